What follows belongs to an exercise in optimizing a design on an open flow for small area; a production flow would make more cautious choices. Where RTL was checked, it was by simulation tests only, not by an equivalence proof against the original. The runs stand in the order in which they began. Some may have run side by side, so a run need not build on the results above it, and the first need not be the original design. Not every run is shown, and edits may drop behaviour that the tests do not exercise. Only the layout flow was run in runs 1, 4, 8 to 10, 17, 20 and 22; the RTL was not checked for function there. The clock cells of runs 15 to 22 come from the design's own scripts or RTL, not from TritonCTS. The clock input has no modelled driver; a real chip could not lean on it and would need a root buffer or a full tree. Power is estimated from default activity; no workload was simulated.

==> flow/design.v <==
`default_nettype none
`timescale 1ns/1ps
module acorn_prng (
    input clk,
    input reset,
    input wire load,
    input wire [1:0] select,
    input wire [11:0] gpio_seed,
    input wire [11:0] LA1_seed,
    output reg [11:0] out,
    output [12:0] io_oeb,
    output wire reset_out
);
assign io_oeb = 13'b0;
assign reset_out = reset;
reg [11:0] seed;
reg [11:0] r01;
reg [11:0] r02;
reg [11:0] r03;
reg [11:0] r04;
reg [11:0] r05;
reg [11:0] r06;
reg [11:0] r07;
reg [11:0] r08;
reg [11:0] r09;
reg [11:0] r010;
reg [11:0] r011;
reg [11:0] r012;
reg [11:0] r013;
reg [11:0] r014;
reg [11:0] r015;
reg [11:0] r10;
reg [11:0] r11;
reg [11:0] r12;
reg [11:0] r13;
reg [11:0] r14;
reg [11:0] r15;
reg [11:0] r16;
reg [11:0] r17;
reg [11:0] r18;
reg [11:0] r19;
reg [11:0] r110;
reg [11:0] r111;
reg [11:0] r112;
reg [11:0] r113;
reg [11:0] r114;
reg [11:0] r115;
reg [3:0] counter;
always @(posedge clk) begin
	if (reset) begin 
		counter <= 0;
		r01 <= 0;
		r02 <= 0;
		r03 <= 0;
		r04 <= 0;
		r05 <= 0;
		r06 <= 0;
		r07 <= 0;
		r08 <= 0;
		r09 <= 0;
		r010 <= 0;
		r011 <= 0;
		r012 <= 0;
		r013 <= 0;
		r014 <= 0;
		r015 <= 0;
		r11 <= 0;
		r12 <= 0;
		r13 <= 0;
		r14 <= 0;
		r15 <= 0;
		r16 <= 0;
		r17 <= 0;
		r18 <= 0;
		r19 <= 0;
		r110 <= 0;
		r111 <= 0;
		r112 <= 0;
		r113 <= 0;
		r114 <= 0;
		r115 <= 0;
		out <= 0;
		seed <= 0;
	end else 
	if (load) begin
	if(select == 2'b00)
	seed <= 12'b100000000001;
	if(select == 2'b11)
	seed <= 12'b111111111111;
	if(select == 2'b01)
	seed <= gpio_seed;
	if(select == 2'b10)
	seed <= LA1_seed;
	end else begin
	counter <= counter + 1;
	if(counter == 0)
	r11 <= r01+seed;
	if(counter == 1)
	r12 <= r02+r11;
	if(counter == 2)
	r13 <= r03+r12;
	if(counter == 3)
	r14 <= r04+r13;
	if(counter == 4)
	r15 <= r05+r14;
	if(counter == 5)
	r16 <= r06+r15;
	if(counter == 6)
	r17 <= r07+r16;
	if(counter == 7)
	r18 <= r08+r17;
	if(counter == 8)
	r19 <= r09+r18;
	if(counter == 9)
	r110 <= r010+r19;
	if(counter == 10)
	r111 <= r011+r110;
	if(counter == 11)
	r112 <= r012+r111;
	if(counter == 12)
	r113 <= r013+r112;
	if(counter == 13)
	r114 <= r014+r113;
	if(counter == 14)
	r115 <= r015+r114;
	if(counter == 15)
		out <= r115;
		r01 <= r11;
		r02 <= r12;
		r03 <= r13;
		r04 <= r14;
		r05 <= r15;
		r06 <= r16;
		r07 <= r17;
		r08 <= r18;
		r09 <= r19;
		r010 <= r110;
		r011 <= r111;
		r012 <= r112;
		r013 <= r113;
		r014 <= r114;
		r015 <= r115;
	end
end
endmodule
==> flow/run.sh <==
#!/bin/bash
# synth_recipe.tcl (not shown) runs the flow's synth.tcl, then flattens the netlist and writes it again
# the make line also repeats each setting of config.mk as NAME=value (left out here)
make -C /OpenROAD-flow-scripts/flow DESIGN_CONFIG=/design/flow/config.mk WORK_HOME=/design/flow/orfs CLKGATE_MAP_FILE= SYNTH_SCRIPT=/design/flow/synth_recipe.tcl finish
==> flow/config.mk <==
export PLATFORM = sky130hd
export DESIGN_NAME = acorn_prng
export DESIGN_NICKNAME = acorn_prng
export VERILOG_FILES = /design/flow/design.v
export SDC_FILE = /design/flow/constraint.sdc
export NUM_CORES = 4
export LEC_CHECK = 0
export CAP_MARGIN = 20
export CORE_MARGIN = 2
export CORE_UTILIZATION = 40
export SLEW_MARGIN = 20
==> flow/constraint.sdc <==
create_clock -name core_clock -period 5.0 [get_ports {clk}]
set_input_delay 1.0000 -clock core_clock [delete_from_list [all_inputs] [get_ports {clk}]]
set_output_delay 1.0000 -clock core_clock [all_outputs]
set_load 0.01 [all_outputs]
==> results of run 1 <==
==> layout make-up <==
cell class,count,area [um2]
Clock buffer,70,1370
Clock inverter,10,88.8
Inverter,20,75.1
Fill cell,5101,28300
Timing Repair Buffer,44,468
Multi-Input combinational cell,1833,12600
Sequential cell,388,7770
Tap cell,680,851
==> placed cells by master (no fill, tap or decap), types with 3 or more instances in the layout <==
master	synthesis	routed
sky130_fd_sc_hd__xor2_1	45	45
sky130_fd_sc_hd__a22o_1	30	30
sky130_fd_sc_hd__inv_1	19	19
sky130_fd_sc_hd__o21ai_0	84	84
sky130_fd_sc_hd__clkbuf_8	0	15
sky130_fd_sc_hd__clkinv_2	0	5
sky130_fd_sc_hd__nor4b_1	26	26
sky130_fd_sc_hd__nor2b_1	31	31
sky130_fd_sc_hd__xnor2_1	88	88
sky130_fd_sc_hd__a211o_1	15	15
sky130_fd_sc_hd__fa_1	15	15
sky130_fd_sc_hd__a311o_1	13	13
sky130_fd_sc_hd__o31ai_1	3	3
sky130_fd_sc_hd__and3_1	12	12
sky130_fd_sc_hd__o21bai_1	28	28
sky130_fd_sc_hd__dfxtp_1	388	388
sky130_fd_sc_hd__a21o_1	32	32
sky130_fd_sc_hd__a211oi_2	5	5
sky130_fd_sc_hd__clkbuf_16	0	45
sky130_fd_sc_hd__nand3_1	3	3
sky130_fd_sc_hd__o21a_1	29	29
sky130_fd_sc_hd__clkdlybuf4s50_1	0	39
sky130_fd_sc_hd__ha_1	172	172
sky130_fd_sc_hd__a31oi_1	27	27
sky130_fd_sc_hd__a21oi_1	210	210
sky130_fd_sc_hd__o21ai_1	6	6
sky130_fd_sc_hd__mux2i_1	207	207
sky130_fd_sc_hd__conb_1	1	13
sky130_fd_sc_hd__o31ai_4	12	12
sky130_fd_sc_hd__clkbuf_1	43	10
sky130_fd_sc_hd__nor3_1	32	32
sky130_fd_sc_hd__nor2_1	343	343
sky130_fd_sc_hd__and2_1	6	6
sky130_fd_sc_hd__o22ai_1	14	14
sky130_fd_sc_hd__nand2_1	245	245
sky130_fd_sc_hd__nand2b_1	14	14
sky130_fd_sc_hd__a211oi_1	62	62
==> worst reg2reg max path, cell delays in order (launching register included) <==
cell	delay [ns]
sky130_fd_sc_hd__dfxtp_1	0.35
sky130_fd_sc_hd__ha_1	0.25
sky130_fd_sc_hd__fa_1	0.42
sky130_fd_sc_hd__a21oi_1	0.16
sky130_fd_sc_hd__nor2b_1	0.08
sky130_fd_sc_hd__a311o_1	0.44
sky130_fd_sc_hd__a31oi_1	0.25
sky130_fd_sc_hd__mux2i_1	0.21
sky130_fd_sc_hd__nand2_1	0.06
==> power by group through the flow <==
stage          Clock (mW)  Sequential [mW]  Combinational [mW]
2_1_floorplan           0             3.19               0.234
3_3_place_gp            0             3.20               0.296
3_5_place_dp            0             3.20               0.302
4_1_cts              3.32             3.13               0.304
5_1_grt              3.46             3.13               0.333
6_report             3.23             3.13               0.301
==> cell families after synthesis <==
logic type | after synthesis | synth area share, %
mux | 207 | 9.89
simple gates | 716 | 14.5
buf+inv | 140 | 3.06
flops | 388 | 37.1
xor+xnor | 133 | 5.56
fa+ha+maj | 187 | 11.7
compound gates | 577 | 18.2
other cells | 1 | 0.0179
==> routing by layer <==
metal	routed length, um	vias up	global-route usage [%]
li1	-	8278	-
met1	21500	7585	21.5
met2	21300	149	29.1
met3	1310	57	2.81
met4	788	0	4.06
met5	0	-	0
==> worst max-delay path by stage <==
stage | end | start | cells past startpoint
after floorplan | r15[8]$_SDFFE_PP0P_ | load | 7
after global placement | r18[10]$_SDFFE_PP0P_ | reset | 4
after detailed placement | r16[10]$_SDFFE_PP0P_ | reset | 4
after CTS | reset_out | reset | 2
after global routing | reset_out | reset | 2
final | reset_out | reset | 2
==> through the flow <==
| stage | hold slack, ns | instance area [um2] | worst slack [ns] | utilization [%] |
|---|---|---|---|---|
| 6_report | 0.462 | 23200 | 1.87 | 45.1 |
| 5_1_grt | 0.488 | 23200 | 1.75 | 45.1 |
| 4_1_cts | 0.462 | 23200 | 1.80 | 45.1 |
| 3_5_place_dp | 0.454 | 21800 | 1.66 | 42.2 |
| 3_3_place_gp | 0.446 | 21800 | 1.73 | 42.2 |
| 2_1_floorplan | 0.441 | 21000 | 2.80 | - |
==> results.cfg, run 1 <==
[worst_setup_path]
path_cells = buf_8 > clkdlybuf4s50_1
worst_setup_path_end_kind = output pin
crit_family = buffers and inverters
r2r_end = r16[10]$_SDFFE_PP0P_
cpPeakStageDelay_ns = 0.67
worst_r2r_path_depth = 8
path_buf_inv = 2
worstPathMaxFanout = 112
critical_path.slowest_cell = sky130_fd_sc_hd__clkdlybuf4s50_1
worst_setup_slack_for_register_to_register_paths_ns = 2.66
worst_r2r_startpoint = r15[0]$_SDFFE_PP0P_
worstPathArrival_ns = 2.13
setup.worst_path.start_class = primary input
worstPathRequired_ns = 4.00
worst-setup-path-type = in2out

[layout]
finish.net_count = 2547
layoutNonFillerInstCount = 3045
flow.area_growth_from_synthesis_pct = 10.8
total_inserted_antenna_cells = 0
share_of_layout_cells_above_drive_strength_1_pct = 4.02

[cts]
post_cts_buffers = 0
worst_setup_hold_path_clk_slew_ns = 0.06
cts_max_path_buffers = 3
tritoncts.num_buffers = 44
cts-hold-fix-buffers = 0
cts.sink_count = 388
clock_latency_ns = 0.57
clock_tree_from_tritoncts = done
cts.root.buffer_cell = sky130_fd_sc_hd__clkbuf_16
post_cts.resized_instances = 0
htreeDepth = 2

[die]
chipWidth_um = 233
die_boundary_height_um = 233
floorplan.initialDensity_pct = 40.7
coreArea_um2 = 51500
floorplan.io_pins = 55
total_number_of_placement_rows = 83
die_area_um2 = 54200

[placement]
detailed_place_hpwl_um = 30700
gp_routability_congestion = 0.780
place.detailed.instances = 2965
io_buffers = 41

[worst_hold_path]
worst_hold_path.num_cells = 2
endpoint_with_the_worst_hold_slack = out[8]$_SDFFE_PP0P_
worst_hold_path_type = reg2reg
holdCritStartpoint = out[8]$_SDFFE_PP0P_

[global_routing]
global_route.usage.total_pct = 16.7
grt_pass1_wl_um = 76700
first_global_vias = 15700
grt_overflow = 0
maximum_number_of_pins_on_one_net_before_global_route_repair = 219
grt_antenna_before_repair = 0

[power]
clk_network_pwr_share_pct = 48.5
switchingPower_mw = 1.51
total_power_mw = 6.66
cell_internal_pwr_mw = 5.15
p_sw_share_pct = 22.7
peakVddDrop_mv = 0.253
comb_power_share_pct = 4.5
pleak_nw = 9.93
seq_power_share_pct = 47.0
cellPowerDensity_nw_per_um2 = 287

[drt]
finalWirelength_um = 44900
avgRoutedWirePerCell_um = 14.8
drt.antenna.violating_nets = 0
drcViolationCount = 0
initialDrtViolationCount = 813
detail_route.vias_per_cell = 5.28
vias = 16100
dr.pass1.iters = 5

[timing]
max_slew_margin_pct = 28.0
finalSetupViolCount = 0
final.setup_skew_ns = 0.0127
timing.final.max_slew_violations = 0
finalSetupTns_ns = 0
final_min_period_over_clock_period_pct = 62.6
rsz0062_at_grt = no
max_slew.worst_pin.slew_ns = 1.08
timing.fmax_mhz = 320
finalCriticalPeriod_ns = 3.13
hold_viol_final = 0

[flow_run]
max_cap_check_violation_count = 0

[synthesis]
synth_edf_count = 0
yosys.area.top_type = sky130_fd_sc_hd__dfxtp_1
yosys_warnings = 1
syn-instance-count = 2349
synth_top_area_share_pct = 37.1
yosysSeqAreaShare_pct = 37.1
synthesis.area_per_instance_um2 = 8.92
synth.ff_latch_count = 388
leading_cell_types_by_total_area_after_synthesis = sky130_fd_sc_hd__dfxtp_1 (37%), sky130_fd_sc_hd__ha_1 (10%), sky130_fd_sc_hd__mux2i_1 (9.9%), sky130_fd_sc_hd__nor2_1 (6.1%), sky130_fd_sc_hd__a21oi_1 (5.0%)
synthesis.area_um2 = 21000
post-synth-top-count-cell = sky130_fd_sc_hd__dfxtp_1
most_used_standard_cells_in_the_synthesized_netlist = sky130_fd_sc_hd__dfxtp_1 (388), sky130_fd_sc_hd__nor2_1 (343), sky130_fd_sc_hd__nand2_1 (245), sky130_fd_sc_hd__a21oi_1 (210), sky130_fd_sc_hd__mux2i_1 (207)
synth_async_sr_flop_share_pct = 0
yosys.cell_types.count = 47
most_instantiated_flip_flop_cell_in_the_synthesis_netlist = sky130_fd_sc_hd__dfxtp_1

[outcome]
outcome = timing/DRC/antenna clean
==> run 2, diff against run 1 <==
==> flow/design.v (replaced) <==
`default_nettype none
`timescale 1ns/1ps
module acorn_prng (
    input clk,
    input reset,
    input wire load,
    input wire [1:0] select,
    input wire [11:0] gpio_seed,
    input wire [11:0] LA1_seed,
    output reg [11:0] out,
    output [12:0] io_oeb,
    output wire reset_out
);
assign io_oeb = 13'b0;
assign reset_out = reset;
reg [11:0] seed;
reg [3:0]  counter;
reg        first;           
reg [11:0] ring [0:13];
wire c0   = (counter == 4'd0);
wire c15  = (counter == 4'd15);
wire step = ~(counter[3] & counter[2] & counter[1]);    
wire [11:0] opa = c0  ? seed : ring[0];
wire [11:0] opb = c15 ? out  : (first ? 12'd0 : ring[1]);
wire [11:0] sum = opa + opb;
integer i;
always @(posedge clk) begin
	if (!load && step) begin
		ring[0] <= sum;
		for (i = 1; i < 13; i = i + 1)
			ring[i] <= ring[i+1];
		ring[13] <= ring[0];
	end
end
always @(posedge clk) begin
	if (reset) begin
		counter <= 0;
		first   <= 1'b1;
		out     <= 0;
		seed    <= 0;
	end else if (load) begin
		case (select)
			2'b00: seed <= 12'h801;
			2'b01: seed <= gpio_seed;
			2'b10: seed <= LA1_seed;
			2'b11: seed <= 12'hfff;
		endcase
	end else begin
		counter <= counter + 1'b1;
		if (c15) begin
			out   <= sum;
			first <= 1'b0;
		end
	end
end
endmodule
==> results.cfg, run 2 <==
[synthesis]
synth_edf_count = 168
synthesis.area_per_instance_um2 = 16.0
most_used_standard_cells_in_the_synthesized_netlist = sky130_fd_sc_hd__edfxtp_1 (168), sky130_fd_sc_hd__nand2_1 (36), sky130_fd_sc_hd__a21oi_1 (32), sky130_fd_sc_hd__nor2_1 (31), sky130_fd_sc_hd__dfxtp_1 (29)
synth_async_sr_flop_share_pct = 0
synthesis.area_um2 = 7220
synth.ff_latch_count = 197
yosys.area.top_type = sky130_fd_sc_hd__edfxtp_1
syn-instance-count = 452
yosys.cell_types.count = 45
post-synth-top-count-cell = sky130_fd_sc_hd__edfxtp_1
leading_cell_types_by_total_area_after_synthesis = sky130_fd_sc_hd__edfxtp_1 (70%), sky130_fd_sc_hd__dfxtp_1 (8.0%), sky130_fd_sc_hd__ha_1 (2.3%), sky130_fd_sc_hd__a21oi_1 (2.2%), sky130_fd_sc_hd__nand2_1 (1.9%)
synth_top_area_share_pct = 69.9
yosys_warnings = 2
yosysSeqAreaShare_pct = 77.9
most_instantiated_flip_flop_cell_in_the_synthesis_netlist = sky130_fd_sc_hd__edfxtp_1

[timing]
hold_slack_ns = 0.421
finalCriticalPeriod_ns = 3.17
rsz0062_at_grt = no
timing.final.max_slew_violations = 0
finalSetupTns_ns = 0
final.setup_skew_ns = 0.0126
timing.fmax_mhz = 316
final_min_period_over_clock_period_pct = 63.3
finalSetupViolCount = 0
max_slew.worst_pin.slew_ns = 0.976
max_slew_margin_pct = 34.9
hold_viol_final = 0

[flow_run]
max_cap_check_violation_count = 0

[drt]
vias = 3628
drcViolationCount = 0
finalWirelength_um = 12400
detail_route.vias_per_cell = 4.90
dr.pass1.iters = 4
avgRoutedWirePerCell_um = 16.7
initialDrtViolationCount = 233
drt.antenna.violating_nets = 0

[layout]
share_of_layout_cells_above_drive_strength_1_pct = 10.5
top_register = ring
top_regs = ring (168), out (12), seed (12)
finish.net_count = 542
largest_register_ffs = 168
layout_commonest_cell = sky130_fd_sc_hd__edfxtp_1
flow.area_growth_from_synthesis_pct = 17.3
finalCoreUtilization_pct = 47.5
total_inserted_antenna_cells = 0
layout_common_cells = sky130_fd_sc_hd__edfxtp_1 (168), sky130_fd_sc_hd__clkdlybuf4s50_1 (41), sky130_fd_sc_hd__nand2_1 (36), sky130_fd_sc_hd__a21oi_1 (32), sky130_fd_sc_hd__nor2_1 (31)

[power]
switchingPower_uw = 774
peakVddDrop_mv = 0.307
p_sw_share_pct = 22.4
seq_power_share_pct = 55.8
comb_power_share_pct = 4.8
clk_network_pwr_share_pct = 39.4
cell_internal_pwr_mw = 2.69
cellPowerDensity_nw_per_um2 = 409
pleak_nw = 3.09
total_power_mw = 3.46

[global_routing]
maximum_number_of_pins_on_one_net_before_global_route_repair = 71
grt_overflow = 0
grt_antenna_before_repair = 0
first_global_vias = 3654
global_route.usage.total_pct = 13.5
grt_pass1_wl_um = 19700

[die]
floorplan.initialDensity_pct = 40.5
die_area_um2 = 19100
coreArea_um2 = 17800
total_number_of_placement_rows = 49
floorplan.io_pins = 55
die_boundary_height_um = 138
chipWidth_um = 138

[worst_setup_path]
worstPathArrival_ns = 3.49
path_cells = inv_1 > ha_1 > nor3b_2 > buf_4 > mux2_2 > ha_1 > fa_1 > a211oi_1 > o21bai_1 > a211oi_1 > xnor2_1 > a21o_1
cpPeakStageDelay_ns = 0.42
critical_path.slowest_cell = sky130_fd_sc_hd__fa_1
worstPathRequired_ns = 5.33
worst_setup_path_end_kind = flip-flop
setup.worst_path.start_class = flip-flop
worst-setup-path-type = reg2reg
worstPathMaxFanout = 12

[cts]
htreeDepth = 4
tritoncts.num_buffers = 17
cts.root.buffer_cell = sky130_fd_sc_hd__clkbuf_16
post_cts.resized_instances = 0
post_cts_buffers = 0
worst_setup_hold_path_clk_slew_ns = 0.07
clock_latency_ns = 0.43
cts_max_path_buffers = 2
cts-hold-fix-buffers = 0
cts.sink_count = 197
clock_tree_from_tritoncts = done

[outcome]
outcome = timing/DRC/antenna clean

[placement]
io_buffers = 41
gp_routability_congestion = 0.831
detailed_place_hpwl_um = 7670

[worst_hold_path]
worst_hold_path_type = reg2reg
## run 2: cells by family (layout without fill, tap and decap cells)
family | Yosys count | after routing | share of synthesized area [%]
compound gates | 61 | 61 | 5.20
xor+xnor | 14 | 14 | 1.70
fa+ha+maj | 14 | 14 | 2.53
buf+inv | 38 | 86 | 2.79
flops | 197 | 197 | 77.9
mux | 14 | 14 | 2.13
other cells | 1 | 13 | 0.0519
simple gates | 113 | 113 | 7.68
## run 2: per-stage QoR
step           setup WS (ns)  cells  instance area [um2]
6_report                1.83    741                 8470
5_1_grt                 1.56    741                 8470
4_1_cts                 1.84    741                 8470
3_5_place_dp            1.62    709                 7860
3_3_place_gp            1.67    709                 7860
2_1_floorplan          0.498    464                 7280
## run 2: path summary, 6_finish.rpt
path,from,to,slack [ns],cells past startpoint
hold reg to reg,ring[4][10]$_DFFE_PP_,ring[3][10]$_DFFE_PP_,0.42,0
hold / removal,ring[4][10]$_DFFE_PP_,ring[3][10]$_DFFE_PP_,0.42,0
setup / recovery,counter[1]$_SDFFE_PP0N_,out[10]$_SDFFE_PP0P_,1.83,12
setup reg to reg,counter[1]$_SDFFE_PP0N_,out[10]$_SDFFE_PP0P_,1.83,12
## run 2: power by group through the flow
stage | logic [mW] | clock network, mW | registers, mW
5_1_grt | 0.184 | 1.47 | 1.94
2_1_floorplan | 0.120 | 0 | 1.95
3_3_place_gp | 0.162 | 0 | 1.97
4_1_cts | 0.166 | 1.41 | 1.93
6_report | 0.165 | 1.36 | 1.93
3_5_place_dp | 0.166 | 0 | 1.97
## run 2: final cells by class
| type | instances | area, um2 |
|---|---|---|
| Inverter | 7 | 26.3 |
| Timing Repair Buffer | 47 | 468 |
| Clock buffer | 17 | 425 |
| Fill cell | 1523 | 9370 |
| Sequential cell | 197 | 5630 |
| Tap cell | 229 | 287 |
| Multi-Input combinational cell | 229 | 1450 |
| Clock inverter | 15 | 183 |
## run 2: worst max-delay path: cells and delay by family (launching register included)
family / cells / cell delay [ns]
AOI/OAI and AO/OA: 4 / 0.92
xor gates and xnor gates: 1 / 0.14
adders and majority gates: 3 / 0.79
buffers and inverters: 2 / 0.33
DFF: 1 / 0.37
muxes: 1 / 0.36
and+or+nand+nor: 1 / 0.14
## run 2: routing by layer
metal | global-route usage (%) | routed length, um | vias to the layer above
met5 | 0 | 0 | -
met4 | 5.48 | 197 | 0
met3 | 3.74 | 509 | 14
met2 | 20.5 | 5740 | 68
met1 | 18.6 | 5920 | 1795
li1 | - | - | 1751
==> run 3, diff against run 2 <==
--- a/flow/config.mk
+++ b/flow/config.mk
@@ -7,5 +7,7 @@
 export LEC_CHECK = 0
+export ABC_AREA = 1
 export CAP_MARGIN = 20
 export CORE_MARGIN = 2
-export CORE_UTILIZATION = 40
+export CORE_UTILIZATION = 60
+export CTS_BUF_LIST = sky130_fd_sc_hd__clkbuf_4 sky130_fd_sc_hd__clkbuf_8
 export SLEW_MARGIN = 20
==> results.cfg, run 3 <==
[synthesis]
most_instantiated_flip_flop_cell_in_the_synthesis_netlist = sky130_fd_sc_hd__edfxtp_1
synth.ff_latch_count = 197
synth_async_sr_flop_share_pct = 0
most_used_standard_cells_in_the_synthesized_netlist = sky130_fd_sc_hd__edfxtp_1 (168), sky130_fd_sc_hd__nand2_1 (73), sky130_fd_sc_hd__inv_1 (49), sky130_fd_sc_hd__nand3_1 (38), sky130_fd_sc_hd__o21ai_0 (38)
synth_edf_count = 168
yosysSeqAreaShare_pct = 75.1
synthesis.area_um2 = 7490
synthesis.area_per_instance_um2 = 14.0
post-synth-top-count-cell = sky130_fd_sc_hd__edfxtp_1
syn-instance-count = 535
yosys.cell_types.count = 35
yosys_warnings = 2
leading_cell_types_by_total_area_after_synthesis = sky130_fd_sc_hd__edfxtp_1 (67%), sky130_fd_sc_hd__dfxtp_1 (7.8%), sky130_fd_sc_hd__nand2_1 (3.7%), sky130_fd_sc_hd__nand3_1 (2.5%), sky130_fd_sc_hd__o21ai_0 (2.5%)
synth_top_area_share_pct = 67.4
yosys.area.top_type = sky130_fd_sc_hd__edfxtp_1

[layout]
share_of_layout_cells_above_drive_strength_1_pct = 10.8
final_area_um2 = 8450
finish.net_count = 625
layoutNonFillerInstCount = 763
top_regs = ring (168), out (12), seed (12)
total_inserted_antenna_cells = 0
layout_commonest_cell = sky130_fd_sc_hd__edfxtp_1
fillers = 868
layout_common_cells = sky130_fd_sc_hd__edfxtp_1 (168), sky130_fd_sc_hd__nand2_1 (73), sky130_fd_sc_hd__inv_1 (48), sky130_fd_sc_hd__clkdlybuf4s50_1 (41)
top_register = ring
largest_register_ffs = 168
flow.area_growth_from_synthesis_pct = 12.9

[timing]
finalCriticalPeriod_ns = 3.40
final.setup_skew_ns = 0.00807
final_min_period_over_clock_period_pct = 67.9
max_slew.worst_pin.slew_ns = 0.647
postLayoutSetupSlackWorst_ns = 1.60
finalSetupViolCount = 0
timing.final.max_slew_violations = 0
timing.fmax_mhz = 294
finalSetupTns_ns = 0
max_slew_margin_pct = 56.9
rsz0062_at_grt = no
hold_viol_final = 0

[flow_run]
max_cap_check_violation_count = 0

[worst_hold_path]
worst_hold_path_type = reg2reg

[global_routing]
grt_overflow = 0
first_global_vias = 3705
maximum_number_of_pins_on_one_net_before_global_route_repair = 56
grt_pass1_wl_um = 18700
global_route.usage.total_pct = 19.2
grt_antenna_before_repair = 0

[cts]
htreeDepth = 4
tritoncts.num_buffers = 17
worst_setup_hold_path_clk_slew_ns = 0.09
post_cts.resized_instances = 0
cts_max_path_buffers = 2
clock_latency_ns = 0.47
clock_tree_from_tritoncts = done
cts-hold-fix-buffers = 0
cts.root.buffer_cell = sky130_fd_sc_hd__clkbuf_8
cts.sink_count = 197
post_cts_buffers = 0

[die]
chipWidth_um = 116
coreArea_um2 = 12100
die_area_um2 = 13400
die_boundary_height_um = 116
floorplan.io_pins = 55
total_number_of_placement_rows = 40
floorplan.initialDensity_pct = 61.8

[power]
pleak_nw = 3.22
total_power_mw = 3.24
peakVddDrop_mv = 0.213
cellPowerDensity_nw_per_um2 = 383

[placement]
gp_routability_congestion = 0.933
dpl_worst_slack_ns = 1.47
detailed_place_hpwl_um = 7600
place.detailed.instances = 731
placed_cell_area_um2 = 8000
io_buffers = 41

[worst_setup_path]
worstPathMaxFanout = 11
worstPathRequired_ns = 4.00
crit_family = buffers and inverters
worstPathArrival_ns = 2.40
worst_setup_path_end_kind = output pin
cpPeakStageDelay_ns = 0.75
critical_path.slowest_cell = sky130_fd_sc_hd__clkdlybuf4s50_1
path_buf_inv = 2
critPathMostFrequentCell = sky130_fd_sc_hd__clkdlybuf4s50_1
path_cells = clkdlybuf4s50_1 > clkdlybuf4s50_1
setup.worst_path.start_class = primary input
worst-setup-path-type = in2out

[drt]
finalWirelength_um = 11700
detail_route.vias_per_cell = 5.21
drt.antenna.violating_nets = 0
avgRoutedWirePerCell_um = 15.4
initialDrtViolationCount = 422
drcViolationCount = 0
vias = 3974
dr.pass1.iters = 4

[outcome]
outcome = timing/DRC/antenna clean
[run 3: routing by layer]
metal	wire (um)	track usage (%)
met3	566	6.17
met2	5090	27.0
met1	5900	28.3
met5	0	0
met4	179	7.38
[run 3: through the flow]
step / util, % / hold WS (ns)
after floorplan: - / 0.400
after global placement: 66.1 / 0.401
after detailed placement: 66.1 / 0.405
after CTS: 69.8 / 0.420
after global routing: 69.8 / 0.420
final: 69.8 / 0.419
[run 3: layout make-up]
cell class / count / area (um2) / area share, %
sequential: 197 / 5630 / 66.6
multi-input combinational: 269 / 1520 / 18.0
timing repair buffer: 46 / 448 / 5.30
clock buffer: 19 / 249 / 2.95
tap: 168 / 210 / 2.49
clock inverter: 13 / 203 / 2.40
inverter: 51 / 195 / 2.31
[run 3: kinds of logic after synthesis]
logic type | Yosys count | share of synthesized area, %
compound gates | 75 | 5.43
xor+xnor | 5 | 0.585
fa+ha+maj | 14 | 2.44
buf+inv | 81 | 5.16
flops | 197 | 75.1
mux | 11 | 2.16
other cells | 1 | 0.0501
simple gates | 151 | 9.06
[run 3: where the power goes]
part	switching, mW	leakage [nW]	internal, mW
combinational	0.106	1.11	0.0748
sequential	0.0366	1.89	1.90
clock	0.520	0.226	0.605
[run 3: path summary, 6_finish.rpt]
| check | depth (start not counted) | startpoint | slack, ns | endpoint |
|---|---|---|---|---|
| setup / recovery | 2 | reset | 1.60 | reset_out |
| hold / removal | 0 | ring[6][1]$_DFFE_PP_ | 0.42 | ring[5][1]$_DFFE_PP_ |
| setup reg to reg | 13 | counter[1]$_SDFFE_PP0N_ | 2.16 | out[6]$_SDFFE_PP0P_ |
| hold reg to reg | 0 | ring[6][1]$_DFFE_PP_ | 0.42 | ring[5][1]$_DFFE_PP_ |
==> run 4, diff against run 3 <==
--- a/flow/design.v
+++ b/flow/design.v
@@ -18,2 +18,3 @@
 reg        first;           
+reg        seed_zero;       
 reg [11:0] ring [0:13];
@@ -22,3 +23,3 @@
 wire step = ~(counter[3] & counter[2] & counter[1]);    
-wire [11:0] opa = c0  ? seed : ring[0];
+wire [11:0] opa = c0  ? (seed_zero ? 12'd0 : seed) : ring[0];
 wire [11:0] opb = c15 ? out  : (first ? 12'd0 : ring[1]);
@@ -35,8 +36,3 @@
 always @(posedge clk) begin
-	if (reset) begin
-		counter <= 0;
-		first   <= 1'b1;
-		out     <= 0;
-		seed    <= 0;
-	end else if (load) begin
+	if (load) begin
 		case (select)
@@ -47,2 +43,12 @@
 		endcase
+	end
+end
+always @(posedge clk) begin
+	if (reset) begin
+		counter <= 0;
+		first   <= 1'b1;
+		out     <= 0;
+		seed_zero <= 1'b1;
+	end else if (load) begin
+		seed_zero <= 1'b0;
 	end else begin
--- a/flow/config.mk
+++ b/flow/config.mk
@@ -7,7 +7,5 @@
 export LEC_CHECK = 0
-export ABC_AREA = 1
 export CAP_MARGIN = 20
 export CORE_MARGIN = 2
-export CORE_UTILIZATION = 60
-export CTS_BUF_LIST = sky130_fd_sc_hd__clkbuf_4 sky130_fd_sc_hd__clkbuf_8
+export CORE_UTILIZATION = 40
 export SLEW_MARGIN = 20
==> results.cfg, run 4 <==
[outcome]
outcome = timing/DRC/antenna clean

[drt]
avgRoutedWirePerCell_um = 15.6
finalWirelength_um = 11500
drt.antenna.violating_nets = 0
detail_route.vias_per_cell = 4.96
drcViolationCount = 0
dr.pass1.iters = 5
initialDrtViolationCount = 308
vias = 3660

[global_routing]
gr-usage-met2_pct = 18.2
maximum_number_of_pins_on_one_net_before_global_route_repair = 123
first_global_vias = 3579
grt_overflow = 0
grt_pass1_wl_um = 18500
global_route.usage.total_pct = 12.5
grtUsageMet1_pct = 17.5
global_route.peak_usage_layer = met2
grt_antenna_before_repair = 0
met3_usage_pct = 4.14

[synthesis]
synth_edf_count = 180
post_synth_xor_area_fraction_pct = 1.68
synthesis.area_um2 = 7280
post_synth_mux_area_share_pct = 0.412
yosys_warnings = 2
synth_top_area_share_pct = 74.2
post-synth-top-count-cell = sky130_fd_sc_hd__edfxtp_1
leading_cell_types_by_total_area_after_synthesis = sky130_fd_sc_hd__edfxtp_1 (74%), sky130_fd_sc_hd__dfxtp_1 (4.9%), sky130_fd_sc_hd__nand2_1 (2.3%), sky130_fd_sc_hd__ha_1 (2.2%), sky130_fd_sc_hd__nor2_1 (1.6%)
synth_simple_gate_area_share_pct = 8.30
synth_async_sr_flop_share_pct = 0
synth_compound_area_share_pct = 5.10
yosys.area.top_type = sky130_fd_sc_hd__edfxtp_1
most_instantiated_flip_flop_cell_in_the_synthesis_netlist = sky130_fd_sc_hd__edfxtp_1
syn-instance-count = 452
yosys.cell_types.count = 43
yosys.area_share.adder_pct = 2.51
most_used_standard_cells_in_the_synthesized_netlist = sky130_fd_sc_hd__edfxtp_1 (180), sky130_fd_sc_hd__nand2_1 (45), sky130_fd_sc_hd__nor2_1 (31), sky130_fd_sc_hd__a21oi_1 (20), sky130_fd_sc_hd__dfxtp_1 (18)
synth_top_family_by_area = simple AND/OR/NAND/NOR gates
yosysSeqAreaShare_pct = 79.2
synthesis.area_per_instance_um2 = 16.1
synth.ff_latch_count = 198

[worst_setup_path]
path_cells = clkdlybuf4s50_1 > clkdlybuf4s50_1
setup.worst_path.start_class = primary input
worstPathArrival_ns = 2.75
cp_num_cells = 2
critical_path.slowest_cell = sky130_fd_sc_hd__clkdlybuf4s50_1
worstPathMaxFanout = 22
worst_r2r_path_depth = 10
cpPeakStageDelay_ns = 1.06
crit_family = buffers and inverters
critPathMostFrequentCell = sky130_fd_sc_hd__clkdlybuf4s50_1
worst-setup-path-type = in2out
path_buf_inv = 2
worst_setup_path_end_kind = output pin
worstPathRequired_ns = 4.00

[flow_run]
max_cap_check_violation_count = 0

[die]
coreArea_um2 = 17900
die_area_um2 = 19300
die_boundary_height_um = 139
total_number_of_placement_rows = 49
floorplan.io_pins = 55
chipWidth_um = 139
floorplan.initialDensity_pct = 40.7

[timing]
timing.fmax_mhz = 267
hold_viol_final = 0
max_slew.worst_pin.slew_ns = 0.897
finalSetupViolCount = 0
rsz0062_at_grt = no
finalCriticalPeriod_ns = 3.75
finalSetupTns_ns = 0
timing.final.max_slew_violations = 0
final_min_period_over_clock_period_pct = 74.9
hold_slack_ns = 0.420
final.setup_skew_ns = 0.00793
max_slew_margin_pct = 40.0

[placement]
detailed_place_hpwl_um = 7050
gp_routability_congestion = 0.856
io_buffers = 41

[cts]
post_cts.resized_instances = 0
clock_tree_from_tritoncts = done
cts.root.buffer_cell = sky130_fd_sc_hd__clkbuf_16
cts.sink_count = 198
worst_setup_hold_path_clk_slew_ns = 0.07
cts_max_path_buffers = 2
post_cts_buffers = 0
tritoncts.num_buffers = 17
htreeDepth = 4
clock_latency_ns = 0.43
cts-hold-fix-buffers = 0

[power]
cell_internal_pwr_mw = 2.73
cellPowerDensity_nw_per_um2 = 408
p_sw_share_pct = 21.1
comb_power_share_pct = 4.5
pleak_nw = 3.06
peakVddDrop_mv = 0.237
seq_power_share_pct = 56.6
clk_network_pwr_share_pct = 38.9
switchingPower_uw = 731

[layout]
layout_commonest_cell = sky130_fd_sc_hd__edfxtp_1
top_regs = ring (168), out (12), seed (12)
share_of_layout_cells_above_drive_strength_1_pct = 7.27
flow.area_growth_from_synthesis_pct = 16.6
largest_register_ffs = 168
layout_common_cells = sky130_fd_sc_hd__edfxtp_1 (180), sky130_fd_sc_hd__nand2_1 (45), sky130_fd_sc_hd__clkdlybuf4s50_1 (41), sky130_fd_sc_hd__nor2_1 (31), sky130_fd_sc_hd__a21oi_1 (20)
finish.net_count = 540
fillers = 1515
total_inserted_antenna_cells = 0
top_register = ring

[worst_hold_path]
worst_hold_path.num_cells = 0
worst_hold_path_type = reg2reg
## run 4: cell types whose count changed after synthesis, moves of 12 or more
cell,previous run,this run
sky130_fd_sc_hd__edfxtp_1,168,180
sky130_fd_sc_hd__o21ai_0,38,17
sky130_fd_sc_hd__nand2b_1,0,13
sky130_fd_sc_hd__nand2_1,73,45
sky130_fd_sc_hd__inv_1,49,7
sky130_fd_sc_hd__nand3_1,38,3
## run 4: metal layers
metal	part of all wire [%]	vias to the layer above	wire [um]
met5	0	-	0
met4	2.0	0	232
met3	5.7	18	657
met2	44	109	5110
met1	48	1802	5510
li1	-	1731	-
## run 4: area by class of cell
| class | count | area [um2] | share of cell area (%) |
|---|---|---|---|
| inverters | 7 | 26.3 | 0.310 |
| clock buffers | 17 | 425 | 5.01 |
| flip-flops and latches | 198 | 5770 | 67.9 |
| clock inverters | 14 | 163 | 1.92 |
| repair buffers | 44 | 445 | 5.25 |
| multi-input cells | 229 | 1380 | 16.2 |
| well taps | 229 | 287 | 3.38 |
## run 4: power by group through the flow
| stage | clock network, mW | logic, mW | registers, mW |
|---|---|---|---|
| after floorplan | 0 | 0.111 | 1.98 |
| after global placement | 0 | 0.150 | 1.99 |
| after detailed placement | 0 | 0.155 | 2.00 |
| after CTS | 1.39 | 0.157 | 1.96 |
| after global routing | 1.45 | 0.174 | 1.97 |
| final | 1.35 | 0.156 | 1.96 |
## run 4: worst reg2reg max path, cell delays in order (launching register included)
cell                       delay (ns)
sky130_fd_sc_hd__dfxtp_1         0.44
sky130_fd_sc_hd__inv_1           0.07
sky130_fd_sc_hd__ha_1            0.17
sky130_fd_sc_hd__or3b_1          0.63
sky130_fd_sc_hd__o21ai_0         0.32
sky130_fd_sc_hd__ha_1            0.38
sky130_fd_sc_hd__a211oi_1        0.07
sky130_fd_sc_hd__o21ai_0         0.48
sky130_fd_sc_hd__nand4_1         0.22
sky130_fd_sc_hd__and3_1          0.25
sky130_fd_sc_hd__xor2_1          0.16
## run 4: logic make-up after synthesis
group / Yosys count
adder cells (fa/ha/maj): 14
AND/OR/NAND/NOR: 124
AO/OA/AOI/OAI: 61
multiplexers: 3
other: 1
XOR/XNOR: 14
buffers and inverters: 37
flip-flops: 198
## run 4: path summary, 6_finish.rpt
check | from | to | slack (ns)
worst min register to register | ring[4][11]$_DFFE_PP_ | ring[3][11]$_DFFE_PP_ | 0.42
worst max register to register | counter[1]$_SDFFE_PP0N_ | ring[0][11]$_DFFE_PP_ | 1.55
worst min-delay path | ring[4][11]$_DFFE_PP_ | ring[3][11]$_DFFE_PP_ | 0.42
worst max-delay path | reset | reset_out | 1.25
## run 4: stage by stage
| stage | instance area (um2) | cells | total power [mW] | util [%] | setup WS [ns] |
|---|---|---|---|---|---|
| global route | 8490 | 738 | 3.60 | 47.4 | 1.23 |
| floorplan | 7340 | 464 | 2.10 | - | 0.675 |
| global placement | 7900 | 707 | 2.14 | 44.1 | 1.30 |
| CTS | 8490 | 738 | 3.51 | 47.4 | 1.27 |
| finish | 8490 | 738 | 3.46 | 47.4 | 1.25 |
| detailed placement | 7900 | 707 | 2.15 | 44.1 | 1.28 |
==> run 5, diff against run 4 <==
--- a/flow/design.v
+++ b/flow/design.v
@@ -18,3 +18,2 @@
 reg        first;           
-reg        seed_zero;       
 reg [11:0] ring [0:13];
@@ -23,3 +22,3 @@
 wire step = ~(counter[3] & counter[2] & counter[1]);    
-wire [11:0] opa = c0  ? (seed_zero ? 12'd0 : seed) : ring[0];
+wire [11:0] opa = c0  ? seed : ring[0];
 wire [11:0] opb = c15 ? out  : (first ? 12'd0 : ring[1]);
@@ -36,3 +35,8 @@
 always @(posedge clk) begin
-	if (load) begin
+	if (reset) begin
+		counter <= 0;
+		first   <= 1'b1;
+		out     <= 0;
+		seed    <= 0;
+	end else if (load) begin
 		case (select)
@@ -43,12 +47,2 @@
 		endcase
-	end
-end
-always @(posedge clk) begin
-	if (reset) begin
-		counter <= 0;
-		first   <= 1'b1;
-		out     <= 0;
-		seed_zero <= 1'b1;
-	end else if (load) begin
-		seed_zero <= 1'b0;
 	end else begin
==> flow/flow/run.sh (new file) <==
#!/bin/bash
set -euo pipefail
export BUFFER_PORTS_ARGS="-buffer_cell sky130_fd_sc_hd__buf_1"
export CTS_ARGS="-sink_clustering_enable -repair_clock_nets -dont_use_dummy_load -buf_list sky130_fd_sc_hd__clkbuf_8"
bash standard.sh > standard.log 2>&1
==> flow/standard.sh (new file) <==
#!/bin/bash
# synth_recipe.tcl (not shown) runs the flow's synth.tcl, then flattens the netlist and writes it again
# the make line also repeats each setting of config.mk as NAME=value (left out here)
make -C /OpenROAD-flow-scripts/flow DESIGN_CONFIG=/design/flow/config.mk WORK_HOME=/design/flow/orfs CLKGATE_MAP_FILE= SYNTH_SCRIPT=/design/flow/synth_recipe.tcl "${@:-finish}"
removed: flow/run.sh
==> results.cfg, run 5 <==
[outcome]
outcome = timing/DRC/antenna clean

[drt]
vias = 3610
drt.antenna.violating_nets = 0
detail_route.vias_per_cell = 4.99
avgRoutedWirePerCell_um = 17.0
initialDrtViolationCount = 241
drcViolationCount = 0
finalWirelength_um = 12300
dr.pass1.iters = 4

[timing]
timing.fmax_mhz = 319
max_slew_margin_pct = 38.1
final_min_period_over_clock_period_pct = 62.7
hold_viol_final = 0
max_slew.worst_pin.slew_ns = 0.929
finalCriticalPeriod_ns = 3.14
hold_slack_ns = 0.402
finalSetupTns_ns = 0
timing.final.max_slew_violations = 0
final.setup_skew_ns = 0.0315
finalSetupViolCount = 0
rsz0062_at_grt = no

[worst_setup_path]
worst_r2r_path_depth = 11
cp_num_cells = 11
cp-startpoint = counter[1]$_SDFFE_PP0N_
critPathMostFrequentCell = sky130_fd_sc_hd__ha_1
worstPathRequired_ns = 5.17
worstPathArrival_ns = 3.31
crit_end = ring[0][11]$_DFFE_PP_
crit_family = simple AND/OR/NAND/NOR gates
cpPeakStageDelay_ns = 0.51
setup.worst_path.start_class = flip-flop
critical_path.slowest_cell = sky130_fd_sc_hd__o21ai_0
worst-setup-path-type = reg2reg
worst_setup_path_end_kind = flip-flop
worst_setup_slack_for_register_to_register_paths_ns = 1.86
worstPathMaxFanout = 12
path_buf_inv = 2
r2r_end = ring[0][11]$_DFFE_PP_
path_cells = inv_1 > ha_1 > nor3b_2 > buf_4 > mux2_2 > ha_1 > o21ai_1 > o21ai_0 > nand4_1 > and3_1 > xor2_1
worst_r2r_startpoint = counter[1]$_SDFFE_PP0N_

[die]
die_boundary_height_um = 138
chipWidth_um = 138
floorplan.io_pins = 55
floorplan.initialDensity_pct = 40.5
coreArea_um2 = 17800
total_number_of_placement_rows = 49
die_area_um2 = 19100

[synthesis]
yosysSeqAreaShare_pct = 77.9
synth_async_sr_flop_share_pct = 0
synthesis.area_um2 = 7220
most_instantiated_flip_flop_cell_in_the_synthesis_netlist = sky130_fd_sc_hd__edfxtp_1
yosys_warnings = 2
synthesis.area_per_instance_um2 = 16.0
most_used_standard_cells_in_the_synthesized_netlist = sky130_fd_sc_hd__edfxtp_1 (168), sky130_fd_sc_hd__nand2_1 (36), sky130_fd_sc_hd__a21oi_1 (32), sky130_fd_sc_hd__nor2_1 (31), sky130_fd_sc_hd__dfxtp_1 (29)
yosys.area.top_type = sky130_fd_sc_hd__edfxtp_1
synth_top_area_share_pct = 69.9
synth_simple_gate_area_share_pct = 7.68
leading_cell_types_by_total_area_after_synthesis = sky130_fd_sc_hd__edfxtp_1 (70%), sky130_fd_sc_hd__dfxtp_1 (8.0%), sky130_fd_sc_hd__ha_1 (2.3%), sky130_fd_sc_hd__a21oi_1 (2.2%), sky130_fd_sc_hd__nand2_1 (1.9%)
synth.ff_latch_count = 197
post_synth_xor_area_fraction_pct = 1.70
synth_compound_area_share_pct = 5.20
syn-instance-count = 452
yosys.area_share.adder_pct = 2.53
post-synth-top-count-cell = sky130_fd_sc_hd__edfxtp_1
synth_edf_count = 168
synth_top_family_by_area = simple AND/OR/NAND/NOR gates
yosys.cell_types.count = 45
post_synth_mux_area_share_pct = 2.13

[global_routing]
maximum_number_of_pins_on_one_net_before_global_route_repair = 169
first_global_vias = 3664
global_route.usage.total_pct = 13.4
grt_overflow = 0
grt_antenna_before_repair = 0
grt_pass1_wl_um = 19600

[worst_hold_path]
worst_hold_path_type = reg2reg

[cts]
tritoncts.num_buffers = 17
post_cts_buffers = 0
clock_tree_from_tritoncts = done
cts.sink_count = 197
clock_latency_ns = 0.45
post_cts.resized_instances = 0
worst_setup_hold_path_clk_slew_ns = 0.09
cts_max_path_buffers = 2
cts-hold-fix-buffers = 0
cts.root.buffer_cell = sky130_fd_sc_hd__clkbuf_8
htreeDepth = 4

[layout]
top_register = ring
layout_common_cells = sky130_fd_sc_hd__edfxtp_1 (168), sky130_fd_sc_hd__buf_1 (41), sky130_fd_sc_hd__nand2_1 (36), sky130_fd_sc_hd__a21oi_1 (32), sky130_fd_sc_hd__nor2_1 (31)
flow.area_growth_from_synthesis_pct = 8.23
finalCoreUtilization_pct = 43.8
finish.net_count = 539
layout_commonest_cell = sky130_fd_sc_hd__edfxtp_1
share_of_layout_cells_above_drive_strength_1_pct = 7.49
total_inserted_antenna_cells = 0
largest_register_ffs = 168
top_regs = ring (168), out (12), seed (12)

[placement]
detailed_place_hpwl_um = 7800
io_buffers = 41
gp_routability_congestion = 0.834

[power]
peakVddDrop_mv = 0.180
cellPowerDensity_nw_per_um2 = 363
pleak_nw = 2.80

[flow_run]
max_cap_check_violation_count = 0
## run 5: worst min path at each step
stage,startpoint,endpoint,slack [ns],depth (start not counted)
after global routing,ring[10][7]$_DFFE_PP_,ring[9][7]$_DFFE_PP_,0.42,0
final,ring[10][7]$_DFFE_PP_,ring[9][7]$_DFFE_PP_,0.40,0
after CTS,ring[10][7]$_DFFE_PP_,ring[9][7]$_DFFE_PP_,0.40,0
after floorplan,ring[11][0]$_DFFE_PP_,ring[10][0]$_DFFE_PP_,0.40,0
after detailed placement,ring[11][0]$_DFFE_PP_,ring[10][0]$_DFFE_PP_,0.40,0
after global placement,ring[3][11]$_DFFE_PP_,ring[2][11]$_DFFE_PP_,0.40,0
## run 5: area by class of cell
cell class,instances,area [um2]
clock buffer,17,234
timing repair buffer,44,189
tap,229,287
inverter,7,26.3
fill,1578,10000
multi-input combinational,229,1450
sequential,197,5630
## run 5: cell families (layout without fill, tap and decap cells)
logic type / count (synthesis) / count (layout)
and+or+nand+nor: 113 / 113
other: 1 / 13
muxes: 14 / 14
xor gates and xnor gates: 14 / 14
DFF: 197 / 197
adders and majority gates: 14 / 14
buffers and inverters: 38 / 68
AOI/OAI and AO/OA: 61 / 61
## run 5: through the flow
step	cells	worst slack [ns]	area (um2)	total power [mW]
floorplan	464	0.498	7280	2.07
global placement	706	1.98	7580	2.11
detailed placement	706	1.94	7580	2.12
CTS	723	1.88	7810	2.88
global route	723	1.60	7810	2.96
finish	723	1.86	7810	2.83
## run 5: per-layer routing
metal  up-vias  GRT usage [%]  wire (um)
li1       1725              -          -
met1      1788           18.3       5830
met2        76           20.2       5610
met3        21           3.71        523
met4         0           6.28        301
met5         -              0          0
## run 5: power breakdown
part | internal [mW] | switching [mW]
sequential | 1.90 | 0.0383
clock | 0.301 | 0.449
combinational | 0.0542 | 0.0948
total | 2.25 | 0.582
==> run 6, diff against run 5 <==
==> flow/flow/run.sh (replaced) <==
#!/bin/bash
set -euo pipefail
export BUFFER_PORTS_ARGS="-buffer_cell sky130_fd_sc_hd__buf_1"
export CTS_ARGS="-sink_clustering_enable -repair_clock_nets -dont_use_dummy_load -sink_clustering_size 50 -sink_clustering_max_diameter 150 -buf_list sky130_fd_sc_hd__clkbuf_16"
bash standard.sh > standard.log 2>&1
==> results.cfg, run 6 <==
[worst_setup_path]
r2r_end = ring[0][11]$_DFFE_PP_
worst_r2r_path_depth = 11
worst_r2r_startpoint = counter[1]$_SDFFE_PP0N_
worstPathRequired_ns = 5.15
path_buf_inv = 2
worst_setup_path_end_kind = flip-flop
worstPathArrival_ns = 3.30
worst_setup_slack_for_register_to_register_paths_ns = 1.86
worst-setup-path-type = reg2reg
cpPeakStageDelay_ns = 0.52
critical_path.slowest_cell = sky130_fd_sc_hd__o21ai_0
cp-startpoint = counter[1]$_SDFFE_PP0N_
worstPathMaxFanout = 12
crit_family = compound AO/OA/AOI/OAI gates
setup.worst_path.start_class = flip-flop
path_cells = inv_1 > ha_1 > nor3b_2 > buf_4 > mux2_2 > ha_1 > o21ai_1 > o21ai_0 > nand4_1 > and3_1 > xor2_1
critPathMostFrequentCell = sky130_fd_sc_hd__ha_1

[cts]
tritoncts.num_buffers = 17
post_cts.resized_instances = 0
cts.root.buffer_cell = sky130_fd_sc_hd__clkbuf_16
clock_latency_ns = 0.43
clock_tree_from_tritoncts = done
htreeDepth = 4
worst_setup_hold_path_clk_slew_ns = 0.06
cts.sink_count = 197
post_cts_buffers = 0
cts-hold-fix-buffers = 0
cts_max_path_buffers = 2

[timing]
final_min_period_over_clock_period_pct = 62.9
rsz0062_at_grt = no
max_slew_margin_pct = 35.6
hold_slack_ns = 0.408
final.setup_skew_ns = 0.0213
timing.fmax_mhz = 318
postLayoutSetupSlackWorst_ns = 1.86
timing.final.max_slew_violations = 0
finalSetupViolCount = 0
max_slew.worst_pin.slew_ns = 0.965
finalCriticalPeriod_ns = 3.14
finalSetupTns_ns = 0
hold_viol_final = 0

[die]
total_number_of_placement_rows = 49
die_area_um2 = 19100
die_boundary_height_um = 138
floorplan.io_pins = 55
chipWidth_um = 138
coreArea_um2 = 17800
floorplan.initialDensity_pct = 40.5

[layout]
multi_input_comb_area_um2 = 1450
total_inserted_antenna_cells = 0
largest_register_ffs = 168
finish.net_count = 539
fillers = 1565
top_register = ring
flow.area_growth_from_synthesis_pct = 10.9
share_of_layout_cells_above_drive_strength_1_pct = 7.49
layout_commonest_cell = sky130_fd_sc_hd__edfxtp_1
layout_common_cells = sky130_fd_sc_hd__edfxtp_1 (168), sky130_fd_sc_hd__buf_1 (41), sky130_fd_sc_hd__nand2_1 (36), sky130_fd_sc_hd__a21oi_1 (32), sky130_fd_sc_hd__nor2_1 (31)
sequential_cell_area_um2 = 5630
top_regs = ring (168), out (12), seed (12)
finalCoreUtilization_pct = 44.9

[drt]
avgRoutedWirePerCell_um = 17.1
drt.antenna.violating_nets = 0
vias = 3623
drcViolationCount = 0
finalWirelength_um = 12400
initialDrtViolationCount = 269
dr.pass1.iters = 4
detail_route.vias_per_cell = 5.01

[synthesis]
synth_edf_count = 168
synthesis.area_per_instance_um2 = 16.0
synth_top_area_share_pct = 69.9
synth.ff_latch_count = 197
synthesis.area_um2 = 7220
post-synth-top-count-cell = sky130_fd_sc_hd__edfxtp_1
syn-instance-count = 452
yosys_warnings = 2
yosysSeqAreaShare_pct = 77.9
yosys.area.top_type = sky130_fd_sc_hd__edfxtp_1
most_instantiated_flip_flop_cell_in_the_synthesis_netlist = sky130_fd_sc_hd__edfxtp_1
most_used_standard_cells_in_the_synthesized_netlist = sky130_fd_sc_hd__edfxtp_1 (168), sky130_fd_sc_hd__nand2_1 (36), sky130_fd_sc_hd__a21oi_1 (32), sky130_fd_sc_hd__nor2_1 (31), sky130_fd_sc_hd__dfxtp_1 (29)
yosys.cell_types.count = 45
synth_async_sr_flop_share_pct = 0
leading_cell_types_by_total_area_after_synthesis = sky130_fd_sc_hd__edfxtp_1 (70%), sky130_fd_sc_hd__dfxtp_1 (8.0%), sky130_fd_sc_hd__ha_1 (2.3%), sky130_fd_sc_hd__a21oi_1 (2.2%), sky130_fd_sc_hd__nand2_1 (1.9%)

[placement]
dpl_worst_slack_ns = 1.94
gp_routability_congestion = 0.834
detailed_place_hpwl_um = 7800
io_buffers = 41

[global_routing]
first_global_vias = 3667
maximum_number_of_pins_on_one_net_before_global_route_repair = 169
global_route.usage.total_pct = 13.6
grt_overflow = 0
grt_antenna_before_repair = 0
grt_pass1_wl_um = 19700

[power]
pleak_nw = 2.89
peakVddDrop_mv = 0.325
cellPowerDensity_nw_per_um2 = 397

[outcome]
outcome = timing/DRC/antenna clean

[worst_hold_path]
holdCritStartpoint = ring[10][7]$_DFFE_PP_
worst_hold_path_type = reg2reg
worst_hold_path.num_cells = 0
endpoint_with_the_worst_hold_slack = ring[9][7]$_DFFE_PP_

[flow_run]
max_cap_check_violation_count = 0
==> run 6: cell types whose count changed in the layout (fill, tap and decap cells not counted) <==
| cell | change |
|---|---|
| sky130_fd_sc_hd__clkbuf_8 | -17 |
| sky130_fd_sc_hd__clkbuf_16 | +17 |
==> run 6: how the worst max path moves through the flow <==
stage	end	slack (ns)	cells past startpoint
2_1_floorplan	ring[0][0]$_DFFE_PP_	0.50	2
3_5_place_dp	out[8]$_SDFFE_PP0P_	1.94	12
4_1_cts	ring[0][8]$_DFFE_PP_	1.90	11
3_3_place_gp	ring[0][10]$_DFFE_PP_	1.98	11
5_1_grt	ring[0][10]$_DFFE_PP_	1.61	11
6_report	ring[0][11]$_DFFE_PP_	1.86	11
==> run 6: power by group <==
| part | internal (mW) | switching [mW] | leakage [nW] |
|---|---|---|---|
| Sequential | 1.90 | 0.0387 | 1.89 |
| Clock | 0.591 | 0.501 | 0.209 |
| Combinational | 0.0542 | 0.0948 | 0.786 |
| Total | 2.54 | 0.634 | 2.89 |
==> run 6: final cells by class <==
type / instances / area share [%]
multi-input combinational: 229 / 18.1
inverter: 7 / 0.328
timing repair buffer: 44 / 2.36
sequential: 197 / 70.3
clock buffer: 17 / 5.31
tap: 229 / 3.58
==> run 6: cell families after synthesis <==
family | Yosys count | share of synthesized area (%)
flops | 197 | 77.9
simple gates | 113 | 7.68
compound gates | 61 | 5.20
buf+inv | 38 | 2.79
fa+ha+maj | 14 | 2.53
xor+xnor | 14 | 1.70
mux | 14 | 2.13
other cells | 1 | 0.0519
==> run 6: metal layers <==
metal | up-vias | share of wire (%) | GRT usage [%]
met3 | 27 | 4.0 | 3.71
li1 | 1731 | - | -
met4 | 0 | 3.1 | 7.09
met1 | 1785 | 47 | 18.3
met5 | - | 0 | 0
met2 | 80 | 46 | 20.2
==> run 6: through the flow <==
stage | cell area [um2] | power [mW] | std cells
2_1_floorplan | 7280 | 2.07 | 464
3_3_place_gp | 7580 | 2.11 | 706
3_5_place_dp | 7580 | 2.12 | 706
4_1_cts | 8010 | 3.21 | 723
5_1_grt | 8010 | 3.30 | 723
6_report | 8010 | 3.18 | 723
==> run 7, diff against run 6 <==
==> flow/flow/run.sh (replaced) <==
#!/bin/bash
set -euo pipefail
export BUFFER_PORTS_ARGS="-buffer_cell sky130_fd_sc_hd__buf_1"
export CTS_ARGS="-sink_clustering_enable -repair_clock_nets -dont_use_dummy_load -sink_clustering_size 30 -sink_clustering_max_diameter 100 -buf_list sky130_fd_sc_hd__clkbuf_8"
bash standard.sh > standard.log 2>&1
==> results.cfg, run 7 <==
[synthesis]
syn-instance-count = 452
synth_edf_count = 168
most_instantiated_flip_flop_cell_in_the_synthesis_netlist = sky130_fd_sc_hd__edfxtp_1
yosysSeqAreaShare_pct = 77.9
yosys.cell_types.count = 45
synthesis.area_um2 = 7220
post-synth-top-count-cell = sky130_fd_sc_hd__edfxtp_1
most_used_standard_cells_in_the_synthesized_netlist = sky130_fd_sc_hd__edfxtp_1 (168), sky130_fd_sc_hd__nand2_1 (36), sky130_fd_sc_hd__a21oi_1 (32), sky130_fd_sc_hd__nor2_1 (31), sky130_fd_sc_hd__dfxtp_1 (29)
synth.ff_latch_count = 197
leading_cell_types_by_total_area_after_synthesis = sky130_fd_sc_hd__edfxtp_1 (70%), sky130_fd_sc_hd__dfxtp_1 (8.0%), sky130_fd_sc_hd__ha_1 (2.3%), sky130_fd_sc_hd__a21oi_1 (2.2%), sky130_fd_sc_hd__nand2_1 (1.9%)
synth_async_sr_flop_share_pct = 0
synth_top_area_share_pct = 69.9
synthesis.area_per_instance_um2 = 16.0
yosys.area.top_type = sky130_fd_sc_hd__edfxtp_1
yosys_warnings = 2

[drt]
initialDrtViolationCount = 241
vias = 3610
dr.pass1.iters = 4
drt.antenna.violating_nets = 0
detail_route.vias_per_cell = 4.99
drcViolationCount = 0
finalWirelength_um = 12300
avgRoutedWirePerCell_um = 17.0

[global_routing]
global_route.usage.total_pct = 13.4
grt_overflow = 0
first_global_vias = 3664
maximum_number_of_pins_on_one_net_before_global_route_repair = 169
grt_pass1_wl_um = 19600
grt_antenna_before_repair = 0

[worst_setup_path]
worst_r2r_startpoint = counter[1]$_SDFFE_PP0N_
critical_path.slowest_cell = sky130_fd_sc_hd__o21ai_0
critPathMostFrequentCell = sky130_fd_sc_hd__ha_1
r2r_end = ring[0][11]$_DFFE_PP_
path_cells = inv_1 > ha_1 > nor3b_2 > buf_4 > mux2_2 > ha_1 > o21ai_1 > o21ai_0 > nand4_1 > and3_1 > xor2_1
worst_r2r_path_depth = 11
cpPeakStageDelay_ns = 0.51
worstPathRequired_ns = 5.17
worstPathMaxFanout = 12
worstPathArrival_ns = 3.31
cp-startpoint = counter[1]$_SDFFE_PP0N_
crit_end = ring[0][11]$_DFFE_PP_
worst_setup_slack_for_register_to_register_paths_ns = 1.86
worst-setup-path-type = reg2reg
setup.worst_path.start_class = flip-flop
worst_setup_path_end_kind = flip-flop

[layout]
layout_commonest_cell = sky130_fd_sc_hd__edfxtp_1
top_register = ring
multi_input_comb_area_um2 = 1450
share_of_layout_cells_above_drive_strength_1_pct = 7.49
flow.area_growth_from_synthesis_pct = 8.23
sequential_cell_area_um2 = 5630
top_regs = ring (168), out (12), seed (12)
finalCoreUtilization_pct = 43.8
layout_common_cells = sky130_fd_sc_hd__edfxtp_1 (168), sky130_fd_sc_hd__buf_1 (41), sky130_fd_sc_hd__nand2_1 (36), sky130_fd_sc_hd__a21oi_1 (32), sky130_fd_sc_hd__nor2_1 (31)
fillers = 1578
final_area_um2 = 7810
largest_register_ffs = 168
total_inserted_antenna_cells = 0
finish.net_count = 539

[power]
cellPowerDensity_nw_per_um2 = 363
pleak_nw = 2.80
peakVddDrop_mv = 0.180

[timing]
finalCriticalPeriod_ns = 3.14
finalSetupViolCount = 0
hold_viol_final = 0
timing.fmax_mhz = 319
timing.final.max_slew_violations = 0
final_min_period_over_clock_period_pct = 62.7
finalSetupTns_ns = 0
max_slew_margin_pct = 38.1
final.setup_skew_ns = 0.0315
max_slew.worst_pin.slew_ns = 0.929
rsz0062_at_grt = no

[die]
die_area_um2 = 19100
coreArea_um2 = 17800
chipWidth_um = 138
floorplan.io_pins = 55
die_boundary_height_um = 138
total_number_of_placement_rows = 49
floorplan.initialDensity_pct = 40.5

[cts]
cts.root.buffer_cell = sky130_fd_sc_hd__clkbuf_8
post_cts.resized_instances = 0
tritoncts.num_buffers = 17
post_cts_buffers = 0
cts_max_path_buffers = 2
cts.sink_count = 197
clock_tree_from_tritoncts = done
cts-hold-fix-buffers = 0
htreeDepth = 4
clock_latency_ns = 0.45
worst_setup_hold_path_clk_slew_ns = 0.09

[placement]
placed_cell_area_um2 = 7580
io_buffers = 41
gp_routability_congestion = 0.834
detailed_place_hpwl_um = 7800

[outcome]
outcome = timing/DRC/antenna clean

[flow_run]
max_cap_check_violation_count = 0

[worst_hold_path]
worst_hold_path_type = reg2reg
==> run 7: cell counts after synthesis <==
Identical to the previous run, type by type.
==> run 7: power by group <==
| part | switching (mW) | leakage, nW | total [mW] | internal [mW] |
|---|---|---|---|---|
| clock | 0.449 | 0.122 | 0.750 | 0.301 |
| sequential | 0.0383 | 1.89 | 1.93 | 1.90 |
| combinational | 0.0948 | 0.786 | 0.149 | 0.0542 |
==> run 7: critical path, delay by kind of cell, from the launching register on <==
family	cells	cell delay, ns
buf+inv	2	0.27
mux	1	0.29
xor+xnor	1	0.16
simple gates	3	0.60
compound gates	2	0.58
flops	1	0.44
fa+ha+maj	2	0.53
==> run 7: how the worst min path moves through the flow <==
| stage | depth (start not counted) | startpoint | slack (ns) | to |
|---|---|---|---|---|
| after CTS | 0 | ring[10][7]$_DFFE_PP_ | 0.40 | ring[9][7]$_DFFE_PP_ |
| after floorplan | 0 | ring[11][0]$_DFFE_PP_ | 0.40 | ring[10][0]$_DFFE_PP_ |
| after detailed placement | 0 | ring[11][0]$_DFFE_PP_ | 0.40 | ring[10][0]$_DFFE_PP_ |
| after global routing | 0 | ring[10][7]$_DFFE_PP_ | 0.42 | ring[9][7]$_DFFE_PP_ |
| final | 0 | ring[10][7]$_DFFE_PP_ | 0.40 | ring[9][7]$_DFFE_PP_ |
| after global placement | 0 | ring[3][11]$_DFFE_PP_ | 0.40 | ring[2][11]$_DFFE_PP_ |
==> run 7: logic make-up after synthesis <==
logic type      after synthesis  share of synthesized area, %
fa+ha+maj                    14                          2.53
buf+inv                      38                          2.79
other cells                   1                        0.0519
simple gates                113                          7.68
flops                       197                          77.9
mux                          14                          2.13
xor+xnor                     14                          1.70
compound gates               61                          5.20
==> run 7: cell type report <==
cell class              count  share of cell area [%]
clock buffers              17                    2.99
inverters                   7                   0.336
multi-input cells         229                    18.6
flip-flops and latches    197                    72.0
repair buffers             44                    2.42
well taps                 229                    3.67
==> run 7: stage by stage <==
stage / setup WS [ns] / total power [mW] / hold WS [ns] / std cells
floorplan: 0.498 / 2.07 / 0.400 / 464
CTS: 1.88 / 2.88 / 0.403 / 723
global placement: 1.98 / 2.11 / 0.400 / 706
global route: 1.60 / 2.96 / 0.416 / 723
detailed placement: 1.94 / 2.12 / 0.405 / 706
finish: 1.86 / 2.83 / 0.402 / 723
==> run 7: per-layer routing <==
metal	GRT usage [%]	routed length, um	share of wire (%)	vias to the layer above
met5	0	0	0	-
met4	6.28	301	2.5	0
met2	20.2	5610	46	76
met1	18.3	5830	48	1788
li1	-	-	-	1725
met3	3.71	523	4.3	21
==> run 8, diff against run 7 <==
--- a/flow/design.v
+++ b/flow/design.v
@@ -24,3 +24,12 @@
 wire [11:0] opb = c15 ? out  : (first ? 12'd0 : ring[1]);
-wire [11:0] sum = opa + opb;
+wire [12:0] cy;
+wire [11:0] sum;
+assign cy[0] = 1'b0;
+genvar g;
+generate
+	for (g = 0; g < 12; g = g + 1) begin : add
+		assign sum[g]  = opa[g] ^ opb[g] ^ cy[g];
+		assign cy[g+1] = (opa[g] & opb[g]) | (cy[g] & (opa[g] ^ opb[g]));
+	end
+endgenerate
 integer i;
==> flow/flow/run.sh (replaced) <==
#!/bin/bash
set -euo pipefail
export BUFFER_PORTS_ARGS="-buffer_cell sky130_fd_sc_hd__buf_1"
export CTS_ARGS="-repair_clock_nets -dont_use_dummy_load -buf_list sky130_fd_sc_hd__clkbuf_8"
bash standard.sh > standard.log 2>&1
==> results.cfg, run 8 <==
[outcome]
outcome = timing/DRC/antenna clean

[global_routing]
grt_pass1_wl_um = 16800
maximum_number_of_pins_on_one_net_before_global_route_repair = 126
first_global_vias = 3144
grt_overflow = 0
grt_antenna_before_repair = 0
global_route.usage.total_pct = 12.3

[worst_hold_path]
holdCritStartpoint = ring[12][5]$_DFFE_PP_
endpoint_with_the_worst_hold_slack = ring[11][5]$_DFFE_PP_
worst_hold_path_type = reg2reg
worst_hold_path.num_cells = 0

[power]
peakVddDrop_mv = 0.186
clk_network_pwr_share_pct = 26.2
comb_power_share_pct = 5.3
seq_power_share_pct = 68.5
cell_internal_pwr_mw = 2.26
pleak_nw = 2.65
cellPowerDensity_nw_per_um2 = 363
switchingPower_uw = 570
p_sw_share_pct = 20.2

[layout]
layout_commonest_cell = sky130_fd_sc_hd__edfxtp_1
fillers = 1496
top_register = ring
top_regs = ring (168), out (12), seed (12)
largest_register_ffs = 168
share_of_layout_cells_above_drive_strength_1_pct = 14.7
flow.area_growth_from_synthesis_pct = 10.8
total_inserted_antenna_cells = 0
final_area_um2 = 7780
finish.net_count = 501
layout_common_cells = sky130_fd_sc_hd__edfxtp_1 (168), sky130_fd_sc_hd__buf_1 (41), sky130_fd_sc_hd__a21oi_1 (34), sky130_fd_sc_hd__nor2_1 (32), sky130_fd_sc_hd__dfxtp_1 (27)

[drt]
detail_route.vias_per_cell = 4.76
dr.pass1.iters = 4
drcViolationCount = 0
drt.antenna.violating_nets = 0
vias = 3243
avgRoutedWirePerCell_um = 15.8
finalWirelength_um = 10800
initialDrtViolationCount = 179

[synthesis]
yosys.cell_types.count = 39
syn-instance-count = 402
yosysSeqAreaShare_pct = 80.2
synthesis.area_per_instance_um2 = 17.5
yosys.area.top_type = sky130_fd_sc_hd__edfxtp_1
synth_top_area_share_pct = 71.9
synth.ff_latch_count = 197
leading_cell_types_by_total_area_after_synthesis = sky130_fd_sc_hd__edfxtp_1 (72%), sky130_fd_sc_hd__dfxtp_1 (8.3%), sky130_fd_sc_hd__fa_1 (2.9%), sky130_fd_sc_hd__a21oi_1 (2.4%), sky130_fd_sc_hd__buf_4 (1.8%)
synth_async_sr_flop_share_pct = 0
most_used_standard_cells_in_the_synthesized_netlist = sky130_fd_sc_hd__edfxtp_1 (168), sky130_fd_sc_hd__a21oi_1 (34), sky130_fd_sc_hd__nor2_1 (32), sky130_fd_sc_hd__dfxtp_1 (29), sky130_fd_sc_hd__buf_4 (17)
synth_edf_count = 168
yosys_warnings = 2
synthesis.area_um2 = 7020
post-synth-top-count-cell = sky130_fd_sc_hd__edfxtp_1
most_instantiated_flip_flop_cell_in_the_synthesis_netlist = sky130_fd_sc_hd__edfxtp_1

[cts]
clock_latency_ns = 0.44
cts.root.buffer_cell = sky130_fd_sc_hd__clkbuf_8
worst_setup_hold_path_clk_slew_ns = 0.08
clock_tree_from_tritoncts = done
cts.sink_count = 197
tritoncts.num_buffers = 17
cts_max_path_buffers = 2
htreeDepth = 4

[die]
chipWidth_um = 136
total_number_of_placement_rows = 48
coreArea_um2 = 17200
die_boundary_height_um = 136
die_area_um2 = 18600
floorplan.initialDensity_pct = 40.7
floorplan.io_pins = 55

[placement]
gp_routability_congestion = 0.780
io_buffers = 41
placed_cell_area_um2 = 7410
detailed_place_hpwl_um = 6720

[timing]
timing.final.max_slew_violations = 0
timing.fmax_mhz = 203
finalCriticalPeriod_ns = 4.92
hold_viol_final = 0
hold_slack_ns = 0.400
max_slew_margin_pct = 48.6
final_min_period_over_clock_period_pct = 98.3
final.setup_skew_ns = 0.0224
finalSetupViolCount = 0
rsz0062_at_grt = yes
max_slew.worst_pin.slew_ns = 0.772

[flow_run]
max_cap_check_violation_count = 0

[worst_setup_path]
worstPathRequired_ns = 5.19
worst_r2r_startpoint = counter[0]$_SDFFE_PP0N_
worst_setup_path_end_kind = flip-flop
r2r_end = ring[0][11]$_DFFE_PP_
worst-setup-path-type = reg2reg
worstPathArrival_ns = 5.11
worst_r2r_path_depth = 20
worstPathMaxFanout = 4
setup.worst_path.start_class = flip-flop
worst_setup_slack_for_register_to_register_paths_ns = 0.08
[run 8: cell types whose count changed after synthesis, sizes merged, moves of 6 or more]
cell,delta
nand3b,-11
ha,-10
nand2b,+8
xnor2,-6
nand2,-22
mux2,-7
fa,+9
[run 8: per-stage QoR]
step | cells | setup TNS [ns] | util, % | setup WS, ns | power, mW
floorplan | 414 | 0 | - | 0.0190 | 2.07
global placement | 659 | 0 | 43.0 | 0.0849 | 2.10
detailed placement | 659 | -0.155 | 43.0 | -0.109 | 2.11
CTS | 678 | -0.00881 | 44.5 | -0.00881 | 2.85
global route | 682 | -0.199 | 45.1 | -0.107 | 2.95
finish | 682 | 0 | 45.1 | 0.0836 | 2.83
[run 8: worst max path at each step]
stage                            start               endpoint  slack (ns)  depth (start not counted)
2_1_floorplan  counter[0]$_SDFFE_PP0N_  ring[0][11]$_DFFE_PP_        0.02                         21
3_3_place_gp   counter[0]$_SDFFE_PP0N_  ring[0][11]$_DFFE_PP_        0.08                         20
5_1_grt        counter[0]$_SDFFE_PP0N_  ring[0][11]$_DFFE_PP_       -0.11                         20
4_1_cts        counter[1]$_SDFFE_PP0N_  ring[0][11]$_DFFE_PP_      -0.009                         20
3_5_place_dp   counter[0]$_SDFFE_PP0N_  ring[0][11]$_DFFE_PP_       -0.11                         20
6_report       counter[0]$_SDFFE_PP0N_  ring[0][11]$_DFFE_PP_        0.08                         20
[run 8: routing by layer]
| layer | vias to the layer above | track usage (%) | wire length, um |
|---|---|---|---|
| met5 | - | 0 | 0 |
| met4 | 0 | 4.17 | 130 |
| met3 | 9 | 4.14 | 613 |
| met2 | 73 | 17.9 | 4840 |
| met1 | 1617 | 17.5 | 5210 |
| li1 | 1544 | - | - |
[run 8: power by group through the flow]
stage	clock network, mW	logic [mW]	registers (mW)
6_report	0.740	0.151	1.94
5_1_grt	0.837	0.168	1.94
3_5_place_dp	0	0.138	1.97
3_3_place_gp	0	0.133	1.97
4_1_cts	0.778	0.141	1.93
2_1_floorplan	0	0.112	1.96
[run 8: final cells by class]
class                      count  area, um2  share of cell area [%]
timing repair buffer          56        279                    3.59
clock buffer                  17        234                    3.01
sequential                   197       5630                    72.4
tap                          225        282                    3.62
multi-input combinational    176       1300                    16.7
inverter                      11       46.3                   0.595
[run 8: critical path, stage by stage (launching register included)]
cell and delay [ns]:
sky130_fd_sc_hd__dfxtp_4 0.39, sky130_fd_sc_hd__inv_4 0.04, sky130_fd_sc_hd__ha_4 0.14, sky130_fd_sc_hd__nor3b_4 0.15
sky130_fd_sc_hd__buf_4 0.13, sky130_fd_sc_hd__mux2_2 0.23, sky130_fd_sc_hd__fa_2 0.21, sky130_fd_sc_hd__fa_2 0.19
sky130_fd_sc_hd__fa_2 0.19, sky130_fd_sc_hd__inv_2 0.03, sky130_fd_sc_hd__fa_2 0.33, sky130_fd_sc_hd__fa_2 0.35
sky130_fd_sc_hd__fa_2 0.35, sky130_fd_sc_hd__fa_2 0.34, sky130_fd_sc_hd__fa_2 0.35, sky130_fd_sc_hd__fa_2 0.34
sky130_fd_sc_hd__fa_2 0.38, sky130_fd_sc_hd__nand2b_4 0.15, sky130_fd_sc_hd__a21boi_2 0.17, sky130_fd_sc_hd__nor2_1 0.07
sky130_fd_sc_hd__xnor2_1 0.13
[run 8: what timing repair did]
item	in CTS	in global routing
setup buffers	2	4
gates resized for setup	6	20
setup endpoints to repair	2	2
hold buffers	0	0
pin swaps	1	0
[run 8: cells by family (layout without fill, tap and decap cells)]
kind of cell    Yosys count  count (layout)  synth area share (%)
fa+ha+maj                13              13                  3.39
other cells               1              13                0.0535
flops                   197             197                  80.2
mux                      12              12                  1.78
compound gates           53              53                  4.89
simple gates             81              81                  5.81
xor+xnor                  4               4                 0.499
buf+inv                  41              84                  3.39
==> run 9, diff against run 8 <==
==> flow/flow/run.sh (replaced) <==
#!/bin/bash
set -euo pipefail
export BUFFER_PORTS_ARGS="-buffer_cell sky130_fd_sc_hd__buf_1"
export CTS_ARGS="-sink_clustering_enable -repair_clock_nets -dont_use_dummy_load -sink_buffer_max_cap_derate 1.0 -buf_list sky130_fd_sc_hd__clkbuf_8"
bash standard.sh > standard.log 2>&1
==> results.cfg, run 9 <==
[worst_setup_path]
cp-startpoint = counter[0]$_SDFFE_PP0N_
worst_setup_path_end_kind = flip-flop
worst_setup_slack_for_register_to_register_paths_ns = 0.08
worst_r2r_startpoint = counter[0]$_SDFFE_PP0N_
worstPathArrival_ns = 5.11
worstPathRequired_ns = 5.19
worstPathMaxFanout = 4
crit_end = ring[0][11]$_DFFE_PP_
setup.worst_path.start_class = flip-flop
r2r_end = ring[0][11]$_DFFE_PP_
worst-setup-path-type = reg2reg
worst_r2r_path_depth = 20

[layout]
flow.area_growth_from_synthesis_pct = 10.8
top_regs = ring (168), out (12), seed (12)
largest_register_ffs = 168
multi_input_comb_area_um2 = 1300
finish.net_count = 501
final_area_um2 = 7780
top_register = ring
sequential_cell_area_um2 = 5630
fillers = 1496
total_inserted_antenna_cells = 0
layout_common_cells = sky130_fd_sc_hd__edfxtp_1 (168), sky130_fd_sc_hd__buf_1 (41), sky130_fd_sc_hd__a21oi_1 (34), sky130_fd_sc_hd__nor2_1 (32), sky130_fd_sc_hd__dfxtp_1 (27)
layout_commonest_cell = sky130_fd_sc_hd__edfxtp_1
share_of_layout_cells_above_drive_strength_1_pct = 14.7
finalCoreUtilization_pct = 45.1

[synthesis]
synth_simple_gate_area_share_pct = 5.81
synth_async_sr_flop_share_pct = 0
yosysSeqAreaShare_pct = 80.2
yosys.area.top_type = sky130_fd_sc_hd__edfxtp_1
yosys.area_share.adder_pct = 3.39
synthesis.area_per_instance_um2 = 17.5
most_used_standard_cells_in_the_synthesized_netlist = sky130_fd_sc_hd__edfxtp_1 (168), sky130_fd_sc_hd__a21oi_1 (34), sky130_fd_sc_hd__nor2_1 (32), sky130_fd_sc_hd__dfxtp_1 (29), sky130_fd_sc_hd__buf_4 (17)
synth_top_family_by_area = simple AND/OR/NAND/NOR gates
yosys_warnings = 2
yosys.cell_types.count = 39
leading_cell_types_by_total_area_after_synthesis = sky130_fd_sc_hd__edfxtp_1 (72%), sky130_fd_sc_hd__dfxtp_1 (8.3%), sky130_fd_sc_hd__fa_1 (2.9%), sky130_fd_sc_hd__a21oi_1 (2.4%), sky130_fd_sc_hd__buf_4 (1.8%)
synth_edf_count = 168
synth.ff_latch_count = 197
synthesis.area_um2 = 7020
post_synth_xor_area_fraction_pct = 0.499
synth_top_area_share_pct = 71.9
synth_compound_area_share_pct = 4.89
post-synth-top-count-cell = sky130_fd_sc_hd__edfxtp_1
post_synth_mux_area_share_pct = 1.78
syn-instance-count = 402
most_instantiated_flip_flop_cell_in_the_synthesis_netlist = sky130_fd_sc_hd__edfxtp_1

[die]
floorplan.initialDensity_pct = 40.7
floorplan.io_pins = 55
die_area_um2 = 18600
die_boundary_height_um = 136
chipWidth_um = 136
total_number_of_placement_rows = 48
coreArea_um2 = 17200

[timing]
finalSetupViolCount = 0
hold_viol_final = 0
final_min_period_over_clock_period_pct = 98.3
timing.fmax_mhz = 203
max_slew_margin_pct = 48.6
finalCriticalPeriod_ns = 4.92
rsz0062_at_grt = yes
final.setup_skew_ns = 0.0224
timing.final.max_slew_violations = 0
max_slew.worst_pin.slew_ns = 0.772

[power]
peakVddDrop_mv = 0.186
pleak_nw = 2.65
cellPowerDensity_nw_per_um2 = 363

[cts]
worst_setup_hold_path_clk_slew_ns = 0.08
cts.sink_count = 197
tritoncts.num_buffers = 17
clock_tree_from_tritoncts = done
clock_latency_ns = 0.44
htreeDepth = 4
cts_max_path_buffers = 2
cts.root.buffer_cell = sky130_fd_sc_hd__clkbuf_8

[placement]
io_buffers = 41
detailed_place_hpwl_um = 6720
placed_cell_area_um2 = 7410
gp_routability_congestion = 0.780

[global_routing]
first_global_vias = 3144
maximum_number_of_pins_on_one_net_before_global_route_repair = 126
global_route.usage.total_pct = 12.3
grt_pass1_wl_um = 16800
grt_overflow = 0
grt_antenna_before_repair = 0

[worst_hold_path]
worst_hold_path_type = reg2reg
holdCritStartpoint = ring[12][5]$_DFFE_PP_

[drt]
drcViolationCount = 0
drt.antenna.violating_nets = 0
detail_route.vias_per_cell = 4.76
initialDrtViolationCount = 179
finalWirelength_um = 10800
avgRoutedWirePerCell_um = 15.8
dr.pass1.iters = 4
vias = 3243

[outcome]
outcome = timing/DRC/antenna clean

[flow_run]
max_cap_check_violation_count = 0
run 9: cell counts in the layout (fill, tap and decap cells not counted):
Identical to the previous run, type by type.
run 9: metrics by stage:
| stage | setup WS [ns] | std cells | setup TNS, ns | power [mW] | hold slack [ns] |
|---|---|---|---|---|---|
| after floorplan | 0.0190 | 414 | 0 | 2.07 | 0.400 |
| after global placement | 0.0849 | 659 | 0 | 2.10 | 0.404 |
| after detailed placement | -0.109 | 659 | -0.155 | 2.11 | 0.405 |
| after CTS | -0.00881 | 678 | -0.00881 | 2.85 | 0.399 |
| after global routing | -0.107 | 682 | -0.199 | 2.95 | 0.401 |
| final | 0.0836 | 682 | 0 | 2.83 | 0.400 |
run 9: final cells by class:
cell class	count	share of cell area, %
flip-flops and latches	197	72.4
multi-input cells	176	16.7
well taps	225	3.62
repair buffers	56	3.59
clock buffers	17	3.01
inverters	11	0.595
run 9: logic make-up after synthesis:
group / count (synthesis)
multiplexers: 12
adder cells (fa/ha/maj): 13
flip-flops: 197
XOR/XNOR: 4
AND/OR/NAND/NOR: 81
AO/OA/AOI/OAI: 53
other: 1
buffers and inverters: 41
run 9: worst min-delay path by stage:
stage          slack (ns)                     to  cells past startpoint
2_1_floorplan        0.40  ring[10][0]$_DFFE_PP_                      0
3_3_place_gp         0.40  ring[12][6]$_DFFE_PP_                      0
3_5_place_dp         0.40   ring[3][7]$_DFFE_PP_                      0
4_1_cts              0.40  ring[11][5]$_DFFE_PP_                      0
5_1_grt              0.40  ring[11][5]$_DFFE_PP_                      0
6_report             0.40  ring[11][5]$_DFFE_PP_                      0
run 9: repair_timing:
item                                    in CTS  in global routing
hold endpoints to repair                     0                  0
setup buffers                                2                  4
pin swaps                                    1                  0
endpoints found under the setup margin       2                  2
hold buffers                                 0                  0
resized for setup                            6                 20
run 9: critical path: stages (launching register included):
cell and delay [ns]:
sky130_fd_sc_hd__dfxtp_4 0.39, sky130_fd_sc_hd__inv_4 0.04, sky130_fd_sc_hd__ha_4 0.14, sky130_fd_sc_hd__nor3b_4 0.15, sky130_fd_sc_hd__buf_4 0.13, sky130_fd_sc_hd__mux2_2 0.23
sky130_fd_sc_hd__fa_2 0.21, sky130_fd_sc_hd__fa_2 0.19, sky130_fd_sc_hd__fa_2 0.19, sky130_fd_sc_hd__inv_2 0.03, sky130_fd_sc_hd__fa_2 0.33, sky130_fd_sc_hd__fa_2 0.35
sky130_fd_sc_hd__fa_2 0.35, sky130_fd_sc_hd__fa_2 0.34, sky130_fd_sc_hd__fa_2 0.35, sky130_fd_sc_hd__fa_2 0.34, sky130_fd_sc_hd__fa_2 0.38, sky130_fd_sc_hd__nand2b_4 0.15
sky130_fd_sc_hd__a21boi_2 0.17, sky130_fd_sc_hd__nor2_1 0.07, sky130_fd_sc_hd__xnor2_1 0.13
run 9: layer usage:
metal / vias up / wire [um] / global-route usage, %
met3: 9 / 613 / 4.14
met1: 1617 / 5210 / 17.5
met4: 0 / 130 / 4.17
met2: 73 / 4840 / 17.9
li1: 1544 / - / -
met5: - / 0 / 0
run 9: power breakdown:
part           internal [mW]  total, mW  switching [mW]
clock network          0.301      0.740           0.439
logic                 0.0591      0.151          0.0916
registers               1.90       1.94          0.0397
==> run 10, diff against run 9 <==
==> flow/design.v (replaced) <==
`default_nettype none
`timescale 1ns/1ps
module acorn_prng (
    input clk,
    input reset,
    input wire load,
    input wire [1:0] select,
    input wire [11:0] gpio_seed,
    input wire [11:0] LA1_seed,
    output reg [11:0] out,
    output [12:0] io_oeb,
    output wire reset_out
);
assign io_oeb = 13'b0;
assign reset_out = reset;
reg [11:0] seed;
reg [3:0]  counter;
reg        first;           
reg [11:0] ring [0:13];
reg        c0;              
reg        c15;             
reg        c14;             
reg        rdb;             
wire step = ~(counter[3] & counter[2] & counter[1]);    
wire [11:0] opa = c0  ? seed : ring[0];
wire [11:0] opb = ({12{c15}} & out) | ({12{rdb}} & ring[1]);
wire [12:0] cy;
wire [11:0] sum;
assign cy[0] = 1'b0;
genvar g;
generate
	for (g = 0; g < 12; g = g + 1) begin : add
		assign sum[g]  = opa[g] ^ opb[g] ^ cy[g];
		assign cy[g+1] = (opa[g] & opb[g]) | (cy[g] & (opa[g] ^ opb[g]));
	end
endgenerate
wire        sh = ~load & step;
wire        hd = load | c14 | c15;           
wire [11:0] ring_nx [0:13];
genvar r;
generate
	for (r = 0; r < 14; r = r + 1) begin : rg
		wire [11:0] src = (r == 0) ? sum : (r == 13) ? ring[0] : ring[(r + 1) % 14];
		assign ring_nx[r] = ({12{sh}} & src) | ({12{hd}} & ring[r]);
		always @(posedge clk)
			ring[r] <= ring_nx[r];
	end
endgenerate
wire        ld     = load & ~reset;
wire        ld_g   = ld & ~select[1] &  select[0];
wire        ld_l   = ld &  select[1] & ~select[0];
wire        ld_f   = ld &  select[1] &  select[0];
wire        ld_e   = ld & (select[1] ~^ select[0]);
wire        keep_s = ~load & ~reset;
wire [11:0] seed_nx = ({12{ld_g}} & gpio_seed) | ({12{ld_l}} & LA1_seed)
                    | {ld_e, {10{ld_f}}, ld_e} | ({12{keep_s}} & seed);
wire        upd    = ~reset & ~load & c15;
wire        keep_o = ~reset & (load | ~c15);
wire [11:0] out_nx = ({12{upd}} & sum) | ({12{keep_o}} & out);
wire        run      = ~reset & ~load;
wire [3:0]  cnt_nx   = reset ? 4'd0 : run ? counter + 1'b1 : counter;
wire        c15_nx   = reset ? 1'b0 : run ? c14 : c15;
wire        first_nx = reset | (first & ~(run & c15));
always @(posedge clk) begin
	seed    <= seed_nx;
	out     <= out_nx;
	counter <= cnt_nx;
	c0      <= reset ? 1'b1 : run ? c15 : c0;
	c14     <= reset ? 1'b0 : run ? (counter == 4'd13) : c14;
	c15     <= c15_nx;
	first   <= first_nx;
	rdb     <= ~c15_nx & ~first_nx;
end
endmodule
==> flow/flow/run.sh (replaced) <==
#!/bin/bash
set -euo pipefail
export BUFFER_PORTS_ARGS="-buffer_cell sky130_fd_sc_hd__buf_1"
export CTS_ARGS="-sink_clustering_enable -repair_clock_nets -dont_use_dummy_load -buf_list sky130_fd_sc_hd__clkbuf_8"
bash standard.sh > standard.log 2>&1
==> results.cfg, run 10 <==
[drt]
drcViolationCount = 0
avgRoutedWirePerCell_um = 15.6
drt.antenna.violating_nets = 0
vias = 4487
initialDrtViolationCount = 312
dr.pass1.iters = 4
finalWirelength_um = 13100
detail_route.vias_per_cell = 5.35

[cts]
cts_max_path_buffers = 3
cts.root.buffer_cell = sky130_fd_sc_hd__clkbuf_8
cts-hold-fix-buffers = 0
clock_tree_from_tritoncts = done
htreeDepth = 2
cts.sink_count = 201
clock_latency_ns = 0.50
worst_setup_hold_path_clk_slew_ns = 0.05
tritoncts.num_buffers = 34

[layout]
multi_input_comb_area_um2 = 2690
top_regs = ring (168), out (12), seed (12)
layout_commonest_cell = sky130_fd_sc_hd__dfxtp_1
layout_common_cells = sky130_fd_sc_hd__dfxtp_1 (200), sky130_fd_sc_hd__a22o_1 (178), sky130_fd_sc_hd__buf_1 (41), sky130_fd_sc_hd__clkbuf_8 (34), sky130_fd_sc_hd__a21oi_1 (26)
largest_register_ffs = 168
total_inserted_antenna_cells = 0
final_area_um2 = 7730
share_of_layout_cells_above_drive_strength_1_pct = 10.9
flow.area_growth_from_synthesis_pct = 9.69
layoutNonFillerInstCount = 838
top_register = ring
sequential_cell_area_um2 = 4030
fillers = 1587
finish.net_count = 657

[timing]
finalCriticalPeriod_ns = 4.94
final_min_period_over_clock_period_pct = 98.9
max_slew_margin_pct = 37.8
hold_viol_final = 0
final.setup_skew_ns = 0.0337
rsz0062_at_grt = yes
finalSetupViolCount = 0
timing.fmax_mhz = 202
timing.final.max_slew_violations = 0
max_slew.worst_pin.slew_ns = 0.932

[synthesis]
post-synth-top-count-cell = sky130_fd_sc_hd__dfxtp_1
yosysSeqAreaShare_pct = 57.1
most_used_standard_cells_in_the_synthesized_netlist = sky130_fd_sc_hd__dfxtp_1 (201), sky130_fd_sc_hd__a22o_1 (178), sky130_fd_sc_hd__a21oi_1 (26), sky130_fd_sc_hd__nand2_1 (22), sky130_fd_sc_hd__clkbuf_1 (21)
synth.ff_latch_count = 201
most_instantiated_flip_flop_cell_in_the_synthesis_netlist = sky130_fd_sc_hd__dfxtp_1
synthesis.area_per_instance_um2 = 12.1
leading_cell_types_by_total_area_after_synthesis = sky130_fd_sc_hd__dfxtp_1 (57%), sky130_fd_sc_hd__a22o_1 (22%), sky130_fd_sc_hd__fa_1 (2.8%), sky130_fd_sc_hd__buf_6 (2.4%), sky130_fd_sc_hd__a21oi_1 (1.8%)
yosys_warnings = 2
synth_top_area_share_pct = 57.1
synth_edf_count = 0
syn-instance-count = 584
synthesis.area_um2 = 7050
yosys.cell_types.count = 30
yosys.area.top_type = sky130_fd_sc_hd__dfxtp_1
synth_async_sr_flop_share_pct = 0

[die]
coreArea_um2 = 17200
chipWidth_um = 137
floorplan.io_pins = 55
die_area_um2 = 18700
total_number_of_placement_rows = 48
floorplan.initialDensity_pct = 40.9
die_boundary_height_um = 137

[placement]
place.detailed.instances = 803
detailed_place_hpwl_um = 7520
io_buffers = 41
placed_cell_area_um2 = 7210
gp_routability_congestion = 0.806

[global_routing]
grt_antenna_before_repair = 0
grt_pass1_wl_um = 22200
grt_overflow = 0
maximum_number_of_pins_on_one_net_before_global_route_repair = 169
first_global_vias = 4460
global_route.usage.total_pct = 14.7

[worst_setup_path]
worstPathRequired_ns = 5.37
worst_setup_path_end_kind = flip-flop
cpPeakStageDelay_ns = 0.43
worstPathArrival_ns = 5.32
path_buf_inv = 1
crit_family = adder cells
worstPathMaxFanout = 2
critPathMostFrequentCell = sky130_fd_sc_hd__fa_2
critical_path.slowest_cell = sky130_fd_sc_hd__fa_2
worst-setup-path-type = reg2reg
setup.worst_path.start_class = flip-flop
path_cells = mux2_4 > ha_4 > fa_2 > fa_2 > fa_2 > fa_2 > fa_2 > fa_2 > fa_2 > fa_2 > fa_2 > inv_2 > fa_2 > a211oi_1

[power]
cellPowerDensity_nw_per_um2 = 436
peakVddDrop_mv = 0.259
pleak_nw = 3.04

[flow_run]
max_cap_check_violation_count = 0

[worst_hold_path]
worst_hold_path_type = reg2reg

[outcome]
outcome = timing/DRC/antenna clean
-- run 10: stage by stage --
step	power, mW	setup slack (ns)	TNS (ns)	hold slack [ns]	util [%]
CTS	3.42	0.00605	0	0.446	44.6
finish	3.37	0.0558	0	0.446	44.9
detailed placement	2.25	0.0324	0	0.440	41.9
global route	3.55	-0.0282	-0.0536	0.466	44.9
floorplan	2.19	0.146	0	0.424	-
global placement	2.24	0.118	0	0.434	41.9
-- run 10: cell type report --
| type | count | share of cell area, % |
|---|---|---|
| Sequential cell | 201 | 52.0 |
| Tap cell | 225 | 3.64 |
| Timing Repair Buffer | 49 | 3.35 |
| Multi-Input combinational cell | 325 | 34.7 |
| Clock buffer | 34 | 6.05 |
| Inverter | 4 | 0.194 |
-- run 10: timing repair --
| item | CTS | global route |
|---|---|---|
| resized for setup | 0 | 9 |
| endpoints found under the hold margin | 0 | 0 |
| setup buffers | 0 | 0 |
| setup endpoints to repair | 0 | 4 |
-- run 10: worst paths after layout --
| check | from | endpoint | slack [ns] | cells after the start |
|---|---|---|---|---|
| min | first$_DFF_P_ | first$_DFF_P_ | 0.45 | 1 |
| max | c0$_SDFFE_PP1P_ | out[10]$_DFF_P_ | 0.06 | 14 |
| max reg2reg | c0$_SDFFE_PP1P_ | out[10]$_DFF_P_ | 0.06 | 14 |
| min reg2reg | first$_DFF_P_ | first$_DFF_P_ | 0.45 | 1 |
-- run 10: kinds of logic (layout without fill, tap and decap cells) --
| logic type | after synthesis | after routing | synth area share (%) |
|---|---|---|---|
| flip-flops | 201 | 201 | 57.1 |
| AO/OA/AOI/OAI | 232 | 232 | 27.0 |
| other | 1 | 13 | 0.0532 |
| multiplexers | 13 | 13 | 2.02 |
| adder cells (fa/ha/maj) | 13 | 13 | 3.37 |
| AND/OR/NAND/NOR | 50 | 50 | 3.44 |
| XOR/XNOR | 4 | 4 | 0.692 |
| buffers and inverters | 70 | 87 | 6.32 |
-- run 10: power breakdown --
group          switching (mW)  leakage [nW]  total [mW]  internal (mW)
sequential              0.120          1.64        1.93           1.81
combinational           0.122          1.16       0.301          0.179
clock                   0.544         0.244        1.14          0.601
total                   0.786          3.04        3.37           2.59
-- run 10: metal layers --
metal  global-route usage, %  vias to the layer above  share of wire [%]
li1                        -                     2188                  -
met2                    20.6                       87                 42
met5                       0                        -                  0
met1                    21.0                     2183                 50
met3                    4.30                       29                5.2
met4                    6.19                        0                2.4
==> run 11, diff against run 10 <==
--- a/flow/design.v
+++ b/flow/design.v
@@ -21,3 +21,2 @@
 reg        c15;             
-reg        c14;             
 reg        rdb;             
@@ -37,3 +36,3 @@
 wire        sh = ~load & step;
-wire        hd = load | c14 | c15;           
+wire        hd = load | c15 | (counter == 4'd14);    
 wire [11:0] ring_nx [0:13];
@@ -61,3 +60,3 @@
 wire [3:0]  cnt_nx   = reset ? 4'd0 : run ? counter + 1'b1 : counter;
-wire        c15_nx   = reset ? 1'b0 : run ? c14 : c15;
+wire        c15_nx   = reset ? 1'b0 : run ? (counter == 4'd14) : c15;
 wire        first_nx = reset | (first & ~(run & c15));
@@ -68,3 +67,2 @@
 	c0      <= reset ? 1'b1 : run ? c15 : c0;
-	c14     <= reset ? 1'b0 : run ? (counter == 4'd13) : c14;
 	c15     <= c15_nx;
==> results.cfg, run 11 <==
[layout]
top_register = ring
fillers = 1619
final_area_um2 = 7460
total_inserted_antenna_cells = 0
top_regs = ring (168), out (12), seed (12)
layout_commonest_cell = sky130_fd_sc_hd__dfxtp_1
layout_common_cells = sky130_fd_sc_hd__dfxtp_1 (199), sky130_fd_sc_hd__a22o_1 (178), sky130_fd_sc_hd__buf_1 (41), sky130_fd_sc_hd__a21oi_1 (26), sky130_fd_sc_hd__nand2_1 (21)
flow.area_growth_from_synthesis_pct = 6.12
finish.net_count = 639
largest_register_ffs = 168
share_of_layout_cells_above_drive_strength_1_pct = 8.74

[placement]
io_buffers = 41
detailed_place_hpwl_um = 7550
placed_cell_area_um2 = 7190
gp_routability_congestion = 0.759

[cts]
cts-hold-fix-buffers = 0
clock_latency_ns = 0.46
post_cts_buffers = 0
htreeDepth = 4
worst_setup_hold_path_clk_slew_ns = 0.08
tritoncts.num_buffers = 17
cts_max_path_buffers = 2
clock_tree_from_tritoncts = done
cts.sink_count = 200
cts.root.buffer_cell = sky130_fd_sc_hd__clkbuf_8

[power]
seq_power_share_pct = 64.6
cellPowerDensity_nw_per_um2 = 397
peakVddDrop_mv = 0.182
comb_power_share_pct = 10.0
p_sw_share_pct = 23.3
pleak_nw = 2.91
switchingPower_uw = 691
cell_internal_pwr_mw = 2.27
clk_network_pwr_share_pct = 25.4
total_power_mw = 2.97

[die]
die_boundary_height_um = 137
chipWidth_um = 137
total_number_of_placement_rows = 48
coreArea_um2 = 17200
die_area_um2 = 18700
floorplan.initialDensity_pct = 40.8
floorplan.io_pins = 55

[drt]
detail_route.vias_per_cell = 5.31
avgRoutedWirePerCell_um = 15.2
dr.pass1.iters = 4
initialDrtViolationCount = 226
drt.antenna.violating_nets = 0
finalWirelength_um = 12500
vias = 4354
drcViolationCount = 0

[synthesis]
post-synth-top-count-cell = sky130_fd_sc_hd__dfxtp_1
syn-instance-count = 583
leading_cell_types_by_total_area_after_synthesis = sky130_fd_sc_hd__dfxtp_1 (57%), sky130_fd_sc_hd__a22o_1 (22%), sky130_fd_sc_hd__fa_1 (2.8%), sky130_fd_sc_hd__buf_6 (2.4%), sky130_fd_sc_hd__a21oi_1 (1.9%)
most_used_standard_cells_in_the_synthesized_netlist = sky130_fd_sc_hd__dfxtp_1 (200), sky130_fd_sc_hd__a22o_1 (178), sky130_fd_sc_hd__a21oi_1 (26), sky130_fd_sc_hd__clkbuf_1 (22), sky130_fd_sc_hd__nand2_1 (21)
yosys.cell_types.count = 32
yosys_warnings = 2
synth_edf_count = 0
synthesis.area_um2 = 7030
yosysSeqAreaShare_pct = 56.9
synth.ff_latch_count = 200
yosys.area.top_type = sky130_fd_sc_hd__dfxtp_1
synth_async_sr_flop_share_pct = 0
most_instantiated_flip_flop_cell_in_the_synthesis_netlist = sky130_fd_sc_hd__dfxtp_1
synth_top_area_share_pct = 56.9
synthesis.area_per_instance_um2 = 12.1

[timing]
timing.final.max_slew_violations = 0
finalSetupViolCount = 0
final_min_period_over_clock_period_pct = 97.4
timing.fmax_mhz = 205
max_slew.worst_pin.slew_ns = 0.925
finalSetupTns_ns = 0
max_slew_margin_pct = 38.2
final.setup_skew_ns = 0.0311
finalCriticalPeriod_ns = 4.87
hold_viol_final = 0
rsz0062_at_grt = no

[worst_setup_path]
critPathMostFrequentCell = sky130_fd_sc_hd__fa_2
worstPathMaxFanout = 2
setup.worst_path.start_class = flip-flop
worst_setup_path_end_kind = flip-flop
worst-setup-path-type = reg2reg
path_buf_inv = 1
worstPathArrival_ns = 5.20
path_cells = mux2_4 > ha_4 > fa_2 > fa_2 > fa_2 > fa_2 > fa_2 > fa_2 > fa_2 > fa_2 > fa_2 > inv_2 > fa_2 > xnor3_1 > a22o_1
worstPathRequired_ns = 5.33
critical_path.slowest_cell = sky130_fd_sc_hd__fa_2
crit_family = adder cells
cpPeakStageDelay_ns = 0.39

[global_routing]
global_route.usage.total_pct = 14.1
grt_pass1_wl_um = 21000
first_global_vias = 4213
grt_overflow = 0
grt_antenna_before_repair = 0
maximum_number_of_pins_on_one_net_before_global_route_repair = 91

[worst_hold_path]
worst_hold_path_type = reg2reg

[flow_run]
max_cap_check_violation_count = 0

[outcome]
outcome = timing/DRC/antenna clean
-- run 11: stage by stage --
stage	util [%]	std cells	hold slack, ns	worst slack (ns)
finish	43.3	820	0.457	0.131
floorplan	-	595	0.419	0.0750
global route	43.3	820	0.486	0.00176
detailed placement	41.7	803	0.437	0.0270
CTS	43.1	820	0.456	0.00853
global placement	41.7	803	0.432	0.112
-- run 11: layout make-up --
| class | instances | area (um2) | share of cell area, % |
|---|---|---|---|
| clock buffers | 17 | 234 | 3.14 |
| well taps | 225 | 282 | 3.77 |
| repair buffers | 50 | 241 | 3.24 |
| inverters | 4 | 15.0 | 0.201 |
| multi-input cells | 324 | 2690 | 36.0 |
| flip-flops and latches | 200 | 4010 | 53.7 |
-- run 11: metal layers --
layer,up-vias,part of all wire [%],track usage [%]
met4,0,0.71,4.17
li1,2159,-,-
met1,2122,51,19.9
met2,68,45,20.8
met3,5,3.7,4.00
met5,-,0,0
-- run 11: timing repair --
action | in CTS | in global routing
endpoints found under the setup margin | 1 | 4
pin swaps | 0 | 0
gates resized for setup | 1 | 9
-- run 11: cell families (layout without fill, tap and decap cells) --
| kind of cell | count (synthesis) | in the layout | synth area share, % |
|---|---|---|---|
| buffers and inverters | 71 | 71 | 6.41 |
| adder cells (fa/ha/maj) | 13 | 13 | 3.38 |
| flip-flops | 200 | 200 | 56.9 |
| AND/OR/NAND/NOR | 49 | 49 | 3.47 |
| AO/OA/AOI/OAI | 233 | 233 | 27.2 |
| multiplexers | 12 | 12 | 1.89 |
| other | 1 | 13 | 0.0533 |
| XOR/XNOR | 4 | 4 | 0.694 |
-- run 11: power groups by stage --
| stage | Clock (mW) | Sequential (mW) | Combinational [mW] |
|---|---|---|---|
| finish | 0.753 | 1.92 | 0.297 |
| global route | 0.850 | 1.94 | 0.332 |
| floorplan | 0 | 1.91 | 0.270 |
| detailed placement | 0 | 1.95 | 0.294 |
| global placement | 0 | 1.95 | 0.285 |
| CTS | 0.788 | 1.92 | 0.298 |
-- run 11: worst reg2reg max path: cells and delay by family (launching register included) --
family	cells	cell delay [ns]
fa+ha+maj	11	3.61
flops	1	0.36
mux	1	0.32
xor+xnor	1	0.22
compound gates	1	0.20
buf+inv	1	0.07
-- run 11: path summary, 6_finish.rpt --
check / start / endpoint / slack, ns / cells after the start
setup reg to reg: c0$_SDFFE_PP1P_ / ring[0][11]$_DFF_P_ / 0.13 / 15
hold reg to reg: ring[6][5]$_DFF_P_ / ring[5][5]$_DFF_P_ / 0.46 / 1
hold / removal: ring[6][5]$_DFF_P_ / ring[5][5]$_DFF_P_ / 0.46 / 1
setup / recovery: c0$_SDFFE_PP1P_ / ring[0][11]$_DFF_P_ / 0.13 / 15
==> run 12, diff against run 11 <==
--- a/flow/config.mk
+++ b/flow/config.mk
@@ -7,2 +7,3 @@
 export LEC_CHECK = 0
+export ABC_AREA = 1
 export CAP_MARGIN = 20
==> results.cfg, run 12 <==
[layout]
final_area_um2 = 8610
largest_register_ffs = 168
finish.net_count = 853
layoutNonFillerInstCount = 1079
layout_common_cells = sky130_fd_sc_hd__dfxtp_1 (199), sky130_fd_sc_hd__inv_1 (198), sky130_fd_sc_hd__o22ai_2 (150), sky130_fd_sc_hd__nand2_1 (62), sky130_fd_sc_hd__buf_1 (41)
top_regs = ring (168), out (12), seed (12)
flow.area_growth_from_synthesis_pct = 5.34
layout_commonest_cell = sky130_fd_sc_hd__dfxtp_1
top_register = ring
finalCoreUtilization_pct = 42.7
total_inserted_antenna_cells = 0
share_of_layout_cells_above_drive_strength_1_pct = 25.5

[worst_setup_path]
cpPeakStageDelay_ns = 0.45
critical_path.slowest_cell = sky130_fd_sc_hd__fa_2
worst_setup_slack_for_register_to_register_paths_ns = 0.16
critPathMostFrequentCell = sky130_fd_sc_hd__fa_2
worst-setup-path-type = reg2reg
worstPathRequired_ns = 5.37
worst_r2r_path_depth = 15
worstPathMaxFanout = 5
r2r_end = ring[0][10]$_DFF_P_
worst_setup_path_end_kind = flip-flop
path_cells = nand2_1 > o21ai_0 > ha_2 > fa_2 > fa_2 > fa_2 > fa_2 > fa_2 > fa_2 > fa_2 > fa_2 > fa_2 > inv_2 > fa_2 > o22ai_1
setup.worst_path.start_class = flip-flop
worstPathArrival_ns = 5.21
worst_r2r_startpoint = c0$_SDFFE_PP1P_

[power]
p_sw_share_pct = 26.6
cellPowerDensity_nw_per_um2 = 381
total_power_mw = 3.28
clk_network_pwr_share_pct = 23.4
pleak_nw = 3.06
seq_power_share_pct = 57.7
comb_power_share_pct = 18.9
switchingPower_uw = 874
cell_internal_pwr_mw = 2.41
peakVddDrop_mv = 0.178

[placement]
detailed_place_hpwl_um = 8230
gp_routability_congestion = 0.810
place.detailed.instances = 1062
placed_cell_area_um2 = 8360
dpl_worst_slack_ns = 0.0439
io_buffers = 41

[drt]
drt.antenna.violating_nets = 0
drcViolationCount = 0
initialDrtViolationCount = 310
vias = 4949
finalWirelength_um = 13300
detail_route.vias_per_cell = 4.59
dr.pass1.iters = 4
avgRoutedWirePerCell_um = 12.3

[global_routing]
first_global_vias = 4879
global_route.usage.total_pct = 12.8
grt_antenna_before_repair = 0
grt_pass1_wl_um = 22900
grt_overflow = 0
maximum_number_of_pins_on_one_net_before_global_route_repair = 113

[cts]
tritoncts.num_buffers = 17
cts.sink_count = 200
worst_setup_hold_path_clk_slew_ns = 0.11
htreeDepth = 4
clock_latency_ns = 0.47
cts.root.buffer_cell = sky130_fd_sc_hd__clkbuf_8
cts_max_path_buffers = 2
clock_tree_from_tritoncts = done

[timing]
finalSetupViolCount = 0
hold_slack_ns = 0.473
finalSetupTns_ns = 0
timing.final.max_slew_violations = 0
max_slew.worst_pin.slew_ns = 0.870
max_slew_margin_pct = 42.0
final_min_period_over_clock_period_pct = 96.9
hold_viol_final = 0
postLayoutSetupSlackWorst_ns = 0.156
finalCriticalPeriod_ns = 4.84
final.setup_skew_ns = 0.0381
timing.fmax_mhz = 206
rsz0062_at_grt = no

[synthesis]
yosysSeqAreaShare_pct = 49.0
yosys.area.top_type = sky130_fd_sc_hd__dfxtp_1
syn-instance-count = 787
synth.ff_latch_count = 200
yosys_warnings = 2
most_instantiated_flip_flop_cell_in_the_synthesis_netlist = sky130_fd_sc_hd__dfxtp_1
most_used_standard_cells_in_the_synthesized_netlist = sky130_fd_sc_hd__dfxtp_1 (200), sky130_fd_sc_hd__inv_1 (200), sky130_fd_sc_hd__o22ai_2 (150), sky130_fd_sc_hd__nand2_1 (62), sky130_fd_sc_hd__o22ai_1 (39)
leading_cell_types_by_total_area_after_synthesis = sky130_fd_sc_hd__dfxtp_1 (49%), sky130_fd_sc_hd__o22ai_2 (23%), sky130_fd_sc_hd__inv_1 (9.2%), sky130_fd_sc_hd__o22ai_1 (3.0%), sky130_fd_sc_hd__nand2_1 (2.8%)
synth_async_sr_flop_share_pct = 0
synthesis.area_per_instance_um2 = 10.4
yosys.cell_types.count = 28
synth_top_area_share_pct = 49.0
synth_edf_count = 0
synthesis.area_um2 = 8170

[outcome]
outcome = timing/DRC/antenna clean

[die]
floorplan.io_pins = 55
die_boundary_height_um = 147
total_number_of_placement_rows = 52
die_area_um2 = 21600
chipWidth_um = 147
coreArea_um2 = 20200
floorplan.initialDensity_pct = 40.5

[flow_run]
max_cap_check_violation_count = 0

[worst_hold_path]
worst_hold_path_type = reg2reg
holdCritStartpoint = ring[13][8]$_DFF_P_
endpoint_with_the_worst_hold_slack = ring[12][8]$_DFF_P_
worst_hold_path.num_cells = 2
[run 12: cell count changes in the layout (fill, tap and decap cells not counted), moves of 12 or more]
cell,delta
sky130_fd_sc_hd__inv_1,+195
sky130_fd_sc_hd__a21oi_1,-25
sky130_fd_sc_hd__a22o_1,-178
sky130_fd_sc_hd__nand2_1,+41
sky130_fd_sc_hd__o21ai_0,+16
sky130_fd_sc_hd__nand2b_1,-15
sky130_fd_sc_hd__o22ai_2,+150
sky130_fd_sc_hd__nand4_1,+12
sky130_fd_sc_hd__o22ai_1,+39
[run 12: routing by layer]
metal / global-route usage (%) / vias up / part of all wire, %
met1: 17.7 / 2261 / 53
li1: - / 2584 / -
met3: 3.82 / 16 / 4.6
met4: 4.42 / 0 / 1.7
met2: 19.2 / 88 / 41
met5: 0 / - / 0
[run 12: logic make-up (layout without fill, tap and decap cells)]
logic type	count (synthesis)	in the layout	synth area share, %
adder cells (fa/ha/maj)	13	13	2.91
flip-flops	200	200	49.0
AO/OA/AOI/OAI	208	208	27.1
other	1	13	0.0459
AND/OR/NAND/NOR	101	101	5.57
buffers and inverters	264	274	15.4
[run 12: worst max-delay path by stage]
stage / startpoint / endpoint / slack (ns) / cells after the start
after floorplan: c15$_DFF_P_ / ring[0][10]$_DFF_P_ / 0.05 / 16
after global placement: c0$_SDFFE_PP1P_ / ring[0][10]$_DFF_P_ / 0.09 / 14
after detailed placement: c0$_SDFFE_PP1P_ / ring[0][10]$_DFF_P_ / 0.04 / 14
after CTS: c0$_SDFFE_PP1P_ / ring[0][10]$_DFF_P_ / 0.04 / 14
after global routing: rdb$_DFF_P_ / out[11]$_DFF_P_ / 0.02 / 20
final: c0$_SDFFE_PP1P_ / ring[0][10]$_DFF_P_ / 0.16 / 15
[run 12: critical path, delay by kind of cell, from the launching register on]
family	cells	cell delay [ns]
buffers and inverters	1	0.07
adders and majority gates	11	4.05
AOI/OAI and AO/OA	2	0.26
and+or+nand+nor	1	0.05
DFF	1	0.35
[run 12: power groups by stage]
stage | Clock, mW | Sequential, mW | Combinational, mW
floorplan | 0 | 1.92 | 0.551
global placement | 0 | 1.93 | 0.610
detailed placement | 0 | 1.93 | 0.616
CTS | 0.808 | 1.90 | 0.623
global route | 0.864 | 1.92 | 0.691
finish | 0.770 | 1.89 | 0.620
[run 12: repair_timing]
| action | CTS | global route |
|---|---|---|
| resized for setup | 0 | 6 |
| hold buffers | 0 | 0 |
| endpoints found under the setup margin | 0 | 4 |
| setup buffers | 0 | 0 |
[run 12: cell type report]
type / instances / area [um2]
fill: 1994 / 11600
sequential: 200 / 4010
multi-input combinational: 335 / 3010
inverter: 205 / 779
tap: 270 / 338
timing repair buffer: 52 / 249
clock buffer: 17 / 234
==> run 13, diff against run 12 <==
--- a/flow/config.mk
+++ b/flow/config.mk
@@ -7,6 +7,5 @@
 export LEC_CHECK = 0
-export ABC_AREA = 1
 export CAP_MARGIN = 20
 export CORE_MARGIN = 2
-export CORE_UTILIZATION = 40
+export CORE_UTILIZATION = 55
 export SLEW_MARGIN = 20
==> results.cfg, run 13 <==
[worst_setup_path]
worst_r2r_startpoint = c0$_SDFFE_PP1P_
setup.worst_path.start_class = flip-flop
worst_r2r_path_depth = 15
cp-startpoint = c0$_SDFFE_PP1P_
worstPathRequired_ns = 5.32
worst_setup_slack_for_register_to_register_paths_ns = 0.15
worstPathArrival_ns = 5.17
worst-setup-path-type = reg2reg
worstPathMaxFanout = 2
worst_setup_path_end_kind = flip-flop
r2r_end = ring[0][11]$_DFF_P_

[synthesis]
yosys.area.top_type = sky130_fd_sc_hd__dfxtp_1
most_instantiated_flip_flop_cell_in_the_synthesis_netlist = sky130_fd_sc_hd__dfxtp_1
synth.ff_latch_count = 200
post-synth-top-count-cell = sky130_fd_sc_hd__dfxtp_1
leading_cell_types_by_total_area_after_synthesis = sky130_fd_sc_hd__dfxtp_1 (57%), sky130_fd_sc_hd__a22o_1 (22%), sky130_fd_sc_hd__fa_1 (2.8%), sky130_fd_sc_hd__buf_6 (2.4%), sky130_fd_sc_hd__a21oi_1 (1.9%)
yosys_warnings = 2
synthesis.area_um2 = 7030
synthesis.area_per_instance_um2 = 12.1
syn-instance-count = 583
synth_top_area_share_pct = 56.9
yosys.cell_types.count = 32
synth_edf_count = 0
synth_async_sr_flop_share_pct = 0
yosysSeqAreaShare_pct = 56.9
most_used_standard_cells_in_the_synthesized_netlist = sky130_fd_sc_hd__dfxtp_1 (200), sky130_fd_sc_hd__a22o_1 (178), sky130_fd_sc_hd__a21oi_1 (26), sky130_fd_sc_hd__clkbuf_1 (22), sky130_fd_sc_hd__nand2_1 (21)

[global_routing]
first_global_vias = 4030
grt_antenna_before_repair = 0
grt_pass1_wl_um = 20000
global_route.usage.total_pct = 18.7
maximum_number_of_pins_on_one_net_before_global_route_repair = 169
grt_overflow = 0

[worst_hold_path]
worst_hold_path_type = reg2reg
holdCritStartpoint = first$_DFF_P_
worst_hold_path.num_cells = 1
endpoint_with_the_worst_hold_slack = first$_DFF_P_

[placement]
detailed_place_hpwl_um = 7220
placed_cell_area_um2 = 7120
io_buffers = 41
gp_routability_congestion = 0.782

[cts]
tritoncts.num_buffers = 17
clock_tree_from_tritoncts = done
cts.sink_count = 200
htreeDepth = 4
cts-hold-fix-buffers = 0
cts.root.buffer_cell = sky130_fd_sc_hd__clkbuf_8
worst_setup_hold_path_clk_slew_ns = 0.07
cts_max_path_buffers = 2
clock_latency_ns = 0.45

[layout]
largest_register_ffs = 168
layout_common_cells = sky130_fd_sc_hd__dfxtp_1 (200), sky130_fd_sc_hd__a22o_1 (178), sky130_fd_sc_hd__buf_1 (41), sky130_fd_sc_hd__a21oi_1 (26), sky130_fd_sc_hd__nand2_1 (21)
share_of_layout_cells_above_drive_strength_1_pct = 8.24
finalCoreUtilization_pct = 58.8
final_area_um2 = 7390
fillers = 1072
total_inserted_antenna_cells = 0
flow.area_growth_from_synthesis_pct = 5.07
top_regs = ring (168), out (12), seed (12)
top_register = ring
layout_commonest_cell = sky130_fd_sc_hd__dfxtp_1
finish.net_count = 639

[die]
die_area_um2 = 13700
die_boundary_height_um = 117
floorplan.initialDensity_pct = 55.9
coreArea_um2 = 12600
chipWidth_um = 117
floorplan.io_pins = 55
total_number_of_placement_rows = 41

[drt]
finalWirelength_um = 12200
drcViolationCount = 0
dr.pass1.iters = 5
drt.antenna.violating_nets = 0
initialDrtViolationCount = 320
avgRoutedWirePerCell_um = 15.9
vias = 4315
detail_route.vias_per_cell = 5.63

[timing]
timing.final.max_slew_violations = 0
max_slew_margin_pct = 32.2
hold_viol_final = 0
max_slew.worst_pin.slew_ns = 1.02
finalCriticalPeriod_ns = 4.85
finalSetupViolCount = 0
final.setup_skew_ns = 0.0220
final_min_period_over_clock_period_pct = 97.1
rsz0062_at_grt = no
timing.fmax_mhz = 206
finalSetupTns_ns = 0

[power]
pleak_nw = 2.91
peakVddDrop_mv = 0.219
cellPowerDensity_nw_per_um2 = 401

[flow_run]
max_cap_check_violation_count = 0

[outcome]
outcome = timing/DRC/antenna clean
run 13: cell count changes after synthesis, moves of 11 or more:
cell / delta
sky130_fd_sc_hd__a21o_1: +11
sky130_fd_sc_hd__clkbuf_1: +16
sky130_fd_sc_hd__nand2_1: -41
sky130_fd_sc_hd__o22ai_2: -150
sky130_fd_sc_hd__inv_1: -196
sky130_fd_sc_hd__nand4_1: -12
sky130_fd_sc_hd__buf_4: -13
sky130_fd_sc_hd__a22o_1: +178
sky130_fd_sc_hd__o21ai_0: -17
sky130_fd_sc_hd__nand2b_1: +15
sky130_fd_sc_hd__a21oi_1: +25
sky130_fd_sc_hd__o22ai_1: -39
run 13: kinds of logic after synthesis:
group	after synthesis	share of synthesized area, %
AOI/OAI and AO/OA	233	27.2
DFF	200	56.9
buffers and inverters	71	6.41
and+or+nand+nor	49	3.47
adders and majority gates	13	3.38
muxes	12	1.89
xor gates and xnor gates	4	0.694
other	1	0.0533
run 13: metal layers:
layer	global-route usage, %	routed length, um
met3	5.92	519
met2	25.8	5220
met4	7.14	145
met1	27.4	6330
met5	0	0
run 13: worst max-delay path by stage:
stage	endpoint	slack, ns	cells after the start
global placement	ring[0][11]$_DFF_P_	0.08	15
floorplan	ring[0][11]$_DFF_P_	0.08	17
CTS	ring[0][11]$_DFF_P_	0.02	15
global route	ring[0][11]$_DFF_P_	0.01	15
finish	ring[0][11]$_DFF_P_	0.15	15
detailed placement	ring[0][11]$_DFF_P_	0.05	15
run 13: timing repair:
action	CTS	global route
setup buffers	0	0
endpoints found under the setup margin	0	4
gates resized for setup	0	3
run 13: metrics by stage:
| step | setup WS (ns) | power, mW | instances | hold WS, ns |
|---|---|---|---|---|
| final | 0.145 | 2.96 | 767 | 0.444 |
| after global routing | 0.0105 | 3.11 | 767 | 0.479 |
| after CTS | 0.0221 | 3.00 | 766 | 0.450 |
| after detailed placement | 0.0548 | 2.24 | 749 | 0.431 |
| after global placement | 0.0831 | 2.23 | 749 | 0.427 |
| after floorplan | 0.0750 | 2.18 | 595 | 0.419 |
run 13: layout make-up:
| type | count | area, um2 | share of cell area [%] |
|---|---|---|---|
| clock buffer | 17 | 234 | 3.17 |
| inverter | 4 | 15.0 | 0.203 |
| multi-input combinational | 324 | 2670 | 36.1 |
| sequential | 200 | 4000 | 54.2 |
| tap | 172 | 215 | 2.91 |
| timing repair buffer | 50 | 254 | 3.44 |
run 13: worst max-delay path, stage by stage (launching register included):
cell and delay, ns:
sky130_fd_sc_hd__dfxtp_1 0.34, sky130_fd_sc_hd__mux2_2 0.34, sky130_fd_sc_hd__ha_1 0.19, sky130_fd_sc_hd__fa_2 0.35
sky130_fd_sc_hd__fa_2 0.35, sky130_fd_sc_hd__fa_2 0.35, sky130_fd_sc_hd__fa_2 0.35, sky130_fd_sc_hd__fa_2 0.35
sky130_fd_sc_hd__fa_2 0.34, sky130_fd_sc_hd__fa_2 0.35, sky130_fd_sc_hd__fa_2 0.40, sky130_fd_sc_hd__fa_2 0.35
sky130_fd_sc_hd__inv_2 0.07, sky130_fd_sc_hd__fa_1 0.18, sky130_fd_sc_hd__xnor3_1 0.23, sky130_fd_sc_hd__a22o_1 0.21
run 13: power breakdown:
group,internal [mW],total [mW],switching [mW]
clock,0.301,0.752,0.450
combinational,0.176,0.297,0.121
sequential,1.80,1.91,0.118
==> run 14, diff against run 13 <==
--- a/flow/design.v
+++ b/flow/design.v
@@ -17,3 +17,2 @@
 reg [3:0]  counter;
-reg        first;           
 reg [11:0] ring [0:13];
@@ -61,3 +60,2 @@
 wire        c15_nx   = reset ? 1'b0 : run ? (counter == 4'd14) : c15;
-wire        first_nx = reset | (first & ~(run & c15));
 always @(posedge clk) begin
@@ -68,4 +66,3 @@
 	c15     <= c15_nx;
-	first   <= first_nx;
-	rdb     <= ~c15_nx & ~first_nx;
+	rdb     <= reset ? 1'b0 : (run & c15) ? 1'b1 : (run & (counter == 4'd14)) ? 1'b0 : rdb;
 end
--- a/flow/config.mk
+++ b/flow/config.mk
@@ -9,3 +9,3 @@
 export CORE_MARGIN = 2
-export CORE_UTILIZATION = 55
+export CORE_UTILIZATION = 40
 export SLEW_MARGIN = 20
==> results.cfg, run 14 <==
[outcome]
outcome = timing/DRC/antenna clean

[die]
floorplan.io_pins = 55
die_area_um2 = 18600
floorplan.initialDensity_pct = 40.7
total_number_of_placement_rows = 48
die_boundary_height_um = 136
chipWidth_um = 136
coreArea_um2 = 17200

[worst_setup_path]
setup.worst_path.start_class = flip-flop
r2r_end = ring[0][11]$_DFF_P_
path_cells = mux2_2 > ha_2 > fa_2 > fa_2 > fa_2 > fa_2 > fa_2 > fa_2 > fa_2 > fa_2 > fa_2 > inv_2 > fa_1 > xnor3_1 > a22o_1
critical_path.slowest_cell = sky130_fd_sc_hd__fa_2
worst_r2r_path_depth = 15
worst_setup_slack_for_register_to_register_paths_ns = 0.10
worstPathMaxFanout = 2
worst-setup-path-type = reg2reg
cpPeakStageDelay_ns = 0.39
critPathMostFrequentCell = sky130_fd_sc_hd__fa_2
worst_setup_path_end_kind = flip-flop
crit_family = adder cells
worstPathArrival_ns = 5.22
cp_num_cells = 15
path_buf_inv = 1
worstPathRequired_ns = 5.32
worst_r2r_startpoint = c0$_SDFFE_PP1P_

[layout]
top_regs = ring (168), out (12), seed (12)
top_register = ring
fillers = 1651
layout_commonest_cell = sky130_fd_sc_hd__dfxtp_1
multi_input_comb_area_um2 = 2650
flow.area_growth_from_synthesis_pct = 5.83
largest_register_ffs = 168
sequential_cell_area_um2 = 3990
layout_common_cells = sky130_fd_sc_hd__dfxtp_1 (198), sky130_fd_sc_hd__a22o_1 (178), sky130_fd_sc_hd__buf_1 (41), sky130_fd_sc_hd__a21oi_1 (27), sky130_fd_sc_hd__nand2_1 (22)
total_inserted_antenna_cells = 0
finish.net_count = 638
share_of_layout_cells_above_drive_strength_1_pct = 8.59

[drt]
finalWirelength_um = 12600
initialDrtViolationCount = 291
drt.antenna.violating_nets = 0
drcViolationCount = 0
dr.pass1.iters = 4
avgRoutedWirePerCell_um = 15.4
vias = 4401
detail_route.vias_per_cell = 5.37

[synthesis]
synth_async_sr_flop_share_pct = 0
post_synth_mux_area_share_pct = 1.89
post_synth_xor_area_fraction_pct = 0.697
yosys.area_share.adder_pct = 3.40
most_used_standard_cells_in_the_synthesized_netlist = sky130_fd_sc_hd__dfxtp_1 (199), sky130_fd_sc_hd__a22o_1 (178), sky130_fd_sc_hd__a21oi_1 (27), sky130_fd_sc_hd__nand2_1 (22), sky130_fd_sc_hd__clkbuf_1 (21)
most_instantiated_flip_flop_cell_in_the_synthesis_netlist = sky130_fd_sc_hd__dfxtp_1
synthesis.area_um2 = 7000
synth_compound_area_share_pct = 27.4
yosys.cell_types.count = 30
synth.ff_latch_count = 199
yosys.area.top_type = sky130_fd_sc_hd__dfxtp_1
syn-instance-count = 580
synth_top_family_by_area = compound AO/OA/AOI/OAI gates
synthesis.area_per_instance_um2 = 12.1
post-synth-top-count-cell = sky130_fd_sc_hd__dfxtp_1
synth_top_area_share_pct = 56.9
yosysSeqAreaShare_pct = 56.9
synth_simple_gate_area_share_pct = 3.32
yosys_warnings = 2
leading_cell_types_by_total_area_after_synthesis = sky130_fd_sc_hd__dfxtp_1 (57%), sky130_fd_sc_hd__a22o_1 (22%), sky130_fd_sc_hd__fa_1 (2.9%), sky130_fd_sc_hd__buf_6 (2.4%), sky130_fd_sc_hd__a21oi_1 (1.9%)
synth_edf_count = 0

[cts]
clock_latency_ns = 0.46
tritoncts.num_buffers = 17
htreeDepth = 4
cts_max_path_buffers = 2
cts.root.buffer_cell = sky130_fd_sc_hd__clkbuf_8
worst_setup_hold_path_clk_slew_ns = 0.09
clock_tree_from_tritoncts = done
cts.sink_count = 199

[timing]
hold_viol_final = 0
finalCriticalPeriod_ns = 4.90
max_slew.worst_pin.slew_ns = 1.05
timing.fmax_mhz = 204
rsz0062_at_grt = no
hold_slack_ns = 0.452
timing.final.max_slew_violations = 0
final.setup_skew_ns = 0.0364
final_min_period_over_clock_period_pct = 97.9
max_slew_margin_pct = 30.0
finalSetupViolCount = 0
finalSetupTns_ns = 0

[global_routing]
grtUsageMet1_pct = 20.3
grt_pass1_wl_um = 20900
met3_usage_pct = 4.33
gr-usage-met2_pct = 20.3
grt_overflow = 0
grt_antenna_before_repair = 0
first_global_vias = 4156
global_route.peak_usage_layer = met2
maximum_number_of_pins_on_one_net_before_global_route_repair = 127
global_route.usage.total_pct = 14.3

[worst_hold_path]
holdCritStartpoint = ring[6][6]$_DFF_P_
endpoint_with_the_worst_hold_slack = ring[5][6]$_DFF_P_
worst_hold_path_type = reg2reg
worst_hold_path.num_cells = 1

[power]
cellPowerDensity_nw_per_um2 = 399
total_power_mw = 2.96
peakVddDrop_mv = 0.190
pleak_nw = 2.88

[placement]
io_buffers = 41
detailed_place_hpwl_um = 7610
gp_routability_congestion = 0.815

[flow_run]
max_cap_check_violation_count = 0
-- run 14: kinds of logic after synthesis --
logic type / count (synthesis)
flops: 199
mux: 12
buf+inv: 70
fa+ha+maj: 13
other cells: 1
compound gates: 233
simple gates: 48
xor+xnor: 4
-- run 14: cell type report --
type	count	share of cell area, %
multi-input combinational	323	35.8
timing repair buffer	51	3.26
inverter	4	0.203
sequential	199	53.8
tap	225	3.80
clock buffer	17	3.16
-- run 14: worst max path at each step --
stage	slack, ns	from	to
after floorplan	0.15	c15$_SDFFE_PP0P_	ring[0][11]$_DFF_P_
after global placement	0.08	c0$_SDFFE_PP1P_	ring[0][11]$_DFF_P_
after detailed placement	0.008	c0$_SDFFE_PP1P_	ring[0][11]$_DFF_P_
after CTS	0.01	c0$_SDFFE_PP1P_	ring[0][11]$_DFF_P_
after global routing	0.02	c0$_SDFFE_PP1P_	ring[0][11]$_DFF_P_
final	0.10	c0$_SDFFE_PP1P_	ring[0][11]$_DFF_P_
-- run 14: through the flow --
| step | cells | util (%) | cell area (um2) | setup slack (ns) |
|---|---|---|---|---|
| 2_1_floorplan | 592 | - | 7080 | 0.147 |
| 3_3_place_gp | 801 | 41.7 | 7160 | 0.0786 |
| 3_5_place_dp | 801 | 41.7 | 7160 | 0.00818 |
| 4_1_cts | 819 | 43.1 | 7400 | 0.0104 |
| 5_1_grt | 819 | 43.1 | 7410 | 0.0167 |
| 6_report | 819 | 43.1 | 7410 | 0.104 |
-- run 14: where the power goes --
group,internal (mW),total [mW],switching (mW)
registers,1.79,1.91,0.120
logic,0.175,0.295,0.121
clock network,0.302,0.756,0.454
total,2.26,2.96,0.694
-- run 14: worst reg2reg max path, cell delays in order (launching register included) --
cell and delay, ns:
sky130_fd_sc_hd__dfxtp_2 0.34, sky130_fd_sc_hd__mux2_2 0.34, sky130_fd_sc_hd__ha_2 0.18, sky130_fd_sc_hd__fa_2 0.39
sky130_fd_sc_hd__fa_2 0.35, sky130_fd_sc_hd__fa_2 0.35, sky130_fd_sc_hd__fa_2 0.35, sky130_fd_sc_hd__fa_2 0.35
sky130_fd_sc_hd__fa_2 0.35, sky130_fd_sc_hd__fa_2 0.35, sky130_fd_sc_hd__fa_2 0.35, sky130_fd_sc_hd__fa_2 0.39
sky130_fd_sc_hd__inv_2 0.07, sky130_fd_sc_hd__fa_1 0.18, sky130_fd_sc_hd__xnor3_1 0.24, sky130_fd_sc_hd__a22o_1 0.21
-- run 14: routing by layer --
metal	vias up	share of wire (%)
met3	12	5.1
met1	2145	50
met4	0	1.5
met5	-	0
li1	2153	-
met2	91	43
-- run 14: repair_timing --
| action | in CTS | in global routing |
|---|---|---|
| setup buffers | 1 | 0 |
| endpoints found under the hold margin | 0 | 0 |
| endpoints found under the setup margin | 1 | 4 |
| hold buffers | 0 | 0 |
| resized for setup | 0 | 3 |
| gates cloned | 0 | 0 |
==> run 15, diff against run 14 <==
==> flow/flow/run.sh (replaced) <==
#!/bin/bash
set -euo pipefail
here=$(pwd)
export BUFFER_PORTS_ARGS="-buffer_cell sky130_fd_sc_hd__buf_1"
export CTS_ARGS="-sink_clustering_enable -repair_clock_nets -dont_use_dummy_load -buf_list sky130_fd_sc_hd__clkbuf_8"
export POST_CTS_TCL="$here/flow/post_cts.tcl"
bash standard.sh > standard.log 2>&1
==> flow/flow/mytree.tcl (new file) <==
# Manual clock tree: remove any clock buffers on the clock net, cluster the flip-flops into
# NCLUST groups by position (k-means), and drive each group from one buffer placed at its
# centre; the clock port drives the group buffers directly.
proc mytree_build {nclust bufcell {rootcell ""}} {
  set db [ord::get_db]
  set block [ord::get_db_block]
  set clknet [$block findNet clk]
  set master [$db findMaster $bufcell]
  # flip-flop clock pins
  set sinks {}
  foreach inst [$block getInsts] {
    set it [$inst findITerm CLK]
    if {$it ne "NULL" && $it ne ""} { lappend sinks $it }
  }
  # remove existing clock buffers (CTS-made) and their nets
  foreach inst [$block getInsts] {
    set m [[$inst getMaster] getName]
    if {[string match "*clkbuf*" $m] || [string match "clkload*" [$inst getName]]} {
      set a [$inst findITerm A]
      if {$a ne "NULL" && [$a getNet] ne "NULL"} {
        set n [$a getNet]
        if {[$n getSigType] ne "CLOCK" && [$n getName] ne "clk"} { continue }
      }
      set o [$inst findITerm X]
      set on "NULL"
      if {$o ne "NULL"} { set on [$o getNet] }
      odb::dbInst_destroy $inst
      if {$on ne "NULL" && [$on getName] ne "clk"} {
        if {[llength [$on getITerms]] == 0} { odb::dbNet_destroy $on }
      }
    }
  }
  foreach it $sinks {
    set n [$it getNet]
    if {$n ne "NULL"} { $it disconnect }
  }
  foreach n [$block getNets] {
    if {[$n getSigType] eq "CLOCK" && [$n getName] ne "clk" && [llength [$n getITerms]] == 0 && [llength [$n getBTerms]] == 0} {
      odb::dbNet_destroy $n
    }
  }
  # sink positions
  set pts {}
  foreach it $sinks {
    set bb [[$it getInst] getBBox]
    lappend pts [list [expr {([$bb xMin] + [$bb xMax]) / 2.0}] [expr {([$bb yMin] + [$bb yMax]) / 2.0}]]
  }
  set n [llength $pts]
  # k-means, seeded along x
  set sorted [lsort -real -index 0 $pts]
  set cent {}
  for {set k 0} {$k < $nclust} {incr k} {
    lappend cent [lindex $sorted [expr {int(($k + 0.5) * $n / $nclust)}]]
  }
  set cap [expr {int(ceil(double($n) / $nclust * 1.15))}]
  for {set iter 0} {$iter < 50} {incr iter} {
    # balanced assignment: points take the nearest centre that still has room
    set cnt [lrepeat $nclust 0]
    set pairs {}
    for {set i 0} {$i < $n} {incr i} {
      set p [lindex $pts $i]
      for {set k 0} {$k < $nclust} {incr k} {
        set c [lindex $cent $k]
        set d [expr {abs([lindex $p 0] - [lindex $c 0]) + abs([lindex $p 1] - [lindex $c 1])}]
        lappend pairs [list $d $i $k]
      }
    }
    set asg [lrepeat $n -1]
    foreach pr [lsort -real -index 0 $pairs] {
      lassign $pr d i k
      if {[lindex $asg $i] >= 0} continue
      if {[lindex $cnt $k] >= $cap} continue
      lset asg $i $k
      lset cnt $k [expr {[lindex $cnt $k] + 1}]
    }
    set sx [lrepeat $nclust 0.0]; set sy [lrepeat $nclust 0.0]
    for {set i 0} {$i < $n} {incr i} {
      set k [lindex $asg $i]; set p [lindex $pts $i]
      lset sx $k [expr {[lindex $sx $k] + [lindex $p 0]}]
      lset sy $k [expr {[lindex $sy $k] + [lindex $p 1]}]
    }
    set newc {}
    for {set k 0} {$k < $nclust} {incr k} {
      set c [lindex $cnt $k]
      if {$c == 0} { lappend newc [lindex $cent $k] } else {
        lappend newc [list [expr {[lindex $sx $k] / $c}] [expr {[lindex $sy $k] / $c}]]
      }
    }
    set cent $newc
  }
  # buffers
  set drv $clknet
  if {$rootcell ne ""} {
    set r [odb::dbInst_create $block [$db findMaster $rootcell] "clkbuf_root"]
    set rnet [odb::dbNet_create $block "clknet_root"]
    $rnet setSigType CLOCK
    [$r findITerm A] connect $clknet
    [$r findITerm X] connect $rnet
    set sx 0.0; set sy 0.0
    foreach c $cent { set sx [expr {$sx + [lindex $c 0]}]; set sy [expr {$sy + [lindex $c 1]}] }
    $r setLocation [expr {int($sx / $nclust)}] [expr {int($sy / $nclust)}]
    $r setPlacementStatus PLACED
    set drv $rnet
  }
  for {set k 0} {$k < $nclust} {incr k} {
    set b [odb::dbInst_create $block $master "clkbuf_leaf_$k"]
    set net [odb::dbNet_create $block "clknet_leaf_$k"]
    $net setSigType CLOCK
    [$b findITerm A] connect $drv
    [$b findITerm X] connect $net
    set c [lindex $cent $k]
    $b setLocation [expr {int([lindex $c 0])}] [expr {int([lindex $c 1])}]
    $b setPlacementStatus PLACED
    set bufs($k) $net
  }
  for {set i 0} {$i < $n} {incr i} {
    [lindex $sinks $i] connect $bufs([lindex $asg $i])
  }
  puts "mytree: $n sinks in $nclust groups of [join $cnt { }]"
}
==> flow/flow/post_cts.tcl (new file) <==
# Runs at the end of the CTS step: replaces the tree clock_tree_synthesis built by a
# one-level tree of buffers, one per group of nearby flip-flops, under one root buffer.
source [file join [file dirname [info script]] mytree.tcl]
mytree_build 11 sky130_fd_sc_hd__clkbuf_8 sky130_fd_sc_hd__clkbuf_8
detailed_placement
check_placement -verbose
estimate_parasitics -placement
report_clock_skew
==> results.cfg, run 15 <==
[drt]
drcViolationCount = 0
vias = 4379
drt.antenna.violating_nets = 0
dr.pass1.iters = 4
detail_route.vias_per_cell = 5.38
avgRoutedWirePerCell_um = 15.5
initialDrtViolationCount = 305
finalWirelength_um = 12600

[worst_hold_path]
worst_hold_path.num_cells = 1
worst_hold_path_type = reg2reg
endpoint_with_the_worst_hold_slack = ring[8][6]$_DFF_P_
holdCritStartpoint = ring[9][6]$_DFF_P_

[worst_setup_path]
worst_r2r_startpoint = c0$_SDFFE_PP1P_
cpPeakStageDelay_ns = 0.39
worst_r2r_path_depth = 15
critical_path.slowest_cell = sky130_fd_sc_hd__fa_2
critPathMostFrequentCell = sky130_fd_sc_hd__fa_2
worstPathMaxFanout = 2
worst_setup_path_end_kind = flip-flop
r2r_end = ring[0][11]$_DFF_P_
worstPathRequired_ns = 5.33
worstPathArrival_ns = 5.22
worst_setup_slack_for_register_to_register_paths_ns = 0.11
setup.worst_path.start_class = flip-flop
path_cells = mux2_2 > ha_2 > fa_2 > fa_2 > fa_2 > fa_2 > fa_2 > fa_2 > fa_2 > fa_2 > fa_2 > inv_2 > fa_1 > xnor3_1 > a22o_1
worst-setup-path-type = reg2reg

[power]
cellPowerDensity_nw_per_um2 = 390
pleak_nw = 2.85
peakVddDrop_mv = 0.197
total_power_mw = 2.86

[timing]
finalCriticalPeriod_ns = 4.89
finalSetupViolCount = 0
final.setup_skew_ns = 0.0130
timing.fmax_mhz = 204
hold_viol_final = 0
rsz0062_at_grt = yes
final_min_period_over_clock_period_pct = 97.8
timing.final.max_slew_violations = 0
max_slew.worst_pin.slew_ns = 1.04
max_slew_margin_pct = 30.8

[layout]
finish.net_count = 633
total_inserted_antenna_cells = 0
top_regs = ring (168), out (12), seed (12)
flow.area_growth_from_synthesis_pct = 4.84
largest_register_ffs = 168
layout_common_cells = sky130_fd_sc_hd__dfxtp_1 (198), sky130_fd_sc_hd__a22o_1 (178), sky130_fd_sc_hd__buf_1 (41), sky130_fd_sc_hd__a21oi_1 (27), sky130_fd_sc_hd__nand2_1 (22)
finalCoreUtilization_pct = 42.7
top_register = ring
share_of_layout_cells_above_drive_strength_1_pct = 7.81
layout_commonest_cell = sky130_fd_sc_hd__dfxtp_1
fillers = 1658

[die]
coreArea_um2 = 17200
chipWidth_um = 136
floorplan.initialDensity_pct = 40.7
die_boundary_height_um = 136
die_area_um2 = 18600
total_number_of_placement_rows = 48
floorplan.io_pins = 55

[synthesis]
most_instantiated_flip_flop_cell_in_the_synthesis_netlist = sky130_fd_sc_hd__dfxtp_1
yosys.cell_types.count = 30
post-synth-top-count-cell = sky130_fd_sc_hd__dfxtp_1
synth_edf_count = 0
leading_cell_types_by_total_area_after_synthesis = sky130_fd_sc_hd__dfxtp_1 (57%), sky130_fd_sc_hd__a22o_1 (22%), sky130_fd_sc_hd__fa_1 (2.9%), sky130_fd_sc_hd__buf_6 (2.4%), sky130_fd_sc_hd__a21oi_1 (1.9%)
most_used_standard_cells_in_the_synthesized_netlist = sky130_fd_sc_hd__dfxtp_1 (199), sky130_fd_sc_hd__a22o_1 (178), sky130_fd_sc_hd__a21oi_1 (27), sky130_fd_sc_hd__nand2_1 (22), sky130_fd_sc_hd__clkbuf_1 (21)
synthesis.area_um2 = 7000
synthesis.area_per_instance_um2 = 12.1
yosys_warnings = 2
syn-instance-count = 580
synth_top_area_share_pct = 56.9
yosys.area.top_type = sky130_fd_sc_hd__dfxtp_1
yosysSeqAreaShare_pct = 56.9
synth_async_sr_flop_share_pct = 0
synth.ff_latch_count = 199

[cts]
worst_setup_hold_path_clk_slew_ns = 0.11
clock_latency_ns = 0.43
cts.sink_count = 199

[outcome]
outcome = timing/DRC/antenna clean

[global_routing]
first_global_vias = 4097
grt_overflow = 0
maximum_number_of_pins_on_one_net_before_global_route_repair = 127
global_route.usage.total_pct = 13.5
grt_antenna_before_repair = 0
grt_pass1_wl_um = 20700

[placement]
detailed_place_hpwl_um = 7610
io_buffers = 41
gp_routability_congestion = 0.815

[flow_run]
max_cap_check_violation_count = 0
## run 15: cell families (layout without fill, tap and decap cells)
group | Yosys count | count (layout) | synth area share, %
AOI/OAI and AO/OA | 233 | 233 | 27.4
xor gates and xnor gates | 4 | 4 | 0.697
adders and majority gates | 13 | 13 | 3.40
buffers and inverters | 70 | 67 | 6.36
DFF | 199 | 199 | 56.9
muxes | 12 | 12 | 1.89
other | 1 | 13 | 0.0536
and+or+nand+nor | 48 | 48 | 3.33
## run 15: worst max-delay path, delay by kind of cell (launching register included)
kind            cells  cell delay [ns]
buf+inv             1             0.06
flops               1             0.35
xor+xnor            1             0.24
mux                 1             0.34
compound gates      1             0.20
fa+ha+maj          11             3.58
## run 15: layout make-up
type                            instances  area (um2)  share of cell area [%]
Buffer                                 12         165                    2.25
Timing Repair Buffer                   51         241                    3.29
Tap cell                              225         282                    3.84
Multi-Input combinational cell        323        2650                    36.1
Sequential cell                       199        3990                    54.3
Inverter                                4        15.0                   0.205
## run 15: metal layers
metal	wire length (um)	up-vias	part of all wire, %	GRT usage (%)
li1	-	2146	-	-
met1	6460	2142	51	20.0
met2	5420	75	43	20.0
met3	563	16	4.5	2.76
met4	206	0	1.6	3.18
met5	0	-	0	0
## run 15: worst max path at each step
stage | cells after the start | start | endpoint
after global routing | 15 | c0$_SDFFE_PP1P_ | ring[0][11]$_DFF_P_
final | 15 | c0$_SDFFE_PP1P_ | ring[0][11]$_DFF_P_
after floorplan | 16 | c15$_SDFFE_PP0P_ | ring[0][11]$_DFF_P_
after detailed placement | 15 | c0$_SDFFE_PP1P_ | ring[0][11]$_DFF_P_
after global placement | 15 | c0$_SDFFE_PP1P_ | ring[0][11]$_DFF_P_
## run 15: where the power goes
group / switching (mW) / leakage, nW / internal, mW
registers: 0.120 / 1.63 / 1.79
clock network: 0.442 / 0.0863 / 0.217
logic: 0.121 / 1.14 / 0.175
## run 15: through the flow
step           hold slack [ns]  TNS (ns)  instances  setup WS (ns)  instance area, um2
6_report                 0.478         0        814          0.109                7340
5_1_grt                  0.498  -0.00226        814       -0.00226                7340
3_5_place_dp             0.452         0        801        0.00818                7160
3_3_place_gp             0.453         0        801         0.0786                7160
2_1_floorplan            0.442         0        592          0.147                7080
==> run 16, diff against run 15 <==
--- a/flow/config.mk
+++ b/flow/config.mk
@@ -9,3 +9,3 @@
 export CORE_MARGIN = 2
-export CORE_UTILIZATION = 40
+export CORE_UTILIZATION = 60
 export SLEW_MARGIN = 20
==> results.cfg, run 16 <==
[placement]
detailed_place_hpwl_um = 7260
io_buffers = 41
gp_routability_congestion = 0.797

[synthesis]
synthesis.area_per_instance_um2 = 12.1
yosys.cell_types.count = 30
yosysSeqAreaShare_pct = 56.9
leading_cell_types_by_total_area_after_synthesis = sky130_fd_sc_hd__dfxtp_1 (57%), sky130_fd_sc_hd__a22o_1 (22%), sky130_fd_sc_hd__fa_1 (2.9%), sky130_fd_sc_hd__buf_6 (2.4%), sky130_fd_sc_hd__a21oi_1 (1.9%)
yosys.area.top_type = sky130_fd_sc_hd__dfxtp_1
post-synth-top-count-cell = sky130_fd_sc_hd__dfxtp_1
synth_top_family_by_area = compound AO/OA/AOI/OAI gates
synth_edf_count = 0
synth_async_sr_flop_share_pct = 0
synth_top_area_share_pct = 56.9
post_synth_mux_area_share_pct = 1.89
most_used_standard_cells_in_the_synthesized_netlist = sky130_fd_sc_hd__dfxtp_1 (199), sky130_fd_sc_hd__a22o_1 (178), sky130_fd_sc_hd__a21oi_1 (27), sky130_fd_sc_hd__nand2_1 (22), sky130_fd_sc_hd__clkbuf_1 (21)
most_instantiated_flip_flop_cell_in_the_synthesis_netlist = sky130_fd_sc_hd__dfxtp_1
synthesis.area_um2 = 7000
syn-instance-count = 580
yosys_warnings = 2
synth_compound_area_share_pct = 27.4
synth_simple_gate_area_share_pct = 3.32
post_synth_xor_area_fraction_pct = 0.697
synth.ff_latch_count = 199
yosys.area_share.adder_pct = 3.40

[layout]
top_register = ring
finalCoreUtilization_pct = 63.7
largest_register_ffs = 168
share_of_layout_cells_above_drive_strength_1_pct = 8.14
finish.net_count = 634
top_regs = ring (168), out (12), seed (12)
layout_commonest_cell = sky130_fd_sc_hd__dfxtp_1
flow.area_growth_from_synthesis_pct = 3.84
layout_common_cells = sky130_fd_sc_hd__dfxtp_1 (198), sky130_fd_sc_hd__a22o_1 (178), sky130_fd_sc_hd__buf_1 (41), sky130_fd_sc_hd__a21oi_1 (27), sky130_fd_sc_hd__nand2_1 (22)
total_inserted_antenna_cells = 0

[cts]
cts.sink_count = 199
clock_latency_ns = 0.44
worst_setup_hold_path_clk_slew_ns = 0.11

[die]
total_number_of_placement_rows = 39
die_boundary_height_um = 112
die_area_um2 = 12500
chipWidth_um = 112
floorplan.initialDensity_pct = 61.3
floorplan.io_pins = 55
coreArea_um2 = 11400

[power]
switchingPower_uw = 673
seq_power_share_pct = 66.9
pleak_nw = 2.86
clk_network_pwr_share_pct = 22.8
cell_internal_pwr_mw = 2.18
comb_power_share_pct = 10.3
cellPowerDensity_nw_per_um2 = 393
p_sw_share_pct = 23.6
peakVddDrop_mv = 0.310

[global_routing]
first_global_vias = 4024
grt_pass1_wl_um = 19900
maximum_number_of_pins_on_one_net_before_global_route_repair = 95
grt_antenna_before_repair = 0
grt_overflow = 0
global_route.usage.total_pct = 18.6

[worst_setup_path]
worst_setup_path_end_kind = flip-flop
worstPathRequired_ns = 5.33
worstPathMaxFanout = 2
critPathMostFrequentCell = sky130_fd_sc_hd__fa_2
worst_setup_slack_for_register_to_register_paths_ns = 0.16
worstPathArrival_ns = 5.17
setup.worst_path.start_class = flip-flop
crit_family = adder cells
cp-startpoint = c0$_SDFFE_PP1P_
path_cells = mux2_2 > ha_2 > fa_2 > fa_2 > fa_2 > fa_2 > fa_2 > fa_2 > fa_2 > fa_2 > fa_2 > inv_2 > fa_1 > xnor3_1 > a22o_1
worst_r2r_startpoint = c0$_SDFFE_PP1P_
worst-setup-path-type = reg2reg
cpPeakStageDelay_ns = 0.39
path_buf_inv = 1
critical_path.slowest_cell = sky130_fd_sc_hd__fa_2

[timing]
final.setup_skew_ns = 0.0284
final_min_period_over_clock_period_pct = 96.8
finalCriticalPeriod_ns = 4.84
rsz0062_at_grt = no
hold_viol_final = 0
timing.final.max_slew_violations = 0
finalSetupTns_ns = 0
timing.fmax_mhz = 207
max_slew_margin_pct = 33.5
finalSetupViolCount = 0
max_slew.worst_pin.slew_ns = 0.995

[drt]
initialDrtViolationCount = 328
dr.pass1.iters = 5
finalWirelength_um = 11800
vias = 4287
detail_route.vias_per_cell = 5.85
drcViolationCount = 0
drt.antenna.violating_nets = 0
avgRoutedWirePerCell_um = 16.1

[worst_hold_path]
worst_hold_path_type = reg2reg
holdCritStartpoint = ring[10][0]$_DFF_P_

[outcome]
outcome = timing/DRC/antenna clean

[flow_run]
max_cap_check_violation_count = 0
-- run 16: cell counts after synthesis --
Identical to the previous run, type by type.
-- run 16: routing by layer --
| layer | vias to the layer above | global-route usage, % | share of wire, % |
|---|---|---|---|
| li1 | 2148 | - | - |
| met5 | - | 0 | 0 |
| met3 | 20 | 3.32 | 4.9 |
| met2 | 80 | 26.5 | 41 |
| met1 | 2039 | 29.5 | 52 |
| met4 | 0 | 4.31 | 2.1 |
-- run 16: kinds of logic (layout without fill, tap and decap cells) --
logic type / Yosys count / after routing
xor gates and xnor gates: 4 / 4
AOI/OAI and AO/OA: 233 / 233
other: 1 / 13
buffers and inverters: 70 / 68
DFF: 199 / 199
and+or+nand+nor: 48 / 48
adders and majority gates: 13 / 13
muxes: 12 / 12
-- run 16: power by group through the flow --
stage | Clock [mW] | Sequential (mW) | Combinational [mW]
floorplan | 0 | 1.90 | 0.270
global placement | 0 | 1.94 | 0.283
detailed placement | 0 | 1.94 | 0.291
global route | 0.728 | 1.93 | 0.332
finish | 0.651 | 1.91 | 0.295
-- run 16: cell type report --
cell class / count / area [um2]
well taps: 143 / 179
repair buffers: 52 / 269
fillers: 942 / 4150
flip-flops and latches: 199 / 3990
plain buffers: 12 / 165
inverters: 4 / 15.0
multi-input cells: 323 / 2660
-- run 16: path summary, 6_finish.rpt --
path | to | depth (start not counted)
max | ring[0][11]$_DFF_P_ | 15
min reg2reg | ring[9][0]$_DFF_P_ | 1
min | ring[9][0]$_DFF_P_ | 1
max reg2reg | ring[0][11]$_DFF_P_ | 15
-- run 16: stage by stage --
stage	std cells	setup WS [ns]	power, mW	area, um2	hold slack, ns
after floorplan	592	0.147	2.17	7080	0.442
after global placement	719	0.0930	2.22	7060	0.450
after detailed placement	719	0.0588	2.23	7060	0.453
after global routing	733	0.0473	2.99	7270	0.478
final	733	0.161	2.85	7270	0.460
==> run 17, diff against run 16 <==
--- a/flow/design.v
+++ b/flow/design.v
@@ -18,5 +18,5 @@
 reg [11:0] ring [0:13];
-reg        c0;              
 reg        c15;             
 reg        rdb;             
+wire c0   = (counter == 4'd0);
 wire step = ~(counter[3] & counter[2] & counter[1]);    
@@ -64,3 +64,2 @@
 	counter <= cnt_nx;
-	c0      <= reset ? 1'b1 : run ? c15 : c0;
 	c15     <= c15_nx;
--- a/flow/config.mk
+++ b/flow/config.mk
@@ -9,3 +9,3 @@
 export CORE_MARGIN = 2
-export CORE_UTILIZATION = 60
+export CORE_UTILIZATION = 40
 export SLEW_MARGIN = 20
==> results.cfg, run 17 <==
[power]
switchingPower_uw = 723
peakVddDrop_mv = 0.233
seq_power_share_pct = 65.9
clk_network_pwr_share_pct = 22.3
p_sw_share_pct = 24.5
cell_internal_pwr_mw = 2.23
cellPowerDensity_nw_per_um2 = 399
pleak_nw = 2.86
comb_power_share_pct = 11.8

[drt]
detail_route.vias_per_cell = 5.37
avgRoutedWirePerCell_um = 15.4
route.layer.met1.wl_um = 6400
top_layer_used = met4
initialDrtViolationCount = 256
dr.pass1.iters = 5
drt.antenna.violating_nets = 0
met2RoutedLength_um = 5430
finalWirelength_um = 12900
vias = 4502
drcViolationCount = 0
route.met3.wl_um = 692

[timing]
finalSetupViolCount = 4
finalSetupTns_ns = -0.762
timing.fmax_mhz = 190
final_min_period_over_clock_period_pct = 105
max_slew.worst_pin.slew_ns = 0.862
max_slew_margin_pct = 42.5
rsz0062_at_grt = yes
timing.final.max_slew_violations = 0
hold_viol_final = 0
finalCriticalPeriod_ns = 5.25
postLayoutSetupSlackWorst_ns = -0.251
final.setup_skew_ns = 0.0353

[synthesis]
synth_simple_gate_area_share_pct = 4.08
yosysSeqAreaShare_pct = 56.4
leading_cell_types_by_total_area_after_synthesis = sky130_fd_sc_hd__dfxtp_1 (56%), sky130_fd_sc_hd__a22o_1 (22%), sky130_fd_sc_hd__fa_1 (2.9%), sky130_fd_sc_hd__buf_6 (2.6%), sky130_fd_sc_hd__nand2_1 (1.9%)
yosys.area_share.adder_pct = 3.56
synthesis.area_um2 = 7020
synth_top_area_share_pct = 56.4
synth.ff_latch_count = 198
synth_top_family_by_area = compound AO/OA/AOI/OAI gates
syn-instance-count = 601
synth_async_sr_flop_share_pct = 0
synth_compound_area_share_pct = 26.2
post-synth-top-count-cell = sky130_fd_sc_hd__dfxtp_1
post_synth_xor_area_fraction_pct = 0.855
post_synth_mux_area_share_pct = 2.17
yosys.area.top_type = sky130_fd_sc_hd__dfxtp_1
synth_edf_count = 0
most_instantiated_flip_flop_cell_in_the_synthesis_netlist = sky130_fd_sc_hd__dfxtp_1
yosys_warnings = 2
most_used_standard_cells_in_the_synthesized_netlist = sky130_fd_sc_hd__dfxtp_1 (198), sky130_fd_sc_hd__a22o_1 (176), sky130_fd_sc_hd__nand2_1 (36), sky130_fd_sc_hd__a21oi_1 (23), sky130_fd_sc_hd__o21ai_0 (21)
yosys.cell_types.count = 33
synthesis.area_per_instance_um2 = 11.7

[worst_setup_path]
worst-setup-path-type = reg2reg
path_cells = inv_2 > ha_1 > nor3b_4 > mux2_4 > ha_4 > fa_2 > fa_2 > fa_2 > fa_2 > fa_2 > fa_2 > fa_2 > fa_2 > fa_2 > inv_2 > fa_2 > xnor2_2 > xnor2_1 > a211oi_1
setup.worst_path.start_class = flip-flop
cpPeakStageDelay_ns = 0.36
critical_path.slowest_cell = sky130_fd_sc_hd__fa_2
worst_r2r_startpoint = counter[0]$_SDFFE_PP0P_
worstPathArrival_ns = 5.58
worstPathMaxFanout = 3
cp-startpoint = counter[0]$_SDFFE_PP0P_
worstPathRequired_ns = 5.33
critPathMostFrequentCell = sky130_fd_sc_hd__fa_2
worst_setup_path_end_kind = flip-flop

[die]
chipWidth_um = 137
die_boundary_height_um = 137
coreArea_um2 = 17200
die_area_um2 = 18600
total_number_of_placement_rows = 48
floorplan.initialDensity_pct = 40.7
floorplan.io_pins = 55

[global_routing]
maximum_number_of_pins_on_one_net_before_global_route_repair = 92
grt_overflow = 0
first_global_vias = 4199
grt_antenna_before_repair = 0
grt_pass1_wl_um = 21400
global_route.usage.total_pct = 13.9

[outcome]
outcome = failed layout checks
failed_layout_checks = negative setup slack

[layout]
layout_commonest_cell = sky130_fd_sc_hd__dfxtp_1
flow.area_growth_from_synthesis_pct = 5.56
share_of_layout_cells_above_drive_strength_1_pct = 9.62
fillers = 1630
layout_common_cells = sky130_fd_sc_hd__dfxtp_1 (196), sky130_fd_sc_hd__a22o_1 (176), sky130_fd_sc_hd__buf_1 (41), sky130_fd_sc_hd__nand2_1 (36), sky130_fd_sc_hd__a21oi_1 (23)
layoutNonFillerInstCount = 838
top_register = ring
total_inserted_antenna_cells = 0
largest_register_ffs = 168
finish.net_count = 658
top_regs = ring (168), out (12), seed (12)

[cts]
worst_setup_hold_path_clk_slew_ns = 0.12
clock_latency_ns = 0.45
cts.sink_count = 198

[placement]
place.detailed.instances = 826
detailed_place_hpwl_um = 8000
gp_routability_congestion = 0.755
io_buffers = 41

[worst_hold_path]
worst_hold_path_type = reg2reg
holdCritStartpoint = ring[8][4]$_DFF_P_

[flow_run]
max_cap_check_violation_count = 0
==> run 17: cell count changes after synthesis, sizes merged, moves of 5 or more <==
cell and change:
a21o -10, buf +6, clkbuf -5, nand2 +14, nand2b -14, nor2 +12, o211ai -9, o21ai +21
==> run 17: metrics by stage <==
stage | setup WS, ns | util (%) | total power [mW] | instance area, um2 | hold WS, ns
finish | -0.251 | 43.0 | 2.95 | 7410 | 0.466
global route | -0.424 | 43.0 | 3.11 | 7410 | 0.484
detailed placement | -0.247 | 42.0 | 2.33 | 7240 | 0.452
global placement | -0.164 | 42.0 | 2.31 | 7240 | 0.449
floorplan | -0.137 | - | 2.25 | 7120 | 0.438
==> run 17: cell type report <==
| class | instances | area, um2 | share of cell area, % |
|---|---|---|---|
| Inverter | 4 | 15.0 | 0.203 |
| Multi-Input combinational cell | 344 | 2710 | 36.6 |
| Buffer | 12 | 165 | 2.23 |
| Tap cell | 225 | 282 | 3.80 |
| Timing Repair Buffer | 55 | 272 | 3.66 |
| Sequential cell | 198 | 3970 | 53.5 |
==> run 17: critical path: cells and delay by family, from the launching register on <==
kind,cells,cell delay (ns)
AO/OA/AOI/OAI,1,0.20
XOR/XNOR,2,0.28
buffers and inverters,2,0.11
AND/OR/NAND/NOR,1,0.25
adder cells (fa/ha/maj),12,3.66
flip-flops,1,0.33
multiplexers,1,0.35
==> run 17: per-layer routing <==
layer	GRT usage, %	vias up
met5	0	-
met4	4.34	0
met3	2.70	23
met2	20.5	92
met1	20.3	2176
li1	-	2211
==> run 17: path summary, 6_finish.rpt <==
check                        to  depth (start not counted)  slack (ns)
min reg2reg  ring[7][4]$_DFF_P_                          1        0.47
max reg2reg     out[11]$_DFF_P_                         19       -0.25
max             out[11]$_DFF_P_                         19       -0.25
min          ring[7][4]$_DFF_P_                          1        0.47
==> run 17: cell families after synthesis <==
group,after synthesis
muxes,14
and+or+nand+nor,67
xor gates and xnor gates,6
AOI/OAI and AO/OA,230
buffers and inverters,71
other,1
adders and majority gates,14
DFF,198
==> run 17: power groups by stage <==
| stage | clock (mW) | sequential [mW] | combinational (mW) |
|---|---|---|---|
| floorplan | 0 | 1.93 | 0.314 |
| global route | 0.746 | 1.98 | 0.390 |
| global placement | 0 | 1.98 | 0.337 |
| detailed placement | 0 | 1.98 | 0.348 |
| finish | 0.659 | 1.95 | 0.349 |
==> run 18, diff against run 17 <==
--- a/flow/design.v
+++ b/flow/design.v
@@ -18,5 +18,5 @@
 reg [11:0] ring [0:13];
+reg        c0;              
 reg        c15;             
 reg        rdb;             
-wire c0   = (counter == 4'd0);
 wire step = ~(counter[3] & counter[2] & counter[1]);    
@@ -64,2 +64,3 @@
 	counter <= cnt_nx;
+	c0      <= reset ? 1'b1 : run ? c15 : c0;
 	c15     <= c15_nx;
--- a/flow/config.mk
+++ b/flow/config.mk
@@ -10,2 +10,3 @@
 export CORE_UTILIZATION = 40
+export GPL_TIMING_DRIVEN = 0
 export SLEW_MARGIN = 20
==> results.cfg, run 18 <==
[outcome]
outcome = timing/DRC/antenna clean

[cts]
cts.sink_count = 199
worst_setup_hold_path_clk_slew_ns = 0.11
clock_latency_ns = 0.46

[power]
clk_network_pwr_share_pct = 23.0
comb_power_share_pct = 11.1
peakVddDrop_mv = 0.228
switchingPower_uw = 717
cell_internal_pwr_mw = 2.20
pleak_nw = 3.05
seq_power_share_pct = 65.9
total_power_mw = 2.92
cellPowerDensity_nw_per_um2 = 379
p_sw_share_pct = 24.6

[drt]
drcViolationCount = 0
finalWirelength_um = 14100
dr.pass1.iters = 4
drt.antenna.violating_nets = 0
initialDrtViolationCount = 145
avgRoutedWirePerCell_um = 16.2
vias = 4482
detail_route.vias_per_cell = 5.16

[layout]
top_register = ring
multi_input_comb_area_um2 = 2640
largest_register_ffs = 168
fillers = 1635
finish.net_count = 688
layout_commonest_cell = sky130_fd_sc_hd__dfxtp_1
layout_common_cells = sky130_fd_sc_hd__dfxtp_1 (196), sky130_fd_sc_hd__a22o_1 (178), sky130_fd_sc_hd__buf_1 (41), sky130_fd_sc_hd__a21oi_1 (27), sky130_fd_sc_hd__nand2_1 (22)
final_area_um2 = 7690
top_regs = ring (168), out (12), seed (12)
share_of_layout_cells_above_drive_strength_1_pct = 12.9
flow.area_growth_from_synthesis_pct = 9.81
total_inserted_antenna_cells = 0
sequential_cell_area_um2 = 4000

[global_routing]
grt_overflow = 0
grt_antenna_before_repair = 0
grt_pass1_wl_um = 23100
global_route.usage.total_pct = 15.4
maximum_number_of_pins_on_one_net_before_global_route_repair = 22
first_global_vias = 4510

[worst_hold_path]
worst_hold_path_type = reg2reg

[timing]
hold_viol_final = 0
finalSetupViolCount = 0
max_slew.worst_pin.slew_ns = 0.525
timing.fmax_mhz = 202
final_min_period_over_clock_period_pct = 98.8
rsz0062_at_grt = yes
hold_slack_ns = 0.463
finalCriticalPeriod_ns = 4.94
timing.final.max_slew_violations = 0
max_slew_margin_pct = 65.0
final.setup_skew_ns = 0.0360

[worst_setup_path]
cpPeakStageDelay_ns = 0.40
critical_path.slowest_cell = sky130_fd_sc_hd__fa_2
worstPathArrival_ns = 5.29
critPathMostFrequentCell = sky130_fd_sc_hd__fa_2
worst_setup_path_end_kind = flip-flop
path_cells = mux2_2 > ha_2 > fa_2 > fa_2 > fa_2 > fa_2 > fa_2 > fa_2 > fa_2 > fa_2 > fa_2 > inv_2 > fa_1 > xnor3_1 > a22o_1
worstPathMaxFanout = 4
setup.worst_path.start_class = flip-flop
worst-setup-path-type = reg2reg
worstPathRequired_ns = 5.35

[die]
coreArea_um2 = 17200
die_area_um2 = 18600
die_boundary_height_um = 136
floorplan.initialDensity_pct = 40.7
total_number_of_placement_rows = 48
floorplan.io_pins = 55
chipWidth_um = 136

[synthesis]
yosys_warnings = 2
yosys.area.top_type = sky130_fd_sc_hd__dfxtp_1
yosys.cell_types.count = 30
synth.ff_latch_count = 199
most_used_standard_cells_in_the_synthesized_netlist = sky130_fd_sc_hd__dfxtp_1 (199), sky130_fd_sc_hd__a22o_1 (178), sky130_fd_sc_hd__a21oi_1 (27), sky130_fd_sc_hd__nand2_1 (22), sky130_fd_sc_hd__clkbuf_1 (21)
synthesis.area_per_instance_um2 = 12.1
syn-instance-count = 580
post-synth-top-count-cell = sky130_fd_sc_hd__dfxtp_1
synth_top_area_share_pct = 56.9
synth_async_sr_flop_share_pct = 0
most_instantiated_flip_flop_cell_in_the_synthesis_netlist = sky130_fd_sc_hd__dfxtp_1
synth_edf_count = 0
leading_cell_types_by_total_area_after_synthesis = sky130_fd_sc_hd__dfxtp_1 (57%), sky130_fd_sc_hd__a22o_1 (22%), sky130_fd_sc_hd__fa_1 (2.9%), sky130_fd_sc_hd__buf_6 (2.4%), sky130_fd_sc_hd__a21oi_1 (1.9%)
yosysSeqAreaShare_pct = 56.9
synthesis.area_um2 = 7000

[placement]
placed_cell_area_um2 = 7510
gp_routability_congestion = 0.843
detailed_place_hpwl_um = 10200
io_buffers = 40

[flow_run]
max_cap_check_violation_count = 0
[run 18: cell types whose count changed after synthesis, sizes merged, moves of 9 or more]
| cell | previous run | this run |
|---|---|---|
| o21ai | 21 | 0 |
| nand2 | 36 | 22 |
| nand2b | 1 | 15 |
| nor2 | 19 | 7 |
| a21o | 0 | 10 |
| o211ai | 1 | 10 |
[run 18: layout make-up]
class	count	share of cell area [%]
tap	225	3.66
inverter	4	0.195
timing repair buffer	42	2.15
buffer	76	7.67
sequential	199	52.0
multi-input combinational	323	34.3
[run 18: worst paths after layout]
check / startpoint / to / slack (ns) / cells past startpoint
hold / removal: ring[11][7]$_DFF_P_ / ring[10][7]$_DFF_P_ / 0.46 / 1
setup reg to reg: c0$_SDFFE_PP1P_ / ring[0][11]$_DFF_P_ / 0.06 / 15
setup / recovery: c0$_SDFFE_PP1P_ / ring[0][11]$_DFF_P_ / 0.06 / 15
hold reg to reg: ring[11][7]$_DFF_P_ / ring[10][7]$_DFF_P_ / 0.46 / 1
[run 18: logic make-up (layout without fill, tap and decap cells)]
group           count (synthesis)  in the layout  share of synthesized area (%)
simple gates                   48             48                           3.33
flops                         199            199                           56.9
buf+inv                        70            122                           6.36
mux                            12             12                           1.89
fa+ha+maj                      13             13                           3.40
compound gates                233            233                           27.4
other cells                     1             13                         0.0536
xor+xnor                        4              4                          0.697
[run 18: stage by stage]
step / setup TNS (ns) / setup slack (ns) / utilization, % / std cells
detailed placement: -0.632 / -0.213 / 43.7 / 857
floorplan: 0 / 0.147 / - / 592
global placement: -0.469 / -0.175 / 43.7 / 857
global route: -0.0387 / -0.0387 / 44.7 / 869
finish: 0 / 0.0589 / 44.7 / 869
[run 18: layer usage]
metal	up-vias	global-route usage, %	share of wire, %
met5	-	0	0
met4	0	3.41	1.8
met3	17	2.27	4.1
met2	77	26.4	47
met1	2121	20.6	47
li1	2267	-	-
[run 18: power groups by stage]
stage	registers, mW	logic (mW)	clock network [mW]
floorplan	1.90	0.270	0
global placement	1.96	0.310	0
detailed placement	1.96	0.321	0
global route	1.95	0.357	0.742
finish	1.92	0.323	0.670
[run 18: critical path, delay by kind of cell, from the launching register on]
| kind | cells | cell delay (ns) |
|---|---|---|
| AO/OA/AOI/OAI | 1 | 0.21 |
| XOR/XNOR | 1 | 0.26 |
| adder cells (fa/ha/maj) | 11 | 3.59 |
| buffers and inverters | 1 | 0.07 |
| flip-flops | 1 | 0.38 |
| multiplexers | 1 | 0.34 |
==> run 19, diff against run 18 <==
--- a/flow/config.mk
+++ b/flow/config.mk
@@ -10,3 +10,3 @@
 export CORE_UTILIZATION = 40
-export GPL_TIMING_DRIVEN = 0
+export PLACE_DENSITY = 0.75
 export SLEW_MARGIN = 20
==> results.cfg, run 19 <==
[timing]
hold_viol_final = 0
max_slew_margin_pct = 34.8
timing.fmax_mhz = 204
timing.final.max_slew_violations = 0
rsz0062_at_grt = no
finalSetupViolCount = 0
final.setup_skew_ns = 0.0372
max_slew.worst_pin.slew_ns = 0.976
final_min_period_over_clock_period_pct = 97.8
finalCriticalPeriod_ns = 4.89

[layout]
final_area_um2 = 7340
finalCoreUtilization_pct = 42.7
total_inserted_antenna_cells = 0
top_regs = ring (168), out (12), seed (12)
share_of_layout_cells_above_drive_strength_1_pct = 7.67
top_register = ring
layoutNonFillerInstCount = 812
layout_common_cells = sky130_fd_sc_hd__dfxtp_1 (198), sky130_fd_sc_hd__a22o_1 (178), sky130_fd_sc_hd__buf_1 (41), sky130_fd_sc_hd__a21oi_1 (27), sky130_fd_sc_hd__nand2_1 (22)
finish.net_count = 631
flow.area_growth_from_synthesis_pct = 4.86
largest_register_ffs = 168
layout_commonest_cell = sky130_fd_sc_hd__dfxtp_1
fillers = 1668

[power]
clk_network_pwr_share_pct = 23.0
peakVddDrop_mv = 0.245
p_sw_share_pct = 24.0
switchingPower_uw = 687
cell_internal_pwr_mw = 2.18
cellPowerDensity_nw_per_um2 = 391
seq_power_share_pct = 66.6
pleak_nw = 2.84
comb_power_share_pct = 10.4

[die]
total_number_of_placement_rows = 48
coreArea_um2 = 17200
die_boundary_height_um = 136
chipWidth_um = 136
floorplan.initialDensity_pct = 40.7
die_area_um2 = 18600
floorplan.io_pins = 55

[synthesis]
yosys.cell_types.count = 30
synthesis.area_per_instance_um2 = 12.1
yosysSeqAreaShare_pct = 56.9
syn-instance-count = 580
synth_edf_count = 0
synthesis.area_um2 = 7000
most_instantiated_flip_flop_cell_in_the_synthesis_netlist = sky130_fd_sc_hd__dfxtp_1
most_used_standard_cells_in_the_synthesized_netlist = sky130_fd_sc_hd__dfxtp_1 (199), sky130_fd_sc_hd__a22o_1 (178), sky130_fd_sc_hd__a21oi_1 (27), sky130_fd_sc_hd__nand2_1 (22), sky130_fd_sc_hd__clkbuf_1 (21)
yosys_warnings = 2
yosys.area.top_type = sky130_fd_sc_hd__dfxtp_1
synth.ff_latch_count = 199
synth_async_sr_flop_share_pct = 0
leading_cell_types_by_total_area_after_synthesis = sky130_fd_sc_hd__dfxtp_1 (57%), sky130_fd_sc_hd__a22o_1 (22%), sky130_fd_sc_hd__fa_1 (2.9%), sky130_fd_sc_hd__buf_6 (2.4%), sky130_fd_sc_hd__a21oi_1 (1.9%)
synth_top_area_share_pct = 56.9
post-synth-top-count-cell = sky130_fd_sc_hd__dfxtp_1

[flow_run]
max_cap_check_violation_count = 0

[global_routing]
grt_pass1_wl_um = 20500
grt_overflow = 0
grt_antenna_before_repair = 0
first_global_vias = 4139
maximum_number_of_pins_on_one_net_before_global_route_repair = 138
global_route.usage.total_pct = 13.2

[placement]
placed_cell_area_um2 = 7150
io_buffers = 41
place.detailed.instances = 800
gp_routability_congestion = 0.814
detailed_place_hpwl_um = 7670

[drt]
vias = 4339
finalWirelength_um = 12400
dr.pass1.iters = 5
route.met3.wl_um = 664
top_layer_used = met4
initialDrtViolationCount = 278
met2RoutedLength_um = 5340
avgRoutedWirePerCell_um = 15.3
drcViolationCount = 0
drt.antenna.violating_nets = 0
route.layer.met1.wl_um = 6260
detail_route.vias_per_cell = 5.34

[worst_setup_path]
worst_r2r_startpoint = c0$_SDFFE_PP1P_
path_cells = mux2_4 > ha_4 > fa_2 > fa_2 > fa_2 > fa_2 > fa_2 > fa_2 > fa_2 > fa_2 > fa_2 > inv_2 > fa_2 > xnor3_1 > a22o_1
worst-setup-path-type = reg2reg
cp_num_cells = 15
worst_setup_slack_for_register_to_register_paths_ns = 0.11
worstPathMaxFanout = 3
worst_setup_path_end_kind = flip-flop
critPathMostFrequentCell = sky130_fd_sc_hd__fa_2
r2r_end = ring[0][11]$_DFF_P_
path_buf_inv = 1
cpPeakStageDelay_ns = 0.40
crit_family = adder cells
worst_r2r_path_depth = 15
cp-startpoint = c0$_SDFFE_PP1P_
setup.worst_path.start_class = flip-flop
worstPathRequired_ns = 5.31
worstPathArrival_ns = 5.20
critical_path.slowest_cell = sky130_fd_sc_hd__fa_2
crit_end = ring[0][11]$_DFF_P_

[cts]
clock_latency_ns = 0.44
worst_setup_hold_path_clk_slew_ns = 0.11
cts.sink_count = 199

[worst_hold_path]
worst_hold_path_type = reg2reg
worst_hold_path.num_cells = 1

[outcome]
outcome = timing/DRC/antenna clean
## run 19: per-layer routing
metal / up-vias / global-route usage [%]
met5: - / 0
met2: 67 / 19.5
met3: 15 / 2.91
li1: 2136 / -
met1: 2121 / 19.7
met4: 0 / 2.60
## run 19: cell families (layout without fill, tap and decap cells)
family / Yosys count / after routing / synth area share [%]
buffers and inverters: 70 / 65 / 6.36
AND/OR/NAND/NOR: 48 / 48 / 3.33
other: 1 / 13 / 0.0536
flip-flops: 199 / 199 / 56.9
multiplexers: 12 / 12 / 1.89
adder cells (fa/ha/maj): 13 / 13 / 3.40
AO/OA/AOI/OAI: 233 / 233 / 27.4
XOR/XNOR: 4 / 4 / 0.697
## run 19: layout make-up
type                       count  area, um2  share of cell area [%]
timing repair buffer          49        226                    3.09
inverter                       4       15.0                   0.205
sequential                   199       3990                    54.3
tap                          225        282                    3.84
multi-input combinational    323       2670                    36.3
buffer                        12        165                    2.25
## run 19: power groups by stage
stage / combinational [mW] / sequential, mW / clock (mW)
global route: 0.328 / 1.93 / 0.741
detailed placement: 0.294 / 1.94 / 0
floorplan: 0.270 / 1.90 / 0
finish: 0.297 / 1.91 / 0.659
global placement: 0.281 / 1.93 / 0
## run 19: worst register-to-register path: cells and delay by family, from the launching register on
family | cells | cell delay [ns]
AO/OA/AOI/OAI | 1 | 0.21
XOR/XNOR | 1 | 0.24
buffers and inverters | 1 | 0.07
adder cells (fa/ha/maj) | 11 | 3.60
flip-flops | 1 | 0.36
multiplexers | 1 | 0.32
## run 19: how the worst min path moves through the flow
stage,endpoint,slack [ns],start
after floorplan,seed[0]$_DFF_P_,0.44,seed[0]$_DFF_P_
after global placement,ring[4][6]$_DFF_P_,0.45,ring[5][6]$_DFF_P_
after detailed placement,ring[9][4]$_DFF_P_,0.46,ring[10][4]$_DFF_P_
after global routing,ring[8][2]$_DFF_P_,0.46,ring[9][2]$_DFF_P_
final,ring[9][3]$_DFF_P_,0.46,ring[10][3]$_DFF_P_
## run 19: metrics by stage
stage	hold slack, ns	setup TNS [ns]	total power [mW]	setup slack, ns
floorplan	0.442	0	2.17	0.147
global placement	0.451	0	2.22	0.0755
global route	0.464	0	3.00	0.0103
finish	0.464	0	2.87	0.109
detailed placement	0.456	-0.00597	2.24	-0.00597
==> run 20, diff against run 19 <==
--- a/flow/design.v
+++ b/flow/design.v
@@ -22,3 +22,4 @@
 wire step = ~(counter[3] & counter[2] & counter[1]);    
-wire [11:0] opa = c0  ? seed : ring[0];
+wire        nc0 = ~c0;
+wire [11:0] opa;
 wire [11:0] opb = ({12{c15}} & out) | ({12{rdb}} & ring[1]);
@@ -52,7 +53,15 @@
 wire        keep_s = ~load & ~reset;
-wire [11:0] seed_nx = ({12{ld_g}} & gpio_seed) | ({12{ld_l}} & LA1_seed)
-                    | {ld_e, {10{ld_f}}, ld_e} | ({12{keep_s}} & seed);
+wire [11:0] seed_nx;
+wire [11:0] ld_c = {ld_e, {10{ld_f}}, ld_e};
 wire        upd    = ~reset & ~load & c15;
 wire        keep_o = ~reset & (load | ~c15);
-wire [11:0] out_nx = ({12{upd}} & sum) | ({12{keep_o}} & out);
+wire [11:0] out_nx;
+generate
+	for (g = 0; g < 12; g = g + 1) begin : hb
+		acorn_seed_bit sb (.ld_g(ld_g), .ld_l(ld_l), .ld_c(ld_c[g]), .keep(keep_s),
+		                   .g(gpio_seed[g]), .l(LA1_seed[g]), .q(seed[g]), .d(seed_nx[g]));
+		acorn_hold_bit ob (.upd(upd), .keep(keep_o), .s(sum[g]), .q(out[g]), .d(out_nx[g]));
+		acorn_hold_bit ab (.upd(c0), .keep(nc0), .s(seed[g]), .q(ring[0][g]), .d(opa[g]));
+	end
+endgenerate
 wire        run      = ~reset & ~load;
@@ -69 +78,14 @@
 endmodule
+module acorn_seed_bit (
+    input wire ld_g, input wire ld_l, input wire ld_c, input wire keep,
+    input wire g, input wire l, input wire q,
+    output wire d
+);
+assign d = (ld_g & g) | (ld_l & l) | ld_c | (keep & q);
+endmodule
+module acorn_hold_bit (
+    input wire upd, input wire keep, input wire s, input wire q,
+    output wire d
+);
+assign d = (upd & s) | (keep & q);
+endmodule
--- a/flow/config.mk
+++ b/flow/config.mk
@@ -10,3 +10,3 @@
 export CORE_UTILIZATION = 40
-export PLACE_DENSITY = 0.75
 export SLEW_MARGIN = 20
+export SYNTH_HIERARCHICAL = 1
==> results.cfg, run 20 <==
[timing]
finalCriticalPeriod_ns = 5.05
hold_slack_ns = 0.461
hold_viol_final = 0
timing.fmax_mhz = 198
rsz0062_at_grt = yes
max_slew_margin_pct = 33.2
postLayoutSetupSlackWorst_ns = -0.0505
timing.final.max_slew_violations = 0
final_min_period_over_clock_period_pct = 101
max_slew.worst_pin.slew_ns = 0.999
finalSetupTns_ns = -0.0991
finalSetupViolCount = 2
final.setup_skew_ns = 0.0220

[layout]
share_of_layout_cells_above_drive_strength_1_pct = 7.87
flow.area_growth_from_synthesis_pct = 6.19
layout_commonest_cell = sky130_fd_sc_hd__dfxtp_1
largest_register_ffs = 168
finish.net_count = 641
layoutNonFillerInstCount = 817
top_regs = ring (168), out (12), seed (12)
fillers = 1612
total_inserted_antenna_cells = 0
final_area_um2 = 7300
layout_common_cells = sky130_fd_sc_hd__dfxtp_1 (198), sky130_fd_sc_hd__a22o_1 (185), sky130_fd_sc_hd__buf_1 (41), sky130_fd_sc_hd__nand2_1 (24), sky130_fd_sc_hd__a22oi_1 (22)
top_register = ring

[global_routing]
first_global_vias = 4189
grt_pass1_wl_um = 20900
global_route.usage.total_pct = 13.7
grt_antenna_before_repair = 0
grt_overflow = 0
maximum_number_of_pins_on_one_net_before_global_route_repair = 91

[worst_setup_path]
cp-startpoint = c0$_SDFFE_PP1P_
setup.worst_path.start_class = flip-flop
path_buf_inv = 4
worstPathRequired_ns = 5.32
worst-setup-path-type = reg2reg
path_cells = clkinv_4 > a22o_1 > ha_2 > inv_2 > fa_2 > fa_2 > fa_2 > fa_2 > fa_2 > fa_2 > fa_2 > fa_2 > inv_2 > fa_2 > inv_2 > fa_2 > xnor2_2 > xnor2_1 > a22o_1
critPathMostFrequentCell = sky130_fd_sc_hd__fa_2
worst_setup_path_end_kind = flip-flop
worstPathMaxFanout = 4
crit_family = adder cells
worst_r2r_startpoint = c0$_SDFFE_PP1P_
critical_path.slowest_cell = sky130_fd_sc_hd__dfxtp_4
cpPeakStageDelay_ns = 0.38
worstPathArrival_ns = 5.37

[die]
die_area_um2 = 18200
die_boundary_height_um = 135
floorplan.io_pins = 55
floorplan.initialDensity_pct = 41.1
chipWidth_um = 135
total_number_of_placement_rows = 47
coreArea_um2 = 16700

[synthesis]
synth_async_sr_flop_share_pct = 0
yosysSeqAreaShare_pct = 58.0
synth_edf_count = 0
leading_cell_types_by_total_area_after_synthesis = sky130_fd_sc_hd__dfxtp_1 (58%), sky130_fd_sc_hd__a22o_1 (24%), sky130_fd_sc_hd__fa_1 (2.9%), sky130_fd_sc_hd__buf_6 (2.5%), sky130_fd_sc_hd__a22oi_1 (2.4%)
synthesis.area_per_instance_um2 = 12.0
post_synth_mux_area_share_pct = 0
post_synth_xor_area_fraction_pct = 0.637
synthesis.area_um2 = 6870
yosys.area_share.adder_pct = 3.46
syn-instance-count = 574
synth_top_area_share_pct = 58.0
most_used_standard_cells_in_the_synthesized_netlist = sky130_fd_sc_hd__dfxtp_1 (199), sky130_fd_sc_hd__a22o_1 (185), sky130_fd_sc_hd__inv_1 (24), sky130_fd_sc_hd__nand2_1 (24), sky130_fd_sc_hd__a22oi_1 (22)
synth_compound_area_share_pct = 28.2
yosys.cell_types.count = 25
post-synth-top-count-cell = sky130_fd_sc_hd__dfxtp_1
most_instantiated_flip_flop_cell_in_the_synthesis_netlist = sky130_fd_sc_hd__dfxtp_1
synth_top_family_by_area = compound AO/OA/AOI/OAI gates
synth.ff_latch_count = 199
yosys.area.top_type = sky130_fd_sc_hd__dfxtp_1
synth_simple_gate_area_share_pct = 2.66
yosys_warnings = 9

[drt]
avgRoutedWirePerCell_um = 15.3
finalWirelength_um = 12500
drcViolationCount = 0
detail_route.vias_per_cell = 5.32
dr.pass1.iters = 4
initialDrtViolationCount = 330
drt.antenna.violating_nets = 0
vias = 4344

[placement]
dpl_worst_slack_ns = -0.141
place.detailed.instances = 804
placed_cell_area_um2 = 7100
io_buffers = 41
gp_routability_congestion = 0.843
detailed_place_hpwl_um = 8060

[power]
switchingPower_uw = 702
peakVddDrop_mv = 0.245
cellPowerDensity_nw_per_um2 = 399
comb_power_share_pct = 10.9
clk_network_pwr_share_pct = 22.5
seq_power_share_pct = 66.6
cell_internal_pwr_mw = 2.21
p_sw_share_pct = 24.1
pleak_nw = 2.90

[outcome]
failed_layout_checks = negative setup slack
outcome = failed layout checks

[worst_hold_path]
holdCritStartpoint = ring[4][11]$_DFF_P_
worst_hold_path_type = reg2reg

[cts]
clock_latency_ns = 0.44
worst_setup_hold_path_clk_slew_ns = 0.11
cts.sink_count = 199

[flow_run]
max_cap_check_violation_count = 0
run 20: final timing paths:
| check | end | slack, ns | cells past startpoint |
|---|---|---|---|
| max reg2reg | out[11]$_DFF_P_ | -0.05 | 19 |
| min | ring[3][11]$_DFF_P_ | 0.46 | 1 |
| min reg2reg | ring[3][11]$_DFF_P_ | 0.46 | 1 |
| max | out[11]$_DFF_P_ | -0.05 | 19 |
run 20: worst register-to-register path: cells and delay by family (launching register included):
kind / cells / cell delay [ns]
fa+ha+maj: 11 / 3.72
xor+xnor: 2 / 0.30
compound gates: 2 / 0.34
buf+inv: 4 / 0.21
flops: 1 / 0.38
run 20: area by class of cell:
cell class              count  area, um2  area share (%)
inverters                  24       95.1            1.30
plain buffers              12        165            2.26
repair buffers             54        264            3.62
well taps                 220        275            3.77
flip-flops and latches    199       3990            54.6
multi-input cells         308       2510            34.4
run 20: cells by family after synthesis:
family	after synthesis
AOI/OAI and AO/OA	236
DFF	199
and+or+nand+nor	41
buffers and inverters	79
xor gates and xnor gates	5
other	1
adders and majority gates	13
run 20: power groups by stage:
| stage | clock (mW) | combinational, mW | sequential (mW) |
|---|---|---|---|
| detailed placement | 0 | 0.311 | 1.98 |
| finish | 0.656 | 0.317 | 1.94 |
| global placement | 0 | 0.303 | 1.97 |
| floorplan | 0 | 0.278 | 1.93 |
| global route | 0.745 | 0.354 | 1.97 |
run 20: Yosys stat by module, one instance, submodules excluded:
| module | flip-flops and latches | copies in the design | area [um2] |
|---|---|---|---|
| acorn_seed_bit | 0 | 12 | 16.3 |
| acorn_hold_bit | 0 | 24 | 8.76 |
| acorn_prng | 199 | 1 | 6470 |
run 20: through the flow:
stage	utilization, %	total power, mW
finish	43.7	2.91
global placement	42.5	2.28
floorplan	-	2.21
global route	43.7	3.07
detailed placement	42.5	2.29
run 20: per-layer routing:
metal | GRT usage (%) | up-vias | routed length (um)
li1 | - | 2151 | -
met1 | 19.8 | 2100 | 6340
met2 | 21.5 | 78 | 5490
met3 | 2.25 | 15 | 511
met4 | 3.13 | 0 | 203
met5 | 0 | - | 0
==> run 21, diff against run 20 <==
--- a/flow/design.v
+++ b/flow/design.v
@@ -22,4 +22,3 @@
 wire step = ~(counter[3] & counter[2] & counter[1]);    
-wire        nc0 = ~c0;
-wire [11:0] opa;
+wire [11:0] opa = c0  ? seed : ring[0];
 wire [11:0] opb = ({12{c15}} & out) | ({12{rdb}} & ring[1]);
@@ -63,3 +62,2 @@
 		acorn_hold_bit ob (.upd(upd), .keep(keep_o), .s(sum[g]), .q(out[g]), .d(out_nx[g]));
-		acorn_hold_bit ab (.upd(c0), .keep(nc0), .s(seed[g]), .q(ring[0][g]), .d(opa[g]));
 	end
==> results.cfg, run 21 <==
[die]
coreArea_um2 = 16700
die_area_um2 = 18200
die_boundary_height_um = 135
total_number_of_placement_rows = 47
floorplan.initialDensity_pct = 41.1
floorplan.io_pins = 55
chipWidth_um = 135

[placement]
io_buffers = 41
place.detailed.instances = 792
gp_routability_congestion = 0.817
detailed_place_hpwl_um = 8060
dpl_worst_slack_ns = -0.0203

[layout]
top_regs = ring (168), out (12), seed (12)
layoutNonFillerInstCount = 804
layout_common_cells = sky130_fd_sc_hd__dfxtp_1 (197), sky130_fd_sc_hd__a22o_1 (173), sky130_fd_sc_hd__buf_1 (41), sky130_fd_sc_hd__nand2_1 (24), sky130_fd_sc_hd__a22oi_1 (22)
total_inserted_antenna_cells = 0
flow.area_growth_from_synthesis_pct = 5.71
top_register = ring
layout_commonest_cell = sky130_fd_sc_hd__dfxtp_1
finalCoreUtilization_pct = 43.4
largest_register_ffs = 168
finish.net_count = 628
share_of_layout_cells_above_drive_strength_1_pct = 6.85

[timing]
max_slew.worst_pin.slew_ns = 1.02
finalCriticalPeriod_ns = 4.83
timing.fmax_mhz = 207
timing.final.max_slew_violations = 0
postLayoutSetupSlackWorst_ns = 0.173
max_slew_margin_pct = 31.6
rsz0062_at_grt = no
final_min_period_over_clock_period_pct = 96.5
finalSetupViolCount = 0
final.setup_skew_ns = 0.0235
finalSetupTns_ns = 0
hold_viol_final = 0

[power]
peakVddDrop_mv = 0.226
cellPowerDensity_nw_per_um2 = 403
pleak_nw = 2.92
total_power_mw = 2.92

[global_routing]
grt_overflow = 0
maximum_number_of_pins_on_one_net_before_global_route_repair = 139
grt_pass1_wl_um = 20600
grt_antenna_before_repair = 0
global_route.usage.total_pct = 13.7
first_global_vias = 4021

[synthesis]
synthesis.area_um2 = 6860
synthesis.area_per_instance_um2 = 12.1
most_instantiated_flip_flop_cell_in_the_synthesis_netlist = sky130_fd_sc_hd__dfxtp_1
synth_edf_count = 0
synth_async_sr_flop_share_pct = 0
leading_cell_types_by_total_area_after_synthesis = sky130_fd_sc_hd__dfxtp_1 (58%), sky130_fd_sc_hd__a22o_1 (22%), sky130_fd_sc_hd__fa_1 (2.9%), sky130_fd_sc_hd__a22oi_1 (2.4%), sky130_fd_sc_hd__buf_6 (2.3%)
yosysSeqAreaShare_pct = 58.1
yosys_warnings = 8
synth.ff_latch_count = 199
syn-instance-count = 565
post-synth-top-count-cell = sky130_fd_sc_hd__dfxtp_1
synth_top_area_share_pct = 58.1
yosys.cell_types.count = 28
yosys.area.top_type = sky130_fd_sc_hd__dfxtp_1
most_used_standard_cells_in_the_synthesized_netlist = sky130_fd_sc_hd__dfxtp_1 (199), sky130_fd_sc_hd__a22o_1 (173), sky130_fd_sc_hd__nand2_1 (24), sky130_fd_sc_hd__a22oi_1 (22)

[worst_hold_path]
worst_hold_path.num_cells = 1
holdCritStartpoint = ring[12][4]$_DFF_P_
worst_hold_path_type = reg2reg
endpoint_with_the_worst_hold_slack = ring[11][4]$_DFF_P_

[drt]
dr.pass1.iters = 5
initialDrtViolationCount = 277
finalWirelength_um = 12600
avgRoutedWirePerCell_um = 15.7
vias = 4232
drcViolationCount = 0
drt.antenna.violating_nets = 0
detail_route.vias_per_cell = 5.26

[worst_setup_path]
worstPathArrival_ns = 5.16
worst_setup_path_end_kind = flip-flop
worst-setup-path-type = reg2reg
r2r_end = out[11]$_DFF_P_
worst_r2r_startpoint = c0$_SDFFE_PP1P_
cp-startpoint = c0$_SDFFE_PP1P_
worst_setup_slack_for_register_to_register_paths_ns = 0.17
worstPathMaxFanout = 2
worstPathRequired_ns = 5.33
setup.worst_path.start_class = flip-flop
worst_r2r_path_depth = 17

[cts]
cts.sink_count = 199
worst_setup_hold_path_clk_slew_ns = 0.12
clock_latency_ns = 0.44

[outcome]
outcome = timing/DRC/antenna clean

[flow_run]
max_cap_check_violation_count = 0
## run 21: cell count changes after synthesis
| cell | before | now |
|---|---|---|
| sky130_fd_sc_hd__clkbuf_1 | 12 | 13 |
| sky130_fd_sc_hd__a22o_1 | 185 | 173 |
| sky130_fd_sc_hd__mux2_2 | 0 | 2 |
| sky130_fd_sc_hd__mux2i_1 | 0 | 10 |
| sky130_fd_sc_hd__buf_6 | 15 | 14 |
| sky130_fd_sc_hd__xnor2_1 | 3 | 1 |
| sky130_fd_sc_hd__buf_2 | 14 | 16 |
| sky130_fd_sc_hd__inv_1 | 24 | 14 |
| sky130_fd_sc_hd__xnor3_1 | 0 | 1 |
## run 21: per-module statistics from Yosys, one instance, submodules excluded
module | times used | flip-flops and latches | cells
acorn_hold_bit | 12 | 0 | 1
acorn_seed_bit | 12 | 0 | 3
acorn_prng | 1 | 199 | 517
## run 21: logic make-up after synthesis
family	Yosys count	synth area share, %
buffers and inverters	71	6.48
adder cells (fa/ha/maj)	13	3.47
XOR/XNOR	4	0.711
AND/OR/NAND/NOR	41	2.66
AO/OA/AOI/OAI	224	26.8
flip-flops	199	58.1
other	1	0.0547
multiplexers	12	1.79
## run 21: how the worst max path moves through the flow
stage                      endpoint  cells after the start
finish              out[11]$_DFF_P_                     17
floorplan           out[11]$_DFF_P_                     18
global route        out[11]$_DFF_P_                     17
detailed placement  out[11]$_DFF_P_                     17
global placement    out[11]$_DFF_P_                     17
## run 21: final cells by class
cell class | instances | area (um2)
Fill cell | 1593 | 9450
Sequential cell | 199 | 3990
Multi-Input combinational cell | 307 | 2510
Tap cell | 220 | 275
Timing Repair Buffer | 52 | 256
Buffer | 12 | 165
Inverter | 14 | 52.6
## run 21: routing by layer
metal	global-route usage [%]	part of all wire (%)	up-vias
met5	0	0	-
met4	4.40	2.8	0
met3	2.10	3.9	21
met2	20.8	42	61
met1	20.0	51	2037
li1	-	-	2113
## run 21: stage by stage
stage / hold slack, ns / area (um2)
after floorplan: 0.443 / 6930
after global placement: 0.452 / 7070
after detailed placement: 0.453 / 7070
after global routing: 0.483 / 7250
final: 0.466 / 7250
## run 21: power breakdown
part	switching (mW)	leakage [nW]	internal (mW)
Clock	0.441	0.0863	0.217
Combinational	0.127	1.21	0.185
Sequential	0.136	1.63	1.81
## run 21: critical path: stages, from the launching register on
cell                      delay, ns
sky130_fd_sc_hd__dfxtp_2       0.35
sky130_fd_sc_hd__mux2_2        0.22
sky130_fd_sc_hd__ha_1          0.13
sky130_fd_sc_hd__inv_1         0.05
sky130_fd_sc_hd__fa_2          0.34
sky130_fd_sc_hd__fa_2          0.35
sky130_fd_sc_hd__fa_2          0.34
sky130_fd_sc_hd__fa_2          0.35
sky130_fd_sc_hd__fa_2          0.39
sky130_fd_sc_hd__fa_2          0.34
sky130_fd_sc_hd__fa_2          0.36
sky130_fd_sc_hd__fa_2          0.39
sky130_fd_sc_hd__inv_2         0.06
sky130_fd_sc_hd__fa_1          0.16
sky130_fd_sc_hd__inv_1         0.06
sky130_fd_sc_hd__fa_2          0.38
sky130_fd_sc_hd__xnor3_1       0.21
sky130_fd_sc_hd__a22o_1        0.22
==> run 22, diff against run 21 <==
--- a/flow/design.v
+++ b/flow/design.v
@@ -59,4 +59,6 @@
 	for (g = 0; g < 12; g = g + 1) begin : hb
-		acorn_seed_bit sb (.ld_g(ld_g), .ld_l(ld_l), .ld_c(ld_c[g]), .keep(keep_s),
-		                   .g(gpio_seed[g]), .l(LA1_seed[g]), .q(seed[g]), .d(seed_nx[g]));
+		wire sk;
+		acorn_seed_bit sb (.ld_g(ld_g), .ld_l(ld_l), .keep(keep_s),
+		                   .g(gpio_seed[g]), .l(LA1_seed[g]), .q(seed[g]), .dn(sk));
+		assign seed_nx[g] = ~sk | ld_c[g];
 		acorn_hold_bit ob (.upd(upd), .keep(keep_o), .s(sum[g]), .q(out[g]), .d(out_nx[g]));
@@ -77,7 +79,7 @@
 module acorn_seed_bit (
-    input wire ld_g, input wire ld_l, input wire ld_c, input wire keep,
+    input wire ld_g, input wire ld_l, input wire keep,
     input wire g, input wire l, input wire q,
-    output wire d
+    output wire dn
 );
-assign d = (ld_g & g) | (ld_l & l) | ld_c | (keep & q);
+assign dn = ~((ld_g & g) | (ld_l & l) | (keep & q));
 endmodule
==> results.cfg, run 22 <==
[outcome]
outcome = timing/DRC/antenna clean

[cts]
cts.sink_count = 199
clock_latency_ns = 0.43
worst_setup_hold_path_clk_slew_ns = 0.11

[die]
coreArea_um2 = 16600
total_number_of_placement_rows = 47
floorplan.io_pins = 55
floorplan.initialDensity_pct = 41.0
die_boundary_height_um = 135
chipWidth_um = 135
die_area_um2 = 18100

[layout]
final_area_um2 = 7250
finish.net_count = 616
top_regs = ring (168), out (12), seed (12)
share_of_layout_cells_above_drive_strength_1_pct = 7.52
total_inserted_antenna_cells = 0
top_register = ring
finalCoreUtilization_pct = 43.6
layout_commonest_cell = sky130_fd_sc_hd__dfxtp_1
layout_common_cells = sky130_fd_sc_hd__dfxtp_1 (197), sky130_fd_sc_hd__a22o_1 (173), sky130_fd_sc_hd__buf_1 (41), sky130_fd_sc_hd__nand2_1 (26), sky130_fd_sc_hd__conb_1 (13)
largest_register_ffs = 168
flow.area_growth_from_synthesis_pct = 6.19

[timing]
timing.fmax_mhz = 205
postLayoutSetupSlackWorst_ns = 0.133
hold_viol_final = 0
max_slew_margin_pct = 34.9
final_min_period_over_clock_period_pct = 97.3
rsz0062_at_grt = no
timing.final.max_slew_violations = 0
finalSetupViolCount = 0
finalSetupTns_ns = 0
finalCriticalPeriod_ns = 4.87
final.setup_skew_ns = 0.0169
max_slew.worst_pin.slew_ns = 0.974

[synthesis]
yosysSeqAreaShare_pct = 58.3
yosys.area.top_type = sky130_fd_sc_hd__dfxtp_1
yosys_warnings = 8
synth_edf_count = 0
most_used_standard_cells_in_the_synthesized_netlist = sky130_fd_sc_hd__dfxtp_1 (199), sky130_fd_sc_hd__a22o_1 (173), sky130_fd_sc_hd__nand2_1 (26), sky130_fd_sc_hd__buf_2 (16)
syn-instance-count = 553
synth_simple_gate_area_share_pct = 2.75
synth_top_area_share_pct = 58.3
synth_top_family_by_area = compound AO/OA/AOI/OAI gates
post_synth_xor_area_fraction_pct = 0.843
most_instantiated_flip_flop_cell_in_the_synthesis_netlist = sky130_fd_sc_hd__dfxtp_1
post-synth-top-count-cell = sky130_fd_sc_hd__dfxtp_1
leading_cell_types_by_total_area_after_synthesis = sky130_fd_sc_hd__dfxtp_1 (58%), sky130_fd_sc_hd__a22o_1 (22%), sky130_fd_sc_hd__fa_1 (2.9%), sky130_fd_sc_hd__buf_6 (2.3%), sky130_fd_sc_hd__a222oi_1 (1.8%)
post_synth_mux_area_share_pct = 1.80
synth.ff_latch_count = 199
yosys.cell_types.count = 29
synth_async_sr_flop_share_pct = 0
synthesis.area_um2 = 6830
yosys.area_share.adder_pct = 3.48
synthesis.area_per_instance_um2 = 12.3
synth_compound_area_share_pct = 26.3

[global_routing]
maximum_number_of_pins_on_one_net_before_global_route_repair = 160
grt_pass1_wl_um = 20500
global_route.usage.total_pct = 13.5
grt_antenna_before_repair = 0
first_global_vias = 4002
grt_overflow = 0

[worst_setup_path]
worst_r2r_startpoint = c15$_SDFFE_PP0P_
setup.worst_path.start_class = flip-flop
worst_setup_path_end_kind = flip-flop
cp-startpoint = c15$_SDFFE_PP0P_
worstPathRequired_ns = 5.32
worst-setup-path-type = reg2reg
worstPathMaxFanout = 3
worstPathArrival_ns = 5.19

[power]
switchingPower_uw = 702
seq_power_share_pct = 66.7
peakVddDrop_mv = 0.215
comb_power_share_pct = 10.8
cellPowerDensity_nw_per_um2 = 403
cell_internal_pwr_mw = 2.22
clk_network_pwr_share_pct = 22.4
total_power_mw = 2.92
p_sw_share_pct = 24.0
pleak_nw = 2.92

[placement]
io_buffers = 41
gp_routability_congestion = 0.804
placed_cell_area_um2 = 7040
detailed_place_hpwl_um = 7700
dpl_worst_slack_ns = -0.0657

[flow_run]
max_cap_check_violation_count = 0

[worst_hold_path]
holdCritStartpoint = ring[11][7]$_DFF_P_
worst_hold_path_type = reg2reg

[drt]
drt.antenna.violating_nets = 0
initialDrtViolationCount = 288
drcViolationCount = 0
dr.pass1.iters = 4
avgRoutedWirePerCell_um = 15.6
finalWirelength_um = 12400
detail_route.vias_per_cell = 5.28
vias = 4183
run 22: cell types whose count changed in the layout (fill, tap and decap cells not counted), moves of 2 or more:
cell	previous run	this run
sky130_fd_sc_hd__a21oi_1	16	3
sky130_fd_sc_hd__a222oi_1	0	12
sky130_fd_sc_hd__a22oi_1	22	10
sky130_fd_sc_hd__and3_1	2	0
sky130_fd_sc_hd__buf_4	9	7
sky130_fd_sc_hd__buf_6	0	2
sky130_fd_sc_hd__inv_1	13	11
sky130_fd_sc_hd__nand2_1	24	26
run 22: worst paths after layout:
path                         endpoint  cells after the start  slack, ns
hold / removal    ring[10][7]$_DFF_P_                      1       0.47
setup / recovery      out[10]$_DFF_P_                     17       0.13
hold reg to reg   ring[10][7]$_DFF_P_                      1       0.47
setup reg to reg      out[10]$_DFF_P_                     17       0.13
run 22: logic make-up after synthesis:
group / count (synthesis)
multiplexers: 12
buffers and inverters: 70
XOR/XNOR: 5
adder cells (fa/ha/maj): 13
AO/OA/AOI/OAI: 210
other: 1
flip-flops: 199
AND/OR/NAND/NOR: 43
run 22: area by class of cell:
cell class / instances / area [um2]
buffer: 12 / 165
inverter: 13 / 48.8
sequential: 199 / 3990
fill: 1562 / 9390
multi-input combinational: 296 / 2510
tap: 220 / 275
timing repair buffer: 52 / 269
run 22: worst max-delay path, stage by stage, from the launching register on:
cell,delay (ns)
sky130_fd_sc_hd__dfxtp_1,0.37
sky130_fd_sc_hd__a22o_1,0.18
sky130_fd_sc_hd__ha_4,0.14
sky130_fd_sc_hd__inv_2,0.03
sky130_fd_sc_hd__fa_2,0.39
sky130_fd_sc_hd__fa_2,0.36
sky130_fd_sc_hd__fa_2,0.40
sky130_fd_sc_hd__fa_2,0.36
sky130_fd_sc_hd__fa_2,0.37
sky130_fd_sc_hd__fa_2,0.38
sky130_fd_sc_hd__fa_2,0.40
sky130_fd_sc_hd__fa_2,0.34
sky130_fd_sc_hd__inv_2,0.07
sky130_fd_sc_hd__fa_2,0.17
sky130_fd_sc_hd__inv_1,0.05
sky130_fd_sc_hd__fa_2,0.52
sky130_fd_sc_hd__inv_1,0.04
sky130_fd_sc_hd__a22o_1,0.19
run 22: stage by stage:
stage | cells | hold WS, ns
floorplan | 565 | 0.443
detailed placement | 778 | 0.452
global route | 792 | 0.482
finish | 792 | 0.467
global placement | 778 | 0.453
run 22: per-layer routing:
| metal | up-vias | GRT usage, % | share of wire (%) |
|---|---|---|---|
| met5 | - | 0 | 0 |
| met4 | 0 | 3.27 | 1.5 |
| met3 | 14 | 1.61 | 3.6 |
| met2 | 59 | 20.9 | 44 |
| met1 | 2023 | 20.2 | 51 |
| li1 | 2087 | - | - |
run 22: modules after synthesis, one instance, submodules excluded:
module          cells inside  flops+latches  cell area (um2)
acorn_seed_bit             1              0             10.0
acorn_hold_bit             1              0             8.76
acorn_prng               529            199             6600
run 22: power by group through the flow:
stage               Combinational, mW  Sequential [mW]  Clock, mW
floorplan                       0.282             1.94          0
global placement                0.301             1.98          0
detailed placement              0.311             1.98          0
global route                    0.356             1.98      0.747
finish                          0.317             1.95      0.655

-- re-timing with driven ports --
The results above use ideal ports. As a check the final layouts listed here were re-extracted and re-timed, cells and wires unchanged.
Step 1, drivers: a clkbuf_16 drives clk and a buf_2 each remaining input, both assumed.
Step 2, shift: input delay + t, output delay - t, t = (earliest + latest rising clock arrival at the registers) / 2. This alone moves slack from input paths to output paths.
Three values: no drivers, after step 1, after step 2; two values: the first two.
| run | shift t [ns] | setup slack, ns | worst hold slack (ns) | cell pins on the clock port's net |
|---|---|---|---|---|
| run 1 | 0.615 | 1.871 / 1.822 / 1.644 | 0.462 / 0.462 / 0.462 | 1 |
| run 2 | 0.469 | 1.834 / 1.834 / 1.699 | 0.421 / 0.421 / 0.421 | 1 |
| run 3 | 0.503 | 1.603 / 1.572 / 1.514 | 0.419 / 0.419 / 0.419 | 1 |
| run 4 | 0.464 | 1.255 / 1.227 / 1.227 | 0.420 / 0.420 / 0.420 | 1 |
| run 5 | 0.471 | 1.863 / 1.863 / 1.863 | 0.402 / 0.402 / 0.402 | 1 |
| run 6 | 0.459 | 1.856 / 1.856 / 1.856 | 0.408 / 0.408 / 0.408 | 1 |
| run 7 | 0.471 | 1.863 / 1.863 / 1.863 | 0.402 / 0.402 / 0.402 | 1 |
| run 8 | 0.470 | 0.084 / 0.084 / 0.084 | 0.400 / 0.400 / 0.400 | 1 |
| run 9 | 0.470 | 0.084 / 0.084 / 0.084 | 0.400 / 0.400 / 0.400 | 1 |
| run 10 | 0.512 | 0.056 / 0.056 / 0.056 | 0.446 / 0.446 / 0.446 | 1 |
| run 11 | 0.469 | 0.131 / 0.131 / 0.131 | 0.457 / 0.457 / 0.457 | 1 |
| run 12 | 0.483 | 0.156 / 0.156 / 0.156 | 0.473 / 0.473 / 0.473 | 1 |
| run 13 | 0.472 | 0.145 / 0.145 / 0.145 | 0.444 / 0.444 / 0.444 | 1 |
| run 14 | 0.473 | 0.104 / 0.104 / 0.104 | 0.452 / 0.452 / 0.452 | 1 |
| run 15 | 0.467 | 0.109 / 0.109 / 0.109 | 0.478 / 0.478 / 0.478 | 1 |
| run 16 | 0.459 | 0.161 / 0.161 / 0.161 | 0.460 / 0.460 / 0.460 | 1 |
| run 17 | 0.471 | -0.251 / -0.251 / -0.251 | 0.466 / 0.466 / 0.466 | 1 |
| run 18 | 0.481 | 0.059 / 0.059 / 0.059 | 0.463 / 0.463 / 0.463 | 1 |
| run 19 | 0.461 | 0.109 / 0.109 / 0.109 | 0.464 / 0.464 / 0.464 | 1 |
| run 20 | 0.463 | -0.050 / -0.050 / -0.050 | 0.461 / 0.461 / 0.461 | 1 |
| run 21 | 0.471 | 0.173 / 0.173 / 0.173 | 0.466 / 0.466 / 0.466 | 1 |
| run 22 | 0.465 | 0.133 / 0.133 / 0.133 | 0.467 / 0.467 / 0.467 | 1 |
The setup slack of run 1, which loses most, moves by -0.049 ns with the drivers and by -0.227 ns with both steps.
